This design comes from an exercise in tuning for small area, a short achievable clock period and few clock cycles per item on the open sky130 flow, not from production work. RTL that was checked went through simulation tests only; none was proved equivalent to the original. Order is by start time. A run may have started before the one above it ended, and the first run may already hold edits. Not every run is shown, and edits may drop behaviour that the tests do not exercise. No functional check of the RTL was part of runs 1, 2, 6, 7, 12 and 13.

==> flow/design.v <==
module ev_142_3(input [141:0] a, output [482:0] e);
  wire [70:0] as = a[70:0] ^ { a[141:71]};
  wire [160:0] e0, e1; wire [160:0] e2;
  ev_71_2 v0(a[70:0], e0);
  ev_71_2 v2(a[141:71], e2);
  ev_71_2 v1(as, e1);
  assign e = {e1, e2, e0};
endmodule
module ev_35_1(input [34:0] a, output [52:0] e);
  wire [17:0] as = a[17:0] ^ {1'b0, a[34:18]};
  assign e = {as, a[34:18], a[17:0]};
endmodule
module ev_36_1(input [35:0] a, output [53:0] e);
  wire [17:0] as = a[17:0] ^ { a[35:18]};
  assign e = {as, a[35:18], a[17:0]};
endmodule
module ev_71_2(input [70:0] a, output [160:0] e);
  wire [35:0] as = a[35:0] ^ {1'b0, a[70:36]};
  wire [53:0] e0, e1; wire [52:0] e2;
  ev_36_1 v0(a[35:0], e0);
  ev_35_1 v2(a[70:36], e2);
  ev_36_1 v1(as, e1);
  assign e = {e1, e2, e0};
endmodule
module ip_142_3(input [482:0] a, input [482:0] b, output [282:0] p);
  wire [140:0] p0, p1; wire [140:0] p2;
  ip_71_2 u0(a[160:0], b[160:0], p0);
  ip_71_2 u2(a[321:161], b[321:161], p2);
  ip_71_2 u1(a[482:322], b[482:322], p1);
  wire [282:0] t1 = {142'b0, p0} ^ ({142'b0, p0} << 71);
  wire [282:0] t2 = {142'b0, p1 ^ p2} << 71;
  wire [282:0] t3 = {p2, 142'b0};
  assign p = (t1 ^ t3) ^ t2;
endmodule
module ip_35_1(input [52:0] a, input [52:0] b, output [68:0] p);
  wire [34:0] p0, p1; wire [32:0] p2;
  kmul_18 u0(a[17:0], b[17:0], p0);
  kmul_17 u2(a[34:18], b[34:18], p2);
  kmul_18 u1(a[52:35], b[52:35], p1);
  wire [68:0] t1 = {34'b0, p0} ^ ({34'b0, p0} << 18);
  wire [68:0] t2 = {34'b0, p1 ^ {2'b0, p2}} << 18;
  wire [68:0] t3 = {p2, 36'b0};
  assign p = (t1 ^ t3) ^ t2;
endmodule
module ip_36_1(input [53:0] a, input [53:0] b, output [70:0] p);
  wire [34:0] p0, p1; wire [34:0] p2;
  kmul_18 u0(a[17:0], b[17:0], p0);
  kmul_18 u2(a[35:18], b[35:18], p2);
  kmul_18 u1(a[53:36], b[53:36], p1);
  wire [70:0] t1 = {36'b0, p0} ^ ({36'b0, p0} << 18);
  wire [70:0] t2 = {36'b0, p1 ^ p2} << 18;
  wire [70:0] t3 = {p2, 36'b0};
  assign p = (t1 ^ t3) ^ t2;
endmodule
module ip_71_2(input [160:0] a, input [160:0] b, output [140:0] p);
  wire [70:0] p0, p1; wire [68:0] p2;
  ip_36_1 u0(a[53:0], b[53:0], p0);
  ip_35_1 u2(a[106:54], b[106:54], p2);
  ip_36_1 u1(a[160:107], b[160:107], p1);
  wire [140:0] t1 = {70'b0, p0} ^ ({70'b0, p0} << 36);
  wire [140:0] t2 = {70'b0, p1 ^ {2'b0, p2}} << 36;
  wire [140:0] t3 = {p2, 72'b0};
  assign p = (t1 ^ t3) ^ t2;
endmodule
module kmul_17(input [16:0] a, input [16:0] b, output [32:0] p);
  wire [16:0] p0, p1; wire [14:0] p2;
  wire [8:0] as = a[8:0] ^ {1'b0, a[16:9]};
  wire [8:0] bs = b[8:0] ^ {1'b0, b[16:9]};
  sbm_9 u0(a[8:0], b[8:0], p0);
  sbm_8 u2(a[16:9], b[16:9], p2);
  sbm_9 u1(as, bs, p1);
  wire [32:0] q = {16'b0, p0} ^ ({18'b0, p2} << 9);
  wire [32:0] s = q ^ (q << 9);
  assign p = s ^ ({16'b0, p1} << 9);
endmodule
module kmul_18(input [17:0] a, input [17:0] b, output [34:0] p);
  wire [16:0] p0, p1; wire [16:0] p2;
  wire [8:0] as = a[8:0] ^ { a[17:9]};
  wire [8:0] bs = b[8:0] ^ { b[17:9]};
  sbm_9 u0(a[8:0], b[8:0], p0);
  sbm_9 u2(a[17:9], b[17:9], p2);
  sbm_9 u1(as, bs, p1);
  wire [34:0] q = {18'b0, p0} ^ ({18'b0, p2} << 9);
  wire [34:0] s = q ^ (q << 9);
  assign p = s ^ ({18'b0, p1} << 9);
endmodule
module sbm_8(input [7:0] a, input [7:0] b, output [14:0] p);
  assign p[0] = ^{a[0]&b[0]};
  assign p[1] = ^{a[0]&b[1], a[1]&b[0]};
  assign p[2] = ^{a[0]&b[2], a[1]&b[1], a[2]&b[0]};
  assign p[3] = ^{a[0]&b[3], a[1]&b[2], a[2]&b[1], a[3]&b[0]};
  assign p[4] = ^{a[0]&b[4], a[1]&b[3], a[2]&b[2], a[3]&b[1], a[4]&b[0]};
  assign p[5] = ^{a[0]&b[5], a[1]&b[4], a[2]&b[3], a[3]&b[2], a[4]&b[1], a[5]&b[0]};
  assign p[6] = ^{a[0]&b[6], a[1]&b[5], a[2]&b[4], a[3]&b[3], a[4]&b[2], a[5]&b[1], a[6]&b[0]};
  assign p[7] = ^{a[0]&b[7], a[1]&b[6], a[2]&b[5], a[3]&b[4], a[4]&b[3], a[5]&b[2], a[6]&b[1], a[7]&b[0]};
  assign p[8] = ^{a[1]&b[7], a[2]&b[6], a[3]&b[5], a[4]&b[4], a[5]&b[3], a[6]&b[2], a[7]&b[1]};
  assign p[9] = ^{a[2]&b[7], a[3]&b[6], a[4]&b[5], a[5]&b[4], a[6]&b[3], a[7]&b[2]};
  assign p[10] = ^{a[3]&b[7], a[4]&b[6], a[5]&b[5], a[6]&b[4], a[7]&b[3]};
  assign p[11] = ^{a[4]&b[7], a[5]&b[6], a[6]&b[5], a[7]&b[4]};
  assign p[12] = ^{a[5]&b[7], a[6]&b[6], a[7]&b[5]};
  assign p[13] = ^{a[6]&b[7], a[7]&b[6]};
  assign p[14] = ^{a[7]&b[7]};
endmodule
module sbm_9(input [8:0] a, input [8:0] b, output [16:0] p);
  assign p[0] = ^{a[0]&b[0]};
  assign p[1] = ^{a[0]&b[1], a[1]&b[0]};
  assign p[2] = ^{a[0]&b[2], a[1]&b[1], a[2]&b[0]};
  assign p[3] = ^{a[0]&b[3], a[1]&b[2], a[2]&b[1], a[3]&b[0]};
  assign p[4] = ^{a[0]&b[4], a[1]&b[3], a[2]&b[2], a[3]&b[1], a[4]&b[0]};
  assign p[5] = ^{a[0]&b[5], a[1]&b[4], a[2]&b[3], a[3]&b[2], a[4]&b[1], a[5]&b[0]};
  assign p[6] = ^{a[0]&b[6], a[1]&b[5], a[2]&b[4], a[3]&b[3], a[4]&b[2], a[5]&b[1], a[6]&b[0]};
  assign p[7] = ^{a[0]&b[7], a[1]&b[6], a[2]&b[5], a[3]&b[4], a[4]&b[3], a[5]&b[2], a[6]&b[1], a[7]&b[0]};
  assign p[8] = ^{a[0]&b[8], a[1]&b[7], a[2]&b[6], a[3]&b[5], a[4]&b[4], a[5]&b[3], a[6]&b[2], a[7]&b[1], a[8]&b[0]};
  assign p[9] = ^{a[1]&b[8], a[2]&b[7], a[3]&b[6], a[4]&b[5], a[5]&b[4], a[6]&b[3], a[7]&b[2], a[8]&b[1]};
  assign p[10] = ^{a[2]&b[8], a[3]&b[7], a[4]&b[6], a[5]&b[5], a[6]&b[4], a[7]&b[3], a[8]&b[2]};
  assign p[11] = ^{a[3]&b[8], a[4]&b[7], a[5]&b[6], a[6]&b[5], a[7]&b[4], a[8]&b[3]};
  assign p[12] = ^{a[4]&b[8], a[5]&b[7], a[6]&b[6], a[7]&b[5], a[8]&b[4]};
  assign p[13] = ^{a[5]&b[8], a[6]&b[7], a[7]&b[6], a[8]&b[5]};
  assign p[14] = ^{a[6]&b[8], a[7]&b[7], a[8]&b[6]};
  assign p[15] = ^{a[7]&b[8], a[8]&b[7]};
  assign p[16] = ^{a[8]&b[8]};
endmodule
module SeqMul_70(clk, reset, U0, U1, U2, U3, V0, V1, V2, V3, W, done);
    input clk, reset;
    input [70:0] U0, U1, U2, U3;
    input [70:0] V0, V1, V2, V3;
    output [567:0] W;
    output reg done;
    wire [141:0] a0 = {U2, U3}, a1 = {U0, U1};
    wire [141:0] b0 = {V2, V3}, b1 = {V0, V1};
    reg s1, s2, s3;
    wire [141:0] ma = reset ? a0 : s1 ? a1 : a0 ^ a1;
    wire [141:0] mb = reset ? b0 : s1 ? b1 : b0 ^ b1;
    wire [482:0] ea, eb;
    ev_142_3 eva(ma, ea);
    ev_142_3 evb(mb, eb);
    reg [482:0] xa, xb;
    always @(posedge clk) begin
        xa <= ea;
        xb <= eb;
    end
    wire [282:0] p;
    ip_142_3 core(xa, xb, p);
    reg [282:0] r0, r1, r2;
    always @(posedge clk) begin
        if (s1) r0 <= p;
        if (s2) r2 <= p;
        if (s3) r1 <= p;
        if (reset) begin
            s1 <= 1'b1;
            s2 <= 1'b0;
            s3 <= 1'b0;
            done <= 1'b0;
        end else begin
            s1 <= 1'b0;
            s2 <= s1;
            s3 <= s2;
            if (s3) done <= 1'b1;
        end
    end
    wire [566:0] q = {284'b0, r0} ^ ({284'b0, r2} << 142);
    wire [566:0] s = q ^ (q << 142);
    wire [566:0] w = s ^ ({284'b0, r1} << 142);
    assign W = {w, 1'b0};
endmodule
==> flow/flow/run.sh <==
#!/bin/bash
set -euo pipefail
bash standard.sh SETUP_SLACK_MARGIN=6.5 finish > standard.log 2>&1
==> flow/standard.sh <==
#!/bin/bash
# synth_recipe.tcl (not shown) runs the flow's synth.tcl, then flattens the netlist and writes it again
# the make line also repeats each setting of config.mk as NAME=value (left out here)
make -C /OpenROAD-flow-scripts/flow DESIGN_CONFIG=/design/flow/config.mk WORK_HOME=/design/flow/orfs CLKGATE_MAP_FILE= SYNTH_SCRIPT=/design/flow/synth_recipe.tcl "${@:-finish}"
==> flow/config.mk <==
export PLATFORM = sky130hd
export DESIGN_NAME = SeqMul_70
export DESIGN_NICKNAME = SeqMul_70
export VERILOG_FILES = /design/flow/design.v
export SDC_FILE = /design/flow/constraint.sdc
export NUM_CORES = 8
export LEC_CHECK = 0
export CAP_MARGIN = 20
export CELL_PAD_IN_SITES_DETAIL_PLACEMENT = 2
export CELL_PAD_IN_SITES_GLOBAL_PLACEMENT = 2
export CORE_MARGIN = 2
export CORE_UTILIZATION = 40
export PLACE_DENSITY = 0.5
export SETUP_SLACK_MARGIN = 5
export SLEW_MARGIN = 20
==> flow/constraint.sdc <==
create_clock -name core_clock -period 10.0 [get_ports {clk}]
set_input_delay 2.0000 -clock core_clock [delete_from_list [all_inputs] [get_ports {clk}]]
set_output_delay 2.0000 -clock core_clock [all_outputs]
set_load 0.01 [all_outputs]
==> flow_metrics.tcl, run 1 <==
set metrics [dict create \
    failed_stage "clock tree synthesis (4_1_cts)" \
    ctsRootBufferMaster "sky130_fd_sc_hd__clkbuf_16" \
    postCtsHoldBufs 0 \
    yosys_warnings 1 \
    synth_top_flop_cell "sky130_fd_sc_hd__dfxtp_1" \
    syn-cell-area_sq_um 175000 \
    fp.dieW_um 666 \
    flip_flop_and_latch_count_after_synthesis 1807 \
    top_post_synthesis_cells_by_area "sky130_fd_sc_hd__xnor2_1 (25%), sky130_fd_sc_hd__edfxtp_1 (15%), sky130_fd_sc_hd__xnor3_1 (14%)" \
    port-buffer-count 1137 \
    synthDistinctLibCells 34 \
    yosysSeqAreaShare_pct 25.5 \
    synth-edff-count 849 \
    post-dp-hpwl_um 924000 \
    top_level_ports 1139 \
    post_cts_resized 7598 \
    yosys.area.top_type_share_pct 25.1 \
    numClockSinks 1807 \
    synth_area_leader_cell "sky130_fd_sc_hd__xnor2_1" \
    cts_inserted_buffers 215 \
    cts_post_setup_buffers_inserted 1890 \
    h-tree-depth 4 \
    first-error "[ERROR DPL-0033] detailed placement checks failed during check placement." \
    final_replace_weighted_congestion 1.05 \
    core.rowCount 243 \
    postSynthCellCount 19441 \
    synthArstFlopShare_pct 0 \
    outcome "aborted with a tool error" \
    mappedNetlistNets 20011 \
    initial_utilization_pct 40.1 \
    syn_avg_cell_area_sq_um 9.02 \
    dieHeight_um 666 \
    ctsLongestPathBuffers 4 \
]
-- how the worst max path moves through the flow --
| stage | endpoint | slack [ps] | cells after the start |
|---|---|---|---|
| 2_1_floorplan | xa[480]$_DFF_P_ | 5900 | 9 |
| 3_3_place_gp | r0[143]$_DFFE_PP_ | 3500 | 9 |
| 3_5_place_dp | xa[466]$_DFF_P_ | 3890 | 8 |
-- stage by stage --
step | setup WS, ps | area [sq um] | cells | utilization (%) | hold slack (ps)
after floorplan | 5900 | 184000 | 19441 | - | 503
after detailed placement | 3890 | 201000 | 25697 | 46.1 | 464
after global placement | 3500 | 201000 | 25685 | 46.0 | 462
-- cell usage after synthesis, drive strengths merged (3+ instances only) --
master and n:
nand2 4323, nand2b 327, dfxtp 958, or3b 14
mux2 56, edfxtp 849, xor2 2077, o21ai 308
xor3 61, a22oi 22, nor2b 39, nor3b 3
clkbuf 545, inv 341, xnor3 1128, buf 846
nor2 2112, xnor2 5111, nand3b 5, a32oi 311
-- cells by family after synthesis --
logic type,after synthesis,synth area share (%)
xor+xnor,8377,51.7
compound gates,644,2.54
mux,56,0.360
flops,1807,25.5
buf+inv,1732,4.76
other cells,1,0.00214
simple gates,6824,15.2
==> inputs of run 2 (changes only) <==
==> flow/run.sh (new file) <==
#!/bin/bash
# synth_recipe.tcl (not shown) runs the flow's synth.tcl, then flattens the netlist and writes it again
# the make line also repeats each setting of config.mk as NAME=value (left out here)
make -C /OpenROAD-flow-scripts/flow DESIGN_CONFIG=/design/flow/config.mk WORK_HOME=/design/flow/orfs CLKGATE_MAP_FILE= SYNTH_SCRIPT=/design/flow/synth_recipe.tcl finish
--- a/flow/config.mk
+++ b/flow/config.mk
@@ -9,7 +9,7 @@
 export CELL_PAD_IN_SITES_DETAIL_PLACEMENT = 2
 export CELL_PAD_IN_SITES_GLOBAL_PLACEMENT = 2
 export CORE_MARGIN = 2
-export CORE_UTILIZATION = 40
-export PLACE_DENSITY = 0.5
+export CORE_UTILIZATION = 30
+export PLACE_DENSITY = 0.35
 export SETUP_SLACK_MARGIN = 5
 export SLEW_MARGIN = 20
removed: flow/flow/run.sh
removed: flow/standard.sh
==> run 2 against run 1 <==
Net effect:
- now clean on timing, DRC and antenna
- synthesized area unchanged
- synthesized cell count unchanged
==> flow_metrics.tcl, run 2 <==
set metrics [dict create \
    crit_path_end_kind "register" \
    synth_area_leader_cell "sky130_fd_sc_hd__xnor2_1" \
    holdPathEnd "done$_SDFFE_PP0P_" \
    top_post_synthesis_cells_by_area "sky130_fd_sc_hd__xnor2_1 (25%), sky130_fd_sc_hd__edfxtp_1 (15%), sky130_fd_sc_hd__xnor3_1 (14%)" \
    cap_viol_max_count 0 \
    min_path_type "register to register" \
    timing.clock.skew_ps 158 \
    drt_pre_antenna_iters 8 \
    post-dp-hpwl_um 1030000 \
    post_synth_most_frequent_cells "sky130_fd_sc_hd__xnor2_1 (5018), sky130_fd_sc_hd__nand2_1 (4321), sky130_fd_sc_hd__nor2_1 (2112)" \
    postCtsHoldBufs 0 \
    postSynthCellCount 19441 \
    whs_path_depth 2 \
    report.final.hold_viol_count 0 \
    yosys-mux-area-fraction_pct 0.360 \
    rsz0062_at_grt "yes" \
    dpl-instance-area_sq_um 200000 \
    flip_flop_and_latch_count_after_synthesis 1807 \
    area_growth_syn_to_layout_pct 20.6 \
    ctsLongestPathBuffers 4 \
    most_repeated_cell_in_the_gate_level_netlist_after_synthesis "sky130_fd_sc_hd__xnor2_1" \
    reg2reg_from "xb[452]$_DFF_P_" \
    grt_start_max_net_pins 161 \
    synth-adder-area-share_pct 0 \
    via_per_inst 5.37 \
    detailedRoute.firstIterationViolations 18533 \
    cts_inserted_buffers 225 \
    synthDistinctLibCells 34 \
    reg2reg_setup_slack_ps 4800 \
    syn_avg_cell_area_sq_um 9.02 \
    via_count_of_the_first_global_routing_pass 150400 \
    h-tree-depth 4 \
    yosys_warnings 1 \
    clock_insertion_delay_worst_skew_ps 1040 \
    setup.worst_path.class "register to register" \
    final_cell_count_no_fill 28534 \
    mappedNetlistNets 20011 \
    numClockSinks 1807 \
    synth-simple-area-share_pct 15.2 \
    path_clk_slew_ps 60 \
    final.period_utilization_pct 52.0 \
    layout_top_registers "xa (477), xb (477)" \
    synthArstFlopShare_pct 0 \
    final-max-slew-violation-count 0 \
    ant_nets 0 \
    fp.dieW_um 769 \
    met2WireLength_um 518000 \
    transition_time_at_the_pin_with_the_least_slew_margin_ps 1270 \
    highest_layer "met5" \
    number_of_antenna_violations_at_the_first_check_in_global_routing 220 \
    layout.cells.most_common_list "sky130_fd_sc_hd__xnor2_1 (4702), sky130_fd_sc_hd__nand2_1 (4321), sky130_fd_sc_hd__nor2_1 (2112), sky130_fd_sc_hd__xor2_1 (2023), sky130_fd_sc_hd__clkdlybuf4s50_1 (1134)" \
    m1_wire_length_um 513000 \
    critical_path.reg2reg.endpoint "r0[160]$_DFFE_PP_" \
    critical_path.cell_chain "nand2_1 -> xor2_1 -> xnor3_1 -> xnor2_1 -> xnor2_1 -> xor2_1 -> xor2_1 -> xnor2_1 -> xnor3_1" \
    worstRegToRegCells 9 \
    outcome "finished clean" \
    design.final.nets 21084 \
    dieHeight_um 769 \
    postRouteWirelength_um 1240000 \
    ctsRootBufferMaster "sky130_fd_sc_hd__clkbuf_16" \
    critical_path.n_buffers_inverters 0 \
    postLayoutCellArea_sq_um 211000 \
    critical_path.top_delay_family "XOR/XNOR gates" \
    crit_fanout 10 \
    fraction_of_synthesized_cell_area_in_xor_and_xnor_cells_pct 51.7 \
    mostFrequentLayoutCell "sky130_fd_sc_hd__xnor2_1" \
    cp_data_arrival_time_ps 5870 \
    initial_utilization_pct 30.1 \
    top_level_ports 1139 \
    relSlewSlack_pct 15.0 \
    worst_setup_path_start_kind "register" \
    syn-cell-area_sq_um 175000 \
    worst_path_largest_cell_delay_ps 1020 \
    overflow 0 \
    setup_viol 0 \
    synth_top_family_by_area "XOR/XNOR gates" \
    cts_tree "done" \
    groute.usage.overall_pct 40.6 \
    detailroute.wirelength.met3_um 106000 \
    avgRoutedWirePerCell_um 43.5 \
    maxClockFrequency_ghz 0.192 \
    critPathSlowestCell "sky130_fd_sc_hd__dfxtp_1" \
    synth_compound_gate_area_share_pct 2.54 \
    port-buffer-count 1137 \
    holdCritStartpoint "done$_SDFFE_PP0P_" \
    global_route_wire_length_before_repair_um 1580000 \
    setup_tns_ps 0 \
    core.rowCount 280 \
    post_route_cells_drive_above_1_share_pct 11.8 \
    overall_via_count_from_detail_route 153141 \
    drc_errors 0 \
    min_period_ps 5200 \
    final_replace_weighted_congestion 1.00 \
    post-route-util_pct 36.3 \
    required_ps 10670 \
    yosysSeqAreaShare_pct 25.5 \
    post-place-cells 28017 \
    synth_top_flop_cell "sky130_fd_sc_hd__dfxtp_1" \
    yosys.area.top_type_share_pct 25.1 \
    fp.coreArea_sq_um 582000 \
    synth-edff-count 849 \
    design.die.area_sq_um 591000 \
]
## run 2: logic make-up after synthesis
family	Yosys count
AND/OR/NAND/NOR	6824
other	1
flip-flops	1807
multiplexers	56
XOR/XNOR	8377
buffers and inverters	1732
AO/OA/AOI/OAI	644
## run 2: worst reg2reg max path: stages (launching register included)
cell and delay [ps]:
sky130_fd_sc_hd__dfxtp_1 1020, sky130_fd_sc_hd__nand2_1 190, sky130_fd_sc_hd__xor2_1 210, sky130_fd_sc_hd__xnor3_1 420, sky130_fd_sc_hd__xnor2_1 540, sky130_fd_sc_hd__xnor2_1 210, sky130_fd_sc_hd__xor2_1 650, sky130_fd_sc_hd__xor2_1 220
sky130_fd_sc_hd__xnor2_1 930, sky130_fd_sc_hd__xnor3_1 420
## run 2: cell type report
class	count	area, sq um
inverters	341	1310
clock buffers	286	6110
fillers	63758	370000
flip-flops and latches	1807	45000
clock inverters	131	1660
repair buffers	2236	20100
well taps	7755	9700
repair inverters	1	8.76
diodes	75	188
multi-input cells	15902	127000
## run 2: routing by layer
layer,global-route usage (%),vias up
li1,-,62580
met1,52.9,81194
met2,60.0,7426
met3,9.18,1843
met4,27.4,98
met5,0,-
## run 2: per-stage QoR
step	setup slack (ps)	hold WS, ps
finish	4800	491
global route	4970	541
CTS	4890	493
detailed placement	3400	475
global placement	2230	468
floorplan	5700	503
## run 2: worst max path at each step
stage                         start                 to  slack, ps  cells after the start
finish              xb[452]$_DFF_P_  r0[160]$_DFFE_PP_       4800                      9
global route        xa[236]$_DFF_P_  r1[148]$_DFFE_PP_       4970                      9
CTS                 xa[249]$_DFF_P_  r2[144]$_DFFE_PP_       4890                      9
detailed placement            reset    xb[467]$_DFF_P_       3400                      9
global placement              reset    xa[466]$_DFF_P_       2230                      8
floorplan                s1$_DFF_P_    xb[471]$_DFF_P_       5700                      9
## run 2: what timing repair did
| item | 4_1_cts | 5_1_grt |
|---|---|---|
| endpoints found under the hold margin | 0 | 0 |
| gates resized for setup | 476 | 160 |
| pin swaps | 10 | 6 |
| gates cloned | 1 | 1 |
| setup buffers | 12 | 8 |
| setup endpoints to repair | 505 | 194 |
Power of run 2 is not shown: default switching activity piles up to over one toggle a cycle in this logic, so the estimate is an artifact.
==> inputs of run 3 (changes only) <==
--- a/flow/design.v
+++ b/flow/design.v
@@ -141,11 +141,16 @@
     end
     wire [282:0] p;
     ip_142_3 core(xa, xb, p);
-    reg [282:0] r0, r1, r2;
+    reg [282:0] ra, rb;
     always @(posedge clk) begin
-        if (s1) r0 <= p;
-        if (s2) r2 <= p;
-        if (s3) r1 <= p;
+        ra <= p;
+        rb <= ra;
+    end
+    wire [566:0] q = {284'b0, rb} ^ ({284'b0, ra} << 142);
+    wire [566:0] s = q ^ (q << 142);
+    reg [566:0] w;
+    always @(posedge clk) begin
+        if (s3) w <= s ^ ({284'b0, p} << 142);
         if (reset) begin
             s1 <= 1'b1;
             s2 <= 1'b0;
@@ -158,8 +163,5 @@
             if (s3) done <= 1'b1;
         end
     end
-    wire [566:0] q = {284'b0, r0} ^ ({284'b0, r2} << 142);
-    wire [566:0] s = q ^ (q << 142);
-    wire [566:0] w = s ^ ({284'b0, r1} << 142);
     assign W = {w, 1'b0};
 endmodule
==> flow/flow/run.sh (new file) <==
#!/bin/bash
set -euo pipefail
bash standard.sh SETUP_SLACK_MARGIN=6.5 finish > standard.log 2>&1
==> flow/standard.sh (new file) <==
#!/bin/bash
# synth_recipe.tcl (not shown) runs the flow's synth.tcl, then flattens the netlist and writes it again
# the make line also repeats each setting of config.mk as NAME=value (left out here)
make -C /OpenROAD-flow-scripts/flow DESIGN_CONFIG=/design/flow/config.mk WORK_HOME=/design/flow/orfs CLKGATE_MAP_FILE= SYNTH_SCRIPT=/design/flow/synth_recipe.tcl "${@:-finish}"
==> flow/config.mk (replaced) <==
export PLATFORM = sky130hd
export DESIGN_NAME = SeqMul_70
export DESIGN_NICKNAME = SeqMul_70
export VERILOG_FILES = /design/flow/design.v
export SDC_FILE = /design/flow/constraint.sdc
export NUM_CORES = 8
export LEC_CHECK = 0
export CAP_MARGIN = 20
export CELL_PAD_IN_SITES_DETAIL_PLACEMENT = 1
export CELL_PAD_IN_SITES_GLOBAL_PLACEMENT = 1
export CORE_MARGIN = 2
export CORE_UTILIZATION = 40
export PLACE_DENSITY = 0.5
export SETUP_SLACK_MARGIN = 5
export SLEW_MARGIN = 20
removed: flow/run.sh
==> run 3 against run 2 <==
Net effect:
- routed wire length down 5.4%
- final cell count up 1.5%
- via count up 11%
- first-iteration DRC count up 18%
- sequential cell count up 284
- hold slack worse by 140 ps
==> flow_metrics.tcl, run 3 <==
set metrics [dict create \
    mostFrequentLayoutCell "sky130_fd_sc_hd__nand2_1" \
    post_route_cells_drive_above_1_share_pct 34.0 \
    min_path_type "register to register" \
    final.period_utilization_pct 44.6 \
    postRouteWirelength_um 1170000 \
    post_synth_most_frequent_cells "sky130_fd_sc_hd__xnor2_1 (4962), sky130_fd_sc_hd__nand2_1 (4319), sky130_fd_sc_hd__xor2_1 (2128)" \
    setup_viol 0 \
    fp.dieW_um 667 \
    number_of_antenna_violations_at_the_first_check_in_global_routing 122 \
    synth-edff-count 567 \
    via_per_inst 5.85 \
    critical_path.n_buffers_inverters 2 \
    syn-cell-area_sq_um 176000 \
    path_clk_slew_ps 80 \
    overflow 0 \
    yosys_warnings 1 \
    outcome "finished clean" \
    cp_data_arrival_time_ps 5160 \
    cts_inserted_buffers 231 \
    h-tree-depth 4 \
    cap_viol_max_count 0 \
    drc_errors 0 \
    worst_setup_path_start_kind "register" \
    synthArstFlopShare_pct 0 \
    overall_via_count_from_detail_route 169543 \
    min_period_ps 4460 \
    port-buffer-count 1137 \
    setup.worst_path.class "register to register" \
    layout.filler_cells 46010 \
    avgRoutedWirePerCell_um 40.5 \
    layout_top_registers "w (567), xa (477), xb (477)" \
    final_replace_weighted_congestion 1.07 \
    synthDistinctLibCells 37 \
    detailedRoute.firstIterationViolations 21896 \
    transition_time_at_the_pin_with_the_least_slew_margin_ps 1160 \
    crit_path_end_kind "register" \
    syn_avg_cell_area_sq_um 9.04 \
    via_count_of_the_first_global_routing_pass 159628 \
    critPathSlowestCell "sky130_fd_sc_hd__xnor3_4" \
    critical_path.top_delay_family "XOR/XNOR gates" \
    postSynthCellCount 19436 \
    worst_path_largest_cell_delay_ps 790 \
    area_growth_syn_to_layout_pct 47.6 \
    area_occupied_by_multi_input_gates_sq_um 149000 \
    layout.cells.most_common_list "sky130_fd_sc_hd__nand2_1 (4126), sky130_fd_sc_hd__xnor2_1 (3658), sky130_fd_sc_hd__nor2_1 (1952), sky130_fd_sc_hd__buf_4 (1928), sky130_fd_sc_hd__xor2_1 (1844)" \
    design.die.area_sq_um 445000 \
    largest_register_ff_count 567 \
    post-dp-hpwl_um 859000 \
    global_route_wire_length_before_repair_um 1470000 \
    setup_tns_ps 0 \
    ctsLongestPathBuffers 4 \
    numClockSinks 2091 \
    postCtsHoldBufs 0 \
    fp.coreArea_sq_um 438000 \
    final-max-slew-violation-count 0 \
    timing.clock.skew_ps 100 \
    top_post_synthesis_cells_by_area "sky130_fd_sc_hd__xnor2_1 (25%), sky130_fd_sc_hd__dfxtp_1 (17%), sky130_fd_sc_hd__xnor3_1 (14%)" \
    cts_tree "done" \
    dieHeight_um 667 \
    core.rowCount 243 \
    rsz0062_at_grt "yes" \
    maxClockFrequency_ghz 0.224 \
    yosys.area.top_type_share_pct 24.7 \
    synth_top_flop_cell "sky130_fd_sc_hd__dfxtp_1" \
    report.final.hold_viol_count 0 \
    initial_utilization_pct 40.1 \
    most_repeated_cell_in_the_gate_level_netlist_after_synthesis "sky130_fd_sc_hd__xnor2_1" \
    groute.usage.overall_pct 49.2 \
    mappedNetlistNets 20006 \
    clock_insertion_delay_worst_skew_ps 1050 \
    flip_flop_and_latch_count_after_synthesis 2091 \
    registers.top_by_ff_count "w" \
    relSlewSlack_pct 22.1 \
    required_ps 10700 \
    top_level_ports 1139 \
    ctsRootBufferMaster "sky130_fd_sc_hd__clkbuf_16" \
    design.final.nets 23511 \
    grt_start_max_net_pins 266 \
    ant_nets 0 \
    yosysSeqAreaShare_pct 27.0 \
    drt_pre_antenna_iters 7 \
    crit_fanout 5 \
    area.sequential_sq_um 50000 \
    synth_area_leader_cell "sky130_fd_sc_hd__xnor2_1" \
    critical_path.cell_chain "buf_4 -> nand2_1 -> xor2_1 -> xnor3_2 -> xor2_4 -> xnor2_2 -> xnor3_4 -> xnor3_2 -> xnor2_4 -> buf_12 -> xnor3_1 -> xnor2_2" \
]
==> run 3: changes by cell type after synthesis, moves of 8 or more <==
cell                       change
sky130_fd_sc_hd__xnor2_2      -28
sky130_fd_sc_hd__edfxtp_1    -282
sky130_fd_sc_hd__clkbuf_1    +196
sky130_fd_sc_hd__xnor2_1      -56
sky130_fd_sc_hd__dfxtp_1     +566
sky130_fd_sc_hd__xnor2_4       -8
sky130_fd_sc_hd__buf_4       -300
sky130_fd_sc_hd__buf_2       -191
sky130_fd_sc_hd__inv_1        +16
sky130_fd_sc_hd__xor2_1       +54
==> run 3: layout make-up <==
type / instances / share of cell area, %
clock buffer: 333 / 2.59
timing repair buffer: 4373 / 16.8
multi-input combinational: 15882 / 57.4
clock inverter: 97 / 0.492
timing repair inverter: 3 / 0.0111
antenna: 71 / 0.0685
inverter: 359 / 0.528
tap: 5757 / 2.78
sequential: 2091 / 19.3
==> run 3: cells by family after synthesis <==
| logic type | count (synthesis) | share of synthesized area [%] |
|---|---|---|
| xor gates and xnor gates | 8363 | 51.5 |
| and+or+nand+nor | 6823 | 15.2 |
| DFF | 2091 | 27.0 |
| buffers and inverters | 1464 | 3.43 |
| AOI/OAI and AO/OA | 644 | 2.53 |
| muxes | 50 | 0.320 |
| other | 1 | 0.00213 |
==> run 3: metrics by stage <==
stage                     hold slack (ps)  setup WS [ps]  std cells  instance area [sq um]  util [%]
after floorplan                       349           5420      19436                 179000         -
after global placement                351           3540      25932                 199000      45.4
after detailed placement              354           3710      25952                 199000      45.5
after CTS                             345           5830      27969                 243000      55.6
after global routing                  360           5630      28915                 259000      59.2
final                                 348           5540      28966                 259000      59.2
==> run 3: path summary, 6_finish.rpt <==
kind / startpoint / end / slack (ps) / depth (start not counted)
setup / recovery: xb[89]$_DFF_P_ / w[278]$_DFFE_PP_ / 5540 / 12
hold / removal: ra[255]$_DFF_P_ / rb[255]$_DFF_P_ / 350 / 0
setup reg to reg: xb[89]$_DFF_P_ / w[278]$_DFFE_PP_ / 5540 / 12
hold reg to reg: ra[255]$_DFF_P_ / rb[255]$_DFF_P_ / 350 / 0
==> run 3: metal layers <==
metal / GRT usage, % / up-vias / wire length, um
li1: - / 67458 / -
met1: 59.6 / 86229 / 418000
met2: 68.3 / 11969 / 466000
met3: 17.9 / 3845 / 155000
met4: 43.0 / 42 / 135000
met5: 0 / - / 989
==> run 3: worst reg2reg max path: cells and delay by family, from the launching register on <==
family,cells,cell delay (ps)
xor+xnor,9,3320
flops,1,410
buf+inv,2,340
simple gates,1,70
==> run 3: what timing repair did <==
| action | CTS | global route |
|---|---|---|
| setup buffers | 1565 | 916 |
| endpoints found under the setup margin | 1979 | 970 |
| gates resized for setup | 7162 | 1484 |
| pin swaps | 1230 | 918 |
| cloned | 22 | 10 |
Testbench counts for the RTL of run 3, summed over its fixed seeds: cycles 640, items 160.
Power of run 3 is left out for the same reason.
==> inputs of run 4 (changes only) <==
==> flow/config.mk (replaced) <==
export PLATFORM = sky130hd
export DESIGN_NAME = SeqMul_70
export DESIGN_NICKNAME = SeqMul_70
export VERILOG_FILES = /design/flow/design.v
export SDC_FILE = /design/flow/constraint.sdc
export NUM_CORES = 8
export LEC_CHECK = 0
export CAP_MARGIN = 20
export CELL_PAD_IN_SITES_DETAIL_PLACEMENT = 2
export CELL_PAD_IN_SITES_GLOBAL_PLACEMENT = 2
export CORE_MARGIN = 2
export CORE_UTILIZATION = 30
export PLACE_DENSITY = 0.35
export SETUP_SLACK_MARGIN = 5
export SLEW_MARGIN = 20
==> run 4 against run 3 <==
Net effect:
- still clean
- global-route usage decreased by 7.1 points
- critical path depth increased by 6
- fmax fell by 0.61%
- hold slack got worse by 75 ps
- synthesized cell count unchanged
- largest cell class unchanged
- highest routed layer unchanged
==> flow_metrics.tcl, run 4 <==
set metrics [dict create \
    yosys_warnings 1 \
    top_post_synthesis_cells_by_area "sky130_fd_sc_hd__xnor2_1 (25%), sky130_fd_sc_hd__dfxtp_1 (17%), sky130_fd_sc_hd__xnor3_1 (14%)" \
    yosys.area.top_type_share_pct 24.7 \
    registers.top_by_ff_count "w" \
    setup.worst_path.class "register to register" \
    transition_time_at_the_pin_with_the_least_slew_margin_ps 1140 \
    ctsRootBufferMaster "sky130_fd_sc_hd__clkbuf_16" \
    cpMostUsedCell "sky130_fd_sc_hd__buf_6" \
    drc_errors 0 \
    postRouteWirelength_um 1310000 \
    grt_start_max_net_pins 88 \
    synthArstFlopShare_pct 0 \
    cp_data_arrival_time_ps 5150 \
    cts_inserted_buffers 271 \
    dieHeight_um 769 \
    clock_insertion_delay_worst_skew_ps 1070 \
    final-max-slew-violation-count 0 \
    core.rowCount 281 \
    initial_utilization_pct 30.1 \
    yosysSeqAreaShare_pct 27.0 \
    worst_setup_path_start_kind "register" \
    global_route.usage.met1_pct 53.0 \
    syn-cell-area_sq_um 176000 \
    min_path_type "register to register" \
    fp.dieW_um 769 \
    grt_util_met3_pct 10.0 \
    path_clk_slew_ps 60 \
    synth_area_leader_cell "sky130_fd_sc_hd__xnor2_1" \
    design.die.area_sq_um 592000 \
    global_route_wire_length_before_repair_um 1660000 \
    numClockSinks 2091 \
    layout_top_registers "w (567), xa (477), xb (477)" \
    via_per_inst 5.31 \
    area_growth_syn_to_layout_pct 50.2 \
    worst_path_largest_cell_delay_ps 610 \
    report.final.hold_viol_count 0 \
    rsz0062_at_grt "yes" \
    final_replace_weighted_congestion 0.981 \
    synth-edff-count 567 \
    overflow 0 \
    crit_fanout 3 \
    port-buffer-count 1137 \
    avgRoutedWirePerCell_um 41.9 \
    cap_viol_max_count 0 \
    most_repeated_cell_in_the_gate_level_netlist_after_synthesis "sky130_fd_sc_hd__xnor2_1" \
    groute.usage.overall_pct 42.1 \
    drt_pre_antenna_iters 5 \
    h-tree-depth 5 \
    timing.clock.skew_ps 161 \
    mappedNetlistNets 20006 \
    setup_tns_ps 0 \
    mostFrequentLayoutCell "sky130_fd_sc_hd__nand2_1" \
    critical_path.cell_chain "buf_12 -> buf_8 -> nand2_4 -> xnor3_1 -> xnor3_2 -> buf_6 -> buf_6 -> buf_6 -> buf_6 -> xnor2_4 -> xnor2_2 -> buf_6 -> xor3_4 -> xnor2_4 -> xnor2_2 -> buf_12 -> xnor3_2 -> xnor2_1" \
    globalRoute.busiestLayer "met2" \
    postSynthCellCount 19436 \
    layout.cells.most_common_list "sky130_fd_sc_hd__nand2_1 (4182), sky130_fd_sc_hd__xnor2_1 (3701), sky130_fd_sc_hd__nor2_1 (1968), sky130_fd_sc_hd__buf_4 (1937), sky130_fd_sc_hd__xor2_1 (1797)" \
    detailedRoute.firstIterationViolations 16875 \
    largest_register_ff_count 567 \
    post-dp-hpwl_um 1010000 \
    final.period_utilization_pct 44.9 \
    area.sequential_sq_um 49700 \
    post_route_cells_drive_above_1_share_pct 34.1 \
    maxClockFrequency_ghz 0.223 \
    relSlewSlack_pct 23.6 \
    via_count_of_the_first_global_routing_pass 164490 \
    flip_flop_and_latch_count_after_synthesis 2091 \
    number_of_antenna_violations_at_the_first_check_in_global_routing 185 \
    post_synth_most_frequent_cells "sky130_fd_sc_hd__xnor2_1 (4962), sky130_fd_sc_hd__nand2_1 (4319), sky130_fd_sc_hd__xor2_1 (2128)" \
    area_occupied_by_multi_input_gates_sq_um 148000 \
    syn_avg_cell_area_sq_um 9.04 \
    setup_viol 0 \
    outcome "finished clean" \
    postCtsHoldBufs 0 \
    critPathSlowestCell "sky130_fd_sc_hd__xor3_4" \
    fp.coreArea_sq_um 585000 \
    overall_via_count_from_detail_route 165364 \
    required_ps 10660 \
    layout.filler_cells 60078 \
    synthDistinctLibCells 37 \
    ctsLongestPathBuffers 4 \
    synth_top_flop_cell "sky130_fd_sc_hd__dfxtp_1" \
    ant_nets 0 \
    cts_tree "done" \
    crit_path_end_kind "register" \
    min_period_ps 4490 \
    design.final.nets 23640 \
    top_level_ports 1139 \
    globalRouteMet2Util_pct 62.2 \
]
==> run 4: cell types whose count changed in the layout (fill, tap and decap cells not counted), moves of 33 or more <==
cell,delta
sky130_fd_sc_hd__buf_12,+71
sky130_fd_sc_hd__buf_8,+35
sky130_fd_sc_hd__xnor2_1,+43
sky130_fd_sc_hd__xor2_4,+33
sky130_fd_sc_hd__xnor2_4,-72
sky130_fd_sc_hd__nand2_2,-35
sky130_fd_sc_hd__nand2_1,+56
sky130_fd_sc_hd__xor2_1,-47
sky130_fd_sc_hd__dfxtp_2,+81
sky130_fd_sc_hd__a32oi_2,+34
sky130_fd_sc_hd__clkbuf_16,+43
sky130_fd_sc_hd__dfxtp_4,-105
==> run 4: kinds of logic (layout without fill, tap and decap cells) <==
group           count (synthesis)  count (layout)  synth area share, %
xor+xnor                     8363            8365                 51.5
mux                            50              50                0.320
buf+inv                      1464            5307                 3.43
other cells                     1              83              0.00213
compound gates                644             644                 2.53
simple gates                 6823            6823                 15.2
flops                        2091            2091                 27.0
==> run 4: worst paths after layout <==
path / start / slack, ps / endpoint / cells past startpoint
hold / removal: ra[29]$_DFF_P_ / 270 / rb[29]$_DFF_P_ / 0
setup reg to reg: xa[303]$_DFF_P_ / 5510 / w[295]$_DFFE_PP_ / 18
hold reg to reg: ra[29]$_DFF_P_ / 270 / rb[29]$_DFF_P_ / 0
setup / recovery: xa[303]$_DFF_P_ / 5510 / w[295]$_DFFE_PP_ / 18
==> run 4: critical path: cells and delay by family, from the launching register on <==
kind / cells / cell delay [ps]
xor+xnor: 9 / 2600
buf+inv: 8 / 1040
flops: 1 / 370
simple gates: 1 / 40
==> run 4: stage by stage <==
step	cells	hold slack, ps	instance area (sq um)	setup WS, ps	utilization (%)
after detailed placement	28265	355	205000	3510	35.0
after global placement	28221	350	204000	2330	34.8
after CTS	30273	274	250000	5630	42.8
after floorplan	19436	349	179000	5420	-
final	31145	272	264000	5510	45.1
after global routing	31078	290	264000	5500	45.1
==> run 4: final cells by class <==
cell class                 instances  area share (%)
timing repair buffer            4461            17.2
antenna                           82          0.0777
multi-input combinational      15883            56.1
tap                             7782            3.69
inverter                         359           0.522
clock buffer                     356            2.88
timing repair inverter             3          0.0119
clock inverter                   128           0.621
sequential                      2091            18.8
==> run 4: routing by layer <==
metal | routed length (um) | part of all wire, %
met5 | 483 | 0.037
met4 | 128000 | 9.8
met3 | 117000 | 9.0
met2 | 548000 | 42
met1 | 512000 | 39
==> run 4: what timing repair did <==
action / in CTS / in global routing
gates cloned: 33 / 9
endpoints found under the setup margin: 1953 / 965
pin swaps: 1207 / 891
resized for setup: 7173 / 1363
setup buffers: 1491 / 781
Power of run 4 is left out for the same reason.
==> inputs of run 5 (changes only) <==
==> flow/flow/run.sh (replaced) <==
#!/bin/bash
# Own flow: the standard layout (standard.sh, ORFS), with these changes:
#  - synthesis and repair may not use the 3-input XOR/XNOR cells (slow in this
#    XOR-heavy design; two 2-input cells are smaller and faster),
#  - the port buffers are buf_2 cells instead of ORFS's default choice,
set -euo pipefail
here=$(pwd)
du=$(make -s -C "$FLOW_HOME" DESIGN_CONFIG="$here/config.mk" WORK_HOME="$here/orfs" print-DONT_USE_CELLS 2>/dev/null | sed -n 's/^DONT_USE_CELLS: //p')
[[ -n "$du" ]] || { echo "could not read DONT_USE_CELLS" >&2; exit 1; }
for c in xor3 xnor3; do for s in 1 2 4; do du="$du sky130_fd_sc_hd__${c}_$s"; done; done
margin=$(cat flow/margin 2>/dev/null || echo 6)
bash standard.sh "DONT_USE_CELLS=$du" "BUFFER_PORTS_ARGS=-buffer_cell sky130_fd_sc_hd__buf_2" \
  "SETUP_SLACK_MARGIN=$margin" finish > standard.log 2>&1
==> flow/flow/margin (new file) <==
5
==> flow/config.mk (replaced) <==
export PLATFORM = sky130hd
export DESIGN_NAME = SeqMul_70
export DESIGN_NICKNAME = SeqMul_70
export VERILOG_FILES = /design/flow/design.v
export SDC_FILE = /design/flow/constraint.sdc
export NUM_CORES = 8
export LEC_CHECK = 0
export CAP_MARGIN = 20
export CELL_PAD_IN_SITES_DETAIL_PLACEMENT = 1
export CELL_PAD_IN_SITES_GLOBAL_PLACEMENT = 1
export CORE_MARGIN = 2
export CORE_UTILIZATION = 40
export PLACE_DENSITY = 0.5
export SLEW_MARGIN = 20
==> run 5 against run 4 <==
Net effect:
- sequential cell count did not move
- clock skew rose by 1.5 ps
- routed wire length fell by 26%
- core utilization rose by 0.94 points
- fmax fell by 13%
==> flow_metrics.tcl, run 5 <==
set metrics [dict create \
    outcome "finished clean" \
    synthDistinctLibCells 30 \
    critical_path.n_buffers_inverters 0 \
    yosys.area.top_type_share_pct 34.1 \
    layout.cells.most_common_list "sky130_fd_sc_hd__xnor2_1 (6481), sky130_fd_sc_hd__nand2_1 (4315), sky130_fd_sc_hd__xor2_1 (2280), sky130_fd_sc_hd__nor2_1 (2111), sky130_fd_sc_hd__dfxtp_1 (1502)" \
    path_clk_slew_ps 60 \
    rsz0062_at_grt "yes" \
    holdPathEnd "rb[130]$_DFF_P_" \
    maxClockFrequency_ghz 0.193 \
    synthArstFlopShare_pct 0 \
    cts_inserted_buffers 239 \
    min_path_type "register to register" \
    overflow 0 \
    ant_nets 0 \
    setup.worst_path.class "register to register" \
    post-route-util_pct 46.1 \
    min_period_ps 5180 \
    fp.coreArea_sq_um 434000 \
    groute.usage.overall_pct 42.1 \
    post_synth_most_frequent_cells "sky130_fd_sc_hd__xnor2_1 (6764), sky130_fd_sc_hd__nand2_1 (4315), sky130_fd_sc_hd__xor2_1 (2333)" \
    most_repeated_cell_in_the_gate_level_netlist_after_synthesis "sky130_fd_sc_hd__xnor2_1" \
    timing.clock.skew_ps 162 \
    transition_time_at_the_pin_with_the_least_slew_margin_ps 1350 \
    numClockSinks 2091 \
    area_growth_syn_to_layout_pct 14.9 \
    via_count_of_the_first_global_routing_pass 143074 \
    drt_pre_antenna_iters 6 \
    initial_utilization_pct 40.1 \
    cpMostUsedCell "sky130_fd_sc_hd__xnor2_1" \
    syn_avg_cell_area_sq_um 8.42 \
    largest_register_ff_count 567 \
    registers.top_by_ff_count "w" \
    top_post_synthesis_cells_by_area "sky130_fd_sc_hd__xnor2_1 (34%), sky130_fd_sc_hd__dfxtp_1 (18%), sky130_fd_sc_hd__xor2_1 (12%)" \
    mappedNetlistNets 21229 \
    whs_path_depth 0 \
    worst_path_largest_cell_delay_ps 920 \
    reg2reg_from "xb[132]$_DFF_P_" \
    relSlewSlack_pct 9.59 \
    clock_insertion_delay_worst_skew_ps 1120 \
    layout.filler_cells 51213 \
    dieHeight_um 663 \
    ctsRootBufferMaster "sky130_fd_sc_hd__clkbuf_16" \
    fp.dieW_um 663 \
    cap_viol_max_count 0 \
    worstRegToRegCells 13 \
    top_level_ports 1139 \
    setup_viol 0 \
    worst_setup_path_start_kind "register" \
    reg2reg_setup_slack_ps 4820 \
    design.final.nets 22319 \
    post-dp-hpwl_um 783000 \
    port-buffer-count 1137 \
    global_route_wire_length_before_repair_um 1270000 \
    setup_tns_ps 0 \
    yosys_warnings 1 \
    critical_path.reg2reg.endpoint "w[286]$_DFFE_PP_" \
    yosysSeqAreaShare_pct 27.3 \
    syn-cell-area_sq_um 174000 \
    number_of_antenna_violations_at_the_first_check_in_global_routing 70 \
    cts_tree "done" \
    holdCritStartpoint "ra[130]$_DFF_P_" \
    design.die.area_sq_um 440000 \
    final.period_utilization_pct 51.8 \
    via_per_inst 5.37 \
    h-tree-depth 4 \
    postSynthCellCount 20659 \
    critical_path.top_delay_family "XOR/XNOR gates" \
    synth_top_flop_cell "sky130_fd_sc_hd__dfxtp_1" \
    drc_errors 0 \
    overall_via_count_from_detail_route 148765 \
    critical_path.cell_chain "xnor2_1 -> nor2_1 -> xor2_1 -> xnor2_1 -> xnor2_1 -> xnor2_1 -> xnor2_1 -> xnor2_1 -> xnor2_1 -> xnor2_1 -> xnor2_2 -> xnor2_1 -> xnor2_1" \
    postRouteWirelength_um 963000 \
    crit_fanout 10 \
    flip_flop_and_latch_count_after_synthesis 2091 \
    detailedRoute.firstIterationViolations 16017 \
    ctsLongestPathBuffers 4 \
    critPathSlowestCell "sky130_fd_sc_hd__xnor2_1" \
    avgRoutedWirePerCell_um 34.8 \
    report.final.hold_viol_count 0 \
    mostFrequentLayoutCell "sky130_fd_sc_hd__xnor2_1" \
    post_route_cells_drive_above_1_share_pct 15.0 \
    synth-edff-count 567 \
    final_replace_weighted_congestion 1.02 \
    cp_data_arrival_time_ps 5940 \
    postCtsHoldBufs 0 \
    synth_area_leader_cell "sky130_fd_sc_hd__xnor2_1" \
    grt_start_max_net_pins 209 \
    required_ps 10750 \
    layout_top_registers "w (567), xa (477), xb (477)" \
    final-max-slew-violation-count 0 \
    crit_path_end_kind "register" \
    core.rowCount 242 \
]
## run 5: cell types whose count changed after synthesis, sizes merged, moves of 10 or more
cell and change:
xnor2 +2198, buf +555, or3b -12, xor2 +202, xor3 -70, xnor3 -1142
nand3b +10, inv +42, clkbuf -558
## run 5: final cells by class
cell class              instances  area (sq um)  share of cell area, %
multi-input cells           17065        123000                   61.6
flip-flops and latches       2091         47600                   23.8
repair buffers               1951         12100                   6.07
well taps                    5734          7170                   3.59
clock buffers                 339          6890                   3.45
inverters                     401          1510                  0.757
clock inverters               111          1350                  0.674
diodes                         18          45.0                 0.0225
## run 5: metal layers
metal | vias to the layer above | wire length [um] | share of wire (%) | track usage [%]
met5 | - | 99 | 0.010 | 0
met4 | 16 | 87200 | 9.0 | 31.4
met3 | 1778 | 89900 | 9.3 | 10.2
met2 | 7108 | 400000 | 42 | 61.7
met1 | 74839 | 386000 | 40 | 53.6
li1 | 65024 | - | - | -
## run 5: through the flow
stage / hold slack (ps) / cells / cell area [sq um] / worst slack [ps]
floorplan: 350 / 20659 / 174000 / 5420
global placement: 352 / 27186 / 188000 / 2660
detailed placement: 355 / 27219 / 189000 / 3680
CTS: 336 / 27673 / 199000 / 4860
global route: 348 / 27697 / 200000 / 4940
finish: 328 / 27710 / 200000 / 4820
## run 5: repair_timing
item / CTS / global route
buffers inserted: 4 / 11
hold endpoints to repair: 0 / 0
pin swaps: 3 / 7
resized for setup: 239 / 84
endpoints found under the setup margin: 233 / 82
## run 5: cells by family (layout without fill, tap and decap cells)
group / after synthesis / after routing / share of synthesized area [%]
AO/OA/AOI/OAI: 646 / 646 / 2.57
XOR/XNOR: 9551 / 9551 / 50.2
buffers and inverters: 1503 / 2802 / 4.32
flip-flops: 2091 / 2091 / 27.3
multiplexers: 50 / 50 / 0.324
other: 1 / 19 / 0.00216
AND/OR/NAND/NOR: 6817 / 6817 / 15.3
## run 5: worst max path at each step
stage | depth (start not counted) | from | slack, ps | to
after floorplan | 0 | s3$_SDFF_PP0_ | 5420 | w[0]$_DFFE_PP_
after global placement | 12 | xb[106]$_DFF_P_ | 2660 | w[284]$_DFFE_PP_
after detailed placement | 12 | xa[142]$_DFF_P_ | 3680 | w[243]$_DFFE_PP_
after CTS | 14 | xb[142]$_DFF_P_ | 4860 | w[309]$_DFFE_PP_
after global routing | 14 | xa[65]$_DFF_P_ | 4940 | w[291]$_DFFE_PP_
final | 13 | xb[132]$_DFF_P_ | 4820 | w[286]$_DFFE_PP_
## run 5: worst register-to-register path, stage by stage (launching register included)
cell and delay [ps]:
sky130_fd_sc_hd__dfxtp_1 480, sky130_fd_sc_hd__xnor2_1 930, sky130_fd_sc_hd__nor2_1 120, sky130_fd_sc_hd__xor2_1 210, sky130_fd_sc_hd__xnor2_1 150, sky130_fd_sc_hd__xnor2_1 340
sky130_fd_sc_hd__xnor2_1 130, sky130_fd_sc_hd__xnor2_1 740, sky130_fd_sc_hd__xnor2_1 310, sky130_fd_sc_hd__xnor2_1 200, sky130_fd_sc_hd__xnor2_1 230, sky130_fd_sc_hd__xnor2_2 630
sky130_fd_sc_hd__xnor2_1 250, sky130_fd_sc_hd__xnor2_1 170
Power of run 5 is left out for the same reason.
==> inputs of run 6 (changes only) <==
--- a/flow/design.v
+++ b/flow/design.v
@@ -141,16 +141,16 @@
     end
     wire [282:0] p;
     ip_142_3 core(xa, xb, p);
-    reg [282:0] ra, rb;
+    reg [566:0] w;
+    reg [140:0] hp, lp;
+    wire [140:0] hl = hp ^ lp;
+    wire [282:0] pre = {hl ^ w[566:426], w[425] ^ w[141], hl ^ w[140:0]};
     always @(posedge clk) begin
-        ra <= p;
-        rb <= ra;
-    end
-    wire [566:0] q = {284'b0, rb} ^ ({284'b0, ra} << 142);
-    wire [566:0] s = q ^ (q << 142);
-    reg [566:0] w;
-    always @(posedge clk) begin
-        if (s3) w <= s ^ ({284'b0, p} << 142);
+        if (s1) w[141:0] <= p[141:0];
+        if (s1) hp <= p[282:142];
+        lp <= p[140:0];
+        if (s2) w[566:425] <= p[282:141];
+        if (s3) w[424:142] <= pre ^ p;
         if (reset) begin
             s1 <= 1'b1;
             s2 <= 1'b0;
==> flow/flow/margin (replaced) <==
6.5
--- a/flow/config.mk
+++ b/flow/config.mk
@@ -9,6 +9,8 @@
 export CELL_PAD_IN_SITES_DETAIL_PLACEMENT = 1
 export CELL_PAD_IN_SITES_GLOBAL_PLACEMENT = 1
 export CORE_MARGIN = 2
-export CORE_UTILIZATION = 40
-export PLACE_DENSITY = 0.5
+export CORE_UTILIZATION = 50
+export CTS_CLUSTER_DIAMETER = 80
+export CTS_CLUSTER_SIZE = 30
+export PLACE_DENSITY = 0.7
 export SLEW_MARGIN = 20
==> run 6 against run 5 <==
Net effect:
- the run now fails in clock tree synthesis (4_1_cts)
- synthesized cell count shrank 1.3%
- synthesized area shrank 3.4%
==> flow_metrics.tcl, run 6 <==
set metrics [dict create \
    synthArstFlopShare_pct 0 \
    ctsLongestPathBuffers 4 \
    most_repeated_cell_in_the_gate_level_netlist_after_synthesis "sky130_fd_sc_hd__xnor2_1" \
    post-dp-hpwl_um 757000 \
    failed_stage "clock tree synthesis (4_1_cts)" \
    mappedNetlistNets 20960 \
    cts_post_setup_buffers_inserted 2004 \
    ctsRootBufferMaster "sky130_fd_sc_hd__clkbuf_16" \
    port-buffer-count 1137 \
    postSynthCellCount 20390 \
    synth_top_flop_cell "sky130_fd_sc_hd__dfxtp_1" \
    postCtsHoldBufs 0 \
    syn_avg_cell_area_sq_um 8.24 \
    cts_inserted_buffers 140 \
    post_synth_most_frequent_cells "sky130_fd_sc_hd__xnor2_1 (6901), sky130_fd_sc_hd__nand2_1 (4311), sky130_fd_sc_hd__xor2_1 (2331)" \
    synth_area_leader_cell "sky130_fd_sc_hd__xnor2_1" \
    outcome "aborted with a tool error" \
    fp.dieW_um 584 \
    first-error "[ERROR DPL-0033] detailed placement checks failed during check placement." \
    yosys.area.top_type_share_pct 36.0 \
    yosysSeqAreaShare_pct 25.7 \
    h-tree-depth 4 \
    core.rowCount 212 \
    synth-edff-count 708 \
    post_cts_resized 5117 \
    initial_utilization_pct 50.3 \
    top_level_ports 1139 \
    final_replace_weighted_congestion 1.10 \
    yosys_warnings 1 \
    synthDistinctLibCells 30 \
    numClockSinks 1807 \
    place_worst_setup_slack_ps 3900 \
    syn-cell-area_sq_um 168000 \
    flip_flop_and_latch_count_after_synthesis 1807 \
    top_post_synthesis_cells_by_area "sky130_fd_sc_hd__xnor2_1 (36%), sky130_fd_sc_hd__dfxtp_1 (13%), sky130_fd_sc_hd__edfxtp_1 (13%)" \
    dieHeight_um 584 \
]
[run 6: how the worst min path moves through the flow]
stage                 startpoint           endpoint  slack [ps]  depth (start not counted)
3_3_place_gp   done$_SDFFE_PP0P_  done$_SDFFE_PP0P_         520                          2
3_5_place_dp   done$_SDFFE_PP0P_  done$_SDFFE_PP0P_         510                          2
2_1_floorplan  done$_SDFFE_PP0P_  done$_SDFFE_PP0P_         500                          2
[run 6: cell families after synthesis]
family	after synthesis	share of synthesized area, %
XOR/XNOR	9545	51.2
AND/OR/NAND/NOR	6816	15.8
flip-flops	1807	25.7
buffers and inverters	1505	4.08
AO/OA/AOI/OAI	651	2.68
multiplexers	65	0.436
other	1	0.00223
[run 6: per-stage QoR]
stage          instances  utilization [%]  cell area (sq um)  hold slack (ps)
2_1_floorplan      20390                -             173000              503
3_5_place_dp       25377             55.1             184000              511
3_3_place_gp       25361             55.0             184000              517
==> inputs of run 7 (changes only) <==
==> flow/config.mk (replaced) <==
export PLATFORM = sky130hd
export DESIGN_NAME = SeqMul_70
export DESIGN_NICKNAME = SeqMul_70
export VERILOG_FILES = /design/flow/design.v
export SDC_FILE = /design/flow/constraint.sdc
export NUM_CORES = 8
export LEC_CHECK = 0
export CAP_MARGIN = 20
export CELL_PAD_IN_SITES_DETAIL_PLACEMENT = 0
export CELL_PAD_IN_SITES_GLOBAL_PLACEMENT = 0
export CORE_MARGIN = 2
export CORE_UTILIZATION = 40
export PLACE_DENSITY = 0.6
export SLEW_MARGIN = 20
==> run 7 against run 6 <==
Net effect:
- now clean on timing, DRC and antenna
- synthesized area did not move
- synthesized cell count did not move
==> flow_metrics.tcl, run 7 <==
set metrics [dict create \
    outcome "finished clean" \
    final-max-slew-violation-count 0 \
    synthArstFlopShare_pct 0 \
    reg2reg_from "xa[388]$_DFF_P_" \
    design.die.area_sq_um 425000 \
    cts_inserted_buffers 215 \
    dieHeight_um 652 \
    path_clk_slew_ps 70 \
    design.final.nets 24981 \
    registers.top_by_ff_count "w" \
    cts_tree "done" \
    core.rowCount 238 \
    synth_area_leader_cell "sky130_fd_sc_hd__xnor2_1" \
    largest_register_ff_count 567 \
    postSynthCellCount 20390 \
    synthDistinctLibCells 30 \
    critical_path.cell_chain "buf_4 -> buf_4 -> nand2_1 -> xnor2_1 -> xnor2_1 -> xnor2_2 -> buf_4 -> xnor2_2 -> xnor2_2 -> xnor2_2 -> xnor2_2 -> xnor2_2 -> buf_4 -> xnor2_4 -> xnor2_4 -> xnor2_4 -> xnor2_1" \
    worst_path_largest_cell_delay_ps 540 \
    groute.usage.overall_pct 42.8 \
    yosys.area.top_type_share_pct 36.0 \
    report.final.hold_viol_count 0 \
    crit_end "w[303]$_DFFE_PP_" \
    via_count_of_the_first_global_routing_pass 149624 \
    ant_nets 0 \
    worst_setup_path_start_kind "register" \
    setup_viol 0 \
    flip_flop_and_latch_count_after_synthesis 1807 \
    overflow 0 \
    crit_path_end_kind "register" \
    synth-edff-count 708 \
    setup.worst_path.class "register to register" \
    postRouteWirelength_um 990000 \
    final_replace_weighted_congestion 1.09 \
    layout.filler_cells 31693 \
    maxClockFrequency_ghz 0.242 \
    number_of_antenna_violations_at_the_first_check_in_global_routing 161 \
    drt_pre_antenna_iters 6 \
    cpMostUsedCell "sky130_fd_sc_hd__xnor2_2" \
    via_per_inst 5.55 \
    transition_time_at_the_pin_with_the_least_slew_margin_ps 1060 \
    avgRoutedWirePerCell_um 32.6 \
    grt_start_max_net_pins 199 \
    ctsLongestPathBuffers 4 \
    worstRegToRegCells 17 \
    syn_avg_cell_area_sq_um 8.24 \
    initial_utilization_pct 40.1 \
    port-buffer-count 1137 \
    top_level_ports 1139 \
    syn-cell-area_sq_um 168000 \
    ctsRootBufferMaster "sky130_fd_sc_hd__clkbuf_16" \
    mostFrequentLayoutCell "sky130_fd_sc_hd__xnor2_1" \
    yosys_warnings 1 \
    cp_data_arrival_time_ps 4850 \
    fp.coreArea_sq_um 419000 \
    top_post_synthesis_cells_by_area "sky130_fd_sc_hd__xnor2_1 (36%), sky130_fd_sc_hd__dfxtp_1 (13%), sky130_fd_sc_hd__edfxtp_1 (13%)" \
    min_path_type "register to register" \
    rsz0062_at_grt "yes" \
    area_growth_syn_to_layout_pct 59.4 \
    critPathSlowestCell "sky130_fd_sc_hd__xnor2_4" \
    detailedRoute.firstIterationViolations 23512 \
    timing.clock.skew_ps 104 \
    yosysSeqAreaShare_pct 25.7 \
    mappedNetlistNets 20960 \
    critical_path.reg2reg.endpoint "w[303]$_DFFE_PP_" \
    post_synth_most_frequent_cells "sky130_fd_sc_hd__xnor2_1 (6901), sky130_fd_sc_hd__nand2_1 (4311), sky130_fd_sc_hd__xor2_1 (2331)" \
    layout.cells.most_common_list "sky130_fd_sc_hd__xnor2_1 (4362), sky130_fd_sc_hd__nand2_1 (4224), sky130_fd_sc_hd__buf_4 (2505), sky130_fd_sc_hd__xor2_1 (2046), sky130_fd_sc_hd__nor2_1 (1972)" \
    crit_fanout 4 \
    post_route_cells_drive_above_1_share_pct 40.8 \
    numClockSinks 1807 \
    layout_top_registers "w (567), xa (477), xb (477)" \
    synth_top_flop_cell "sky130_fd_sc_hd__dfxtp_1" \
    drc_errors 0 \
    min_period_ps 4140 \
    global_route_wire_length_before_repair_um 1260000 \
    h-tree-depth 4 \
    post-dp-hpwl_um 714000 \
    fp.dieW_um 652 \
    most_repeated_cell_in_the_gate_level_netlist_after_synthesis "sky130_fd_sc_hd__xnor2_1" \
    crit_path_start "xa[388]$_DFF_P_" \
    final.period_utilization_pct 41.4 \
    relSlewSlack_pct 29.6 \
    reg2reg_setup_slack_ps 5860 \
    clock_insertion_delay_worst_skew_ps 1050 \
    cap_viol_max_count 0 \
    overall_via_count_from_detail_route 168343 \
    setup_tns_ps 0 \
    required_ps 10710 \
]
==> run 7: kinds of logic (layout without fill, tap and decap cells) <==
| family | count (synthesis) | count (layout) | synth area share (%) |
|---|---|---|---|
| AO/OA/AOI/OAI | 651 | 651 | 2.68 |
| multiplexers | 65 | 65 | 0.436 |
| flip-flops | 1807 | 1807 | 25.7 |
| other | 1 | 211 | 0.00223 |
| buffers and inverters | 1505 | 5702 | 4.08 |
| AND/OR/NAND/NOR | 6816 | 6816 | 15.8 |
| XOR/XNOR | 9545 | 9551 | 51.2 |
==> run 7: per-layer routing <==
metal	routed length [um]	global-route usage, %	part of all wire, %	vias to the layer above
met3	141000	15.8	14	3894
li1	-	-	-	70562
met5	1290	0.294	0.13	-
met2	397000	59.7	40	12765
met1	330000	49.9	33	81034
met4	120000	41.4	12	88
==> run 7: worst min path at each step <==
| stage | start | to | depth (start not counted) |
|---|---|---|---|
| 2_1_floorplan | done$_SDFFE_PP0P_ | done$_SDFFE_PP0P_ | 2 |
| 3_3_place_gp | w[566]$_DFFE_PP_ | w[424]$_DFFE_PP_ | 1 |
| 3_5_place_dp | w[566]$_DFFE_PP_ | w[424]$_DFFE_PP_ | 1 |
| 4_1_cts | w[566]$_DFFE_PP_ | w[424]$_DFFE_PP_ | 2 |
| 5_1_grt | w[566]$_DFFE_PP_ | w[424]$_DFFE_PP_ | 2 |
| 6_report | w[566]$_DFFE_PP_ | w[424]$_DFFE_PP_ | 2 |
==> run 7: cell type report <==
class | instances | area [sq um] | area share [%]
Timing Repair Buffer | 4903 | 45100 | 16.8
Multi-Input combinational cell | 17084 | 160000 | 59.8
Tap cell | 5520 | 6910 | 2.58
Sequential cell | 1807 | 46200 | 17.2
Inverter | 398 | 1530 | 0.572
Antenna cell | 210 | 526 | 0.196
Clock inverter | 106 | 1360 | 0.506
Clock buffer | 293 | 5990 | 2.24
Timing Repair inverter | 2 | 17.5 | 0.00654
==> run 7: per-stage QoR <==
stage                     hold WS [ps]  worst slack (ps)  cell area [sq um]  cells  utilization, %
after detailed placement           564              3720             185000  26454            44.1
after CTS                          650              6200             245000  28911            58.5
final                              645              5860             268000  30323            63.9
after global placement             561              3520             185000  26447            44.1
after global routing               666              5940             268000  30238            63.8
after floorplan                    503              5960             173000  20390               -
==> run 7: worst max-delay path, delay by kind of cell (launching register included) <==
kind | cells | cell delay, ps
AND/OR/NAND/NOR | 1 | 60
flip-flops | 1 | 400
buffers and inverters | 4 | 660
XOR/XNOR | 12 | 2650
==> run 7: what timing repair did <==
item | in CTS | in global routing
pin swaps | 1440 | 1733
hold buffers | 0 | 0
gates cloned | 31 | 12
setup endpoints to repair | 1996 | 1053
resized for setup | 5164 | 1991
setup buffers | 2027 | 1190
Power of run 7 is left out for the same reason.
==> inputs of run 8 (changes only) <==
--- a/flow/design.v
+++ b/flow/design.v
@@ -141,16 +141,16 @@
     end
     wire [282:0] p;
     ip_142_3 core(xa, xb, p);
+    reg [282:0] ra, rb;
+    always @(posedge clk) begin
+        ra <= p;
+        rb <= ra;
+    end
+    wire [566:0] q = {284'b0, rb} ^ ({284'b0, ra} << 142);
+    wire [566:0] s = q ^ (q << 142);
     reg [566:0] w;
-    reg [140:0] hp, lp;
-    wire [140:0] hl = hp ^ lp;
-    wire [282:0] pre = {hl ^ w[566:426], w[425] ^ w[141], hl ^ w[140:0]};
     always @(posedge clk) begin
-        if (s1) w[141:0] <= p[141:0];
-        if (s1) hp <= p[282:142];
-        lp <= p[140:0];
-        if (s2) w[566:425] <= p[282:141];
-        if (s3) w[424:142] <= pre ^ p;
+        if (s3) w <= s ^ ({284'b0, p} << 142);
         if (reset) begin
             s1 <= 1'b1;
             s2 <= 1'b0;
==> flow/flow/margin (replaced) <==
6
==> flow/config.mk (replaced) <==
export PLATFORM = sky130hd
export DESIGN_NAME = SeqMul_70
export DESIGN_NICKNAME = SeqMul_70
export VERILOG_FILES = /design/flow/design.v
export SDC_FILE = /design/flow/constraint.sdc
export NUM_CORES = 8
export LEC_CHECK = 0
export CAP_MARGIN = 20
export CELL_PAD_IN_SITES_DETAIL_PLACEMENT = 1
export CELL_PAD_IN_SITES_GLOBAL_PLACEMENT = 1
export CORE_MARGIN = 2
export CORE_UTILIZATION = 40
export PLACE_DENSITY = 0.5
export SLEW_MARGIN = 20
==> run 8 against run 7 <==
Net effect:
- via count is 10% lower
- sequential share of layout area grew 4.9 points
- die area is 3.5% higher
- hold slack got worse by 310 ps
- clock-buffer cell count grew 34
- synthesized cell count rose by 1.3%
- sequential cell count grew 284
- synthesized area rose by 3.5%
- worst setup slack worse by 100 ps
- critical path type is now primary input to register
==> flow_metrics.tcl, run 8 <==
set metrics [dict create \
    setup_viol 0 \
    groute.usage.overall_pct 41.1 \
    ctsRootBufferMaster "sky130_fd_sc_hd__clkbuf_16" \
    final-max-slew-violation-count 0 \
    fp.dieW_um 663 \
    synthDistinctLibCells 30 \
    postCtsHoldBufs 0 \
    report.final.hold_viol_count 0 \
    h-tree-depth 4 \
    cts_tree "done" \
    design.die.area_sq_um 440000 \
    drc_errors 0 \
    layout.cells.most_common_list "sky130_fd_sc_hd__xnor2_1 (5609), sky130_fd_sc_hd__nand2_1 (4313), sky130_fd_sc_hd__xor2_1 (2216), sky130_fd_sc_hd__nor2_1 (2110), sky130_fd_sc_hd__buf_2 (1137)" \
    avgRoutedWirePerCell_um 33.5 \
    setup.worst_path.class "primary input to register" \
    synth-edff-count 567 \
    path_clk_slew_ps 70 \
    syn-cell-area_sq_um 174000 \
    mostFrequentLayoutCell "sky130_fd_sc_hd__xnor2_1" \
    grt_start_max_net_pins 219 \
    worst_setup_path_start_kind "primary input" \
    fp.coreArea_sq_um 434000 \
    design.final.nets 22779 \
    dieHeight_um 663 \
    top_post_synthesis_cells_by_area "sky130_fd_sc_hd__xnor2_1 (34%), sky130_fd_sc_hd__dfxtp_1 (18%), sky130_fd_sc_hd__xor2_1 (12%)" \
    overflow 0 \
    post-dp-hpwl_um 752000 \
    yosys.area.top_type_share_pct 34.1 \
    drt_pre_antenna_iters 6 \
    rsz0062_at_grt "yes" \
    post_route_cells_drive_above_1_share_pct 24.3 \
    synthArstFlopShare_pct 0 \
    yosys_warnings 1 \
    yosysSeqAreaShare_pct 27.3 \
    min_path_type "register to register" \
    outcome "finished clean" \
    ant_nets 0 \
    setup_tns_ps 0 \
    flip_flop_and_latch_count_after_synthesis 2091 \
    postSynthCellCount 20659 \
    global_route_wire_length_before_repair_um 1250000 \
    synth_area_leader_cell "sky130_fd_sc_hd__xnor2_1" \
    ctsLongestPathBuffers 4 \
    core.rowCount 242 \
    via_count_of_the_first_global_routing_pass 144854 \
    detailedRoute.firstIterationViolations 15993 \
    overall_via_count_from_detail_route 150695 \
    number_of_antenna_violations_at_the_first_check_in_global_routing 94 \
    clock_insertion_delay_worst_skew_ps 1050 \
    largest_register_ff_count 567 \
    cap_viol_max_count 0 \
    post_synth_most_frequent_cells "sky130_fd_sc_hd__xnor2_1 (6764), sky130_fd_sc_hd__nand2_1 (4315), sky130_fd_sc_hd__xor2_1 (2333)" \
    cp_data_arrival_time_ps 5070 \
    postRouteWirelength_um 944000 \
    cts_inserted_buffers 240 \
    crit_path_end_kind "register" \
    mappedNetlistNets 21229 \
    via_per_inst 5.35 \
    area_growth_syn_to_layout_pct 26.7 \
    relSlewSlack_pct 20.6 \
    top_level_ports 1139 \
    final.period_utilization_pct 42.4 \
    min_period_ps 4240 \
    required_ps 10830 \
    most_repeated_cell_in_the_gate_level_netlist_after_synthesis "sky130_fd_sc_hd__xnor2_1" \
    layout_top_registers "w (567), xa (477), xb (477)" \
    final_replace_weighted_congestion 1.02 \
    timing.clock.skew_ps 120 \
    synth_top_flop_cell "sky130_fd_sc_hd__dfxtp_1" \
    numClockSinks 2091 \
    registers.top_by_ff_count "w" \
    crit_fanout 71 \
    port-buffer-count 1137 \
    transition_time_at_the_pin_with_the_least_slew_margin_ps 1190 \
    initial_utilization_pct 40.1 \
    syn_avg_cell_area_sq_um 8.42 \
    maxClockFrequency_ghz 0.236 \
]
run 8: cell types whose count changed after synthesis, moves of 15 or more:
cell                       delta
sky130_fd_sc_hd__clkbuf_1    -96
sky130_fd_sc_hd__buf_4      +142
sky130_fd_sc_hd__buf_6       +29
sky130_fd_sc_hd__xnor2_1    -137
sky130_fd_sc_hd__dfxtp_1    +425
sky130_fd_sc_hd__edfxtp_1   -141
sky130_fd_sc_hd__xnor2_2    +136
sky130_fd_sc_hd__buf_2       -79
sky130_fd_sc_hd__mux2_2      -15
run 8: path summary, 6_finish.rpt:
kind                   from               end  slack, ps  cells past startpoint
max                   reset   xa[471]$_DFF_P_       5760                     11
min          ra[54]$_DFF_P_    rb[54]$_DFF_P_        330                      0
max reg2reg  xa[17]$_DFF_P_  w[233]$_DFFE_PP_       5830                     12
min reg2reg  ra[54]$_DFF_P_    rb[54]$_DFF_P_        330                      0
run 8: per-layer routing:
layer	global-route usage [%]	wire, um	vias up
met2	60.7	399000	6913
met4	30.8	84600	16
met5	0	121	-
met3	8.47	82300	1682
met1	52.8	378000	76053
li1	-	-	66031
run 8: final cells by class:
| cell class | count | area, sq um |
|---|---|---|
| well taps | 5734 | 7170 |
| diodes | 42 | 105 |
| flip-flops and latches | 2091 | 48800 |
| multi-input cells | 17069 | 137000 |
| fillers | 49286 | 213000 |
| inverters | 401 | 1520 |
| clock inverters | 118 | 1420 |
| clock buffers | 327 | 6830 |
| repair buffers | 2406 | 17700 |
run 8: metrics by stage:
| stage | hold WS [ps] | instances | worst slack, ps | utilization, % | area, sq um |
|---|---|---|---|---|---|
| floorplan | 350 | 20659 | 5420 | - | 174000 |
| global placement | 353 | 27143 | 3340 | 43.2 | 187000 |
| CTS | 333 | 27928 | 5810 | 49.4 | 214000 |
| detailed placement | 356 | 27153 | 3940 | 43.3 | 188000 |
| global route | 339 | 28170 | 5800 | 50.8 | 220000 |
| finish | 335 | 28188 | 5760 | 50.8 | 220000 |
run 8: cell families after synthesis:
| logic type | after synthesis | share of synthesized area, % |
|---|---|---|
| compound gates | 646 | 2.57 |
| buf+inv | 1503 | 4.32 |
| xor+xnor | 9551 | 50.2 |
| simple gates | 6817 | 15.3 |
| mux | 50 | 0.324 |
| flops | 2091 | 27.3 |
| other cells | 1 | 0.00216 |
run 8: repair_timing:
action / CTS / global route
setup buffers: 328 / 214
hold endpoints to repair: 0 / 0
setup endpoints to repair: 630 / 231
pin swaps: 241 / 209
cloned: 2 / 4
resized for setup: 2157 / 643
run 8: critical path, stage by stage:
cell and delay (ps):
sky130_fd_sc_hd__buf_2 170, sky130_fd_sc_hd__inv_12 220, sky130_fd_sc_hd__buf_16 270, sky130_fd_sc_hd__buf_6 270, sky130_fd_sc_hd__o21ai_0 120, sky130_fd_sc_hd__a32oi_1 250, sky130_fd_sc_hd__buf_4 340, sky130_fd_sc_hd__xor2_2 160
sky130_fd_sc_hd__buf_4 260, sky130_fd_sc_hd__xor2_1 330, sky130_fd_sc_hd__xor2_1 450
Testbench counts for the RTL of run 8, summed over its fixed seeds: cycles 640, items 160.
Power of run 8 is left out for the same reason.
==> inputs of run 9 (changes only) <==
--- a/flow/design.v
+++ b/flow/design.v
@@ -128,9 +128,9 @@
     output reg done;
     wire [141:0] a0 = {U2, U3}, a1 = {U0, U1};
     wire [141:0] b0 = {V2, V3}, b1 = {V0, V1};
-    reg s1, s2, s3;
-    wire [141:0] ma = reset ? a0 : s1 ? a1 : a0 ^ a1;
-    wire [141:0] mb = reset ? b0 : s1 ? b1 : b0 ^ b1;
+    reg s0, s1, s2, s3, rs;
+    wire [141:0] ma = s1 ? a1 : s2 ? a0 ^ a1 : a0;
+    wire [141:0] mb = s1 ? b1 : s2 ? b0 ^ b1 : b0;
     wire [482:0] ea, eb;
     ev_142_3 eva(ma, ea);
     ev_142_3 evb(mb, eb);
@@ -141,23 +141,26 @@
     end
     wire [282:0] p;
     ip_142_3 core(xa, xb, p);
-    reg [282:0] ra, rb;
+    reg [566:0] w;
+    reg [140:0] hp, lp;
+    wire [140:0] hl = hp ^ lp;
+    wire [282:0] pre = {hl ^ w[566:426], w[425] ^ w[141], hl ^ w[140:0]};
     always @(posedge clk) begin
-        ra <= p;
-        rb <= ra;
-    end
-    wire [566:0] q = {284'b0, rb} ^ ({284'b0, ra} << 142);
-    wire [566:0] s = q ^ (q << 142);
-    reg [566:0] w;
-    always @(posedge clk) begin
-        if (s3) w <= s ^ ({284'b0, p} << 142);
+        if (s1) w[141:0] <= p[141:0];
+        if (s1) hp <= p[282:142];
+        lp <= p[140:0];
+        if (s2) w[566:425] <= p[282:141];
+        if (s3) w[424:142] <= pre ^ p;
+        rs <= reset;
         if (reset) begin
-            s1 <= 1'b1;
+            s0 <= rs | s1 | s2;
+            s1 <= !(rs | s1 | s2);
             s2 <= 1'b0;
             s3 <= 1'b0;
             done <= 1'b0;
         end else begin
-            s1 <= 1'b0;
+            s0 <= 1'b0;
+            s1 <= s0;
             s2 <= s1;
             s3 <= s2;
             if (s3) done <= 1'b1;
==> run 9 against run 8 <==
Net effect:
- still clean on timing, DRC and antenna
- core utilization rose by 0.86 points
- final area fell by 2.3%
- final cell count fell by 2.0%
- clock-buffer cell count fell by 52
- clock skew fell by 43 ps
- synthesized cell count fell by 2.0%
- routed wire length barely moved
- critical path type is now register to register
==> flow_metrics.tcl, run 9 <==
set metrics [dict create \
    via_per_inst 5.45 \
    port-buffer-count 1137 \
    synth_top_flop_cell "sky130_fd_sc_hd__dfxtp_1" \
    rsz0062_at_grt "yes" \
    number_of_antenna_violations_at_the_first_check_in_global_routing 110 \
    postSynthCellCount 20244 \
    top_level_ports 1139 \
    globalRoute.busiestLayer "met2" \
    whs_ps 455 \
    area_growth_syn_to_layout_pct 28.6 \
    h-tree-depth 4 \
    post-dp-hpwl_um 753000 \
    synthDistinctLibCells 30 \
    holdPathEnd "s1$_DFF_P_" \
    groute.usage.overall_pct 42.9 \
    ctsRootBufferMaster "sky130_fd_sc_hd__clkbuf_16" \
    reg2reg_from "s2$_SDFF_PP0_" \
    mostFrequentLayoutCell "sky130_fd_sc_hd__xnor2_1" \
    cts_inserted_buffers 219 \
    detailedRoute.firstIterationViolations 16026 \
    fp.dieW_um 651 \
    min_path_type "register to register" \
    largest_register_ff_count 567 \
    core.rowCount 237 \
    postCtsHoldBufs 0 \
    synth_area_leader_cell "sky130_fd_sc_hd__xnor2_1" \
    yosysSeqAreaShare_pct 25.9 \
    worstRegToRegCells 8 \
    maxClockFrequency_ghz 0.241 \
    drc_errors 0 \
    crit_fanout 103 \
    setup_viol 0 \
    transition_time_at_the_pin_with_the_least_slew_margin_ps 1260 \
    layout.cells.most_common_list "sky130_fd_sc_hd__xnor2_1 (5525), sky130_fd_sc_hd__nand2_1 (4595), sky130_fd_sc_hd__xor2_1 (2133), sky130_fd_sc_hd__nor2_1 (2116), sky130_fd_sc_hd__xnor2_2 (1185)" \
    worst_setup_path_start_kind "register" \
    numClockSinks 1809 \
    fp.coreArea_sq_um 417000 \
    dieHeight_um 651 \
    drt_pre_antenna_iters 7 \
    via_count_of_the_first_global_routing_pass 145579 \
    cap_viol_max_count 0 \
    layout_top_registers "w (567), xa (477), xb (477)" \
    layout.filler_cells 47677 \
    initial_utilization_pct 40.2 \
    ant_nets 0 \
    synthArstFlopShare_pct 0 \
    report.final.hold_viol_count 0 \
    overflow 0 \
    holdCritStartpoint "s0$_SDFF_PN0_" \
    syn-cell-area_sq_um 167000 \
    setup_tns_ps 0 \
    min_period_ps 4140 \
    most_repeated_cell_in_the_gate_level_netlist_after_synthesis "sky130_fd_sc_hd__xnor2_1" \
    mappedNetlistNets 20814 \
    global_route_wire_length_before_repair_um 1260000 \
    critical_path.reg2reg.endpoint "xa[478]$_DFF_P_" \
    whs_path_depth 1 \
    required_ps 10870 \
    area_occupied_by_multi_input_gates_sq_um 136000 \
    flip_flop_and_latch_count_after_synthesis 1809 \
    post_route_cells_drive_above_1_share_pct 25.8 \
    timing.clock.skew_ps 76.8 \
    setup.worst_path.class "register to register" \
    grt_start_max_net_pins 195 \
    grt_util_met3_pct 10.4 \
    overall_via_count_from_detail_route 150478 \
    design.final.nets 22448 \
    top_post_synthesis_cells_by_area "sky130_fd_sc_hd__xnor2_1 (37%), sky130_fd_sc_hd__dfxtp_1 (13%), sky130_fd_sc_hd__edfxtp_1 (13%)" \
    avgRoutedWirePerCell_um 34.2 \
    reg2reg_setup_slack_ps 5860 \
    yosys_warnings 1 \
    registers.top_by_ff_count "w" \
    global_route.usage.met1_pct 53.6 \
    final-max-slew-violation-count 0 \
    final_replace_weighted_congestion 1.03 \
    final.period_utilization_pct 41.4 \
    ctsLongestPathBuffers 4 \
    cts_tree "done" \
    cp_data_arrival_time_ps 5010 \
    globalRouteMet2Util_pct 63.5 \
    outcome "finished clean" \
    syn_avg_cell_area_sq_um 8.27 \
    post_synth_most_frequent_cells "sky130_fd_sc_hd__xnor2_1 (7006), sky130_fd_sc_hd__nand2_1 (4597), sky130_fd_sc_hd__xor2_1 (2206)" \
    postRouteWirelength_um 945000 \
    relSlewSlack_pct 16.1 \
    clock_insertion_delay_worst_skew_ps 1040 \
    design.die.area_sq_um 424000 \
    area.sequential_sq_um 44900 \
    synth-edff-count 708 \
    path_clk_slew_ps 60 \
    crit_path_end_kind "register" \
    yosys.area.top_type_share_pct 36.7 \
]
## run 9: cell types whose count changed after synthesis, sizes merged, moves of 141 or more
cell    before   now
inv        401   255
a32oi      312    29
a32o         0   283
edfxtp     567   708
nand2     4317  4600
dfxtp     1524  1101
nand2b     326    38
## run 9: repair_timing
action / in CTS / in global routing
setup buffers: 408 / 226
resized for setup: 2348 / 690
endpoints found under the setup margin: 770 / 293
pin swaps: 344 / 210
cloned: 1 / 3
## run 9: how the worst max path moves through the flow
stage,slack (ps),end,from,depth (start not counted)
finish,5860,xa[478]$_DFF_P_,s2$_SDFF_PP0_,8
global route,5880,w[318]$_DFFE_PP_,xa[91]$_DFF_P_,13
CTS,5830,w[265]$_DFFE_PP_,xb[343]$_DFF_P_,13
detailed placement,4080,w[323]$_DFFE_PP_,xa[69]$_DFF_P_,13
global placement,3150,w[287]$_DFFE_PP_,xb[165]$_DFF_P_,13
floorplan,5990,xa[465]$_DFF_P_,s1$_DFF_P_,8
## run 9: cells by family after synthesis
family | share of synthesized area (%)
multiplexers | 0.424
other | 0.00224
flip-flops | 25.9
AND/OR/NAND/NOR | 15.5
XOR/XNOR | 51.6
AO/OA/AOI/OAI | 2.88
buffers and inverters | 3.80
## run 9: critical path, cell delays in order (launching register included)
cell                      delay [ps]
sky130_fd_sc_hd__dfxtp_4         710
sky130_fd_sc_hd__buf_12          440
sky130_fd_sc_hd__buf_8           460
sky130_fd_sc_hd__nand2_1         100
sky130_fd_sc_hd__a32o_1          280
sky130_fd_sc_hd__buf_4           230
sky130_fd_sc_hd__xnor2_2         840
sky130_fd_sc_hd__xor2_2          380
sky130_fd_sc_hd__xor2_1          250
## run 9: layer usage
layer	vias up	wire length (um)
met2	6930	402000
li1	65263	-
met1	76352	368000
met3	1905	87000
met5	-	181
met4	28	87700
## run 9: per-stage QoR
stage | util [%] | cell area [sq um] | cells | setup slack [ps]
finish | 51.7 | 215000 | 27614 | 5860
global placement | 43.6 | 182000 | 26507 | 3150
floorplan | - | 168000 | 20244 | 5990
detailed placement | 43.7 | 182000 | 26516 | 4080
global route | 51.7 | 215000 | 27596 | 5880
CTS | 50.2 | 209000 | 27336 | 5830
## run 9: cell type report
class	count	share of cell area [%]
inverters	255	0.454
multi-input cells	17075	63.4
clock buffers	275	2.82
diodes	49	0.0570
repair buffers	2518	8.45
well taps	5497	3.20
flip-flops and latches	1809	20.8
clock inverters	136	0.792
Testbench counts for the RTL of run 9, summed over its fixed seeds: cycles 648, items 160.
Power of run 9 is left out for the same reason.
==> inputs of run 10 (changes only) <==
==> flow/flow/run.sh (replaced) <==
#!/bin/bash
# Own flow: the standard layout (standard.sh, ORFS), with these changes:
#  - synthesis and repair may not use the 3-input XOR/XNOR cells (slow in this
#    XOR-heavy design; two 2-input cells are smaller and faster),
#  - the port buffers are buf_2 cells instead of ORFS's default choice,
#  - before the post-placement repair_design, a max-fanout limit (flow/fanout.tcl)
#    so that high-fanout nets get proper buffer trees,
set -euo pipefail
here=$(pwd)
du=$(make -s -C "$FLOW_HOME" DESIGN_CONFIG="$here/config.mk" WORK_HOME="$here/orfs" print-DONT_USE_CELLS 2>/dev/null | sed -n 's/^DONT_USE_CELLS: //p')
[[ -n "$du" ]] || { echo "could not read DONT_USE_CELLS" >&2; exit 1; }
for c in xor3 xnor3; do for s in 1 2 4; do du="$du sky130_fd_sc_hd__${c}_$s"; done; done
margin=$(cat flow/margin 2>/dev/null || echo 6)
extra=()
if [[ -f flow/extra ]]; then while read -r line; do [[ -n "$line" ]] && extra+=("$line"); done < flow/extra; fi
bash standard.sh "DONT_USE_CELLS=$du" "BUFFER_PORTS_ARGS=-buffer_cell sky130_fd_sc_hd__buf_2" \
  "SETUP_SLACK_MARGIN=$margin" "PRE_RESIZE_TCL=$here/flow/fanout.tcl" "${extra[@]}" finish > standard.log 2>&1
==> flow/flow/fanout.tcl (new file) <==
# Before repair_design after placement: limit fanout so that high-fanout nets
# (the operand-select nets) are buffered as trees.
set_max_fanout 16 [current_design]
--- a/flow/config.mk
+++ b/flow/config.mk
@@ -10,5 +10,7 @@
 export CELL_PAD_IN_SITES_GLOBAL_PLACEMENT = 1
 export CORE_MARGIN = 2
 export CORE_UTILIZATION = 40
+export CTS_CLUSTER_DIAMETER = 80
+export CTS_CLUSTER_SIZE = 30
 export PLACE_DENSITY = 0.5
 export SLEW_MARGIN = 20
==> run 10 against run 9 <==
Net effect:
- still clean on timing, DRC and antenna
- routed wire length rose by 1.2%
- final area rose by 0.52%
- first-iteration DRC count rose by 3.8%
- fmax fell by 6.0%
- synthesized area did not move
- final cell count rose by 0.21%
- worst setup slack got worse by 270 ps
- clock skew fell by 3.9 ps
- critical path type unchanged
==> flow_metrics.tcl, run 10 <==
set metrics [dict create \
    h-tree-depth 4 \
    yosysSeqAreaShare_pct 25.9 \
    groute.usage.overall_pct 42.8 \
    layout.cells.most_common_list "sky130_fd_sc_hd__xnor2_1 (5521), sky130_fd_sc_hd__nand2_1 (4595), sky130_fd_sc_hd__nor2_1 (2115), sky130_fd_sc_hd__xor2_1 (2102), sky130_fd_sc_hd__buf_4 (1186)" \
    design.final.nets 22583 \
    layout_top_registers "w (567), xa (477), xb (477)" \
    overflow 0 \
    postCtsHoldBufs 0 \
    syn_avg_cell_area_sq_um 8.27 \
    fp.coreArea_sq_um 417000 \
    rsz0062_at_grt "yes" \
    cts_tree "done" \
    setup.worst_path.class "register to register" \
    drt_pre_antenna_iters 6 \
    syn-cell-area_sq_um 167000 \
    core.rowCount 237 \
    via_count_of_the_first_global_routing_pass 142627 \
    ctsLongestPathBuffers 4 \
    postRouteWirelength_um 956000 \
    mostFrequentLayoutCell "sky130_fd_sc_hd__xnor2_1" \
    registers.top_by_ff_count "w" \
    port-buffer-count 1137 \
    post_route_cells_drive_above_1_share_pct 26.1 \
    ctsRootBufferMaster "sky130_fd_sc_hd__clkbuf_16" \
    synth_top_flop_cell "sky130_fd_sc_hd__dfxtp_1" \
    crit_fanout 10 \
    required_ps 10710 \
    top_level_ports 1139 \
    dieHeight_um 651 \
    post_synth_most_frequent_cells "sky130_fd_sc_hd__xnor2_1 (7006), sky130_fd_sc_hd__nand2_1 (4597), sky130_fd_sc_hd__xor2_1 (2206)" \
    place_worst_setup_slack_ps -251 \
    cp_data_arrival_time_ps 5120 \
    number_of_antenna_violations_at_the_first_check_in_global_routing 118 \
    detailedRoute.firstIterationViolations 16635 \
    final-max-slew-violation-count 0 \
    avgRoutedWirePerCell_um 34.5 \
    global_route_wire_length_before_repair_um 1250000 \
    overall_via_count_from_detail_route 151796 \
    min_path_type "register to register" \
    grt_start_max_net_pins 32 \
    cap_viol_max_count 0 \
    most_repeated_cell_in_the_gate_level_netlist_after_synthesis "sky130_fd_sc_hd__xnor2_1" \
    yosys.area.top_type_share_pct 36.7 \
    cts_inserted_buffers 139 \
    design.die.area_sq_um 424000 \
    crit_path_end_kind "register" \
    area_growth_syn_to_layout_pct 29.3 \
    final_replace_weighted_congestion 1.03 \
    setup_viol 0 \
    outcome "finished clean" \
    worstRegToRegCells 11 \
    whs_path_depth 1 \
    initial_utilization_pct 40.2 \
    top_post_synthesis_cells_by_area "sky130_fd_sc_hd__xnor2_1 (37%), sky130_fd_sc_hd__dfxtp_1 (13%), sky130_fd_sc_hd__edfxtp_1 (13%)" \
    post-place-cells 26676 \
    flip_flop_and_latch_count_after_synthesis 1809 \
    final.period_utilization_pct 44.1 \
    transition_time_at_the_pin_with_the_least_slew_margin_ps 1250 \
    min_period_ps 4410 \
    ant_nets 0 \
    largest_register_ff_count 567 \
    fp.dieW_um 651 \
    worst_setup_path_start_kind "register" \
    whs_ps 470 \
    path_clk_slew_ps 100 \
    post-dp-hpwl_um 769000 \
    synthArstFlopShare_pct 0 \
    synthDistinctLibCells 30 \
    via_per_inst 5.49 \
    final_cell_count_no_fill 27672 \
    postSynthCellCount 20244 \
    clock_insertion_delay_worst_skew_ps 980 \
    relSlewSlack_pct 16.2 \
    numClockSinks 1809 \
    report.final.hold_viol_count 0 \
    synth-edff-count 708 \
    timing.clock.skew_ps 72.9 \
    mappedNetlistNets 20814 \
    yosys_warnings 1 \
    synth_area_leader_cell "sky130_fd_sc_hd__xnor2_1" \
    maxClockFrequency_ghz 0.227 \
    drc_errors 0 \
    finalWorstSetupSlack_ps 5590 \
]
## run 10: stage by stage
step,utilization (%),setup TNS [ps],area [sq um]
6_report,51.9,0,216000
5_1_grt,51.9,0,216000
4_1_cts,47.1,0,196000
3_5_place_dp,44.1,-1260,184000
3_3_place_gp,43.6,0,182000
2_1_floorplan,-,0,168000
## run 10: worst paths after layout
check / start / to / slack, ps
worst max-delay path: xb[388]$_DFF_P_ / w[331]$_DFFE_PP_ / 5590
worst min-delay path: s0$_SDFF_PN0_ / s1$_DFF_P_ / 470
worst min register to register: s0$_SDFF_PN0_ / s1$_DFF_P_ / 470
worst max register to register: xb[388]$_DFF_P_ / w[331]$_DFFE_PP_ / 5590
## run 10: timing repair
action / CTS / global route
resized for setup: 1041 / 2623
setup endpoints to repair: 2035 / 1294
gates cloned: 0 / 2
pin swaps: 84 / 498
buffers inserted: 121 / 570
## run 10: worst max-delay path, stage by stage, from the launching register on
cell and delay, ps:
sky130_fd_sc_hd__dfxtp_2 600, sky130_fd_sc_hd__nand2_1 120, sky130_fd_sc_hd__xor2_1 190, sky130_fd_sc_hd__xnor2_1 190, sky130_fd_sc_hd__xnor2_1 120, sky130_fd_sc_hd__xnor2_2 470
sky130_fd_sc_hd__xnor2_1 190, sky130_fd_sc_hd__xnor2_2 460, sky130_fd_sc_hd__xnor2_2 220, sky130_fd_sc_hd__xnor2_1 990, sky130_fd_sc_hd__xor2_2 350, sky130_fd_sc_hd__xnor2_1 230
## run 10: cell families (layout without fill, tap and decap cells)
group           after synthesis  count (layout)  share of synthesized area [%]
simple gates               6817            6817                           15.5
buf+inv                    1363            3237                           3.80
other cells                   1              57                        0.00224
mux                          63              63                          0.424
flops                      1809            1809                           25.9
compound gates              646             646                           2.88
xor+xnor                   9545            9546                           51.6
## run 10: layout make-up
class | instances | area, sq um
Fill cell | 47633 | 200000
Tap cell | 5497 | 6880
Sequential cell | 1809 | 44600
Clock buffer | 152 | 3650
Multi-Input combinational cell | 17073 | 138000
Antenna cell | 56 | 140
Timing Repair Buffer | 2735 | 20900
Inverter | 255 | 972
Clock inverter | 95 | 1500
## run 10: routing by layer
metal	part of all wire, %	global-route usage [%]	wire length (um)	vias to the layer above
met5	0.039	0.374	369	-
met4	9.4	32.2	90200	26
met1	39	53.6	370000	77086
met3	9.3	10.5	89100	1933
met2	43	63.3	406000	7284
li1	-	-	-	65467
Power of run 10 is left out for the same reason.
==> inputs of run 11 (changes only) <==
==> flow/flow/run.sh (replaced) <==
#!/bin/bash
# Own flow: the standard layout (standard.sh, ORFS), with these changes:
#  - synthesis and repair may not use the 3-input XOR/XNOR cells (slow in this
#    XOR-heavy design; two 2-input cells are smaller and faster),
#  - the port buffers are buf_2 cells instead of ORFS's default choice,
set -euo pipefail
here=$(pwd)
du=$(make -s -C "$FLOW_HOME" DESIGN_CONFIG="$here/config.mk" WORK_HOME="$here/orfs" print-DONT_USE_CELLS 2>/dev/null | sed -n 's/^DONT_USE_CELLS: //p')
[[ -n "$du" ]] || { echo "could not read DONT_USE_CELLS" >&2; exit 1; }
for c in xor3 xnor3; do for s in 1 2 4; do du="$du sky130_fd_sc_hd__${c}_$s"; done; done
margin=$(cat flow/margin 2>/dev/null || echo 6)
bash standard.sh "DONT_USE_CELLS=$du" "BUFFER_PORTS_ARGS=-buffer_cell sky130_fd_sc_hd__buf_2" \
  "SETUP_SLACK_MARGIN=$margin" finish > standard.log 2>&1
removed: flow/flow/fanout.tcl
==> run 11 against run 10 <==
Net effect:
- still clean on timing, DRC and antenna
- clock-buffer cell count grew 2
- core utilization shrank 1.0 points
- synthesized area is the same
- sequential cell count is the same
- routed wire length shrank 1.7%
- final area shrank 1.9%
- non-clock buffer count shrank 287
- critical path type unchanged
==> flow_metrics.tcl, run 11 <==
set metrics [dict create \
    port-buffer-count 1137 \
    registers.top_by_ff_count "w" \
    synthArstFlopShare_pct 0 \
    overall_via_count_from_detail_route 149471 \
    layout.filler_cells 47825 \
    flip_flop_and_latch_count_after_synthesis 1809 \
    setup_viol 0 \
    setup.worst_path.class "register to register" \
    syn_avg_cell_area_sq_um 8.27 \
    cp_data_arrival_time_ps 5000 \
    synthDistinctLibCells 30 \
    report.final.hold_viol_count 0 \
    drt_pre_antenna_iters 6 \
    cap_viol_max_count 0 \
    numClockSinks 1809 \
    ctsLongestPathBuffers 4 \
    worstRegToRegCells 8 \
    transition_time_at_the_pin_with_the_least_slew_margin_ps 1270 \
    worst_path_largest_cell_delay_ps 720 \
    avgRoutedWirePerCell_um 34.3 \
    mostFrequentLayoutCell "sky130_fd_sc_hd__xnor2_1" \
    fp.dieW_um 651 \
    dieHeight_um 651 \
    yosys_warnings 1 \
    yosysSeqAreaShare_pct 25.9 \
    initial_utilization_pct 40.2 \
    crit_path_end_kind "register" \
    maxClockFrequency_ghz 0.241 \
    relSlewSlack_pct 15.4 \
    cpMostUsedCell "sky130_fd_sc_hd__xor2_1" \
    synth_area_leader_cell "sky130_fd_sc_hd__xnor2_1" \
    top_post_synthesis_cells_by_area "sky130_fd_sc_hd__xnor2_1 (37%), sky130_fd_sc_hd__dfxtp_1 (13%), sky130_fd_sc_hd__edfxtp_1 (13%)" \
    outcome "finished clean" \
    ant_nets 0 \
    globalRouteMet2Util_pct 63.3 \
    drc_errors 0 \
    crit_fanout 109 \
    rsz0062_at_grt "yes" \
    area.sequential_sq_um 44800 \
    layout.cells.most_common_list "sky130_fd_sc_hd__xnor2_1 (5562), sky130_fd_sc_hd__nand2_1 (4595), sky130_fd_sc_hd__xor2_1 (2130), sky130_fd_sc_hd__nor2_1 (2116), sky130_fd_sc_hd__xnor2_2 (1154)" \
    post-dp-hpwl_um 753000 \
    number_of_antenna_violations_at_the_first_check_in_global_routing 108 \
    grt_util_met3_pct 9.37 \
    holdCritStartpoint "s0$_SDFF_PN0_" \
    groute.usage.overall_pct 42.7 \
    synth_top_flop_cell "sky130_fd_sc_hd__dfxtp_1" \
    area_occupied_by_multi_input_gates_sq_um 136000 \
    via_per_inst 5.46 \
    h-tree-depth 4 \
    design.final.nets 22302 \
    worst_setup_path_start_kind "register" \
    whs_path_depth 1 \
    area_growth_syn_to_layout_pct 26.8 \
    post_route_cells_drive_above_1_share_pct 25.1 \
    cts_tree "done" \
    min_period_ps 4160 \
    postCtsHoldBufs 0 \
    setup_tns_ps 0 \
    final-max-slew-violation-count 0 \
    postSynthCellCount 20244 \
    required_ps 10840 \
    reg2reg_from "s2$_SDFF_PP0_" \
    reg2reg_setup_slack_ps 5840 \
    syn-cell-area_sq_um 167000 \
    holdPathEnd "s1$_DFF_P_" \
    final_cell_count_no_fill 27393 \
    cts_inserted_buffers 142 \
    final_replace_weighted_congestion 1.03 \
    final.period_utilization_pct 41.6 \
    yosys.area.top_type_share_pct 36.7 \
    timing.clock.skew_ps 88.1 \
    post-place-cells 26516 \
    path_clk_slew_ps 110 \
    finalWorstSetupSlack_ps 5840 \
    synth-edff-count 708 \
    post_synth_most_frequent_cells "sky130_fd_sc_hd__xnor2_1 (7006), sky130_fd_sc_hd__nand2_1 (4597), sky130_fd_sc_hd__xor2_1 (2206)" \
    critical_path.cell_chain "inv_8 -> buf_12 -> o21ai_0 -> a32o_1 -> xnor2_2 -> buf_4 -> xor2_1 -> xor2_1" \
    mappedNetlistNets 20814 \
    largest_register_ff_count 567 \
    fp.coreArea_sq_um 417000 \
    globalRoute.busiestLayer "met2" \
    postRouteWirelength_um 939000 \
    ctsRootBufferMaster "sky130_fd_sc_hd__clkbuf_16" \
    whs_ps 450 \
    clock_insertion_delay_worst_skew_ps 990 \
    global_route_wire_length_before_repair_um 1250000 \
    place_worst_setup_slack_ps 4080 \
    design.die.area_sq_um 424000 \
    overflow 0 \
    most_repeated_cell_in_the_gate_level_netlist_after_synthesis "sky130_fd_sc_hd__xnor2_1" \
    critPathSlowestCell "sky130_fd_sc_hd__dfxtp_4" \
    global_route.usage.met1_pct 54.0 \
    top_level_ports 1139 \
    detailedRoute.firstIterationViolations 16109 \
    critical_path.reg2reg.endpoint "xa[481]$_DFF_P_" \
    layout_top_registers "w (567), xa (477), xb (477)" \
    via_count_of_the_first_global_routing_pass 144078 \
    core.rowCount 237 \
    grt_start_max_net_pins 195 \
    min_path_type "register to register" \
]
## run 11: changes by cell type in the layout (fill, tap and decap cells not counted), moves of 37 or more
cell / delta
sky130_fd_sc_hd__buf_12: -64
sky130_fd_sc_hd__dfxtp_4: +60
sky130_fd_sc_hd__xnor2_4: -48
sky130_fd_sc_hd__xnor2_1: +41
sky130_fd_sc_hd__dfxtp_2: -37
sky130_fd_sc_hd__buf_4: -84
sky130_fd_sc_hd__xor2_4: -42
## run 11: metal layers
metal / vias up / share of wire [%]
met1: 75763 / 39
met3: 1741 / 9.3
met5: - / 0.014
met2: 7055 / 42
li1: 64892 / -
met4: 20 / 9.3
## run 11: critical path, delay by kind of cell (launching register included)
kind,cells,cell delay (ps)
AO/OA/AOI/OAI,2,930
XOR/XNOR,3,1010
buffers and inverters,3,920
flip-flops,1,720
## run 11: layout make-up
| type | count | share of cell area (%) |
|---|---|---|
| Antenna cell | 53 | 0.0625 |
| Clock buffer | 154 | 1.73 |
| Clock inverter | 101 | 0.801 |
| Inverter | 255 | 0.462 |
| Multi-Input combinational cell | 17076 | 64.2 |
| Sequential cell | 1809 | 21.1 |
| Tap cell | 5497 | 3.24 |
| Timing Repair Buffer | 2448 | 8.42 |
## run 11: repair_timing
| item | CTS | global route |
|---|---|---|
| gates resized for setup | 2276 | 704 |
| endpoints found under the setup margin | 796 | 287 |
| gates cloned | 1 | 5 |
| setup buffers | 380 | 182 |
| pin swaps | 311 | 199 |
## run 11: how the worst max path moves through the flow
stage / start / to / cells after the start
floorplan: s1$_DFF_P_ / xa[465]$_DFF_P_ / 8
global placement: xb[165]$_DFF_P_ / w[287]$_DFFE_PP_ / 13
detailed placement: xa[69]$_DFF_P_ / w[323]$_DFFE_PP_ / 13
CTS: xa[474]$_DFF_P_ / w[426]$_DFFE_PP_ / 13
global route: xb[16]$_DFF_P_ / w[255]$_DFFE_PP_ / 14
finish: s2$_SDFF_PP0_ / xa[481]$_DFF_P_ / 8
## run 11: kinds of logic (layout without fill, tap and decap cells)
group                  Yosys count  count (layout)  synth area share (%)
AO/OA/AOI/OAI                  646             646                  2.88
XOR/XNOR                      9545            9549                  51.6
buffers and inverters         1363            2958                  3.80
flip-flops                    1809            1809                  25.9
multiplexers                    63              63                 0.424
other                            1              54               0.00224
AND/OR/NAND/NOR               6817            6817                  15.5
## run 11: stage by stage
step,utilization [%],cell area (sq um)
after floorplan,-,168000
after global placement,43.6,182000
after detailed placement,43.7,182000
after CTS,49.5,206000
after global routing,50.9,212000
final,50.9,212000
Power of run 11 is left out for the same reason.
==> inputs of run 12 (changes only) <==
--- a/flow/design.v
+++ b/flow/design.v
@@ -129,8 +129,9 @@
     wire [141:0] a0 = {U2, U3}, a1 = {U0, U1};
     wire [141:0] b0 = {V2, V3}, b1 = {V0, V1};
     reg s0, s1, s2, s3, rs;
-    wire [141:0] ma = s1 ? a1 : s2 ? a0 ^ a1 : a0;
-    wire [141:0] mb = s1 ? b1 : s2 ? b0 ^ b1 : b0;
+    reg k0, k1;
+    wire [141:0] ma = (a0 & {142{k0}}) ^ (a1 & {142{k1}});
+    wire [141:0] mb = (b0 & {142{k0}}) ^ (b1 & {142{k1}});
     wire [482:0] ea, eb;
     ev_142_3 eva(ma, ea);
     ev_142_3 evb(mb, eb);
@@ -152,6 +153,8 @@
         if (s2) w[566:425] <= p[282:141];
         if (s3) w[424:142] <= pre ^ p;
         rs <= reset;
+        k0 <= !(reset ? !(rs | s1 | s2) : s0);
+        k1 <= (reset ? !(rs | s1 | s2) : s0) | (!reset & s1);
         if (reset) begin
             s0 <= rs | s1 | s2;
             s1 <= !(rs | s1 | s2);
==> run 12 against run 11 <==
Net effect:
- still clean on timing, DRC and antenna
- sequential cell count grew 2
- synthesized area fell by 0.81%
- clock skew is 5.0 ps lower
- worst setup slack got worse by 39 ps
- core utilization rose by 0.21 points
- die area fell by 0.80%
- clock-buffer cell count up 8
- synthesized cell count shrank 1.0%
- final area decreased by 0.44%
- global-route usage rose by 1.3 points
- critical path depth shrank 2
- critical path type unchanged
- largest cell class unchanged
- highest routed layer unchanged
==> flow_metrics.tcl, run 12 <==
set metrics [dict create \
    cts_tree "done" \
    synth_top_flop_cell "sky130_fd_sc_hd__dfxtp_1" \
    outcome "finished clean" \
    postRouteWirelength_um 956000 \
    globalRoute.busiestLayer "met2" \
    via_count_of_the_first_global_routing_pass 140909 \
    flip_flop_and_latch_count_after_synthesis 1811 \
    area.sequential_sq_um 44800 \
    critical_path.cell_chain "buf_12 -> nand2_1 -> xor2_4 -> xor2_1 -> xor2_1 -> xor2_1" \
    core.rowCount 236 \
    fp.dieW_um 648 \
    design.final.nets 22205 \
    overflow 0 \
    setup.worst_path.class "register to register" \
    yosysSeqAreaShare_pct 26.1 \
    post-dp-hpwl_um 764000 \
    ctsRootBufferMaster "sky130_fd_sc_hd__clkbuf_16" \
    critical_path.n_buffers_inverters 1 \
    whs_path_depth 2 \
    cp_data_arrival_time_ps 5040 \
    area_growth_syn_to_layout_pct 27.3 \
    postCtsHoldBufs 0 \
    transition_time_at_the_pin_with_the_least_slew_margin_ps 1260 \
    initial_utilization_pct 40.2 \
    critPathSlowestCell "sky130_fd_sc_hd__xor2_4" \
    top_post_synthesis_cells_by_area "sky130_fd_sc_hd__xnor2_1 (36%), sky130_fd_sc_hd__xor2_1 (14%), sky130_fd_sc_hd__dfxtp_1 (13%)" \
    most_repeated_cell_in_the_gate_level_netlist_after_synthesis "sky130_fd_sc_hd__xnor2_1" \
    maxClockFrequency_ghz 0.238 \
    port-buffer-count 1137 \
    design.die.area_sq_um 420000 \
    mappedNetlistNets 20612 \
    crit_fanout 98 \
    holdCritStartpoint "done$_SDFFE_PP0P_" \
    clock_insertion_delay_worst_skew_ps 990 \
    drc_errors 0 \
    dieHeight_um 648 \
    h-tree-depth 4 \
    largest_register_ff_count 567 \
    timing.clock.skew_ps 83.1 \
    critical_path.top_delay_family "XOR/XNOR gates" \
    layout.cells.most_common_list "sky130_fd_sc_hd__xnor2_1 (5530), sky130_fd_sc_hd__nand2_1 (4881), sky130_fd_sc_hd__xor2_1 (2420), sky130_fd_sc_hd__nor2_1 (2112), sky130_fd_sc_hd__buf_4 (1155)" \
    cap_viol_max_count 0 \
    crit_path_end_kind "register" \
    holdPathEnd "done$_SDFFE_PP0P_" \
    synth_area_leader_cell "sky130_fd_sc_hd__xnor2_1" \
    ant_nets 0 \
    final-max-slew-violation-count 0 \
    yosys_warnings 1 \
    report.final.hold_viol_count 0 \
    overall_via_count_from_detail_route 148129 \
    final.period_utilization_pct 42.0 \
    fp.coreArea_sq_um 413000 \
    synthDistinctLibCells 30 \
    global_route_wire_length_before_repair_um 1260000 \
    relSlewSlack_pct 15.3 \
    numClockSinks 1811 \
    post_route_cells_drive_above_1_share_pct 25.5 \
    mostFrequentLayoutCell "sky130_fd_sc_hd__xnor2_1" \
    required_ps 10840 \
    synth-edff-count 708 \
    registers.top_by_ff_count "w" \
    min_path_type "register to register" \
    grt_util_met3_pct 10.5 \
    yosys.area.top_type_share_pct 36.2 \
    layout_top_registers "w (567), xa (477), xb (477)" \
    cpMostUsedCell "sky130_fd_sc_hd__xor2_1" \
    grt_start_max_net_pins 122 \
    reg2reg_setup_slack_ps 5800 \
    critical_path_depth 6 \
    post_synth_most_frequent_cells "sky130_fd_sc_hd__xnor2_1 (6868), sky130_fd_sc_hd__nand2_1 (4882), sky130_fd_sc_hd__xor2_1 (2615)" \
    synthArstFlopShare_pct 0 \
    worst_setup_path_start_kind "register" \
    critical_path.reg2reg.endpoint "xa[471]$_DFF_P_" \
    final_replace_weighted_congestion 1.05 \
    groute.usage.overall_pct 44.0 \
    rsz0062_at_grt "yes" \
    ctsLongestPathBuffers 4 \
    globalRouteMet2Util_pct 62.7 \
    detailedRoute.firstIterationViolations 18149 \
    area_occupied_by_multi_input_gates_sq_um 135000 \
    via_per_inst 5.43 \
    global_route.usage.met1_pct 56.6 \
    syn-cell-area_sq_um 166000 \
    number_of_antenna_violations_at_the_first_check_in_global_routing 149 \
    layout.filler_cells 47343 \
    worstRegToRegCells 6 \
    postSynthCellCount 20042 \
    post-route-util_pct 51.1 \
    reg2reg_from "k1$_DFF_P_" \
    worst_path_largest_cell_delay_ps 960 \
    cts_inserted_buffers 144 \
    drt_pre_antenna_iters 5 \
    min_period_ps 4200 \
    syn_avg_cell_area_sq_um 8.28 \
    setup_viol 0 \
    avgRoutedWirePerCell_um 35.0 \
    path_clk_slew_ps 110 \
    setup_tns_ps 0 \
    top_level_ports 1139 \
    whs_ps 469 \
]
run 12: cell type report:
| cell class | instances | area share (%) |
|---|---|---|
| sequential | 1811 | 21.2 |
| clock inverter | 100 | 0.849 |
| multi-input combinational | 17071 | 64.1 |
| antenna | 68 | 0.0806 |
| tap | 5474 | 3.24 |
| timing repair buffer | 2490 | 8.48 |
| clock buffer | 162 | 1.81 |
| inverter | 117 | 0.208 |
run 12: worst max-delay path by stage:
stage	slack (ps)	endpoint	startpoint
6_report	5800	xa[471]$_DFF_P_	k1$_DFF_P_
5_1_grt	5840	w[289]$_DFFE_PP_	xb[464]$_DFF_P_
4_1_cts	5770	w[265]$_DFFE_PP_	xb[376]$_DFF_P_
3_5_place_dp	3720	w[296]$_DFFE_PP_	xa[170]$_DFF_P_
3_3_place_gp	3670	w[304]$_DFFE_PP_	xb[142]$_DFF_P_
2_1_floorplan	6880	hp[0]$_DFFE_PP_	xa[33]$_DFF_P_
run 12: repair_timing:
| item | CTS | global route |
|---|---|---|
| cloned | 0 | 1 |
| pin swaps | 267 | 221 |
| gates resized for setup | 2314 | 642 |
| setup endpoints to repair | 711 | 314 |
| setup buffers | 328 | 212 |
run 12: stage by stage:
step	instance area, sq um	setup slack (ps)	cells
floorplan	166000	6880	20042
global placement	181000	3670	26418
detailed placement	182000	3720	26422
CTS	205000	5770	27012
global route	211000	5840	27237
finish	211000	5800	27293
run 12: logic make-up (layout without fill, tap and decap cells):
kind of cell,count (synthesis),count (layout),share of synthesized area [%]
xor+xnor,9830,9831,53.6
simple gates,7100,7100,16.2
flops,1811,1811,26.1
buf+inv,1161,2869,3.30
compound gates,77,77,0.335
mux,62,62,0.420
other cells,1,69,0.00226
run 12: worst min-delay path, stage by stage, from the launching register on:
cell                      delay [ps]
sky130_fd_sc_hd__dfxtp_1         330
sky130_fd_sc_hd__nor2_1           40
sky130_fd_sc_hd__nor2_1           70
run 12: routing by layer:
metal | share of wire, % | wire [um]
met2 | 41 | 393000
met4 | 9.5 | 90800
met1 | 39 | 375000
met3 | 10 | 96500
met5 | 0.033 | 314
Power of run 12 is left out for the same reason.
==> inputs of run 13 (changes only) <==
--- a/flow/design.v
+++ b/flow/design.v
@@ -128,8 +128,9 @@
     output reg done;
     wire [141:0] a0 = {U2, U3}, a1 = {U0, U1};
     wire [141:0] b0 = {V2, V3}, b1 = {V0, V1};
-    reg s0, s1, s2, s3, rs;
-    reg k0, k1;
+    reg s1, s2, s3;
+    wire k0 = reset | !s1;
+    wire k1 = !reset & (s1 | s2);
     wire [141:0] ma = (a0 & {142{k0}}) ^ (a1 & {142{k1}});
     wire [141:0] mb = (b0 & {142{k0}}) ^ (b1 & {142{k1}});
     wire [482:0] ea, eb;
@@ -152,18 +153,13 @@
         lp <= p[140:0];
         if (s2) w[566:425] <= p[282:141];
         if (s3) w[424:142] <= pre ^ p;
-        rs <= reset;
-        k0 <= !(reset ? !(rs | s1 | s2) : s0);
-        k1 <= (reset ? !(rs | s1 | s2) : s0) | (!reset & s1);
         if (reset) begin
-            s0 <= rs | s1 | s2;
-            s1 <= !(rs | s1 | s2);
+            s1 <= 1'b1;
             s2 <= 1'b0;
             s3 <= 1'b0;
             done <= 1'b0;
         end else begin
-            s0 <= 1'b0;
-            s1 <= s0;
+            s1 <= 1'b0;
             s2 <= s1;
             s3 <= s2;
             if (s3) done <= 1'b1;
==> flow/config.mk (replaced) <==
export PLATFORM = sky130hd
export DESIGN_NAME = SeqMul_70
export DESIGN_NICKNAME = SeqMul_70
export VERILOG_FILES = /design/flow/design.v
export SDC_FILE = /design/flow/constraint.sdc
export NUM_CORES = 8
export LEC_CHECK = 0
export CAP_MARGIN = 20
export CELL_PAD_IN_SITES_DETAIL_PLACEMENT = 0
export CELL_PAD_IN_SITES_GLOBAL_PLACEMENT = 0
export CORE_MARGIN = 2
export CORE_UTILIZATION = 50
export CTS_CLUSTER_DIAMETER = 80
export CTS_CLUSTER_SIZE = 30
export PLACE_DENSITY = 0.65
export SLEW_MARGIN = 20
==> run 13 against run 12 <==
Net effect:
- worst setup slack got worse by 140 ps
- hold slack improved by 19 ps
- final cell count decreased by 2.4%
- still clean on timing, DRC and antenna
- non-clock buffer count increased by 350
- synthesized area about the same
- via count increased by 8.7%
==> flow_metrics.tcl, run 13 <==
set metrics [dict create \
    cts_inserted_buffers 119 \
    core.rowCount 211 \
    largest_register_ff_count 567 \
    design.final.nets 22662 \
    worst_path_largest_cell_delay_ps 980 \
    mostFrequentLayoutCell "sky130_fd_sc_hd__xnor2_1" \
    dpl-instance-area_sq_um 182000 \
    synth_area_leader_cell "sky130_fd_sc_hd__xnor2_1" \
    setup_viol 0 \
    final.period_utilization_pct 43.3 \
    yosys.area.top_type_share_pct 37.4 \
    setup_tns_ps 0 \
    layout_top_registers "w (567), xa (477), xb (477)" \
    postRouteWirelength_um 993000 \
    path_clk_slew_ps 110 \
    layout.filler_cells 26783 \
    global_route_wire_length_before_repair_um 1300000 \
    required_ps 10950 \
    ctsRootBufferMaster "sky130_fd_sc_hd__clkbuf_16" \
    maxClockFrequency_ghz 0.231 \
    crit_fanout 50 \
    h-tree-depth 3 \
    most_repeated_cell_in_the_gate_level_netlist_after_synthesis "sky130_fd_sc_hd__xnor2_1" \
    top_level_ports 1139 \
    post_route_cells_drive_above_1_share_pct 26.0 \
    dieHeight_um 580 \
    outcome "finished clean" \
    syn-cell-area_sq_um 166000 \
    critical_path.top_delay_family "compound AO/OA/AOI/OAI gates" \
    rsz0062_at_grt "yes" \
    relSlewSlack_pct 19.6 \
    area_growth_syn_to_layout_pct 30.8 \
    syn_avg_cell_area_sq_um 8.22 \
    synth_top_flop_cell "sky130_fd_sc_hd__dfxtp_1" \
    fp.coreArea_sq_um 331000 \
    number_of_antenna_violations_at_the_first_check_in_global_routing 143 \
    mappedNetlistNets 20768 \
    synthDistinctLibCells 28 \
    synthArstFlopShare_pct 0 \
    area_occupied_by_multi_input_gates_sq_um 139000 \
    overflow 0 \
    final-max-slew-violation-count 0 \
    grt_start_max_net_pins 115 \
    critical_path.cell_chain "buf_2 -> nand2b_2 -> buf_12 -> nand2_8 -> a21oi_1 -> a311oi_4 -> xnor2_1 -> xor2_1 -> xor2_1" \
    detailedRoute.firstIterationViolations 26916 \
    cap_viol_max_count 0 \
    avgRoutedWirePerCell_um 37.3 \
    drt_pre_antenna_iters 12 \
    postLayoutCellArea_sq_um 217000 \
    cts_tree "done" \
    area.sequential_sq_um 44400 \
    ant_nets 0 \
    post-dp-hpwl_um 780000 \
    setup.worst_path.class "primary input to register" \
    post_synth_most_frequent_cells "sky130_fd_sc_hd__xnor2_1 (7086), sky130_fd_sc_hd__nand2_1 (4318), sky130_fd_sc_hd__nor2_1 (2391)" \
    cpMostUsedCell "sky130_fd_sc_hd__xor2_1" \
    drc_errors 0 \
    final_replace_weighted_congestion 1.16 \
    post-route-util_pct 65.7 \
    min_path_type "register to register" \
    report.final.hold_viol_count 0 \
    fp.dieW_um 580 \
    critPathSlowestCell "sky130_fd_sc_hd__a311oi_4" \
    top_post_synthesis_cells_by_area "sky130_fd_sc_hd__xnor2_1 (37%), sky130_fd_sc_hd__dfxtp_1 (13%), sky130_fd_sc_hd__edfxtp_1 (13%)" \
    clock_insertion_delay_worst_skew_ps 1020 \
    via_per_inst 6.04 \
    transition_time_at_the_pin_with_the_least_slew_margin_ps 1210 \
    critical_path.n_buffers_inverters 2 \
    postSynthCellCount 20198 \
    initial_utilization_pct 50.2 \
    layout.cells.most_common_list "sky130_fd_sc_hd__xnor2_1 (5624), sky130_fd_sc_hd__nand2_1 (4311), sky130_fd_sc_hd__nor2_1 (2385), sky130_fd_sc_hd__xor2_1 (2144), sky130_fd_sc_hd__buf_4 (1299)" \
    worst_setup_path_start_kind "primary input" \
    cp_data_arrival_time_ps 5280 \
    synth-edff-count 708 \
    registers.top_by_ff_count "w" \
    overall_via_count_from_detail_route 160998 \
    design.die.area_sq_um 337000 \
    min_period_ps 4330 \
    groute.usage.overall_pct 56.3 \
    timing.clock.skew_ps 81.5 \
    yosysSeqAreaShare_pct 26.1 \
    crit_path_end_kind "register" \
    port-buffer-count 1137 \
    numClockSinks 1807 \
    via_count_of_the_first_global_routing_pass 144594 \
    yosys_warnings 1 \
    post-place-cells 25463 \
    ctsLongestPathBuffers 4 \
    final_cell_count_no_fill 26646 \
    flip_flop_and_latch_count_after_synthesis 1807 \
]
==> run 13: kinds of logic after synthesis <==
| group | synth area share (%) |
|---|---|
| XOR/XNOR | 51.7 |
| AND/OR/NAND/NOR | 15.6 |
| flip-flops | 26.1 |
| buffers and inverters | 3.66 |
| AO/OA/AOI/OAI | 2.66 |
| multiplexers | 0.380 |
| other | 0.00226 |
==> run 13: layer usage <==
| metal | global-route usage, % | part of all wire (%) |
|---|---|---|
| met5 | 1.29 | 0.17 |
| met4 | 51.2 | 12 |
| met3 | 28.8 | 17 |
| met2 | 73.2 | 37 |
| met1 | 66.1 | 34 |
==> run 13: timing repair <==
action                                   CTS  global route
setup buffers                            552           298
endpoints found under the setup margin  1471           502
hold buffers                               0             0
gates resized for setup                 2165           975
pin swaps                                396           349
gates cloned                              11            12
==> run 13: path summary, 6_finish.rpt <==
kind	start	end	slack [ps]	cells after the start
min reg2reg	done$_SDFFE_PP0P_	done$_SDFFE_PP0P_	490	2
max	reset	xb[480]$_DFF_P_	5670	9
max reg2reg	xb[382]$_DFF_P_	w[311]$_DFFE_PP_	5750	12
min	done$_SDFFE_PP0P_	done$_SDFFE_PP0P_	490	2
==> run 13: final cells by class <==
type	count	share of cell area [%]
Antenna cell	93	0.107
Clock buffer	139	1.45
Clock inverter	77	0.765
Inverter	256	0.442
Multi-Input combinational cell	17068	64.0
Sequential cell	1807	20.4
Tap cell	4366	2.52
Timing Repair Buffer	2840	10.3
==> run 13: worst min-delay path, delay by kind of cell (launching register included) <==
kind | cells | cell delay (ps)
AND/OR/NAND/NOR | 2 | 120
flip-flops | 1 | 330
==> run 13: per-stage QoR <==
stage	worst slack, ps	hold slack (ps)
after floorplan	5870	503
after global placement	3040	451
after detailed placement	3370	463
after CTS	5830	485
after global routing	5810	532
final	5670	488
Power of run 13 is left out for the same reason.
==> inputs of run 14 (changes only) <==
==> flow/design.v (replaced) <==
module ev_142_4(input [141:0] a, output [725:0] e);
  wire [70:0] as = a[70:0] ^ { a[141:71]};
  wire [241:0] e0, e1; wire [241:0] e2;
  ev_71_3 v0(a[70:0], e0);
  ev_71_3 v2(a[141:71], e2);
  ev_71_3 v1(as, e1);
  assign e = {e1, e2, e0};
endmodule
module ev_17_1(input [16:0] a, output [25:0] e);
  wire [8:0] as = a[8:0] ^ {1'b0, a[16:9]};
  assign e = {as, a[16:9], a[8:0]};
endmodule
module ev_18_1(input [17:0] a, output [26:0] e);
  wire [8:0] as = a[8:0] ^ { a[17:9]};
  assign e = {as, a[17:9], a[8:0]};
endmodule
module ev_35_2(input [34:0] a, output [79:0] e);
  wire [17:0] as = a[17:0] ^ {1'b0, a[34:18]};
  wire [26:0] e0, e1; wire [25:0] e2;
  ev_18_1 v0(a[17:0], e0);
  ev_17_1 v2(a[34:18], e2);
  ev_18_1 v1(as, e1);
  assign e = {e1, e2, e0};
endmodule
module ev_36_2(input [35:0] a, output [80:0] e);
  wire [17:0] as = a[17:0] ^ { a[35:18]};
  wire [26:0] e0, e1; wire [26:0] e2;
  ev_18_1 v0(a[17:0], e0);
  ev_18_1 v2(a[35:18], e2);
  ev_18_1 v1(as, e1);
  assign e = {e1, e2, e0};
endmodule
module ev_71_3(input [70:0] a, output [241:0] e);
  wire [35:0] as = a[35:0] ^ {1'b0, a[70:36]};
  wire [80:0] e0, e1; wire [79:0] e2;
  ev_36_2 v0(a[35:0], e0);
  ev_35_2 v2(a[70:36], e2);
  ev_36_2 v1(as, e1);
  assign e = {e1, e2, e0};
endmodule
module ip_142_4(input [725:0] a, input [725:0] b, output [282:0] p);
  wire [140:0] p0, p1; wire [140:0] p2;
  ip_71_3 u0(a[241:0], b[241:0], p0);
  ip_71_3 u2(a[483:242], b[483:242], p2);
  ip_71_3 u1(a[725:484], b[725:484], p1);
  wire [282:0] t1 = {142'b0, p0} ^ ({142'b0, p0} << 71);
  wire [282:0] t2 = {142'b0, p1 ^ p2} << 71;
  wire [282:0] t3 = {p2, 142'b0};
  assign p = (t1 ^ t3) ^ t2;
endmodule
module ip_17_1(input [25:0] a, input [25:0] b, output [32:0] p);
  wire [16:0] p0, p1; wire [14:0] p2;
  sbm_9 u0(a[8:0], b[8:0], p0);
  sbm_8 u2(a[16:9], b[16:9], p2);
  sbm_9 u1(a[25:17], b[25:17], p1);
  wire [32:0] t1 = {16'b0, p0} ^ ({16'b0, p0} << 9);
  wire [32:0] t2 = {16'b0, p1 ^ {2'b0, p2}} << 9;
  wire [32:0] t3 = {p2, 18'b0};
  assign p = (t1 ^ t3) ^ t2;
endmodule
module ip_18_1(input [26:0] a, input [26:0] b, output [34:0] p);
  wire [16:0] p0, p1; wire [16:0] p2;
  sbm_9 u0(a[8:0], b[8:0], p0);
  sbm_9 u2(a[17:9], b[17:9], p2);
  sbm_9 u1(a[26:18], b[26:18], p1);
  wire [34:0] t1 = {18'b0, p0} ^ ({18'b0, p0} << 9);
  wire [34:0] t2 = {18'b0, p1 ^ p2} << 9;
  wire [34:0] t3 = {p2, 18'b0};
  assign p = (t1 ^ t3) ^ t2;
endmodule
module ip_35_2(input [79:0] a, input [79:0] b, output [68:0] p);
  wire [34:0] p0, p1; wire [32:0] p2;
  ip_18_1 u0(a[26:0], b[26:0], p0);
  ip_17_1 u2(a[52:27], b[52:27], p2);
  ip_18_1 u1(a[79:53], b[79:53], p1);
  wire [68:0] t1 = {34'b0, p0} ^ ({34'b0, p0} << 18);
  wire [68:0] t2 = {34'b0, p1 ^ {2'b0, p2}} << 18;
  wire [68:0] t3 = {p2, 36'b0};
  assign p = (t1 ^ t3) ^ t2;
endmodule
module ip_36_2(input [80:0] a, input [80:0] b, output [70:0] p);
  wire [34:0] p0, p1; wire [34:0] p2;
  ip_18_1 u0(a[26:0], b[26:0], p0);
  ip_18_1 u2(a[53:27], b[53:27], p2);
  ip_18_1 u1(a[80:54], b[80:54], p1);
  wire [70:0] t1 = {36'b0, p0} ^ ({36'b0, p0} << 18);
  wire [70:0] t2 = {36'b0, p1 ^ p2} << 18;
  wire [70:0] t3 = {p2, 36'b0};
  assign p = (t1 ^ t3) ^ t2;
endmodule
module ip_71_3(input [241:0] a, input [241:0] b, output [140:0] p);
  wire [70:0] p0, p1; wire [68:0] p2;
  ip_36_2 u0(a[80:0], b[80:0], p0);
  ip_35_2 u2(a[160:81], b[160:81], p2);
  ip_36_2 u1(a[241:161], b[241:161], p1);
  wire [140:0] t1 = {70'b0, p0} ^ ({70'b0, p0} << 36);
  wire [140:0] t2 = {70'b0, p1 ^ {2'b0, p2}} << 36;
  wire [140:0] t3 = {p2, 72'b0};
  assign p = (t1 ^ t3) ^ t2;
endmodule
module sbm_8(input [7:0] a, input [7:0] b, output [14:0] p);
  assign p[0] = ^{a[0]&b[0]};
  assign p[1] = ^{a[0]&b[1], a[1]&b[0]};
  assign p[2] = ^{a[0]&b[2], a[1]&b[1], a[2]&b[0]};
  assign p[3] = ^{a[0]&b[3], a[1]&b[2], a[2]&b[1], a[3]&b[0]};
  assign p[4] = ^{a[0]&b[4], a[1]&b[3], a[2]&b[2], a[3]&b[1], a[4]&b[0]};
  assign p[5] = ^{a[0]&b[5], a[1]&b[4], a[2]&b[3], a[3]&b[2], a[4]&b[1], a[5]&b[0]};
  assign p[6] = ^{a[0]&b[6], a[1]&b[5], a[2]&b[4], a[3]&b[3], a[4]&b[2], a[5]&b[1], a[6]&b[0]};
  assign p[7] = ^{a[0]&b[7], a[1]&b[6], a[2]&b[5], a[3]&b[4], a[4]&b[3], a[5]&b[2], a[6]&b[1], a[7]&b[0]};
  assign p[8] = ^{a[1]&b[7], a[2]&b[6], a[3]&b[5], a[4]&b[4], a[5]&b[3], a[6]&b[2], a[7]&b[1]};
  assign p[9] = ^{a[2]&b[7], a[3]&b[6], a[4]&b[5], a[5]&b[4], a[6]&b[3], a[7]&b[2]};
  assign p[10] = ^{a[3]&b[7], a[4]&b[6], a[5]&b[5], a[6]&b[4], a[7]&b[3]};
  assign p[11] = ^{a[4]&b[7], a[5]&b[6], a[6]&b[5], a[7]&b[4]};
  assign p[12] = ^{a[5]&b[7], a[6]&b[6], a[7]&b[5]};
  assign p[13] = ^{a[6]&b[7], a[7]&b[6]};
  assign p[14] = ^{a[7]&b[7]};
endmodule
module sbm_9(input [8:0] a, input [8:0] b, output [16:0] p);
  assign p[0] = ^{a[0]&b[0]};
  assign p[1] = ^{a[0]&b[1], a[1]&b[0]};
  assign p[2] = ^{a[0]&b[2], a[1]&b[1], a[2]&b[0]};
  assign p[3] = ^{a[0]&b[3], a[1]&b[2], a[2]&b[1], a[3]&b[0]};
  assign p[4] = ^{a[0]&b[4], a[1]&b[3], a[2]&b[2], a[3]&b[1], a[4]&b[0]};
  assign p[5] = ^{a[0]&b[5], a[1]&b[4], a[2]&b[3], a[3]&b[2], a[4]&b[1], a[5]&b[0]};
  assign p[6] = ^{a[0]&b[6], a[1]&b[5], a[2]&b[4], a[3]&b[3], a[4]&b[2], a[5]&b[1], a[6]&b[0]};
  assign p[7] = ^{a[0]&b[7], a[1]&b[6], a[2]&b[5], a[3]&b[4], a[4]&b[3], a[5]&b[2], a[6]&b[1], a[7]&b[0]};
  assign p[8] = ^{a[0]&b[8], a[1]&b[7], a[2]&b[6], a[3]&b[5], a[4]&b[4], a[5]&b[3], a[6]&b[2], a[7]&b[1], a[8]&b[0]};
  assign p[9] = ^{a[1]&b[8], a[2]&b[7], a[3]&b[6], a[4]&b[5], a[5]&b[4], a[6]&b[3], a[7]&b[2], a[8]&b[1]};
  assign p[10] = ^{a[2]&b[8], a[3]&b[7], a[4]&b[6], a[5]&b[5], a[6]&b[4], a[7]&b[3], a[8]&b[2]};
  assign p[11] = ^{a[3]&b[8], a[4]&b[7], a[5]&b[6], a[6]&b[5], a[7]&b[4], a[8]&b[3]};
  assign p[12] = ^{a[4]&b[8], a[5]&b[7], a[6]&b[6], a[7]&b[5], a[8]&b[4]};
  assign p[13] = ^{a[5]&b[8], a[6]&b[7], a[7]&b[6], a[8]&b[5]};
  assign p[14] = ^{a[6]&b[8], a[7]&b[7], a[8]&b[6]};
  assign p[15] = ^{a[7]&b[8], a[8]&b[7]};
  assign p[16] = ^{a[8]&b[8]};
endmodule
module SeqMul_70(clk, reset, U0, U1, U2, U3, V0, V1, V2, V3, W, done);
    input clk, reset;
    input [70:0] U0, U1, U2, U3;
    input [70:0] V0, V1, V2, V3;
    output [567:0] W;
    output reg done;
    wire [141:0] a0 = {U2, U3}, a1 = {U0, U1};
    wire [141:0] b0 = {V2, V3}, b1 = {V0, V1};
    reg s0, s1, s2, s3, rs;
    reg k0, k1;
    wire [141:0] ma = (a0 & {142{k0}}) ^ (a1 & {142{k1}});
    wire [141:0] mb = (b0 & {142{k0}}) ^ (b1 & {142{k1}});
    wire [725:0] ea, eb;
    ev_142_4 eva(ma, ea);
    ev_142_4 evb(mb, eb);
    reg [725:0] xa, xb;
    always @(posedge clk) begin
        xa <= ea;
        xb <= eb;
    end
    wire [282:0] p;
    ip_142_4 core(xa, xb, p);
    reg [566:0] w;
    reg [140:0] hp, lp;
    wire [140:0] hl = hp ^ lp;
    wire [282:0] pre = {hl ^ w[566:426], w[425] ^ w[141], hl ^ w[140:0]};
    always @(posedge clk) begin
        if (s1) w[141:0] <= p[141:0];
        if (s1) hp <= p[282:142];
        lp <= p[140:0];
        if (s2) w[566:425] <= p[282:141];
        if (s3) w[424:142] <= pre ^ p;
        rs <= reset;
        k0 <= !(reset ? !(rs | s1 | s2) : s0);
        k1 <= (reset ? !(rs | s1 | s2) : s0) | (!reset & s1);
        if (reset) begin
            s0 <= rs | s1 | s2;
            s1 <= !(rs | s1 | s2);
            s2 <= 1'b0;
            s3 <= 1'b0;
            done <= 1'b0;
        end else begin
            s0 <= 1'b0;
            s1 <= s0;
            s2 <= s1;
            s3 <= s2;
            if (s3) done <= 1'b1;
        end
    end
    assign W = {w, 1'b0};
endmodule
==> flow/config.mk (replaced) <==
export PLATFORM = sky130hd
export DESIGN_NAME = SeqMul_70
export DESIGN_NICKNAME = SeqMul_70
export VERILOG_FILES = /design/flow/design.v
export SDC_FILE = /design/flow/constraint.sdc
export NUM_CORES = 8
export LEC_CHECK = 0
export CAP_MARGIN = 20
export CELL_PAD_IN_SITES_DETAIL_PLACEMENT = 1
export CELL_PAD_IN_SITES_GLOBAL_PLACEMENT = 1
export CORE_MARGIN = 2
export CORE_UTILIZATION = 40
export CTS_CLUSTER_DIAMETER = 80
export CTS_CLUSTER_SIZE = 30
export PLACE_DENSITY = 0.5
export SLEW_MARGIN = 20
==> run 14 against run 13 <==
Net effect:
- die area is 31% higher
- routed wire length is 1.3% higher
- core utilization is 17 points lower
- synthesized cell count is 3.3% higher
- sequential cell count is 484 higher
- register-to-register slack better by 160 ps
- first-iteration DRC count is 36% lower
- critical path depth is 1 higher
- critical endpoint is now xa[717]$_DFF_P_
- sequential share of layout area is 5.1 points higher
- synthesized area is 4.7% higher
- non-clock buffer count is 617 lower
==> flow_metrics.tcl, run 14 <==
set metrics [dict create \
    overflow 0 \
    synth-simple-area-share_pct 15.3 \
    cp_data_arrival_time_ps 4900 \
    via_count_of_the_first_global_routing_pass 143423 \
    transition_time_at_the_pin_with_the_least_slew_margin_ps 1360 \
    overall_via_count_from_detail_route 148879 \
    yosys-mux-area-fraction_pct 0.00576 \
    global_route_wire_length_before_repair_um 1320000 \
    synth_compound_gate_area_share_pct 0 \
    post_route_cells_drive_above_1_share_pct 21.4 \
    h-tree-depth 4 \
    syn_avg_cell_area_sq_um 8.33 \
    worstRegToRegCells 10 \
    report.final.hold_viol_count 0 \
    dieHeight_um 663 \
    synth-edff-count 708 \
    detailedRoute.firstIterationViolations 17106 \
    postCtsHoldBufs 0 \
    cap_viol_max_count 0 \
    cpMostUsedCell "sky130_fd_sc_hd__xor2_1" \
    ctsRootBufferMaster "sky130_fd_sc_hd__clkbuf_16" \
    worst_path_largest_cell_delay_ps 630 \
    avgRoutedWirePerCell_um 36.3 \
    setup_viol 0 \
    timing.clock.skew_ps 77.0 \
    reg2reg_from "k1$_DFF_P_" \
    fp.coreArea_sq_um 434000 \
    critical_path_depth 10 \
    final-max-slew-violation-count 0 \
    required_ps 10810 \
    core.rowCount 242 \
    most_repeated_cell_in_the_gate_level_netlist_after_synthesis "sky130_fd_sc_hd__nand2_1" \
    critical_path.n_buffers_inverters 4 \
    reg2reg_setup_slack_ps 5910 \
    path_clk_slew_ps 80 \
    synth_area_leader_cell "sky130_fd_sc_hd__xnor2_1" \
    number_of_antenna_violations_at_the_first_check_in_global_routing 122 \
    clock_insertion_delay_worst_skew_ps 1020 \
    top_post_synthesis_cells_by_area "sky130_fd_sc_hd__xnor2_1 (34%), sky130_fd_sc_hd__dfxtp_1 (18%), sky130_fd_sc_hd__xor2_1 (16%)" \
    worst_setup_path_start_kind "register" \
    setup.worst_path.class "register to register" \
    setup_tns_ps 0 \
    groute.usage.overall_pct 44.2 \
    crit_end "xa[717]$_DFF_P_" \
    crit_path_start "k1$_DFF_P_" \
    design.final.nets 22314 \
    crit_fanout 104 \
    fraction_of_synthesized_cell_area_in_xor_and_xnor_cells_pct 50.4 \
    mappedNetlistNets 21436 \
    drt_pre_antenna_iters 8 \
    postRouteWirelength_um 1010000 \
    yosysSeqAreaShare_pct 30.5 \
    post_synth_most_frequent_cells "sky130_fd_sc_hd__nand2_1 (7065), sky130_fd_sc_hd__xnor2_1 (6678), sky130_fd_sc_hd__xor2_1 (3093)" \
    critPathSlowestCell "sky130_fd_sc_hd__xor2_1" \
    relSlewSlack_pct 9.17 \
    critical_path.cell_chain "buf_12 -> buf_8 -> nand2_1 -> xor2_2 -> buf_4 -> xor2_1 -> buf_4 -> xor2_2 -> xor2_1 -> xor2_1" \
    layout_top_registers "xa (717), xb (717), w (567)" \
    design.die.area_sq_um 440000 \
    crit_path_end_kind "register" \
    grt_start_max_net_pins 140 \
    min_period_ps 4090 \
    synth-adder-area-share_pct 0 \
    maxClockFrequency_ghz 0.244 \
    top_level_ports 1139 \
    postSynthCellCount 20866 \
    cts_tree "done" \
    via_per_inst 5.38 \
    final_replace_weighted_congestion 1.10 \
    ant_nets 0 \
    area_growth_syn_to_layout_pct 21.2 \
    critical_path.top_delay_family "XOR/XNOR gates" \
    numClockSinks 2291 \
    synthDistinctLibCells 23 \
    mostFrequentLayoutCell "sky130_fd_sc_hd__nand2_1" \
    drc_errors 0 \
    port-buffer-count 1137 \
    synth_top_family_by_area "XOR/XNOR gates" \
    post-dp-hpwl_um 813000 \
    min_path_type "register to register" \
    synth_top_flop_cell "sky130_fd_sc_hd__dfxtp_1" \
    flip_flop_and_latch_count_after_synthesis 2291 \
    cts_inserted_buffers 170 \
    ctsLongestPathBuffers 4 \
    syn-cell-area_sq_um 174000 \
    yosys.area.top_type_share_pct 33.7 \
    critical_path.reg2reg.endpoint "xa[717]$_DFF_P_" \
    layout.cells.most_common_list "sky130_fd_sc_hd__nand2_1 (7059), sky130_fd_sc_hd__xnor2_1 (5619), sky130_fd_sc_hd__xor2_1 (2775), sky130_fd_sc_hd__buf_2 (1137), sky130_fd_sc_hd__buf_4 (953)" \
    synthArstFlopShare_pct 0 \
    final.period_utilization_pct 40.9 \
    layout.filler_cells 49940 \
    initial_utilization_pct 40.1 \
    fp.dieW_um 663 \
    rsz0062_at_grt "yes" \
    yosys_warnings 1 \
    outcome "finished clean" \
]
run 14: layout make-up:
cell class | instances | area, sq um | area share, %
tap | 5734 | 7170 | 3.41
clock buffer | 183 | 4470 | 2.12
sequential | 2291 | 53800 | 25.5
clock inverter | 130 | 2020 | 0.960
timing repair buffer | 2223 | 15300 | 7.28
multi-input combinational | 16968 | 127000 | 60.5
antenna | 55 | 138 | 0.0653
inverter | 90 | 338 | 0.160
run 14: cell families after synthesis:
group,after synthesis
xor+xnor,9890
buf+inv,1607
flops,2291
mux,1
other cells,1
simple gates,7076
run 14: through the flow:
stage,hold WS (ps),cells,utilization (%),area [sq um],worst slack (ps)
6_report,474,27674,48.6,211000,5910
5_1_grt,502,27638,48.6,211000,5880
4_1_cts,474,27501,47.6,207000,5800
3_5_place_dp,468,26886,43.3,188000,4190
3_3_place_gp,446,26881,43.3,188000,4240
2_1_floorplan,428,20866,-,174000,6400
run 14: worst min path at each step:
stage	depth (start not counted)	slack [ps]	start	to
after global routing	1	500	s0$_SDFF_PN0_	k0$_DFF_P_
after detailed placement	1	470	s0$_SDFF_PN0_	k0$_DFF_P_
after floorplan	1	430	s0$_SDFF_PN0_	k0$_DFF_P_
after global placement	2	450	done$_SDFFE_PP0P_	done$_SDFFE_PP0P_
after CTS	1	470	s0$_SDFF_PN0_	k0$_DFF_P_
final	1	470	s0$_SDFF_PN0_	k0$_DFF_P_
run 14: worst register-to-register path: stages, from the launching register on:
cell and delay (ps):
sky130_fd_sc_hd__dfxtp_4 570, sky130_fd_sc_hd__buf_12 380, sky130_fd_sc_hd__buf_8 550, sky130_fd_sc_hd__nand2_1 190, sky130_fd_sc_hd__xor2_2 170, sky130_fd_sc_hd__buf_4 330, sky130_fd_sc_hd__xor2_1 200, sky130_fd_sc_hd__buf_4 240
sky130_fd_sc_hd__xor2_2 560, sky130_fd_sc_hd__xor2_1 640, sky130_fd_sc_hd__xor2_1 130
run 14: metal layers:
layer	vias to the layer above	GRT usage (%)	routed length, um
met5	-	0	362
met4	49	34.9	96700
met3	2037	11.0	95600
met2	7404	64.7	421000
met1	75779	55.4	392000
li1	63610	-	-
run 14: repair_timing:
item                       4_1_cts  5_1_grt
cloned                           0        1
hold endpoints to repair         0        0
gates resized for setup       1332      688
setup endpoints to repair      702      257
pin swaps                      234      124
buffers inserted               302      117
Testbench counts for the RTL of run 14, summed over its fixed seeds: cycles 648, items 160.
Power of run 14 is left out for the same reason.
==> inputs of run 15 (changes only) <==
==> flow/flow/margin (replaced) <==
6.2
==> run 15 against run 14 <==
Net effect:
- sequential share of layout area is 0.46 points lower
- die area stayed put
- register-to-register slack improved by 170 ps
- clock-buffer cell count stayed put
- routed wire length increased by 0.60%
- critical path depth did not move
- hold slack got worse by 4.3 ps
==> flow_metrics.tcl, run 15 <==
set metrics [dict create \
    dieHeight_um 663 \
    initial_utilization_pct 40.1 \
    groute.usage.overall_pct 44.4 \
    drt_pre_antenna_iters 8 \
    area_occupied_by_multi_input_gates_sq_um 132000 \
    critical_path.top_delay_family "XOR/XNOR gates" \
    via_per_inst 5.39 \
    fp.coreArea_sq_um 434000 \
    fp.dieW_um 663 \
    min_path_type "register to register" \
    cpMostUsedCell "sky130_fd_sc_hd__xor2_1" \
    cts_inserted_buffers 170 \
    post_route_cells_drive_above_1_share_pct 26.1 \
    via_count_of_the_first_global_routing_pass 145012 \
    report.final.hold_viol_count 0 \
    postCtsHoldBufs 0 \
    place_worst_setup_slack_ps 4190 \
    top_level_ports 1139 \
    holdCritStartpoint "s0$_SDFF_PN0_" \
    cp_data_arrival_time_ps 4780 \
    critical_path.reg2reg.endpoint "xb[719]$_DFF_P_" \
    critical_path.cell_chain "buf_2 -> nand2_1 -> xor2_2 -> buf_4 -> xor2_1 -> buf_4 -> xor2_1 -> buf_4 -> xor2_1 -> xor2_1" \
    most_repeated_cell_in_the_gate_level_netlist_after_synthesis "sky130_fd_sc_hd__nand2_1" \
    crit_fanout 4 \
    critPathSlowestCell "sky130_fd_sc_hd__xor2_2" \
    avgRoutedWirePerCell_um 36.2 \
    yosys.area.top_type_share_pct 33.7 \
    path_clk_slew_ps 80 \
    final_replace_weighted_congestion 1.10 \
    postRouteWirelength_um 1010000 \
    worstRegToRegCells 9 \
    post_synth_most_frequent_cells "sky130_fd_sc_hd__nand2_1 (7065), sky130_fd_sc_hd__xnor2_1 (6678), sky130_fd_sc_hd__xor2_1 (3093)" \
    yosysSeqAreaShare_pct 30.5 \
    top_post_synthesis_cells_by_area "sky130_fd_sc_hd__xnor2_1 (34%), sky130_fd_sc_hd__dfxtp_1 (18%), sky130_fd_sc_hd__xor2_1 (16%)" \
    grt_start_max_net_pins 140 \
    layout.filler_cells 49325 \
    worst_setup_path_start_kind "primary input" \
    holdPathEnd "k0$_DFF_P_" \
    maxClockFrequency_ghz 0.252 \
    design.final.nets 22620 \
    setup.worst_path.class "primary input to register" \
    clock_insertion_delay_worst_skew_ps 1020 \
    crit_path_end_kind "register" \
    whs_path_depth 1 \
    reg2reg_setup_slack_ps 6080 \
    mostFrequentLayoutCell "sky130_fd_sc_hd__nand2_1" \
    flip_flop_and_latch_count_after_synthesis 2291 \
    layout.cells.most_common_list "sky130_fd_sc_hd__nand2_1 (7050), sky130_fd_sc_hd__xnor2_1 (5269), sky130_fd_sc_hd__xor2_1 (2742), sky130_fd_sc_hd__xnor2_2 (1205), sky130_fd_sc_hd__buf_4 (1182)" \
    synth-edff-count 708 \
    numClockSinks 2291 \
    worst_path_largest_cell_delay_ps 610 \
    design.die.area_sq_um 440000 \
    synth_top_flop_cell "sky130_fd_sc_hd__dfxtp_1" \
    yosys_warnings 1 \
    critical_path.n_buffers_inverters 4 \
    core.rowCount 242 \
    overflow 0 \
    ctsLongestPathBuffers 4 \
    final_cell_count_no_fill 27975 \
    rsz0062_at_grt "yes" \
    number_of_antenna_violations_at_the_first_check_in_global_routing 125 \
    area.sequential_sq_um 54900 \
    cap_viol_max_count 0 \
    detailedRoute.firstIterationViolations 17385 \
    syn_avg_cell_area_sq_um 8.33 \
    area_growth_syn_to_layout_pct 25.9 \
    transition_time_at_the_pin_with_the_least_slew_margin_ps 1310 \
    synthDistinctLibCells 23 \
    setup_tns_ps 0 \
    final.period_utilization_pct 39.7 \
    port-buffer-count 1137 \
    reg2reg_from "k0$_DFF_P_" \
    ant_nets 0 \
    setup_viol 0 \
    relSlewSlack_pct 12.6 \
    syn-cell-area_sq_um 174000 \
    timing.clock.skew_ps 80.6 \
    mappedNetlistNets 21436 \
    outcome "finished clean" \
    finalWorstSetupSlack_ps 6030 \
    ctsRootBufferMaster "sky130_fd_sc_hd__clkbuf_16" \
    synthArstFlopShare_pct 0 \
    h-tree-depth 4 \
    final-max-slew-violation-count 0 \
    min_period_ps 3970 \
    layout_top_registers "xa (717), xb (717), w (567)" \
    postSynthCellCount 20866 \
    drc_errors 0 \
    required_ps 10820 \
    synth_area_leader_cell "sky130_fd_sc_hd__xnor2_1" \
    overall_via_count_from_detail_route 150871 \
    post-dp-hpwl_um 813000 \
    post-place-cells 26886 \
    global_route_wire_length_before_repair_um 1330000 \
    cts_tree "done" \
]
## run 15: cell types whose count changed in the layout (fill, tap and decap cells not counted), sizes merged
cell	previous run	this run
diode	55	50
clkbuf	185	190
buf	2221	2522
## run 15: logic make-up after synthesis
| logic type | share of synthesized area, % |
|---|---|
| xor+xnor | 50.4 |
| buf+inv | 3.80 |
| flops | 30.5 |
| mux | 0.00576 |
| other cells | 0.00216 |
| simple gates | 15.3 |
## run 15: worst max path at each step
stage / from / endpoint / slack [ps] / cells after the start
global route: xb[269]$_DFF_P_ / w[315]$_DFFE_PP_ / 6070 / 15
floorplan: U1[53] / xa[725]$_DFF_P_ / 6400 / 6
finish: V2[45] / xb[717]$_DFF_P_ / 6030 / 10
global placement: xa[12]$_DFF_P_ / w[275]$_DFFE_PP_ / 4240 / 12
CTS: xa[8]$_DFF_P_ / w[278]$_DFFE_PP_ / 6030 / 15
detailed placement: xb[29]$_DFF_P_ / w[278]$_DFFE_PP_ / 4190 / 13
## run 15: metrics by stage
stage | hold WS, ps | area (sq um) | util [%]
detailed placement | 468 | 188000 | 43.3
CTS | 474 | 212000 | 48.9
floorplan | 428 | 174000 | -
global route | 499 | 219000 | 50.4
global placement | 446 | 188000 | 43.3
finish | 470 | 219000 | 50.5
## run 15: routing by layer
layer | wire length [um] | up-vias | part of all wire, % | global-route usage (%)
li1 | - | 64260 | - | -
met1 | 392000 | 76809 | 39 | 55.5
met2 | 425000 | 7636 | 42 | 65.3
met3 | 96500 | 2118 | 9.5 | 11.0
met4 | 97600 | 48 | 9.6 | 35.0
met5 | 342 | - | 0.034 | 0
## run 15: what timing repair did
action,CTS,global route
cloned,0,1
endpoints found under the setup margin,797,309
resized for setup,2221,1007
pin swaps,408,279
buffers inserted,494,231
## run 15: layout make-up
class                      count  area share (%)
multi-input combinational  16968            60.1
sequential                  2291            25.1
timing repair buffer        2529            8.32
tap                         5734            3.28
clock buffer                 183            2.04
clock inverter               130           0.924
inverter                      90           0.154
antenna                       50          0.0572
Power of run 15 is left out for the same reason.
==> inputs of run 16 (changes only) <==
==> flow/flow/margin (replaced) <==
5.8
==> run 16 against run 15 <==
Net effect:
- clock-buffer cell count up 8
- sequential cell count unchanged
- non-clock buffer count down 471
- final cell count decreased by 1.6%
- die area stayed put
- register-to-register slack lost 430 ps
- fmax is 8.9% lower
- routed wire length is 1.3% lower
- still clean
- synthesized cell count stayed put
- hold slack better by 8.6 ps
- clock skew fell by 11 ps
- worst setup slack worse by 390 ps
==> flow_metrics.tcl, run 16 <==
set metrics [dict create \
    outcome "finished clean" \
    cap_viol_max_count 0 \
    critical_path.cell_chain "nand2_1 -> xnor2_1 -> xnor2_1 -> xnor2_1 -> xnor2_2 -> xnor2_1 -> xnor2_1 -> xnor2_2 -> xnor2_2 -> xnor2_1 -> xnor2_1" \
    top_level_ports 1139 \
    postRouteWirelength_um 999000 \
    yosysSeqAreaShare_pct 30.5 \
    synthArstFlopShare_pct 0 \
    synth_top_flop_cell "sky130_fd_sc_hd__dfxtp_1" \
    min_period_ps 4350 \
    overflow 0 \
    core.rowCount 242 \
    synthDistinctLibCells 23 \
    detailedRoute.firstIterationViolations 16651 \
    mappedNetlistNets 21436 \
    required_ps 10740 \
    layout_top_registers "xa (717), xb (717), w (567)" \
    worst_setup_path_start_kind "register" \
    synth-edff-count 708 \
    final_replace_weighted_congestion 1.06 \
    via_count_of_the_first_global_routing_pass 142586 \
    worst_path_largest_cell_delay_ps 820 \
    clock_insertion_delay_worst_skew_ps 1030 \
    setup.worst_path.class "register to register" \
    dieHeight_um 663 \
    avgRoutedWirePerCell_um 36.3 \
    cts_inserted_buffers 177 \
    flip_flop_and_latch_count_after_synthesis 2291 \
    overall_via_count_from_detail_route 148069 \
    post_synth_most_frequent_cells "sky130_fd_sc_hd__nand2_1 (7065), sky130_fd_sc_hd__xnor2_1 (6678), sky130_fd_sc_hd__xor2_1 (3093)" \
    ctsRootBufferMaster "sky130_fd_sc_hd__clkbuf_16" \
    global_route_wire_length_before_repair_um 1310000 \
    layout.filler_cells 50048 \
    relSlewSlack_pct 9.55 \
    cp_data_arrival_time_ps 5090 \
    layout.cells.most_common_list "sky130_fd_sc_hd__nand2_1 (7062), sky130_fd_sc_hd__xnor2_1 (5759), sky130_fd_sc_hd__xor2_1 (2768), sky130_fd_sc_hd__dfxtp_1 (1295), sky130_fd_sc_hd__buf_2 (1137)" \
    maxClockFrequency_ghz 0.230 \
    report.final.hold_viol_count 0 \
    post-route-util_pct 48.0 \
    postCtsHoldBufs 0 \
    number_of_antenna_violations_at_the_first_check_in_global_routing 132 \
    timing.clock.skew_ps 69.4 \
    transition_time_at_the_pin_with_the_least_slew_margin_ps 1350 \
    design.die.area_sq_um 440000 \
    min_path_type "register to register" \
    post_route_cells_drive_above_1_share_pct 18.6 \
    grt_start_max_net_pins 138 \
    yosys_warnings 1 \
    groute.usage.overall_pct 43.9 \
    syn-cell-area_sq_um 174000 \
    port-buffer-count 1137 \
    ant_nets 0 \
    setup_tns_ps 0 \
    critical_path.n_buffers_inverters 0 \
    most_repeated_cell_in_the_gate_level_netlist_after_synthesis "sky130_fd_sc_hd__nand2_1" \
    critPathSlowestCell "sky130_fd_sc_hd__xnor2_1" \
    final.period_utilization_pct 43.5 \
    design.final.nets 22156 \
    numClockSinks 2291 \
    top_post_synthesis_cells_by_area "sky130_fd_sc_hd__xnor2_1 (34%), sky130_fd_sc_hd__dfxtp_1 (18%), sky130_fd_sc_hd__xor2_1 (16%)" \
    rsz0062_at_grt "yes" \
    ctsLongestPathBuffers 4 \
    path_clk_slew_ps 100 \
    drc_errors 0 \
    mostFrequentLayoutCell "sky130_fd_sc_hd__nand2_1" \
    finalWorstSetupSlack_ps 5650 \
    post-dp-hpwl_um 808000 \
    fp.dieW_um 663 \
    cpMostUsedCell "sky130_fd_sc_hd__xnor2_1" \
    place_worst_setup_slack_ps 4070 \
    drt_pre_antenna_iters 6 \
    h-tree-depth 4 \
    synth_area_leader_cell "sky130_fd_sc_hd__xnor2_1" \
    critical_path.top_delay_family "XOR/XNOR gates" \
    via_per_inst 5.38 \
    crit_fanout 9 \
    syn_avg_cell_area_sq_um 8.33 \
    area.sequential_sq_um 53300 \
    yosys.area.top_type_share_pct 33.7 \
    final-max-slew-violation-count 0 \
    cts_tree "done" \
    initial_utilization_pct 40.1 \
    crit_path_end_kind "register" \
    postSynthCellCount 20866 \
    fp.coreArea_sq_um 434000 \
    area_occupied_by_multi_input_gates_sq_um 126000 \
    setup_viol 0 \
    area_growth_syn_to_layout_pct 19.8 \
]
==> run 16: layout make-up <==
cell class	instances	area share, %
Multi-Input combinational cell	16968	60.6
Clock inverter	135	1.14
Timing Repair Buffer	2058	6.65
Sequential cell	2291	25.6
Clock buffer	191	2.25
Inverter	90	0.162
Tap cell	5734	3.45
Antenna cell	65	0.0782
==> run 16: path summary, 6_finish.rpt <==
| check | start | to | slack (ps) | cells past startpoint |
|---|---|---|---|---|
| worst max-delay path | xb[413]$_DFF_P_ | w[335]$_DFFE_PP_ | 5650 | 11 |
| worst min-delay path | s0$_SDFF_PN0_ | k0$_DFF_P_ | 480 | 1 |
| worst max register to register | xb[413]$_DFF_P_ | w[335]$_DFFE_PP_ | 5650 | 11 |
| worst min register to register | s0$_SDFF_PN0_ | k0$_DFF_P_ | 480 | 1 |
==> run 16: worst register-to-register path, stage by stage, from the launching register on <==
cell and delay, ps:
sky130_fd_sc_hd__dfxtp_1 640, sky130_fd_sc_hd__nand2_1 140, sky130_fd_sc_hd__xnor2_1 160, sky130_fd_sc_hd__xnor2_1 250, sky130_fd_sc_hd__xnor2_1 160, sky130_fd_sc_hd__xnor2_2 210
sky130_fd_sc_hd__xnor2_1 820, sky130_fd_sc_hd__xnor2_1 270, sky130_fd_sc_hd__xnor2_2 580, sky130_fd_sc_hd__xnor2_2 310, sky130_fd_sc_hd__xnor2_1 430, sky130_fd_sc_hd__xnor2_1 130
==> run 16: kinds of logic (layout without fill, tap and decap cells) <==
family	count (synthesis)	after routing	synth area share (%)
XOR/XNOR	9890	9890	50.4
buffers and inverters	1607	2474	3.80
flip-flops	2291	2291	30.5
multiplexers	1	1	0.00576
other	1	66	0.00216
AND/OR/NAND/NOR	7076	7076	15.3
==> run 16: repair_timing <==
item,CTS,global route
resized for setup,896,542
buffers inserted,168,107
pin swaps,126,94
endpoints found under the setup margin,664,278
==> run 16: metrics by stage <==
| stage | hold WS (ps) | instances | instance area [sq um] |
|---|---|---|---|
| CTS | 483 | 27360 | 204000 |
| global route | 527 | 27482 | 208000 |
| global placement | 454 | 26859 | 188000 |
| floorplan | 428 | 20866 | 174000 |
| finish | 478 | 27532 | 208000 |
| detailed placement | 457 | 26866 | 188000 |
==> run 16: routing by layer <==
metal / vias up / share of wire (%) / global-route usage (%)
met1: 74919 / 39 / 55.5
met3: 2109 / 10 / 11.9
met2: 7672 / 42 / 63.7
met5: - / 0.031 / 0
li1: 63323 / - / -
met4: 46 / 9.3 / 33.5
Power of run 16 is left out for the same reason.
==> inputs of run 17 (changes only) <==
==> flow/flow/margin (replaced) <==
6
--- a/flow/config.mk
+++ b/flow/config.mk
@@ -6,8 +6,8 @@
 export NUM_CORES = 8
 export LEC_CHECK = 0
 export CAP_MARGIN = 20
-export CELL_PAD_IN_SITES_DETAIL_PLACEMENT = 1
-export CELL_PAD_IN_SITES_GLOBAL_PLACEMENT = 1
+export CELL_PAD_IN_SITES_DETAIL_PLACEMENT = 0
+export CELL_PAD_IN_SITES_GLOBAL_PLACEMENT = 0
 export CORE_MARGIN = 2
 export CORE_UTILIZATION = 40
 export CTS_CLUSTER_DIAMETER = 80
==> run 17 against run 16 <==
Net effect:
- still clean on timing, DRC and antenna
- clock skew grew 16 ps
- worst setup slack gained 220 ps
- register-to-register slack gained 220 ps
- critical path depth grew 2
- die area is the same
- via count shrank 2.4%
- routed wire length shrank 8.1%
- final area grew 1.3%
- critical path type unchanged
- critical endpoint is now w[286]$_DFFE_PP_
- highest routed layer unchanged
==> flow_metrics.tcl, run 17 <==
set metrics [dict create \
    outcome "finished clean" \
    synth_area_leader_cell "sky130_fd_sc_hd__xnor2_1" \
    dpl-instance-area_sq_um 187000 \
    m1_wire_length_um 347000 \
    final-max-slew-violation-count 0 \
    global_route_wire_length_before_repair_um 1210000 \
    path_clk_slew_ps 110 \
    flip_flop_and_latch_count_after_synthesis 2291 \
    required_ps 10720 \
    crit_fanout 9 \
    ctsLongestPathBuffers 4 \
    mostFrequentLayoutCell "sky130_fd_sc_hd__nand2_1" \
    cap_viol_max_count 0 \
    relSlewSlack_pct 13.9 \
    synthArstFlopShare_pct 0 \
    setup_viol 0 \
    numClockSinks 2291 \
    post_route_cells_drive_above_1_share_pct 20.4 \
    reg2reg_setup_slack_ps 5870 \
    worst_setup_path_start_kind "register" \
    cts_inserted_buffers 158 \
    fp.coreArea_sq_um 434000 \
    yosys_warnings 1 \
    postLayoutCellArea_sq_um 211000 \
    ctsRootBufferMaster "sky130_fd_sc_hd__clkbuf_16" \
    report.final.hold_viol_count 0 \
    drc_errors 0 \
    dieHeight_um 663 \
    core.rowCount 242 \
    post-dp-hpwl_um 740000 \
    post_synth_most_frequent_cells "sky130_fd_sc_hd__nand2_1 (7065), sky130_fd_sc_hd__xnor2_1 (6678), sky130_fd_sc_hd__xor2_1 (3093)" \
    setup.worst_path.class "register to register" \
    highest_layer "met5" \
    mappedNetlistNets 21436 \
    grt_start_max_net_pins 133 \
    met2WireLength_um 374000 \
    setup_tns_ps 0 \
    most_repeated_cell_in_the_gate_level_netlist_after_synthesis "sky130_fd_sc_hd__nand2_1" \
    min_path_type "register to register" \
    layout.cells.most_common_list "sky130_fd_sc_hd__nand2_1 (7053), sky130_fd_sc_hd__xnor2_1 (5597), sky130_fd_sc_hd__xor2_1 (2813), sky130_fd_sc_hd__buf_2 (1137), sky130_fd_sc_hd__dfxtp_1 (1108)" \
    postSynthCellCount 20866 \
    synthDistinctLibCells 23 \
    layout.filler_cells 41848 \
    overall_via_count_from_detail_route 144496 \
    design.final.nets 22283 \
    top_level_ports 1139 \
    h-tree-depth 4 \
    cp_data_arrival_time_ps 4860 \
    fp.dieW_um 663 \
    layout_top_registers "xa (717), xb (717), w (567)" \
    crit_path_end_kind "register" \
    final_replace_weighted_congestion 1.09 \
    final.period_utilization_pct 41.3 \
    synth_top_flop_cell "sky130_fd_sc_hd__dfxtp_1" \
    timing.clock.skew_ps 85.9 \
    postCtsHoldBufs 0 \
    drt_pre_antenna_iters 6 \
    detailedRoute.firstIterationViolations 18060 \
    transition_time_at_the_pin_with_the_least_slew_margin_ps 1290 \
    via_per_inst 5.23 \
    min_period_ps 4130 \
    whs_ps 454 \
    port-buffer-count 1137 \
    postRouteWirelength_um 918000 \
    syn-cell-area_sq_um 174000 \
    design.die.area_sq_um 440000 \
    cts_tree "done" \
    critPathSlowestCell "sky130_fd_sc_hd__dfxtp_1" \
    maxClockFrequency_ghz 0.242 \
    groute.usage.overall_pct 40.4 \
    rsz0062_at_grt "yes" \
    number_of_antenna_violations_at_the_first_check_in_global_routing 69 \
    initial_utilization_pct 40.1 \
    yosys.area.top_type_share_pct 33.7 \
    via_count_of_the_first_global_routing_pass 134995 \
    area_growth_syn_to_layout_pct 21.3 \
    top_post_synthesis_cells_by_area "sky130_fd_sc_hd__xnor2_1 (34%), sky130_fd_sc_hd__dfxtp_1 (18%), sky130_fd_sc_hd__xor2_1 (16%)" \
    worst_path_largest_cell_delay_ps 640 \
    overflow 0 \
    ant_nets 0 \
    yosysSeqAreaShare_pct 30.5 \
    syn_avg_cell_area_sq_um 8.33 \
    synth-edff-count 708 \
    detailroute.wirelength.met3_um 100000 \
    avgRoutedWirePerCell_um 33.2 \
    clock_insertion_delay_worst_skew_ps 1030 \
    cpMostUsedCell "sky130_fd_sc_hd__xnor2_1" \
    critical_path.cell_chain "nand2_1 -> xnor2_1 -> xnor2_1 -> xnor2_2 -> xnor2_1 -> xnor2_2 -> xnor2_1 -> xnor2_1 -> xnor2_4 -> xnor2_2 -> xnor2_2 -> xnor2_2 -> xnor2_1" \
]
## run 17: cell types whose count changed in the layout (fill, tap and decap cells not counted), moves of 45 or more
cell	delta
sky130_fd_sc_hd__buf_4	+96
sky130_fd_sc_hd__dfxtp_1	-187
sky130_fd_sc_hd__dfxtp_2	+166
sky130_fd_sc_hd__xnor2_1	-162
sky130_fd_sc_hd__xnor2_2	+134
sky130_fd_sc_hd__xor2_1	+45
sky130_fd_sc_hd__xor2_2	-95
sky130_fd_sc_hd__xor2_4	+50
## run 17: layer usage
| metal | vias to the layer above | global-route usage, % |
|---|---|---|
| met5 | - | 0 |
| met4 | 22 | 34.2 |
| met1 | 70901 | 50.1 |
| met2 | 7944 | 57.7 |
| li1 | 63548 | - |
| met3 | 2081 | 11.4 |
## run 17: cells by family after synthesis
| group | count (synthesis) | synth area share [%] |
|---|---|---|
| XOR/XNOR | 9890 | 50.4 |
| buffers and inverters | 1607 | 3.80 |
| flip-flops | 2291 | 30.5 |
| multiplexers | 1 | 0.00576 |
| other | 1 | 0.00216 |
| AND/OR/NAND/NOR | 7076 | 15.3 |
## run 17: repair_timing
action | in CTS | in global routing
endpoints found under the setup margin | 764 | 342
pin swaps | 234 | 160
setup buffers | 313 | 168
resized for setup | 1232 | 689
gates cloned | 1 | 0
## run 17: area by class of cell
class / instances / area (sq um) / area share, %
timing repair buffer: 2204 / 15500 / 7.36
clock buffer: 172 / 4150 / 1.97
tap: 5734 / 7170 / 3.40
multi-input combinational: 16968 / 128000 / 60.7
antenna: 36 / 90.1 / 0.0427
clock inverter: 116 / 1940 / 0.918
sequential: 2291 / 53600 / 25.4
inverter: 90 / 338 / 0.160
## run 17: worst max-delay path: cells and delay by family (launching register included)
family / cells / cell delay, ps
xor gates and xnor gates: 12 / 3050
DFF: 1 / 640
and+or+nand+nor: 1 / 120
## run 17: per-stage QoR
step / util, % / std cells / worst slack [ps]
finish: 48.6 / 27611 / 5870
global route: 48.6 / 27588 / 5840
CTS: 47.5 / 27406 / 5840
detailed placement: 43.2 / 26804 / 4170
global placement: 43.1 / 26798 / 3300
floorplan: - / 20866 / 6400
## run 17: path summary, 6_finish.rpt
check | start | end | cells past startpoint
hold / removal | s0$_SDFF_PN0_ | k0$_DFF_P_ | 1
setup / recovery | xb[204]$_DFF_P_ | w[286]$_DFFE_PP_ | 13
setup reg to reg | xb[204]$_DFF_P_ | w[286]$_DFFE_PP_ | 13
hold reg to reg | s0$_SDFF_PN0_ | k0$_DFF_P_ | 1
Power of run 17 is left out for the same reason.
==> inputs of run 18 (changes only) <==
==> flow/config.mk (replaced) <==
export PLATFORM = sky130hd
export DESIGN_NAME = SeqMul_70
export DESIGN_NICKNAME = SeqMul_70
export VERILOG_FILES = /design/flow/design.v
export SDC_FILE = /design/flow/constraint.sdc
export NUM_CORES = 8
export LEC_CHECK = 0
export CAP_MARGIN = 10
export CELL_PAD_IN_SITES_DETAIL_PLACEMENT = 1
export CELL_PAD_IN_SITES_GLOBAL_PLACEMENT = 1
export CORE_MARGIN = 2
export CORE_UTILIZATION = 40
export CTS_CLUSTER_DIAMETER = 80
export CTS_CLUSTER_SIZE = 30
export PLACE_DENSITY = 0.5
export SLEW_MARGIN = 10
==> run 18 against run 17 <==
Net effect:
- via count up 3.4%
- sequential share of layout area grew 0.094 points
- largest cell class unchanged
- final area hardly changed
- critical path type unchanged
- final cell count rose by 0.25%
- register-to-register slack worse by 20 ps
==> flow_metrics.tcl, run 18 <==
set metrics [dict create \
    post-place-cells 26885 \
    cp_data_arrival_time_ps 4880 \
    layout_top_registers "xa (717), xb (717), w (567)" \
    clock_insertion_delay_worst_skew_ps 1010 \
    top_post_synthesis_cells_by_area "sky130_fd_sc_hd__xnor2_1 (34%), sky130_fd_sc_hd__dfxtp_1 (18%), sky130_fd_sc_hd__xor2_1 (16%)" \
    transition_time_at_the_pin_with_the_least_slew_margin_ps 1360 \
    drt_pre_antenna_iters 5 \
    synthDistinctLibCells 23 \
    postRouteWirelength_um 1000000 \
    crit_fanout 9 \
    cap_viol_max_count 0 \
    avgRoutedWirePerCell_um 36.3 \
    outcome "finished clean" \
    synthArstFlopShare_pct 0 \
    worst_path_largest_cell_delay_ps 670 \
    layout.cells.most_common_list "sky130_fd_sc_hd__nand2_1 (7058), sky130_fd_sc_hd__xnor2_1 (5611), sky130_fd_sc_hd__xor2_1 (2779), sky130_fd_sc_hd__buf_2 (1137), sky130_fd_sc_hd__buf_4 (947)" \
    yosys_warnings 1 \
    holdCritStartpoint "s0$_SDFF_PN0_" \
    ctsRootBufferMaster "sky130_fd_sc_hd__clkbuf_16" \
    timing.clock.skew_ps 74.9 \
    cts_tree "done" \
    critical_path.cell_chain "nand2_1 -> xnor2_1 -> xnor2_1 -> xnor2_2 -> xnor2_1 -> xnor2_2 -> xnor2_1 -> xnor2_4 -> xnor2_2 -> xnor2_1" \
    mappedNetlistNets 21436 \
    critical_path.n_buffers_inverters 0 \
    report.final.hold_viol_count 0 \
    h-tree-depth 4 \
    worstRegToRegCells 10 \
    final_replace_weighted_congestion 1.10 \
    post_synth_most_frequent_cells "sky130_fd_sc_hd__nand2_1 (7065), sky130_fd_sc_hd__xnor2_1 (6678), sky130_fd_sc_hd__xor2_1 (3093)" \
    final_cell_count_no_fill 27681 \
    dieHeight_um 663 \
    drc_errors 0 \
    synth_top_flop_cell "sky130_fd_sc_hd__dfxtp_1" \
    port-buffer-count 1137 \
    design.die.area_sq_um 440000 \
    maxClockFrequency_ghz 0.241 \
    post_route_cells_drive_above_1_share_pct 21.4 \
    global_route_wire_length_before_repair_um 1320000 \
    via_per_inst 5.39 \
    critPathSlowestCell "sky130_fd_sc_hd__xnor2_1" \
    setup_tns_ps 0 \
    synth-edff-count 708 \
    flip_flop_and_latch_count_after_synthesis 2291 \
    number_of_antenna_violations_at_the_first_check_in_global_routing 135 \
    critical_path.top_delay_family "XOR/XNOR gates" \
    syn_avg_cell_area_sq_um 8.33 \
    min_period_ps 4160 \
    numClockSinks 2291 \
    path_clk_slew_ps 80 \
    ctsLongestPathBuffers 4 \
    cts_inserted_buffers 172 \
    setup_viol 0 \
    relSlewSlack_pct 8.98 \
    area_growth_syn_to_layout_pct 21.4 \
    setup.worst_path.class "register to register" \
    post-dp-hpwl_um 813000 \
    grt_start_max_net_pins 140 \
    final-max-slew-violation-count 0 \
    ant_nets 0 \
    top_level_ports 1139 \
    layout.filler_cells 50003 \
    syn-cell-area_sq_um 174000 \
    min_path_type "register to register" \
    yosysSeqAreaShare_pct 30.5 \
    overflow 0 \
    final.period_utilization_pct 41.6 \
    overall_via_count_from_detail_route 149337 \
    crit_path_end_kind "register" \
    area_occupied_by_multi_input_gates_sq_um 128000 \
    via_count_of_the_first_global_routing_pass 143807 \
    synth_area_leader_cell "sky130_fd_sc_hd__xnor2_1" \
    holdPathEnd "k0$_DFF_P_" \
    required_ps 10720 \
    whs_path_depth 1 \
    rsz0062_at_grt "yes" \
    worst_setup_path_start_kind "register" \
    area.sequential_sq_um 53800 \
    reg2reg_from "xa[313]$_DFF_P_" \
    core.rowCount 242 \
    postSynthCellCount 20866 \
    initial_utilization_pct 40.1 \
    yosys.area.top_type_share_pct 33.7 \
    fp.coreArea_sq_um 434000 \
    critical_path.reg2reg.endpoint "w[327]$_DFFE_PP_" \
    most_repeated_cell_in_the_gate_level_netlist_after_synthesis "sky130_fd_sc_hd__nand2_1" \
    groute.usage.overall_pct 44.1 \
    reg2reg_setup_slack_ps 5840 \
    postCtsHoldBufs 0 \
    detailedRoute.firstIterationViolations 17118 \
    cpMostUsedCell "sky130_fd_sc_hd__xnor2_1" \
    design.final.nets 22303 \
    fp.dieW_um 663 \
    mostFrequentLayoutCell "sky130_fd_sc_hd__nand2_1" \
]
run 18: cell types whose count changed in the layout (fill, tap and decap cells not counted), sizes merged:
| cell | delta |
|---|---|
| buf | +7 |
| bufinv | -3 |
| clkbuf | +16 |
| clkinv | +8 |
| diode | +35 |
| inv | +7 |
run 18: area by class of cell:
type	instances	share of cell area, %
Sequential cell	2291	25.5
Antenna cell	71	0.0842
Clock inverter	128	1.03
Timing Repair Buffer	2210	7.17
Clock buffer	189	2.14
Inverter	90	0.160
Tap cell	5734	3.40
Multi-Input combinational cell	16968	60.5
run 18: cell families (layout without fill, tap and decap cells):
kind of cell	Yosys count	in the layout	share of synthesized area [%]
and+or+nand+nor	7076	7076	15.3
xor gates and xnor gates	9890	9890	50.4
other	1	72	0.00216
buffers and inverters	1607	2617	3.80
DFF	2291	2291	30.5
muxes	1	1	0.00576
run 18: per-layer routing:
layer	vias to the layer above	GRT usage, %	wire length (um)
met5	-	0.445	272
met4	40	34.0	95700
met3	2150	10.9	96900
met2	7982	65.1	421000
met1	75558	55.3	390000
li1	63607	-	-
run 18: worst max-delay path by stage:
stage | start | to | slack, ps | depth (start not counted)
global placement | xa[12]$_DFF_P_ | w[275]$_DFFE_PP_ | 4240 | 12
detailed placement | xb[29]$_DFF_P_ | w[278]$_DFFE_PP_ | 4250 | 13
floorplan | U1[53] | xa[725]$_DFF_P_ | 6400 | 6
CTS | xb[522]$_DFF_P_ | w[305]$_DFFE_PP_ | 5750 | 13
global route | xb[251]$_DFF_P_ | w[313]$_DFFE_PP_ | 5810 | 16
finish | xa[313]$_DFF_P_ | w[327]$_DFFE_PP_ | 5840 | 10
run 18: worst register-to-register path, cell delays in order (launching register included):
cell and delay [ps]:
sky130_fd_sc_hd__dfxtp_1 570, sky130_fd_sc_hd__nand2_1 330, sky130_fd_sc_hd__xnor2_1 670, sky130_fd_sc_hd__xnor2_1 290, sky130_fd_sc_hd__xnor2_2 350, sky130_fd_sc_hd__xnor2_1 170
sky130_fd_sc_hd__xnor2_2 330, sky130_fd_sc_hd__xnor2_1 230, sky130_fd_sc_hd__xnor2_4 500, sky130_fd_sc_hd__xnor2_2 280, sky130_fd_sc_hd__xnor2_1 190
run 18: what timing repair did:
| item | 4_1_cts | 5_1_grt |
|---|---|---|
| resized for setup | 1340 | 718 |
| setup buffers | 269 | 139 |
| setup endpoints to repair | 696 | 280 |
| pin swaps | 214 | 131 |
| endpoints found under the hold margin | 0 | 0 |
run 18: metrics by stage:
stage / worst slack [ps] / instance area [sq um] / hold slack [ps] / utilization, %
floorplan: 6400 / 174000 / 428 / -
global placement: 4240 / 188000 / 446 / 43.3
detailed placement: 4250 / 188000 / 466 / 43.3
CTS: 5750 / 206000 / 479 / 47.6
global route: 5810 / 211000 / 493 / 48.6
finish: 5840 / 211000 / 469 / 48.6
Power of run 18 is left out for the same reason.
==> inputs of run 19 (changes only) <==
==> flow/config.mk (replaced) <==
export PLATFORM = sky130hd
export DESIGN_NAME = SeqMul_70
export DESIGN_NICKNAME = SeqMul_70
export VERILOG_FILES = /design/flow/design.v
export SDC_FILE = /design/flow/constraint.sdc
export NUM_CORES = 8
export LEC_CHECK = 0
export CAP_MARGIN = 20
export CELL_PAD_IN_SITES_DETAIL_PLACEMENT = 1
export CELL_PAD_IN_SITES_GLOBAL_PLACEMENT = 1
export CORE_MARGIN = 2
export CORE_UTILIZATION = 40
export CTS_CLUSTER_DIAMETER = 80
export CTS_CLUSTER_SIZE = 30
export PLACE_DENSITY = 0.6
export SLEW_MARGIN = 20
==> run 19 against run 18 <==
Net effect:
- final cell count about the same
- highest routed layer unchanged
- final area about the same
- synthesized cell count is the same
- register-to-register slack lost 90 ps
- synthesized area unchanged
- critical path type unchanged
- clock skew is 15 ps higher
- routed wire length is 0.16% lower
- still clean on timing, DRC and antenna
- clock-buffer cell count is the same
- non-clock buffer count rose by 7
- worst setup slack got worse by 87 ps
==> flow_metrics.tcl, run 19 <==
set metrics [dict create \
    synthArstFlopShare_pct 0 \
    numClockSinks 2291 \
    ctsLongestPathBuffers 4 \
    setup.worst_path.class "register to register" \
    post-dp-hpwl_um 814000 \
    cts_tree "done" \
    global_route_wire_length_before_repair_um 1320000 \
    reg2reg_from "xa[313]$_DFF_P_" \
    top_level_ports 1139 \
    design.final.nets 22306 \
    yosys-mux-area-fraction_pct 0.00576 \
    port-buffer-count 1137 \
    synth-adder-area-share_pct 0 \
    layout.cells.most_common_list "sky130_fd_sc_hd__nand2_1 (7054), sky130_fd_sc_hd__xnor2_1 (5604), sky130_fd_sc_hd__xor2_1 (2776), sky130_fd_sc_hd__buf_2 (1137), sky130_fd_sc_hd__dfxtp_1 (1016)" \
    synthDistinctLibCells 23 \
    synth-simple-area-share_pct 15.3 \
    number_of_antenna_violations_at_the_first_check_in_global_routing 124 \
    initial_utilization_pct 40.1 \
    top_post_synthesis_cells_by_area "sky130_fd_sc_hd__xnor2_1 (34%), sky130_fd_sc_hd__dfxtp_1 (18%), sky130_fd_sc_hd__xor2_1 (16%)" \
    drt_pre_antenna_iters 5 \
    core.rowCount 242 \
    h-tree-depth 4 \
    holdPathEnd "done$_SDFFE_PP0P_" \
    layout_top_registers "xa (717), xb (717), w (567)" \
    dieHeight_um 663 \
    design.die.area_sq_um 440000 \
    clock_insertion_delay_worst_skew_ps 1010 \
    crit_path_end_kind "register" \
    via_count_of_the_first_global_routing_pass 143946 \
    synth-edff-count 708 \
    relSlewSlack_pct 16.9 \
    post_route_cells_drive_above_1_share_pct 21.1 \
    setup_viol 0 \
    area_growth_syn_to_layout_pct 21.5 \
    holdCritStartpoint "done$_SDFFE_PP0P_" \
    drc_errors 0 \
    postSynthCellCount 20866 \
    grt_start_max_net_pins 148 \
    fp.coreArea_sq_um 434000 \
    synth_top_family_by_area "XOR/XNOR gates" \
    overflow 0 \
    syn_avg_cell_area_sq_um 8.33 \
    ant_nets 0 \
    whs_path_depth 2 \
    worst_setup_path_start_kind "register" \
    rsz0062_at_grt "yes" \
    yosysSeqAreaShare_pct 30.5 \
    timing.clock.skew_ps 90.4 \
    detailedRoute.firstIterationViolations 17500 \
    postRouteWirelength_um 1000000 \
    crit_fanout 9 \
    cts_inserted_buffers 168 \
    critical_path.reg2reg.endpoint "w[292]$_DFFE_PP_" \
    required_ps 10750 \
    mappedNetlistNets 21436 \
    via_per_inst 5.40 \
    final.period_utilization_pct 42.4 \
    most_repeated_cell_in_the_gate_level_netlist_after_synthesis "sky130_fd_sc_hd__nand2_1" \
    reg2reg_setup_slack_ps 5760 \
    synth_area_leader_cell "sky130_fd_sc_hd__xnor2_1" \
    yosys_warnings 1 \
    synth_compound_gate_area_share_pct 0 \
    min_path_type "register to register" \
    fraction_of_synthesized_cell_area_in_xor_and_xnor_cells_pct 50.4 \
    final-max-slew-violation-count 0 \
    groute.usage.overall_pct 44.1 \
    maxClockFrequency_ghz 0.236 \
    cp_data_arrival_time_ps 4990 \
    flip_flop_and_latch_count_after_synthesis 2291 \
    fp.dieW_um 663 \
    report.final.hold_viol_count 0 \
    ctsRootBufferMaster "sky130_fd_sc_hd__clkbuf_16" \
    transition_time_at_the_pin_with_the_least_slew_margin_ps 1250 \
    min_period_ps 4240 \
    syn-cell-area_sq_um 174000 \
    avgRoutedWirePerCell_um 36.2 \
    post_synth_most_frequent_cells "sky130_fd_sc_hd__nand2_1 (7065), sky130_fd_sc_hd__xnor2_1 (6678), sky130_fd_sc_hd__xor2_1 (3093)" \
    outcome "finished clean" \
    cap_viol_max_count 0 \
    synth_top_flop_cell "sky130_fd_sc_hd__dfxtp_1" \
    mostFrequentLayoutCell "sky130_fd_sc_hd__nand2_1" \
    postCtsHoldBufs 0 \
    setup_tns_ps 0 \
    final_replace_weighted_congestion 1.07 \
    worstRegToRegCells 12 \
    path_clk_slew_ps 110 \
    yosys.area.top_type_share_pct 33.7 \
    overall_via_count_from_detail_route 149448 \
]
==> run 19: cell counts after synthesis <==
Identical to the previous run, type by type.
==> run 19: worst max-delay path, cell delays in order (launching register included) <==
cell and delay, ps:
sky130_fd_sc_hd__dfxtp_1 610, sky130_fd_sc_hd__nand2_1 410, sky130_fd_sc_hd__xnor2_2 440, sky130_fd_sc_hd__xnor2_1 240, sky130_fd_sc_hd__xnor2_1 540, sky130_fd_sc_hd__xnor2_1 200, sky130_fd_sc_hd__xnor2_2 360, sky130_fd_sc_hd__xnor2_1 170
sky130_fd_sc_hd__buf_4 230, sky130_fd_sc_hd__xnor2_1 190, sky130_fd_sc_hd__buf_4 280, sky130_fd_sc_hd__xnor2_1 220, sky130_fd_sc_hd__xnor2_1 110
==> run 19: worst max-delay path by stage <==
| stage | start | to | slack, ps | cells past startpoint |
|---|---|---|---|---|
| 3_3_place_gp | xa[365]$_DFF_P_ | w[288]$_DFFE_PP_ | 4060 | 12 |
| 6_report | xa[313]$_DFF_P_ | w[292]$_DFFE_PP_ | 5760 | 12 |
| 5_1_grt | xa[685]$_DFF_P_ | w[288]$_DFFE_PP_ | 5820 | 14 |
| 2_1_floorplan | U1[53] | xa[725]$_DFF_P_ | 6400 | 6 |
| 4_1_cts | xa[579]$_DFF_P_ | w[291]$_DFFE_PP_ | 5730 | 14 |
| 3_5_place_dp | xa[365]$_DFF_P_ | w[288]$_DFFE_PP_ | 4110 | 12 |
==> run 19: per-stage QoR <==
| stage | setup slack [ps] | std cells | area [sq um] | hold WS (ps) | util (%) |
|---|---|---|---|---|---|
| after global routing | 5820 | 27628 | 211000 | 492 | 48.7 |
| final | 5760 | 27672 | 211000 | 473 | 48.7 |
| after detailed placement | 4110 | 26873 | 188000 | 455 | 43.3 |
| after global placement | 4060 | 26869 | 187000 | 446 | 43.2 |
| after CTS | 5730 | 27444 | 206000 | 472 | 47.5 |
| after floorplan | 6400 | 20866 | 174000 | 428 | - |
==> run 19: cells by family (layout without fill, tap and decap cells) <==
family        Yosys count  after routing
other cells             1             66
buf+inv              1607           2614
mux                     1              1
simple gates         7076           7076
flops                2291           2291
xor+xnor             9890           9890
==> run 19: cell type report <==
type / instances / area [sq um]
sequential: 2291 / 53700
inverter: 90 / 342
multi-input combinational: 16968 / 128000
fill: 49974 / 223000
tap: 5734 / 7170
clock inverter: 118 / 1780
clock buffer: 189 / 4440
timing repair buffer: 2217 / 15300
antenna: 65 / 163
==> run 19: repair_timing <==
action,4_1_cts,5_1_grt
cloned,0,0
setup endpoints to repair,727,324
gates resized for setup,1313,701
setup buffers,264,163
pin swaps,218,147
==> run 19: metal layers <==
metal  GRT usage [%]  share of wire (%)
met5               0              0.017
met4            35.7                9.9
met3            11.1                9.9
met2            63.8                 41
met1            55.5                 39
Power of run 19 is left out for the same reason.
==> inputs of run 20 (changes only) <==
--- a/flow/config.mk
+++ b/flow/config.mk
@@ -12,5 +12,6 @@
 export CORE_UTILIZATION = 40
 export CTS_CLUSTER_DIAMETER = 80
 export CTS_CLUSTER_SIZE = 30
-export PLACE_DENSITY = 0.6
+export GPL_ROUTABILITY_DRIVEN = 0
+export PLACE_DENSITY = 0.5
 export SLEW_MARGIN = 20
==> run 20 against run 19 <==
Net effect:
- final area about the same
- routed wire length fell by 0.65%
- clock skew increased by 13 ps
- register-to-register slack improved by 140 ps
- largest cell class unchanged
- final cell count hardly changed
- clock-buffer cell count decreased by 4
- highest routed layer unchanged
- sequential cell count is the same
==> flow_metrics.tcl, run 20 <==
set metrics [dict create \
    via_count_of_the_first_global_routing_pass 143489 \
    setup.worst_path.class "register to register" \
    fp.dieW_um 663 \
    initial_utilization_pct 40.1 \
    top_level_ports 1139 \
    cap_viol_max_count 0 \
    report.final.hold_viol_count 0 \
    port-buffer-count 1137 \
    fraction_of_synthesized_cell_area_in_xor_and_xnor_cells_pct 50.4 \
    timing.clock.skew_ps 103 \
    cts_inserted_buffers 168 \
    maxClockFrequency_ghz 0.244 \
    dpl-instance-area_sq_um 188000 \
    cts_tree "done" \
    ctsRootBufferMaster "sky130_fd_sc_hd__clkbuf_16" \
    cp_data_arrival_time_ps 4870 \
    synth_top_flop_cell "sky130_fd_sc_hd__dfxtp_1" \
    synth-simple-area-share_pct 15.3 \
    yosysSeqAreaShare_pct 30.5 \
    design.die.area_sq_um 440000 \
    worst_path_largest_cell_delay_ps 520 \
    transition_time_at_the_pin_with_the_least_slew_margin_ps 1260 \
    dieHeight_um 663 \
    yosys_warnings 1 \
    synth_compound_gate_area_share_pct 0 \
    postLayoutCellArea_sq_um 211000 \
    flip_flop_and_latch_count_after_synthesis 2291 \
    synth-edff-count 708 \
    crit_fanout 8 \
    ctsLongestPathBuffers 4 \
    layout_top_registers "xa (717), xb (717), w (567)" \
    synth-adder-area-share_pct 0 \
    via_per_inst 5.39 \
    fp.coreArea_sq_um 434000 \
    drt_pre_antenna_iters 6 \
    synth_area_leader_cell "sky130_fd_sc_hd__xnor2_1" \
    yosys-mux-area-fraction_pct 0.00576 \
    h-tree-depth 4 \
    min_path_type "register to register" \
    drc_errors 0 \
    ant_nets 0 \
    mappedNetlistNets 21436 \
    postRouteWirelength_um 996000 \
    min_period_ps 4110 \
    numClockSinks 2291 \
    syn-cell-area_sq_um 174000 \
    synthDistinctLibCells 23 \
    synthArstFlopShare_pct 0 \
    post-dp-hpwl_um 804000 \
    post_synth_most_frequent_cells "sky130_fd_sc_hd__nand2_1 (7065), sky130_fd_sc_hd__xnor2_1 (6678), sky130_fd_sc_hd__xor2_1 (3093)" \
    avgRoutedWirePerCell_um 36.0 \
    outcome "finished clean" \
    final-max-slew-violation-count 0 \
    most_repeated_cell_in_the_gate_level_netlist_after_synthesis "sky130_fd_sc_hd__nand2_1" \
    critPathSlowestCell "sky130_fd_sc_hd__xnor2_2" \
    syn_avg_cell_area_sq_um 8.33 \
    grt_start_max_net_pins 124 \
    design.final.nets 22282 \
    groute.usage.overall_pct 43.9 \
    detailedRoute.firstIterationViolations 17004 \
    critical_path.cell_chain "nand2_1 -> xnor2_1 -> xnor2_1 -> xnor2_1 -> xnor2_2 -> xnor2_2 -> buf_4 -> xnor2_2 -> xnor2_1 -> buf_6 -> xnor2_1 -> xnor2_2 -> xnor2_2 -> xnor2_2 -> xnor2_1" \
    path_clk_slew_ps 100 \
    mostFrequentLayoutCell "sky130_fd_sc_hd__nand2_1" \
    worst_setup_path_start_kind "register" \
    core.rowCount 242 \
    rsz0062_at_grt "yes" \
    yosys.area.top_type_share_pct 33.7 \
    area_growth_syn_to_layout_pct 21.6 \
    setup_tns_ps 0 \
    required_ps 10770 \
    final_cell_count_no_fill 27646 \
    post-place-cells 26846 \
    postSynthCellCount 20866 \
    crit_path_end_kind "register" \
    number_of_antenna_violations_at_the_first_check_in_global_routing 111 \
    relSlewSlack_pct 15.4 \
    post_route_cells_drive_above_1_share_pct 21.6 \
    layout.cells.most_common_list "sky130_fd_sc_hd__nand2_1 (7051), sky130_fd_sc_hd__xnor2_1 (5592), sky130_fd_sc_hd__xor2_1 (2748), sky130_fd_sc_hd__buf_2 (1137), sky130_fd_sc_hd__xnor2_2 (958)" \
    overflow 0 \
    setup_viol 0 \
    top_post_synthesis_cells_by_area "sky130_fd_sc_hd__xnor2_1 (34%), sky130_fd_sc_hd__dfxtp_1 (18%), sky130_fd_sc_hd__xor2_1 (16%)" \
    overall_via_count_from_detail_route 149003 \
    clock_insertion_delay_worst_skew_ps 1050 \
    synth_top_family_by_area "XOR/XNOR gates" \
    global_route_wire_length_before_repair_um 1310000 \
    final.period_utilization_pct 41.1 \
]
==> run 20: cell counts after synthesis <==
Identical to the previous run, type by type.
==> run 20: through the flow <==
step	hold slack [ps]	util, %	setup WS [ps]
after floorplan	428	-	6400
after global placement	449	43.2	4180
after detailed placement	455	43.3	4290
after CTS	477	47.5	5850
after global routing	497	48.7	5820
final	488	48.7	5890
==> run 20: layout make-up <==
class                           instances  area, sq um
Clock buffer                          185         4430
Multi-Input combinational cell      16968       128000
Fill cell                           49952       222000
Sequential cell                      2291        53900
Antenna cell                           63          158
Clock inverter                        122         2000
Inverter                               90          338
Timing Repair Buffer                 2193        15200
Tap cell                             5734         7170
==> run 20: worst paths after layout <==
check,cells past startpoint,slack (ps),start,to
hold / removal,1,490,s0$_SDFF_PN0_,k0$_DFF_P_
hold reg to reg,1,490,s0$_SDFF_PN0_,k0$_DFF_P_
setup reg to reg,15,5890,xb[601]$_DFF_P_,w[287]$_DFFE_PP_
setup / recovery,15,5890,xb[601]$_DFF_P_,w[287]$_DFFE_PP_
==> run 20: timing repair <==
item                                    in CTS  in global routing
pin swaps                                  209                170
buffers inserted                           283                147
hold buffers                                 0                  0
cloned                                       0                  0
endpoints found under the setup margin     712                308
resized for setup                         1302                843
==> run 20: metal layers <==
| layer | track usage, % | share of wire, % |
|---|---|---|
| met5 | 0 | 0.046 |
| met4 | 35.2 | 9.6 |
| met3 | 11.7 | 9.9 |
| met2 | 63.9 | 42 |
| met1 | 54.5 | 39 |
==> run 20: worst max-delay path, delay by kind of cell, from the launching register on <==
family                    cells  cell delay [ps]
and+or+nand+nor               1              100
buffers and inverters         2              530
DFF                           1              470
xor gates and xnor gates     12             2690
==> run 20: logic make-up (layout without fill, tap and decap cells) <==
kind of cell  after synthesis  count (layout)
flops                    2291            2291
buf+inv                  1607            2590
other cells                 1              64
mux                         1               1
simple gates             7076            7076
xor+xnor                 9890            9890
Power of run 20 is left out for the same reason.
==> inputs of run 21 (changes only) <==
--- a/flow/config.mk
+++ b/flow/config.mk
@@ -12,6 +12,6 @@
 export CORE_UTILIZATION = 40
 export CTS_CLUSTER_DIAMETER = 80
 export CTS_CLUSTER_SIZE = 30
-export GPL_ROUTABILITY_DRIVEN = 0
+export GPL_TIMING_DRIVEN = 0
 export PLACE_DENSITY = 0.5
 export SLEW_MARGIN = 20
==> run 21 against run 20 <==
Net effect:
- still clean on timing, DRC and antenna
- die area unchanged
- final area up 12%
- synthesized area stayed put
- critical path type unchanged
==> flow_metrics.tcl, run 21 <==
set metrics [dict create \
    outcome "finished clean" \
    worst_path_largest_cell_delay_ps 580 \
    overall_via_count_from_detail_route 157384 \
    yosys.area.top_type_share_pct 33.7 \
    maxClockFrequency_ghz 0.240 \
    via_per_inst 5.37 \
    cts_inserted_buffers 170 \
    report.final.hold_viol_count 0 \
    ctsRootBufferMaster "sky130_fd_sc_hd__clkbuf_16" \
    avgRoutedWirePerCell_um 36.2 \
    ctsLongestPathBuffers 4 \
    transition_time_at_the_pin_with_the_least_slew_margin_ps 1250 \
    top_post_synthesis_cells_by_area "sky130_fd_sc_hd__xnor2_1 (34%), sky130_fd_sc_hd__dfxtp_1 (18%), sky130_fd_sc_hd__xor2_1 (16%)" \
    rsz0062_at_grt "yes" \
    design.die.area_sq_um 440000 \
    min_path_type "register to register" \
    area_growth_syn_to_layout_pct 36.7 \
    grt_start_max_net_pins 54 \
    reg2reg_setup_slack_ps 5830 \
    numClockSinks 2291 \
    initial_utilization_pct 40.1 \
    flip_flop_and_latch_count_after_synthesis 2291 \
    fp.dieW_um 663 \
    worst_setup_path_start_kind "register" \
    synth_top_flop_cell "sky130_fd_sc_hd__dfxtp_1" \
    drc_errors 0 \
    overflow 0 \
    groute.usage.overall_pct 46.5 \
    h-tree-depth 4 \
    syn-cell-area_sq_um 174000 \
    path_clk_slew_ps 100 \
    global_route_wire_length_before_repair_um 1390000 \
    synth-edff-count 708 \
    drt_pre_antenna_iters 6 \
    mappedNetlistNets 21436 \
    mostFrequentLayoutCell "sky130_fd_sc_hd__nand2_1" \
    crit_fanout 10 \
    min_period_ps 4170 \
    design.final.nets 23956 \
    fp.coreArea_sq_um 434000 \
    clock_insertion_delay_worst_skew_ps 1030 \
    reg2reg_from "k0$_DFF_P_" \
    via_count_of_the_first_global_routing_pass 152755 \
    port-buffer-count 1137 \
    dieHeight_um 663 \
    layout.filler_cells 48721 \
    synth_area_leader_cell "sky130_fd_sc_hd__xnor2_1" \
    crit_path_start "k0$_DFF_P_" \
    setup.worst_path.class "register to register" \
    final_replace_weighted_congestion 1.08 \
    critPathSlowestCell "sky130_fd_sc_hd__xor2_2" \
    timing.clock.skew_ps 73.9 \
    core.rowCount 242 \
    crit_path_end_kind "register" \
    critical_path.cell_chain "clkbuf_1 -> clkbuf_2 -> buf_16 -> clkbuf_4 -> nand2_1 -> xor2_2 -> buf_6 -> xor2_4 -> xor2_2 -> xor2_4 -> xor2_1" \
    layout_top_registers "xa (717), xb (717), w (567)" \
    post-dp-hpwl_um 858000 \
    most_repeated_cell_in_the_gate_level_netlist_after_synthesis "sky130_fd_sc_hd__nand2_1" \
    critical_path.reg2reg.endpoint "xb[721]$_DFF_P_" \
    worstRegToRegCells 11 \
    post_route_cells_drive_above_1_share_pct 25.9 \
    syn_avg_cell_area_sq_um 8.33 \
    number_of_antenna_violations_at_the_first_check_in_global_routing 84 \
    layout.cells.most_common_list "sky130_fd_sc_hd__nand2_1 (7054), sky130_fd_sc_hd__xnor2_1 (5192), sky130_fd_sc_hd__xor2_1 (2501), sky130_fd_sc_hd__dfxtp_1 (1578), sky130_fd_sc_hd__buf_2 (1478)" \
    required_ps 10870 \
    cap_viol_max_count 0 \
    final.period_utilization_pct 41.7 \
    final-max-slew-violation-count 0 \
    ant_nets 0 \
    postRouteWirelength_um 1060000 \
    yosys_warnings 1 \
    relSlewSlack_pct 16.3 \
    crit_end "xb[721]$_DFF_P_" \
    top_level_ports 1139 \
    setup_tns_ps 0 \
    synthArstFlopShare_pct 0 \
    yosysSeqAreaShare_pct 30.5 \
    setup_viol 0 \
    synthDistinctLibCells 23 \
    cts_tree "done" \
    postSynthCellCount 20866 \
    detailedRoute.firstIterationViolations 17628 \
    cp_data_arrival_time_ps 5040 \
    post_synth_most_frequent_cells "sky130_fd_sc_hd__nand2_1 (7065), sky130_fd_sc_hd__xnor2_1 (6678), sky130_fd_sc_hd__xor2_1 (3093)" \
]
-- run 21: what timing repair did --
item,4_1_cts,5_1_grt
gates cloned,0,0
hold buffers,0,0
endpoints found under the hold margin,0,0
resized for setup,2266,1079
endpoints found under the setup margin,934,352
pin swaps,476,315
setup buffers,583,235
-- run 21: metrics by stage --
stage                     cell area [sq um]  cells  hold WS, ps  utilization [%]  setup slack (ps)
after floorplan                      174000  20866          428                -              6400
after global placement               187000  27737          446             43.0               179
after detailed placement             202000  28130          473             46.6              3620
after CTS                            231000  29024          495             53.2              5880
after global routing                 237000  29264          513             54.8              5850
final                                238000  29294          487             54.8              5830
-- run 21: how the worst min path moves through the flow --
stage,start,endpoint,slack (ps),depth (start not counted)
4_1_cts,done$_SDFFE_PP0P_,done$_SDFFE_PP0P_,500,2
3_5_place_dp,done$_SDFFE_PP0P_,done$_SDFFE_PP0P_,470,2
2_1_floorplan,s0$_SDFF_PN0_,k0$_DFF_P_,430,1
6_report,done$_SDFFE_PP0P_,done$_SDFFE_PP0P_,490,2
5_1_grt,s0$_SDFF_PN0_,k0$_DFF_P_,510,1
3_3_place_gp,done$_SDFFE_PP0P_,done$_SDFFE_PP0P_,450,2
-- run 21: routing by layer --
metal | track usage, % | share of wire (%)
met5 | 0 | 0.011
met4 | 40.7 | 11
met3 | 12.9 | 11
met2 | 67.2 | 41
met1 | 56.7 | 37
-- run 21: cell families (layout without fill, tap and decap cells) --
logic type                after synthesis  count (layout)  share of synthesized area, %
buffers and inverters                1607            4266                          3.80
DFF                                  2291            2291                          30.5
and+or+nand+nor                      7076            7076                          15.3
muxes                                   1               1                       0.00576
xor gates and xnor gates             9890            9890                          50.4
other                                   1              36                       0.00216
-- run 21: worst max-delay path, delay by kind of cell (launching register included) --
family,cells,cell delay (ps)
flops,1,320
buf+inv,5,1480
xor+xnor,5,2010
simple gates,1,140
-- run 21: area by class of cell --
class | instances | area [sq um] | area share [%]
plain buffers | 1517 | 7550 | 3.18
flip-flops and latches | 2291 | 53000 | 22.3
multi-input cells | 16968 | 140000 | 58.9
clock inverters | 126 | 2210 | 0.932
clock buffers | 185 | 4410 | 1.86
repair buffers | 2348 | 22900 | 9.63
diodes | 35 | 87.6 | 0.0369
well taps | 5734 | 7170 | 3.02
inverters | 90 | 338 | 0.142
Power of run 21 is left out for the same reason.

==> port drivers added, routing unchanged <==
In the flow no input, the clock included, has a driving cell. The finished layouts below were timed again as built, in two steps. Step 1 assumes that a clkbuf_16 drives the clock port and a buf_2 every other input. Step 2 adds t to the input delays and takes it off the output delays; t is the mean of the earliest and latest rising clock arrival at the registers after step 1. Input paths then give back, and output paths get back, about the clock's delay inside the block. Three values: ideal ports, drivers, drivers and shift; two values: the first two.
run | shift t [ns] | setup slack, ns | latest minus earliest clock arrival (ns)
run 2 | 1.114 | 4.797 / 4.797 / 3.992 | 0.159 / 0.159
run 3 | 1.139 | 5.538 / 5.538 / 5.326 | 0.101 / 0.101
run 4 | 1.127 | 5.511 / 5.511 / 5.323 | 0.163 / 0.163
run 5 | 1.157 | 4.817 / 4.817 / 3.869 | 0.162 / 0.162
run 7 | 1.133 | 5.864 / 5.864 / 5.265 | 0.105 / 0.105
run 8 | 1.131 | 5.761 / 5.832 / 4.723 | 0.120 / 0.121
run 9 | 1.108 | 5.858 / 5.858 / 5.345 | 0.083 / 0.082
run 10 | 1.075 | 5.592 / 5.592 / 5.532 | 0.079 / 0.078
run 11 | 1.076 | 5.843 / 5.843 / 5.262 | 0.090 / 0.090
run 12 | 1.091 | 5.805 / 5.805 / 5.013 | 0.083 / 0.083
run 13 | 1.100 | 5.669 / 5.748 / 4.668 | 0.090 / 0.090
run 14 | 1.127 | 5.909 / 5.863 / 4.763 | 0.091 / 0.091
run 15 | 1.127 | 6.033 / 5.930 / 4.804 | 0.086 / 0.085
run 16 | 1.125 | 5.646 / 5.646 / 4.680 | 0.074 / 0.074
run 17 | 1.115 | 5.867 / 5.867 / 5.122 | 0.101 / 0.101
run 18 | 1.102 | 5.844 / 5.844 / 4.886 | 0.083 / 0.083
run 19 | 1.097 | 5.757 / 5.757 / 4.792 | 0.098 / 0.098
run 20 | 1.119 | 5.894 / 5.894 / 4.817 | 0.114 / 0.114
run 21 | 1.136 | 5.829 / 5.829 / 4.864 | 0.076 / 0.076
After both steps setup and hold are still met in every run listed. The setup slack of run 15, which loses most, moves by -0.103 ns with the drivers and by -1.229 ns with both steps.
